Source: an optimization exercise on an open RTL-to-GDS flow (aim: small area, a short achievable clock period and few clock cycles per item). Production flows keep margins and buffers that such runs may drop. RTL that was checked went through simulation tests only; none was proved equivalent to the original. Order is by start time. A run may have started before the one above it ended, and the first run may already hold edits. The series may have gaps, and a smaller design here may also do less where the tests do not look. Function not checked in runs 2, 12 and 15: the RTL went through the layout flow alone.

File: flow/design.v
`timescale 1ns / 1ps
module Booth_v1 #(parameter WIDTH=32)(clk, rst, start, multiplier, multiplicand, product, done);
    input clk, rst, start;                           
    input [WIDTH-1:0] multiplier, multiplicand;      
    output [2*WIDTH-1:0] product;                    
    output done;                                     
    reg [2*WIDTH-1:0] product;                       
    reg done;                                       
    reg [2:0] state;                                 
    reg [4:0] count;                                 
    reg [WIDTH:0] A;                                 
    reg [WIDTH-1:0] Q, M;                            
    reg Q_1;                                         
    parameter IDLE = 3'b000;                         
    parameter INITIALIZE = 3'b001;                   
    parameter OPERATION = 3'b010;                    
    parameter ADD = 3'b011;                          
    parameter SUBTRACT = 3'b100;                     
    parameter SHIFT_RIGHT = 3'b101;                  
    parameter DONE = 3'b110;                         
    always @( posedge clk)
        begin
            if (rst)
                begin
                    state = IDLE;
                    done = 0;
                end
            else
            case (state)  
            IDLE:
                if (start) state = INITIALIZE;
                else state = IDLE;
            INITIALIZE:
                begin
                    done = 0;
                    A = 0; 
                    Q_1 = 0;  
                    count = WIDTH[4:0];
                    M = multiplicand;
                    Q = multiplier;
                    state = OPERATION;
                end 
            OPERATION:
                begin 
                    case ({Q[0],Q_1})
                    2'b01: 
                        state = ADD;
                    2'b10: 
                        state = SUBTRACT;
                    2'b00,2'b11:
                        state = SHIFT_RIGHT;
                    endcase
                end 
            ADD: 
                begin
                    A = A + {M[WIDTH-1], M};
                    state = SHIFT_RIGHT;
                end
            SUBTRACT: 
                begin 
                    A = A - {M[WIDTH-1], M};
                    state = SHIFT_RIGHT;
                end
            SHIFT_RIGHT: 
                begin
                    {A,Q,Q_1} = {A[WIDTH],A,Q};   
                    count = count - 1;
                    if (count == 0) 
                        state = DONE; 
                    else
                       state= OPERATION;
                end
            DONE:
                if (start)
                    begin
                        done = 0;
                        state = INITIALIZE;
                    end
                else
                    done = 1;
            default: state = IDLE;
            endcase
            product = {A[WIDTH-1:0], Q};  
        end
endmodule 
File: flow/run.sh
#!/bin/bash
# synth_recipe.tcl (not shown) runs the flow's synth.tcl, then flattens the netlist and writes it again
# the make line also repeats each setting of config.mk as NAME=value (left out here)
make -C /OpenROAD-flow-scripts/flow DESIGN_CONFIG=/design/flow/config.mk WORK_HOME=/design/flow/orfs CLKGATE_MAP_FILE= SYNTH_SCRIPT=/design/flow/synth_recipe.tcl finish
File: flow/config.mk
export PLATFORM = sky130hd
export DESIGN_NAME = Booth_v1
export DESIGN_NICKNAME = Booth_v1
export VERILOG_FILES = /design/flow/design.v
export SDC_FILE = /design/flow/constraint.sdc
export NUM_CORES = 4
export LEC_CHECK = 0
export CAP_MARGIN = 20
export CORE_MARGIN = 2
export CORE_UTILIZATION = 40
export SLEW_MARGIN = 20
File: flow/constraint.sdc
create_clock -name core_clock -period 5.0 [get_ports {clk}]
set_input_delay 1.0000 -clock core_clock [delete_from_list [all_inputs] [get_ports {clk}]]
set_output_delay 1.0000 -clock core_clock [all_outputs]
set_load 0.01 [all_outputs]
==> out/results.tsv, run 1 <==
stage	metric	value	unit
synth	main combinational cell family by area after synthesis	compound AO/OA/AOI/OAI gates	
min_path	type of the most critical hold path	reg2reg	
sta	Rel. slew slack	38.3	%
floorplan	die height	137	microns
drt	final antenna-violating net count	0	
synth	Avg Cell Area, Syn	10.1	sq um
final_layout	most frequent cells in the layout	131 x clkdlybuf4s50_1, 103 x edfxtp_1, 66 x nor2_1, 56 x nand2_1, 52 x a21oi_1	
sta	Max Fclk	246	MHz
clock_tree	CTS tree	built	
synth	post-synth cell types	68	
global_route	vias in the first global route	5443	
sta	Slew Limit Fails	0	
global_route	first-pass GRT wire length	29000	microns
sta	Final Setup Violations	0	
drt	drt wl/cell	18.3	microns
final_layout	area added between synthesis and finish	23.3	%
job	maxcap violations	0	
clock_tree	H-tree depth	3	
drt	drc violations	0	
worst_setup_path	Setup crit start kind	flop	
final_layout	share of cells above drive strength 1	5.84	%
final_layout	# fillers	1547	
global_route	met3 Use GR	3.70	%
worst_setup_path	CP Data Required Time	5.10	ns
clock_tree	buffer count from post-CTS setup fixing	0	
clock_tree	cts repair resizes	0	
drt	Vias/cell	5.58	
drt	TritonRoute pass-1 iters	5	
clock_tree	clk root buf	clkbuf_16	
synth	share of flip-flops with an asynchronous set or reset	0	%
final_layout	ant diodes	0	
global_route	grt total ovfl	0	
global_route	GRT Util Overall	20.2	%
floorplan	Initial Util	40.8	%
final_layout	commonest non-fill, non-tap cell in the layout	clkdlybuf4s50_1	
clock_tree	CTS buffer count	9	
clock_tree	clock sinks	107	
synth	Compound-Gate Fraction of Synth Area	18.8	%
sta	clock skew	0.0130	ns
sta	fin crit share	81.4	%
final_layout	final core occ	50.3	%
synth	Cells after Synth	696	
synth	post-synthesis xor/xnor area fraction	6.73	%
global_route	Most Crowded Layer GR	met2	
floorplan	core region area	0.0172	sq mm
synth	synthesis warning total	1	
place	DP HPWL	14000	microns
floorplan	Die Width	137	microns
floorplan	Die Area	0.0187	sq mm
clock_tree	worst skew pair latency	0.36	ns
drt	final wirelength	18600	microns
sta	Final Hold Fails	0	
clock_tree	Worst-path clk slew	0.08	ns
drt	1st-iter DRT viols	410	
synth	Primary FF master, synth	edfxtp_1	
clock_tree	cts hold-fix bufs	0	
sta	Slew @ Worst Pin	0.922	ns
synth	Seq/Total Area, Yosys	45.1	%
global_route	met2 Resource Use GR	33.7	%
worst_setup_path	Setup crit end kind	flop	
final_layout	nets	886	
floorplan	Row Count	48	
worst_setup_path	WP data arrival	4.17	ns
synth	simple-gate share of the synthesized area	14.7	%
sta	unrepaired setup endpoints after global routing	false	
synth	post-synthesis mux area share	1.87	%
synth	#FFs+latches synth	107	
drt	DR vias	5652	
global_route	initial antenna violation count	0	
synth	Synth Net Count	799	
worst_setup_path	WS Path Type	reg2reg	
run_status	status	finished clean	
worst_setup_path	CP Max Fanout	25	
floorplan	I/O pins	132	
place	GP Congestion	0.909	
sta	post-layout min period	4.07	ns
place	IO buf count	131	
synth	Post-Synth Adder-Cell Area	6.51	%
clock_tree	Max clock buf depth	2	
global_route	largest net degree at the start of global routing	42	
synth	Post-synth EDFFs	103	
global_route	GR met1 Demand/Resource	27.4	%
synth	Cell Area, Synth	0.00703	sq mm
sta	setup tns final	0	ns
-- path summary, 6_finish.rpt --
path                                  start     endpoint  slack [ns]  cells after the start
worst min register to register  product[16]  product[15]        0.57                      1
worst min-delay path            product[16]  product[15]        0.57                      1
worst max-delay path               state[2]  product[61]        0.93                     13
worst max register to register     state[2]  product[61]        0.93                     13
-- synth_stat cells, types with 4 or more instances --
cell type | count | area, sq um
a21o_1 | 8 | 60.1
a21oi_1 | 52 | 260
a22o_1 | 22 | 193
a22oi_1 | 8 | 60.1
a311oi_1 | 4 | 35.0
a31oi_1 | 5 | 31.3
and2_1 | 5 | 31.3
and3_1 | 6 | 37.5
buf_2 | 4 | 20.0
buf_4 | 32 | 240
clkbuf_1 | 28 | 105
dfxtp_1 | 4 | 80.1
edfxtp_1 | 103 | 3090
ha_1 | 35 | 438
inv_1 | 20 | 75.1
mux2i_1 | 12 | 120
nand2_1 | 56 | 210
nand2b_1 | 6 | 37.5
nand3_1 | 16 | 80.1
nand4_1 | 9 | 56.3
nor2_1 | 68 | 255
nor2b_1 | 9 | 56.3
nor3_1 | 16 | 80.1
o211ai_1 | 7 | 52.6
o21a_1 | 6 | 45.0
o21ai_0 | 33 | 165
o31ai_1 | 6 | 45.0
xnor2_1 | 28 | 245
xor2_1 | 26 | 228
-- worst max-delay path, stage by stage, from the launching register on --
cell	delay, ns
dfxtp_1	0.34
buf_4	0.32
nor3b_2	0.22
buf_4	0.29
a21oi_1	0.09
xnor2_1	0.29
ha_1	0.36
a21oi_1	0.23
nand3_1	0.16
a311oi_2	0.54
o31ai_2	0.19
a31oi_1	0.50
or4_1	0.20
nand3_1	0.09
-- through the flow --
| stage | hold WS, ns | instances | instance area, sq um | setup WS, ns |
|---|---|---|---|---|
| after floorplan | 0.554 | 696 | 7030 | 1.50 |
| after global placement | 0.553 | 997 | 8340 | 1.03 |
| after detailed placement | 0.562 | 997 | 8340 | 0.971 |
| after CTS | 0.581 | 1013 | 8670 | 0.949 |
| after global routing | 0.599 | 1013 | 8670 | 0.573 |
| final | 0.574 | 1013 | 8670 | 0.931 |
-- state kept, by name (all words and copies together), names as in the netlist --
register,count
A,2
M,32
Q_1,1
count,5
done,1
product,63
state,3
-- logic make-up after synthesis --
family                   Yosys count
AO/OA/AOI/OAI                    191
flip-flops                       107
adder cells (fa/ha/maj)           36
XOR/XNOR                          54
buffers and inverters             84
AND/OR/NAND/NOR                  211
multiplexers                      13
-- cell type report --
class	instances	area, sq um	area share (%)
flip-flops and latches	107	3170	36.6
well taps	225	282	3.25
repair buffers	140	1380	15.9
clock buffers	9	225	2.60
clock inverters	7	104	1.20
multi-input cells	505	3430	39.6
inverters	20	75.1	0.866
-- layer usage --
| layer | part of all wire (%) | up-vias |
|---|---|---|
| met5 | 0 | - |
| li1 | - | 2744 |
| met3 | 6.4 | 14 |
| met1 | 45 | 2701 |
| met4 | 1.0 | 0 |
| met2 | 48 | 193 |
Testbench counts, summed over its fixed seeds: cycles 199,231, items 2,400.
Power of run 1 is not shown: the default activity estimate is doubtful for this run.
==> run 2: too many edits to list; what changed since run 1 <==
flow/design.v: 85 -> 2272 lines; modules unchanged: 0
  Booth_v1: edited, 84 -> 2272 lines, shown in part
  code outside the modules changed too, not shown
==> module Booth_v1 as of run 2, first 33 of 2272 lines <==
module Booth_v1 #(parameter WIDTH=32)(clk, rst, start, multiplier, multiplicand, product, done);
    input clk, rst, start;
    input [WIDTH-1:0] multiplier, multiplicand;
    output [2*WIDTH-1:0] product;
    output reg done;
    wire [31:0] x = multiplicand;
    wire [31:0] y = multiplier;
    wire [63:0] p;
    wire one0 = y[0] ^ 1'b0;
    wire two0 = (y[1] & ~y[0] & ~1'b0) | (~y[1] & y[0] & 1'b0);
    wire neg0 = y[1];
    wire [32:0] pp0;
    assign pp0[0] = ((one0 & x[0]) | (two0 & 1'b0)) ^ neg0;
    assign pp0[1] = ((one0 & x[1]) | (two0 & x[0])) ^ neg0;
    assign pp0[2] = ((one0 & x[2]) | (two0 & x[1])) ^ neg0;
    assign pp0[3] = ((one0 & x[3]) | (two0 & x[2])) ^ neg0;
    assign pp0[4] = ((one0 & x[4]) | (two0 & x[3])) ^ neg0;
    assign pp0[5] = ((one0 & x[5]) | (two0 & x[4])) ^ neg0;
    assign pp0[6] = ((one0 & x[6]) | (two0 & x[5])) ^ neg0;
    assign pp0[7] = ((one0 & x[7]) | (two0 & x[6])) ^ neg0;
    assign pp0[8] = ((one0 & x[8]) | (two0 & x[7])) ^ neg0;
    assign pp0[9] = ((one0 & x[9]) | (two0 & x[8])) ^ neg0;
    assign pp0[10] = ((one0 & x[10]) | (two0 & x[9])) ^ neg0;
    assign pp0[11] = ((one0 & x[11]) | (two0 & x[10])) ^ neg0;
    assign pp0[12] = ((one0 & x[12]) | (two0 & x[11])) ^ neg0;
    assign pp0[13] = ((one0 & x[13]) | (two0 & x[12])) ^ neg0;
    assign pp0[14] = ((one0 & x[14]) | (two0 & x[13])) ^ neg0;
    assign pp0[15] = ((one0 & x[15]) | (two0 & x[14])) ^ neg0;
    assign pp0[16] = ((one0 & x[16]) | (two0 & x[15])) ^ neg0;
    assign pp0[17] = ((one0 & x[17]) | (two0 & x[16])) ^ neg0;
    assign pp0[18] = ((one0 & x[18]) | (two0 & x[17])) ^ neg0;
    assign pp0[19] = ((one0 & x[19]) | (two0 & x[18])) ^ neg0;
    assign pp0[20] = ((one0 & x[20]) | (two0 & x[19])) ^ neg0;
removed: flow/run.sh
==> flow/flow/run.sh (new file) <==
#!/bin/bash
# Standard layout, except that the port buffers are sky130_fd_sc_hd__buf_2 instead of the
# delay buffer buffer_ports picks by default. Full tool output goes to standard.log.
set -euo pipefail
export BUFFER_PORTS_ARGS="-buffer_cell sky130_fd_sc_hd__buf_2"
bash standard.sh > standard.log 2>&1
==> flow/standard.sh (new file) <==
#!/bin/bash
# synth_recipe.tcl (not shown) runs the flow's synth.tcl, then flattens the netlist and writes it again
# the make line also repeats each setting of config.mk as NAME=value (left out here)
make -C /OpenROAD-flow-scripts/flow DESIGN_CONFIG=/design/flow/config.mk WORK_HOME=/design/flow/orfs CLKGATE_MAP_FILE= SYNTH_SCRIPT=/design/flow/synth_recipe.tcl "${@:-finish}"
--- a/flow/config.mk
+++ b/flow/config.mk
@@ -7,5 +7,6 @@
 export LEC_CHECK = 0
+export ABC_AREA = 1
 export CAP_MARGIN = 20
 export CORE_MARGIN = 2
-export CORE_UTILIZATION = 40
+export CORE_UTILIZATION = 50
 export SLEW_MARGIN = 20
==> run 2 against run 1 <==
Effect of this change:
- non-clock buffer count is 287 higher
- synthesized area grew to 3.9 times the previous value
- cell count grew to 3.9 times the previous value
- sequential cell count grew 19
- still clean
- global-route usage is 14 points higher
- die area increased to 3.0 times the previous value
- critical endpoint is now qb28
- sequential share of layout area is 24 points lower
==> out/results.tsv, run 2 <==
stage	metric	value	unit
clock_tree	clk root buf	clkbuf_16	
sta	Slew @ Worst Pin	0.725	ns
clock_tree	clock sinks	126	
floorplan	Die Area	0.0561	sq mm
synth	commonest cells in the netlist	525 x xor2_1, 495 x o22ai_1, 446 x inv_1	
global_route	vias in the first global route	23894	
synth	share of flip-flops with an asynchronous set or reset	0	%
drt	drc violations	0	
floorplan	Die Width	237	microns
global_route	initial antenna violation count	0	
worst_setup_path	CP delay by family, top	adder cells	
worst_setup_path	WS Path Type	in2reg	
place	dpl cells	3884	
global_route	grt total ovfl	0	
worst_setup_path	Setup crit start kind	primary input	
drt	final antenna-violating net count	0	
drt	1st-iter DRT viols	2624	
sta	unrepaired setup endpoints after global routing	false	
sta	Final Hold Fails	0	
worst_setup_path	R2R cell count	2	
worst_setup_path	CP Data Required Time	5.26	ns
floorplan	Initial Util	50.4	%
sta	Max Fclk	208	MHz
clock_tree	cts hold-fix bufs	0	
final_layout	area added between synthesis and finish	13.7	%
floorplan	I/O pins	132	
sta	Hold WS	0.477	ns
synth	Primary FF master, synth	edfxtp_1	
clock_tree	Worst-path clk slew	0.06	ns
synth	Avg Cell Area, Syn	8.98	sq um
worst_setup_path	CP Depth	16	
drt	drt wl/cell	24.1	microns
place	IO buf count	131	
synth	Seq/Total Area, Yosys	13.9	%
drt	final wirelength	94500	microns
synth	post-synth top area share	31.8	%
synth	synthesis warning total	1	
final_layout	ant diodes	0	
worst_setup_path	Most common cell on crit path	fa_1	
worst_setup_path	CP Max Fanout	10	
global_route	GRT Util Overall	34.5	%
worst_setup_path	CP peak stage delay	0.54	ns
worst_setup_path	cells along the critical path	buf_2 -> nor2_1 -> buf_4 -> o21ai_2 -> buf_4 -> buf_4 -> o22ai_1 -> xor2_1 -> ha_1 -> inv_1 -> fa_1 -> fa_1 -> fa_1 -> fa_1 -> fa_1 -> inv_1	
synth	Synth Net Count	3625	
synth	Synth area leaders	fa_1 32%, xor2_1 17%, edfxtp_1 14%	
global_route	met2 Resource Use GR	50.6	%
sta	clock skew	0	ns
min_path	hold path cells	2	
clock_tree	worst skew pair latency	0.50	ns
global_route	GR met1 Demand/Resource	48.2	%
drt	TritonRoute pass-1 iters	10	
final_layout	commonest non-fill, non-tap cell in the layout	xor2_1	
global_route	first-pass GRT wire length	145000	microns
clock_tree	buffer count from post-CTS setup fixing	0	
final_layout	share of cells above drive strength 1	16.5	%
synth	Post-synth EDFFs	125	
global_route	Most Crowded Layer GR	met2	
run_status	status	finished clean	
sta	Slew Limit Fails	0	
synth	largest area contributor in the synthesized netlist	fa_1	
synth	#FFs+latches synth	126	
floorplan	Row Count	85	
final_layout	Finished Layout Cells	3915	
drt	DR vias	23407	
global_route	met3 Use GR	10.1	%
final_layout	nets	3816	
synth	count leader, synth	xor2_1	
synth	Cells after Synth	3016	
sta	post-layout min period	4.82	ns
worst_setup_path	critical path buffer and inverter count	6	
sta	fin crit share	96.3	%
place	DP HPWL	74100	microns
synth	Cell Area, Synth	0.0271	sq mm
worst_setup_path	Setup crit end kind	flop	
clock_tree	CTS buffer count	17	
floorplan	die height	237	microns
clock_tree	H-tree depth	4	
global_route	largest net degree at the start of global routing	47	
drt	Vias/cell	5.98	
synth	post-synth cell types	41	
clock_tree	CTS tree	built	
place	GP Congestion	0.974	
floorplan	core region area	0.0537	sq mm
worst_setup_path	WP data arrival	5.07	ns
sta	Rel. slew slack	51.6	%
min_path	type of the most critical hold path	reg2reg	
sta	Final Setup Violations	0	
final_layout	most frequent cells in the layout	525 x xor2_1, 495 x o22ai_1, 445 x inv_1, 429 x fa_1, 307 x nand2_1	
clock_tree	Max clock buf depth	2	
job	maxcap violations	0	
worst_setup_path	slowest CP cell	fa_1	
run 2: changes by cell type after synthesis, sizes merged, moves of 77 or more:
| cell | delta |
|---|---|
| fa | +429 |
| ha | +77 |
| nand2 | +273 |
| xor2 | +499 |
| inv | +438 |
| buf | +114 |
| clkbuf | +77 |
| o22ai | +495 |
run 2: path summary, 6_finish.rpt:
check,endpoint,slack (ns),startpoint
worst max-delay path,qb28,0.18,multiplier[5]
worst min-delay path,done,0.48,done
worst max register to register,done,4.45,done
worst min register to register,done,0.48,done
run 2: what timing repair did:
action,CTS,global route
gates resized for setup,0,2
setup endpoints to repair,0,10
hold endpoints to repair,0,0
run 2: per-layer routing:
metal	part of all wire, %	vias up
li1	-	10233
met3	11	214
met5	0	-
met4	3.8	0
met2	43	1374
met1	41	11586
run 2: worst register-to-register path: cells and delay by family, from the launching register on:
family,cells,cell delay (ns)
simple gates,2,0.14
flops,1,0.31
run 2: layout make-up:
class / count / area, sq um
well taps: 696 / 871
clock inverters: 13 / 118
repair buffers: 427 / 3330
fillers: 4733 / 22900
inverters: 460 / 1730
flip-flops and latches: 126 / 3770
clock buffers: 18 / 429
multi-input cells: 2175 / 20600
run 2: cells by family (layout without fill, tap and decap cells):
kind of cell	count (synthesis)	after routing	share of synthesized area, %
compound gates	607	607	13.8
xor+xnor	532	532	17.2
fa+ha+maj	542	542	37.0
buf+inv	715	918	10.5
flops	126	126	13.9
simple gates	494	494	7.60
run 2: metrics by stage:
step                cell area (sq um)  setup slack, ns  utilization (%)  TNS, ns
global placement                30300           -0.434             56.3   -11.30
global route                    30800          0.00995             57.4        0
finish                          30800            0.184             57.4        0
detailed placement              30300           -0.419             56.3   -12.00
floorplan                       27200          -0.0351                -  -0.0507
CTS                             30800            0.109             57.3        0
Power of run 2 is not shown: the default activity estimate is doubtful for this run.
==> run 3: too many edits to list; what changed since run 2 <==
flow/design.v: 2272 -> 2238 lines; modules unchanged: 0
  Booth_v1: edited, 2272 -> 2226 lines, shown in part
  Booth_fa: new, 6 lines
  Booth_ha: new, 6 lines
==> module Booth_v1, changes in run 3, first 41 of 2460 lines <==
@@ -600,42 +600,42 @@
     assign pp15[32] = ((one15 & x[31]) | (two15 & x[31])) ^ neg15;
-    wire s1 = neg12 ^ pp0[24];
-    wire c2 = neg12 & pp0[24];
-    wire s3 = pp0[25] ^ pp1[23];
-    wire c4 = pp0[25] & pp1[23];
+    wire s1, c2;
+    Booth_ha u_s1 (.a(neg12), .b(pp0[24]), .s(s1), .co(c2));
+    wire s3, c4;
+    Booth_ha u_s3 (.a(pp0[25]), .b(pp1[23]), .s(s3), .co(c4));
     wire s5, c6;
-    assign {c6, s5} = {neg13} + {pp0[26]} + {pp1[24]};
-    wire s7 = pp2[22] ^ pp3[20];
-    wire c8 = pp2[22] & pp3[20];
+    Booth_fa u_s5 (.a(neg13), .b(pp0[26]), .c(pp1[24]), .s(s5), .co(c6));
+    wire s7, c8;
+    Booth_ha u_s7 (.a(pp2[22]), .b(pp3[20]), .s(s7), .co(c8));
     wire s9, c10;
-    assign {c10, s9} = {pp0[27]} + {pp1[25]} + {pp2[23]};
-    wire s11 = pp3[21] ^ pp4[19];
-    wire c12 = pp3[21] & pp4[19];
+    Booth_fa u_s9 (.a(pp0[27]), .b(pp1[25]), .c(pp2[23]), .s(s9), .co(c10));
+    wire s11, c12;
+    Booth_ha u_s11 (.a(pp3[21]), .b(pp4[19]), .s(s11), .co(c12));
     wire s13, c14;
-    assign {c14, s13} = {neg14} + {pp0[28]} + {pp1[26]};
+    Booth_fa u_s13 (.a(neg14), .b(pp0[28]), .c(pp1[26]), .s(s13), .co(c14));
     wire s15, c16;
-    assign {c16, s15} = {pp2[24]} + {pp3[22]} + {pp4[20]};
-    wire s17 = pp5[18] ^ pp6[16];
-    wire c18 = pp5[18] & pp6[16];
+    Booth_fa u_s15 (.a(pp2[24]), .b(pp3[22]), .c(pp4[20]), .s(s15), .co(c16));
+    wire s17, c18;
+    Booth_ha u_s17 (.a(pp5[18]), .b(pp6[16]), .s(s17), .co(c18));
     wire s19, c20;
-    assign {c20, s19} = {pp0[29]} + {pp1[27]} + {pp2[25]};
+    Booth_fa u_s19 (.a(pp0[29]), .b(pp1[27]), .c(pp2[25]), .s(s19), .co(c20));
     wire s21, c22;
-    assign {c22, s21} = {pp3[23]} + {pp4[21]} + {pp5[19]};
-    wire s23 = pp6[17] ^ pp7[15];
-    wire c24 = pp6[17] & pp7[15];
==> module Booth_fa as of run 3 <==
module Booth_fa(a, b, c, s, co);
    input a, b, c;
    output s, co;
    assign s = a ^ b ^ c;
    assign co = (a & b) | (a & c) | (b & c);
endmodule
==> module Booth_ha as of run 3 <==
module Booth_ha(a, b, s, co);
    input a, b;
    output s, co;
    assign s = a ^ b;
    assign co = a & b;
endmodule
--- a/flow/config.mk
+++ b/flow/config.mk
@@ -8,5 +8,6 @@
 export ABC_AREA = 1
-export CAP_MARGIN = 20
+export CAP_MARGIN = 0
 export CORE_MARGIN = 2
 export CORE_UTILIZATION = 50
-export SLEW_MARGIN = 20
+export SLEW_MARGIN = 0
+export SYNTH_HIERARCHICAL = 1
==> run 3 against run 2 <==
Effect of this change:
- routed wire length decreased by 12%
- sequential cell count decreased by 14
- register-to-register slack about the same
- synthesized cell count decreased by 17%
- setup slack got worse by 0.034 ns
- clock-buffer cell count decreased by 9
- critical path depth decreased by 3
==> out/results.tsv, run 3 <==
stage	metric	value	unit
min_path	type of the most critical hold path	reg2reg	
worst_setup_path	Setup crit start kind	primary input	
synth	Avg Cell Area, Syn	10.1	sq um
synth	post-synth cell types	33	
sta	clock skew	0	ns
sta	post-layout min period	4.85	ns
sta	Hold WS	0.477	ns
sta	Final Hold Fails	0	
worst_setup_path	Worst R2R Start	done	
place	dpl cells	3252	
place	GP Congestion	0.937	
synth	Cells after Synth	2500	
min_path	Min-Delay Endpoint	done	
drt	final wirelength	83200	microns
global_route	grt total ovfl	0	
sta	Slew Limit Fails	0	
final_layout	ant diodes	0	
final_layout	# fillers	4406	
worst_setup_path	CP Max Fanout	7	
synth	Seq/Total Area, Yosys	13.3	%
worst_setup_path	Setup crit end kind	flop	
synth	Post-synth EDFFs	111	
clock_tree	cts hold-fix bufs	0	
global_route	initial antenna violation count	1	
worst_setup_path	WS Path Type	in2reg	
clock_tree	clock sinks	112	
sta	Final Setup Violations	0	
global_route	first-pass GRT wire length	127000	microns
global_route	vias in the first global route	20976	
floorplan	Die Width	229	microns
worst_setup_path	WP data arrival	4.98	ns
worst_setup_path	RR Endpoint	done	
sta	Max Fclk	206	MHz
clock_tree	clk root buf	clkbuf_16	
drt	DR vias	20027	
synth	Synth Net Count	3130	
final_layout	share of cells above drive strength 1	17.4	%
sta	Rel. slew slack	55.5	%
place	IO buf count	131	
drt	drc violations	0	
clock_tree	CTS buffer count	9	
sta	unrepaired setup endpoints after global routing	false	
clock_tree	buffer count from post-CTS setup fixing	0	
sta	Slew @ Worst Pin	0.668	ns
worst_setup_path	r2r setup slk	4.45	ns
clock_tree	CTS tree	built	
synth	Primary FF master, synth	edfxtp_1	
synth	Synth area leaders	fa_1 36%, xor2_1 18%, edfxtp_1 13%	
final_layout	commonest non-fill, non-tap cell in the layout	xor2_1	
floorplan	Die Area	0.0523	sq mm
place	DP HPWL	64600	microns
clock_tree	Worst-path clk slew	0.09	ns
floorplan	I/O pins	132	
worst_setup_path	R2R cell count	2	
synth	largest area contributor in the synthesized netlist	fa_1	
drt	final antenna-violating net count	0	
drt	1st-iter DRT viols	1779	
sta	fin crit share	97.0	%
synth	share of flip-flops with an asynchronous set or reset	0	%
synth	synthesis warning total	7	
drt	TritonRoute pass-1 iters	6	
drt	Vias/cell	6.13	
floorplan	Row Count	82	
final_layout	most frequent cells in the layout	530 x xor2_1, 495 x o22ai_1, 452 x fa_1, 216 x buf_4, 163 x inv_1	
floorplan	Initial Util	50.5	%
final_layout	nets	3221	
floorplan	core region area	0.0500	sq mm
min_path	hold path cells	2	
worst_setup_path	CP Data Required Time	5.13	ns
job	maxcap violations	0	
drt	drt wl/cell	25.5	microns
run_status	status	finished clean	
global_route	largest net degree at the start of global routing	113	
clock_tree	cts repair resizes	0	
synth	post-synth top area share	35.8	%
synth	Cell Area, Synth	0.0253	sq mm
clock_tree	H-tree depth	3	
sta	setup tns final	0	ns
global_route	GRT Util Overall	32.3	%
clock_tree	worst skew pair latency	0.41	ns
synth	count leader, synth	xor2_1	
min_path	hold_sp	done	
floorplan	die height	229	microns
final_layout	Finished Layout Cells	3268	
final_layout	area added between synthesis and finish	11.8	%
clock_tree	Max clock buf depth	2	
synth	commonest cells in the netlist	530 x xor2_1, 495 x o22ai_1, 452 x fa_1	
synth	#FFs+latches synth	112	
-- run 3: cell count changes after synthesis, moves of 10 or more --
cell	previous run	this run
inv_1	446	163
nand2_1	310	129
buf_4	6	64
nand3_1	53	15
nor2_1	86	48
fa_1	430	452
a21oi_1	57	37
buf_1	49	31
buf_2	92	110
edfxtp_1	125	111
clkbuf_1	105	115
nand2_2	18	8
-- run 3: layer usage --
metal,track usage [%],vias to the layer above,share of wire [%]
met2,48.4,1152,44
met4,12.6,2,3.8
li1,-,8607,-
met3,9.97,172,11
met1,43.9,10094,41
met5,0,-,0.017
-- run 3: cell type report --
cell class / count / area [sq um] / share of cell area (%)
tap: 672 / 841 / 2.98
multi-input combinational: 1901 / 19800 / 70.0
inverter: 167 / 627 / 2.22
clock buffer: 9 / 225 / 0.797
clock inverter: 7 / 70.1 / 0.248
timing repair buffer: 400 / 3350 / 11.9
sequential: 112 / 3350 / 11.9
-- run 3: worst max-delay path by stage --
stage                     depth (start not counted)      startpoint  endpoint
after CTS                                        11  multiplier[15]      qb33
after detailed placement                         11  multiplier[15]      qb33
final                                            13   multiplier[3]      qb37
after global placement                           12  multiplier[15]      qb30
after floorplan                                  13   multiplier[5]      qb35
after global routing                             16   multiplier[7]      ql13
-- run 3: worst max-delay path, cell delays in order --
cell and delay (ns):
buf_2 0.13, nor2_1 0.34, inv_1 0.08, nand2_1 0.12
buf_12 0.13, o22ai_1 0.08, xor2_1 0.17, fa_1 0.51
fa_1 0.46, fa_1 0.54, fa_1 0.40, fa_1 0.52
fa_1 0.50
-- run 3: cell families (layout without fill, tap and decap cells) --
logic type / Yosys count / after routing / synth area share [%]
and+or+nand+nor: 209 / 209 / 3.39
buffers and inverters: 487 / 583 / 8.73
DFF: 112 / 112 / 13.3
AOI/OAI and AO/OA: 585 / 585 / 14.4
adders and majority gates: 563 / 563 / 41.3
xor gates and xnor gates: 544 / 544 / 18.9
-- run 3: per-stage QoR --
step                      setup WS, ns  instance area, sq um  util (%)
after detailed placement        -0.318                 27900      55.9
after floorplan                 0.0342                 25300         -
after CTS                        0.118                 28200      56.5
final                            0.151                 28200      56.5
after global placement          -0.315                 27900      55.9
after global routing            0.0320                 28200      56.5
-- run 3: Yosys stat by module (local to each module, per instance) --
| module | flops+latches | times used | cell area [sq um] |
|---|---|---|---|
| Booth_fa | 0 | 425 | 20.0 |
| Booth_ha | 0 | 39 | 12.5 |
| Booth_v1 | 112 | 1 | 16300 |
Testbench counts for the RTL of run 3, summed over its fixed seeds: cycles 2,400, items 2,400.
Power of run 3 is not shown: the default activity estimate is doubtful for this run.
==> run 4: changes to the inputs <==
--- a/flow/config.mk
+++ b/flow/config.mk
@@ -8,6 +8,6 @@
 export ABC_AREA = 1
-export CAP_MARGIN = 0
+export CAP_MARGIN = 20
 export CORE_MARGIN = 2
 export CORE_UTILIZATION = 50
-export SLEW_MARGIN = 0
+export SLEW_MARGIN = 20
 export SYNTH_HIERARCHICAL = 1
==> run 4 against run 3 <==
Effect of this change:
- critical path depth did not move
- fmax did not move
- utilization is the same
- sequential cell count is the same
- cell count unchanged
- non-clock buffer count unchanged
- global-route usage is the same
- via count stayed put
- sequential share of layout area is the same
- critical endpoint unchanged
==> out/results.tsv, run 4 <==
stage	metric	value	unit
global_route	vias in the first global route	20976	
sta	setup tns final	0	ns
drt	Vias/cell	6.13	
place	DP HPWL	64600	microns
floorplan	Initial Util	50.5	%
worst_setup_path	Most common cell on crit path	fa_1	
floorplan	die height	229	microns
final_layout	fin area	0.0282	sq mm
final_layout	commonest non-fill, non-tap cell in the layout	xor2_1	
sta	post-layout min period	4.85	ns
drt	final antenna-violating net count	0	
synth	post-synth cell types	33	
floorplan	Row Count	82	
clock_tree	clock sinks	112	
clock_tree	buffer count from post-CTS setup fixing	0	
global_route	first-pass GRT wire length	127000	microns
synth	share of flip-flops with an asynchronous set or reset	0	%
global_route	largest net degree at the start of global routing	113	
final_layout	share of cells above drive strength 1	17.4	%
worst_setup_path	cells along the critical path	buf_2 -> nor2_1 -> inv_1 -> nand2_1 -> buf_12 -> o22ai_1 -> xor2_1 -> fa_1 -> fa_1 -> fa_1 -> fa_1 -> fa_1 -> fa_1	
synth	Primary FF master, synth	edfxtp_1	
drt	drc violations	0	
final_layout	most frequent cells in the layout	530 x xor2_1, 495 x o22ai_1, 452 x fa_1, 216 x buf_4, 163 x inv_1	
drt	final wirelength	83200	microns
worst_setup_path	WS Path Type	in2reg	
global_route	grt total ovfl	0	
sta	Final Hold Fails	0	
job	maxcap violations	0	
worst_setup_path	CP Data Required Time	5.13	ns
run_status	status	finished clean	
synth	Seq/Total Area, Yosys	13.3	%
clock_tree	Worst-path clk slew	0.09	ns
clock_tree	CTS buffer count	9	
sta	Slew Limit Fails	0	
worst_setup_path	Setup crit end kind	flop	
worst_setup_path	WP data arrival	4.98	ns
clock_tree	CTS tree	built	
worst_setup_path	critical path buffer and inverter count	3	
sta	Final Setup Violations	0	
sta	fin crit share	97.0	%
worst_setup_path	slowest CP cell	fa_1	
floorplan	core region area	0.0500	sq mm
synth	Cell Area, Synth	0.0253	sq mm
floorplan	I/O pins	132	
drt	TritonRoute pass-1 iters	6	
synth	count leader, synth	xor2_1	
worst_setup_path	Setup crit start kind	primary input	
place	GP Congestion	0.937	
synth	Synth Net Count	3130	
synth	commonest cells in the netlist	530 x xor2_1, 495 x o22ai_1, 452 x fa_1	
sta	Rel. slew slack	55.5	%
synth	Post-synth EDFFs	111	
sta	Final WS setup	0.151	ns
synth	largest area contributor in the synthesized netlist	fa_1	
sta	clock skew	0	ns
clock_tree	Max clock buf depth	2	
final_layout	ant diodes	0	
sta	Max Fclk	206	MHz
global_route	GRT Util Overall	32.3	%
worst_setup_path	CP peak stage delay	0.54	ns
place	DP Area	0.0279	sq mm
sta	unrepaired setup endpoints after global routing	false	
final_layout	area added between synthesis and finish	11.8	%
synth	Synth area leaders	fa_1 36%, xor2_1 18%, edfxtp_1 13%	
place	Setup Slack @ Placement	-0.318	ns
drt	1st-iter DRT viols	1779	
synth	#FFs+latches synth	112	
clock_tree	worst skew pair latency	0.41	ns
synth	Cells after Synth	2500	
final_layout	nets	3221	
min_path	type of the most critical hold path	reg2reg	
worst_setup_path	CP delay by family, top	adder cells	
drt	DR vias	20027	
worst_setup_path	CP Max Fanout	7	
clock_tree	H-tree depth	3	
synth	Avg Cell Area, Syn	10.1	sq um
synth	post-synth top area share	35.8	%
synth	synthesis warning total	7	
drt	drt wl/cell	25.5	microns
place	IO buf count	131	
global_route	initial antenna violation count	1	
sta	Slew @ Worst Pin	0.668	ns
floorplan	Die Width	229	microns
floorplan	Die Area	0.0523	sq mm
clock_tree	clk root buf	clkbuf_16	
[run 4: per-module statistics from Yosys, one instance, submodules excluded]
module,cell area [sq um],times used,flops+latches
Booth_fa,20.0,425,0
Booth_ha,12.5,39,0
Booth_v1,16300,1,112
[run 4: routing by layer]
| layer | wire length (microns) | track usage, % | vias to the layer above | part of all wire, % |
|---|---|---|---|---|
| met5 | 14 | 0 | - | 0.017 |
| met4 | 3140 | 12.6 | 2 | 3.8 |
| met3 | 9300 | 9.97 | 172 | 11 |
| met2 | 36700 | 48.4 | 1152 | 44 |
| met1 | 34000 | 43.9 | 10094 | 41 |
| li1 | - | - | 8607 | - |
[run 4: path summary, 6_finish.rpt]
path / from / endpoint / slack (ns) / cells after the start
max: multiplier[3] / qb37 / 0.15 / 13
min reg2reg: done / done / 0.48 / 2
min: done / done / 0.48 / 2
max reg2reg: done / done / 4.45 / 2
[run 4: kinds of logic (layout without fill, tap and decap cells)]
logic type | after synthesis | after routing | synth area share (%)
DFF | 112 | 112 | 13.3
AOI/OAI and AO/OA | 585 | 585 | 14.4
xor gates and xnor gates | 544 | 544 | 18.9
adders and majority gates | 563 | 563 | 41.3
and+or+nand+nor | 209 | 209 | 3.39
buffers and inverters | 487 | 583 | 8.73
[run 4: timing repair]
item	in CTS	in global routing
resized for setup	0	5
hold buffers	0	0
endpoints found under the setup margin	0	11
[run 4: cell type report]
type | count | area (sq um)
fillers | 4406 | 21700
clock buffers | 9 | 225
well taps | 672 | 841
inverters | 167 | 627
repair buffers | 400 | 3350
multi-input cells | 1901 | 19800
clock inverters | 7 | 70.1
flip-flops and latches | 112 | 3350
[run 4: stage by stage]
step / instances / hold slack (ns) / util [%]
floorplan: 2500 / 0.503 / -
global placement: 3252 / 0.444 / 55.9
detailed placement: 3252 / 0.458 / 55.9
CTS: 3268 / 0.480 / 56.5
global route: 3268 / 0.529 / 56.5
finish: 3268 / 0.477 / 56.5
[run 4: tightest hold or removal path: cells and delay by family, from the launching register on]
kind	cells	cell delay, ns
flops	1	0.33
simple gates	2	0.11
Power of run 4 is not shown: the default activity estimate is doubtful for this run.
==> run 5: changes to the inputs <==
==> flow/flow/run.sh (replaced) <==
#!/bin/bash
# Standard layout, except that the port buffers are sky130_fd_sc_hd__buf_2 instead of the
# delay buffer buffer_ports picks by default, and that global routing's repair step downsizes
# gates on paths with positive slack (ORFS's RECOVER_POWER). Full tool output goes to
# standard.log; ORFS's own logs are under orfs/logs.
set -euo pipefail
export BUFFER_PORTS_ARGS="-buffer_cell sky130_fd_sc_hd__buf_2"
export RECOVER_POWER=100
bash standard.sh > standard.log 2>&1
==> run 5 against run 4 <==
Effect of this change:
- sequential cell count stayed put
- now fails the layout checks on max-capacitance violations, max-slew violations
- cell area is 0.50% lower
- synthesized area stayed put
- global-route usage stayed put
- critical path type unchanged
==> out/results.tsv, run 5 <==
stage	metric	value	unit
sta	unrepaired setup endpoints after global routing	false	
synth	Post-Synth Adder-Cell Area	41.3	%
clock_tree	CTS tree	built	
synth	Avg Cell Area, Syn	10.1	sq um
worst_setup_path	WS Path Type	in2reg	
clock_tree	cts hold-fix bufs	0	
run_status	status	failed layout checks	
synth	Primary FF master, synth	edfxtp_1	
sta	Final Hold Fails	0	
synth	main combinational cell family by area after synthesis	adder cells	
min_path	type of the most critical hold path	reg2reg	
clock_tree	buffer count from post-CTS setup fixing	0	
sta	Slew Limit Fails	113	
drt	1st-iter DRT viols	1793	
global_route	GR met1 Demand/Resource	43.9	%
synth	Post-synth EDFFs	111	
clock_tree	worst skew pair latency	0.41	ns
synth	Compound-Gate Fraction of Synth Area	14.4	%
sta	Max Fclk	205	MHz
drt	drt wl/cell	25.4	microns
worst_setup_path	CP Max Fanout	6	
floorplan	Die Width	229	microns
synth	#FFs+latches synth	112	
run_status	layout violations	max-capacitance violations, max-slew violations	
worst_setup_path	WP data arrival	5.03	ns
worst_setup_path	Setup crit start kind	primary input	
worst_setup_path	cells along the critical path	clkbuf_2 -> nor2_1 -> clkbuf_1 -> o21ai_2 -> clkbuf_2 -> o22ai_1 -> buf_4 -> xor2_1 -> ha_1 -> fa_1 -> fa_1 -> fa_1 -> fa_1 -> fa_1	
final_layout	area added between synthesis and finish	11.3	%
floorplan	core region area	0.0500	sq mm
global_route	first-pass GRT wire length	127000	microns
place	dpl cells	3252	
final_layout	nets	3221	
global_route	met2 Resource Use GR	48.4	%
sta	Hold WS	0.482	ns
synth	post-synth top area share	35.8	%
synth	count leader, synth	xor2_1	
place	IO buf count	131	
synth	post-synth cell types	33	
clock_tree	Worst-path clk slew	0.09	ns
floorplan	Row Count	82	
floorplan	Die Area	0.0523	sq mm
place	GP Congestion	0.937	
global_route	initial antenna violation count	1	
synth	Synth Net Count	3130	
job	maxcap violations	1	
final_layout	fin area	0.0281	sq mm
synth	Cells after Synth	2500	
synth	share of flip-flops with an asynchronous set or reset	0	%
final_layout	Finished Layout Cells	3268	
worst_setup_path	Setup crit end kind	flop	
final_layout	final core occ	56.3	%
synth	commonest cells in the netlist	530 x xor2_1, 495 x o22ai_1, 452 x fa_1	
drt	Vias/cell	6.13	
clock_tree	cts repair resizes	0	
drt	final antenna-violating net count	0	
global_route	GRT Util Overall	32.3	%
global_route	grt total ovfl	0	
drt	TritonRoute pass-1 iters	5	
place	DP HPWL	64600	microns
synth	simple-gate share of the synthesized area	3.39	%
drt	DR vias	20017	
final_layout	share of cells above drive strength 1	14.4	%
final_layout	# fillers	4437	
sta	Final Setup Violations	0	
clock_tree	H-tree depth	3	
clock_tree	CTS buffer count	9	
floorplan	die height	229	microns
sta	Slew @ Worst Pin	3.06	ns
global_route	vias in the first global route	20976	
clock_tree	clock sinks	112	
drt	drc violations	0	
final_layout	ant diodes	0	
global_route	largest net degree at the start of global routing	113	
final_layout	most frequent cells in the layout	530 x xor2_1, 495 x o22ai_1, 452 x fa_1, 206 x buf_4, 165 x inv_1	
synth	synthesis warning total	7	
sta	fin crit share	97.6	%
synth	post-synthesis xor/xnor area fraction	18.9	%
sta	clock skew	0	ns
place	DP Area	0.0279	sq mm
worst_setup_path	CP peak stage delay	0.54	ns
global_route	Most Crowded Layer GR	met2	
floorplan	Initial Util	50.5	%
floorplan	I/O pins	132	
drt	final wirelength	83100	microns
final_layout	commonest non-fill, non-tap cell in the layout	xor2_1	
synth	Cell Area, Synth	0.0253	sq mm
worst_setup_path	CP Data Required Time	5.15	ns
clock_tree	clk root buf	clkbuf_16	
synth	Synth area leaders	fa_1 36%, xor2_1 18%, edfxtp_1 13%	
sta	post-layout min period	4.88	ns
synth	largest area contributor in the synthesized netlist	fa_1	
global_route	met3 Use GR	9.97	%
worst_setup_path	slowest CP cell	fa_1	
synth	post-synthesis mux area share	0	%
worst_setup_path	Most common cell on crit path	fa_1	
sta	Rel. slew slack	-104	%
synth	Seq/Total Area, Yosys	13.3	%
clock_tree	Max clock buf depth	2	
## run 5: worst paths after layout
check	start	endpoint	slack, ns	cells past startpoint
worst max register to register	done	done	4.39	2
worst min register to register	done	done	0.48	2
worst max-delay path	multiplier[15]	qb32	0.12	14
worst min-delay path	done	done	0.48	2
## run 5: final cells by class
cell class	count	area [sq um]	area share, %
multi-input combinational	1901	19800	70.3
sequential	112	3350	11.9
tap	672	841	2.99
inverter	167	627	2.23
clock buffer	9	225	0.801
timing repair buffer	400	3230	11.5
clock inverter	7	70.1	0.249
## run 5: per-module statistics from Yosys (local to each module, per instance)
module | times used | flip-flops and latches | cell area [sq um]
Booth_fa | 425 | 0 | 20.0
Booth_ha | 39 | 0 | 12.5
Booth_v1 | 1 | 112 | 16300
## run 5: worst max-delay path: cells and delay by family
family	cells	cell delay, ns
adder cells (fa/ha/maj)	6	2.61
AND/OR/NAND/NOR	1	0.19
XOR/XNOR	1	0.19
buffers and inverters	4	0.70
AO/OA/AOI/OAI	2	0.33
## run 5: metal layers
metal	share of wire, %	up-vias
met5	0.017	-
met4	3.8	2
met3	11	164
met2	44	1118
met1	41	10119
li1	-	8614
## run 5: kinds of logic after synthesis
| family | count (synthesis) |
|---|---|
| flip-flops | 112 |
| adder cells (fa/ha/maj) | 563 |
| buffers and inverters | 487 |
| AND/OR/NAND/NOR | 209 |
| XOR/XNOR | 544 |
| AO/OA/AOI/OAI | 585 |
## run 5: stage by stage
| step | setup WS, ns | TNS [ns] |
|---|---|---|
| after global placement | -0.315 | -8.46 |
| after detailed placement | -0.318 | -8.39 |
| after global routing | 0.0207 | 0 |
| final | 0.118 | 0 |
| after floorplan | 0.0342 | 0 |
| after CTS | 0.118 | 0 |
Power of run 5 is not shown: the default activity estimate is doubtful for this run.
==> run 6: changes to the inputs <==
==> flow/flow/run.sh (replaced) <==
#!/bin/bash
# Standard layout, except that the port buffers are sky130_fd_sc_hd__buf_2 instead of the
# delay buffer buffer_ports picks by default. Full tool output goes to standard.log.
set -euo pipefail
export BUFFER_PORTS_ARGS="-buffer_cell sky130_fd_sc_hd__buf_2"
bash standard.sh > standard.log 2>&1
--- a/flow/config.mk
+++ b/flow/config.mk
@@ -11,2 +11,3 @@
 export CORE_UTILIZATION = 50
+export SETUP_SLACK_MARGIN = 0.5
 export SLEW_MARGIN = 20
==> run 6 against run 5 <==
Effect of this change:
- clock-buffer cell count did not move
- synthesized cell count unchanged
- global-route usage increased by 0.14 points
- sequential cell count did not move
- hold slack worse by 0.0098 ns
- non-clock buffer count shrank 26
- critical path depth down 2
- clock skew did not move
- now clean on timing, DRC and antenna
- synthesized area is the same
- critical path type unchanged
- fmax rose by 5.8%
- routed wire length grew 2.2%
==> out/results.tsv, run 6 <==
stage	metric	value	unit
place	IO buf count	131	
final_layout	most frequent cells in the layout	508 x xor2_1, 449 x o22ai_1, 390 x fa_1, 174 x buf_4, 143 x inv_1	
drt	Vias/cell	6.23	
final_layout	Finished Layout Cells	3245	
final_layout	commonest non-fill, non-tap cell in the layout	xor2_1	
sta	Final WS setup	0.385	ns
sta	post-layout min period	4.61	ns
worst_setup_path	WS Path Type	in2reg	
floorplan	Die Width	229	microns
floorplan	Die Area	0.0523	sq mm
synth	commonest cells in the netlist	530 x xor2_1, 495 x o22ai_1, 452 x fa_1	
sta	Final Hold Fails	0	
place	GP Congestion	0.937	
drt	drt wl/cell	26.2	microns
drt	DR vias	20201	
final_layout	Register Area	0.00335	sq mm
final_layout	area added between synthesis and finish	16.8	%
floorplan	die height	229	microns
drt	TritonRoute pass-1 iters	8	
clock_tree	Max clock buf depth	2	
sta	Slew @ Worst Pin	0.636	ns
worst_setup_path	CP Max Fanout	6	
final_layout	Multi-input gate area	0.0209	sq mm
sta	Max Fclk	217	MHz
min_path	type of the most critical hold path	reg2reg	
clock_tree	H-tree depth	3	
place	Setup Slack @ Placement	-0.141	ns
sta	unrepaired setup endpoints after global routing	true	
synth	Synth Net Count	3130	
clock_tree	clk root buf	clkbuf_16	
sta	Final Setup Violations	0	
run_status	status	finished clean	
sta	Slew Limit Fails	0	
drt	final antenna-violating net count	0	
clock_tree	CTS tree	built	
global_route	largest net degree at the start of global routing	41	
place	DP Area	0.0280	sq mm
global_route	vias in the first global route	20991	
synth	post-synth top area share	35.8	%
synth	largest area contributor in the synthesized netlist	fa_1	
global_route	grt total ovfl	0	
clock_tree	worst skew pair latency	0.40	ns
synth	Primary FF master, synth	edfxtp_1	
final_layout	# fillers	4209	
synth	Cells after Synth	2500	
drt	final wirelength	84900	microns
synth	post-synth cell types	33	
worst_setup_path	WP data arrival	4.76	ns
worst_setup_path	Setup crit end kind	flop	
global_route	GRT Util Overall	32.4	%
synth	Avg Cell Area, Syn	10.1	sq um
synth	share of flip-flops with an asynchronous set or reset	0	%
sta	Rel. slew slack	57.6	%
sta	clock skew	0	ns
sta	Hold WS	0.472	ns
worst_setup_path	Setup crit start kind	primary input	
worst_setup_path	CP Data Required Time	5.14	ns
job	maxcap violations	0	
final_layout	fin area	0.0295	sq mm
final_layout	ant diodes	0	
synth	Cell Area, Synth	0.0253	sq mm
place	dpl cells	3208	
floorplan	core region area	0.0500	sq mm
synth	#FFs+latches synth	112	
synth	synthesis warning total	7	
clock_tree	Worst-path clk slew	0.08	ns
global_route	initial antenna violation count	0	
final_layout	nets	3198	
floorplan	Row Count	82	
clock_tree	CTS buffer count	9	
synth	count leader, synth	xor2_1	
sta	fin crit share	92.3	%
final_layout	share of cells above drive strength 1	24.5	%
global_route	first-pass GRT wire length	129000	microns
clock_tree	clock sinks	112	
synth	Synth area leaders	fa_1 36%, xor2_1 18%, edfxtp_1 13%	
place	DP HPWL	64500	microns
floorplan	I/O pins	132	
synth	Post-synth EDFFs	111	
floorplan	Initial Util	50.5	%
drt	1st-iter DRT viols	2158	
drt	drc violations	0	
synth	Seq/Total Area, Yosys	13.3	%
==> run 6: changes by cell type in the layout (fill, tap and decap cells not counted), moves of 19 or more <==
cell / before / now
buf_2: 67 / 110
buf_4: 206 / 174
buf_6: 0 / 19
clkbuf_1: 68 / 0
fa_1: 452 / 390
fa_2: 0 / 62
inv_1: 165 / 143
nand2_1: 134 / 99
nor2_1: 48 / 29
o22ai_1: 495 / 449
o22ai_2: 0 / 40
xor2_1: 530 / 508
xor2_2: 0 / 22
==> run 6: cell families after synthesis <==
family,synth area share [%]
flip-flops,13.3
buffers and inverters,8.73
AO/OA/AOI/OAI,14.4
adder cells (fa/ha/maj),41.3
AND/OR/NAND/NOR,3.39
XOR/XNOR,18.9
==> run 6: area by class of cell <==
class,instances,area share [%]
multi-input cells,1904,70.8
repair buffers,374,11.7
flip-flops and latches,112,11.4
well taps,672,2.85
inverters,167,2.20
clock buffers,9,0.764
clock inverters,7,0.322
==> run 6: routing by layer <==
| metal | wire length (microns) | vias up | global-route usage, % |
|---|---|---|---|
| met5 | 0 | - | 0 |
| met4 | 3530 | 0 | 13.6 |
| met3 | 9010 | 185 | 6.46 |
| met2 | 37300 | 1275 | 48.7 |
| met1 | 35100 | 10176 | 46.0 |
| li1 | - | 8565 | - |
==> run 6: final timing paths <==
kind                                      from   end  slack (ns)  cells past startpoint
worst min-delay path                      done  done        0.47                      2
worst max register to register            done  done        4.45                      2
worst max-delay path            multiplier[11]  qb37        0.39                     12
worst min register to register            done  done        0.47                      2
==> run 6: what timing repair did <==
action,4_1_cts,5_1_grt
gates cloned,1,7
setup buffers,4,9
endpoints found under the setup margin,44,52
hold endpoints to repair,0,0
resized for setup,41,173
pin swaps,11,72
hold buffers,0,0
==> run 6: metrics by stage <==
stage	utilization [%]	setup TNS, ns
floorplan	-	0
global placement	56.0	-0.513
detailed placement	56.0	-1.23
CTS	57.1	0
global route	59.0	0
finish	59.0	0
==> run 6: critical path, stage by stage <==
cell	delay, ns
buf_8	0.11
inv_4	0.06
o21ai_4	0.26
buf_12	0.17
o22ai_4	0.07
xor2_2	0.19
fa_2	0.59
fa_1	0.46
fa_2	0.48
fa_2	0.37
fa_1	0.55
fa_1	0.44
==> run 6: per-module statistics from Yosys, one instance, submodules excluded <==
| module | flip-flops and latches | cells |
|---|---|---|
| Booth_fa | 0 | 1 |
| Booth_ha | 0 | 1 |
| Booth_v1 | 112 | 2036 |
Power of run 6 is not shown: the default activity estimate is doubtful for this run.
==> run 7: changes to the inputs <==
--- a/flow/config.mk
+++ b/flow/config.mk
@@ -11,3 +11,3 @@
 export CORE_UTILIZATION = 50
-export SETUP_SLACK_MARGIN = 0.5
+export SETUP_SLACK_MARGIN = 0.35
 export SLEW_MARGIN = 20
==> run 7 against run 6 <==
Effect of this change:
- clock-buffer cell count grew 1
- synthesized cell count did not move
- cell count is essentially flat
- cell area fell by 2.3%
- global-route usage is 0.066 points lower
- clock skew unchanged
- critical path depth is 2 higher
- sequential cell count did not move
- routed wire length is 1.6% lower
- first-iteration DRC count shrank 2.5%
- critical path type unchanged
- critical endpoint is now qb35
- highest routed layer unchanged
==> out/results.tsv, run 7 <==
stage	metric	value	unit
job	maxcap violations	0	
worst_setup_path	CP Max Fanout	6	
global_route	grt total ovfl	0	
worst_setup_path	WP data arrival	4.89	ns
drt	1st-iter DRT viols	2103	
floorplan	Die Area	0.0523	sq mm
synth	synthesis warning total	7	
min_path	type of the most critical hold path	reg2reg	
final_layout	most frequent cells in the layout	523 x xor2_1, 462 x o22ai_1, 410 x fa_1, 184 x buf_4, 150 x inv_1	
worst_setup_path	r2r setup slk	4.45	ns
clock_tree	Max clock buf depth	2	
worst_setup_path	Most common cell on crit path	fa_2	
worst_setup_path	RR Endpoint	done	
floorplan	core region area	0.0500	sq mm
sta	clock skew	0	ns
sta	Slew @ Worst Pin	0.683	ns
synth	largest area contributor in the synthesized netlist	fa_1	
sta	unrepaired setup endpoints after global routing	true	
synth	Cell Area, Synth	0.0253	sq mm
clock_tree	CTS buffer count	9	
clock_tree	H-tree depth	3	
worst_setup_path	WS Path Type	in2reg	
min_path	hold path cells	2	
sta	Final Hold Fails	0	
synth	count leader, synth	xor2_1	
worst_setup_path	cells along the critical path	buf_2 -> buf_4 -> nand2_2 -> nand2_2 -> o21ai_4 -> buf_12 -> o22ai_2 -> xor2_1 -> fa_1 -> fa_2 -> fa_2 -> fa_2 -> fa_1 -> fa_2	
sta	Rel. slew slack	54.4	%
sta	Max Fclk	211	MHz
synth	Seq/Total Area, Yosys	13.3	%
place	IO buf count	131	
global_route	GRT Util Overall	32.4	%
clock_tree	worst skew pair latency	0.40	ns
worst_setup_path	CP peak stage delay	0.60	ns
clock_tree	clock sinks	112	
synth	Synth area leaders	fa_1 36%, xor2_1 18%, edfxtp_1 13%	
worst_setup_path	Worst R2R Start	done	
place	DP HPWL	64000	microns
synth	Post-synth EDFFs	111	
global_route	initial antenna violation count	0	
final_layout	area added between synthesis and finish	14.1	%
synth	share of flip-flops with an asynchronous set or reset	0	%
synth	Avg Cell Area, Syn	10.1	sq um
floorplan	Initial Util	50.5	%
place	GP Congestion	0.935	
synth	#FFs+latches synth	112	
drt	final antenna-violating net count	0	
drt	TritonRoute pass-1 iters	6	
clock_tree	CTS tree	built	
final_layout	ant diodes	0	
run_status	status	finished clean	
global_route	largest net degree at the start of global routing	42	
sta	Slew Limit Fails	0	
drt	final wirelength	83600	microns
sta	setup tns final	0	ns
synth	commonest cells in the netlist	530 x xor2_1, 495 x o22ai_1, 452 x fa_1	
floorplan	die height	229	microns
drt	DR vias	20167	
synth	post-synth cell types	33	
synth	Cells after Synth	2500	
worst_setup_path	slowest CP cell	fa_1	
final_layout	# fillers	4297	
worst_setup_path	Setup crit start kind	primary input	
worst_setup_path	CP Data Required Time	5.15	ns
sta	Final Setup Violations	0	
min_path	Min-Delay Endpoint	done	
clock_tree	clk root buf	clkbuf_16	
place	dpl cells	3212	
worst_setup_path	R2R cell count	2	
global_route	vias in the first global route	21190	
global_route	first-pass GRT wire length	129000	microns
floorplan	Die Width	229	microns
sta	Hold WS	0.473	ns
drt	Vias/cell	6.21	
floorplan	Row Count	82	
min_path	hold_sp	done	
synth	Synth Net Count	3130	
sta	fin crit share	94.9	%
worst_setup_path	worst setup path start	multiplier[5]	
final_layout	final core occ	57.7	%
final_layout	commonest non-fill, non-tap cell in the layout	xor2_1	
clock_tree	cts hold-fix bufs	0	
sta	post-layout min period	4.74	ns
worst_setup_path	Setup crit end kind	flop	
synth	Primary FF master, synth	edfxtp_1	
clock_tree	Worst-path clk slew	0.09	ns
final_layout	Finished Layout Cells	3247	
final_layout	nets	3200	
final_layout	share of cells above drive strength 1	22.0	%
drt	drt wl/cell	25.7	microns
drt	drc violations	0	
floorplan	I/O pins	132	
synth	post-synth top area share	35.8	%
-- run 7: timing repair --
item                                    in CTS  in global routing
gates resized for setup                     20                107
gates cloned                                 1                  0
setup buffers                                5                 13
endpoints found under the setup margin      32                 46
endpoints found under the hold margin        0                  0
pin swaps                                    3                 47
-- run 7: cells by family (layout without fill, tap and decap cells) --
family	Yosys count	in the layout	share of synthesized area, %
DFF	112	112	13.3
and+or+nand+nor	209	209	3.39
xor gates and xnor gates	544	544	18.9
AOI/OAI and AO/OA	585	586	14.4
buffers and inverters	487	561	8.73
adders and majority gates	563	563	41.3
-- run 7: metrics by stage --
step           cell area, sq um  setup WS, ns
2_1_floorplan             25700         0.248
3_3_place_gp              27800        -0.194
3_5_place_dp              27800        -0.233
4_1_cts                   28200         0.362
5_1_grt                   28800         0.248
6_report                  28800         0.256
-- run 7: critical path, delay by kind of cell --
family | cells | cell delay, ns
adder cells (fa/ha/maj) | 6 | 3.00
buffers and inverters | 3 | 0.44
XOR/XNOR | 1 | 0.17
AO/OA/AOI/OAI | 2 | 0.14
AND/OR/NAND/NOR | 2 | 0.13
-- run 7: cell type report --
type / instances / area [sq um] / share of cell area, %
Clock buffer: 10 / 229 / 0.794
Clock inverter: 6 / 58.8 / 0.204
Inverter: 167 / 641 / 2.22
Multi-Input combinational cell: 1902 / 20400 / 70.9
Sequential cell: 112 / 3350 / 11.6
Tap cell: 672 / 841 / 2.92
Timing Repair Buffer: 378 / 3270 / 11.3
-- run 7: worst max path at each step --
stage | cells past startpoint | to
floorplan | 13 | qb35
global placement | 11 | qb34
detailed placement | 13 | qb28
CTS | 14 | qb35
global route | 13 | qb34
finish | 14 | qb35
-- run 7: routing by layer --
metal  vias to the layer above  part of all wire (%)  global-route usage, %
li1                       8565                     -                      -
met1                     10303                    43                   46.1
met2                      1158                    44                   48.1
met3                       141                    10                   8.52
met4                         0                   2.9                   10.5
met5                         -                     0                      0
-- run 7: per-module statistics from Yosys, one instance, submodules excluded --
module,cells inside,area (sq um),times used,flops+latches
Booth_v1,2036,16300,1,112
Booth_fa,1,20.0,425,0
Booth_ha,1,12.5,39,0
Power of run 7 is not shown: the default activity estimate is doubtful for this run.
==> run 8: changes to the inputs <==
--- a/flow/config.mk
+++ b/flow/config.mk
@@ -10,4 +10,4 @@
 export CORE_MARGIN = 2
-export CORE_UTILIZATION = 50
-export SETUP_SLACK_MARGIN = 0.35
+export CORE_UTILIZATION = 65
+export SETUP_SLACK_MARGIN = 0.25
 export SLEW_MARGIN = 20
==> run 8 against run 7 <==
Effect of this change:
- first-iteration DRC count grew 25%
- clock skew stayed put
- critical path depth is 3 lower
- highest routed layer is now met5
- critical endpoint is now qb30
==> out/results.tsv, run 8 <==
stage	metric	value	unit
sta	setup tns final	0	ns
job	maxcap violations	0	
drt	final wirelength	82100	microns
clock_tree	CTS buffer count	9	
worst_setup_path	RR Endpoint	done	
floorplan	Die Area	0.0404	sq mm
drt	final antenna-violating net count	0	
global_route	GRT Util Overall	41.0	%
drt	drc violations	0	
worst_setup_path	WP data arrival	4.87	ns
floorplan	Initial Util	65.7	%
place	GP Congestion	0.968	
final_layout	share of cells above drive strength 1	19.4	%
synth	Cells after Synth	2500	
sta	Rel. slew slack	59.3	%
clock_tree	Worst-path clk slew	0.08	ns
synth	commonest cells in the netlist	530 x xor2_1, 495 x o22ai_1, 452 x fa_1	
sta	Final Hold Fails	0	
worst_setup_path	WS Path Type	in2reg	
synth	post-synth cell types	33	
drt	1st-iter DRT viols	2629	
place	dpl cells	3038	
sta	Slew Limit Fails	0	
synth	#FFs+latches synth	112	
worst_setup_path	R2R cell count	2	
sta	Max Fclk	211	MHz
sta	post-layout min period	4.74	ns
sta	Slew @ Worst Pin	0.607	ns
sta	Hold WS	0.469	ns
min_path	type of the most critical hold path	reg2reg	
worst_setup_path	CP endpoint	qb30	
worst_setup_path	Setup crit end kind	flop	
clock_tree	worst skew pair latency	0.39	ns
synth	Cell Area, Synth	0.0253	sq mm
global_route	initial antenna violation count	2	
worst_setup_path	Setup crit start kind	primary input	
floorplan	Die Width	201	microns
floorplan	die height	201	microns
final_layout	Finished Layout Cells	3074	
global_route	vias in the first global route	21412	
final_layout	commonest non-fill, non-tap cell in the layout	xor2_1	
clock_tree	clk root buf	clkbuf_16	
synth	Synth Net Count	3130	
sta	Final Setup Violations	0	
worst_setup_path	CP Max Fanout	5	
clock_tree	H-tree depth	3	
global_route	first-pass GRT wire length	125000	microns
synth	share of flip-flops with an asynchronous set or reset	0	%
floorplan	I/O pins	132	
sta	unrepaired setup endpoints after global routing	true	
clock_tree	Max clock buf depth	2	
drt	Vias/cell	6.69	
final_layout	area added between synthesis and finish	11.1	%
sta	clock skew	0	ns
floorplan	core region area	0.0385	sq mm
synth	post-synth top area share	35.8	%
clock_tree	cts hold-fix bufs	0	
synth	count leader, synth	xor2_1	
synth	Post-synth EDFFs	111	
global_route	grt total ovfl	0	
global_route	largest net degree at the start of global routing	42	
synth	synthesis warning total	7	
drt	drt wl/cell	26.7	microns
clock_tree	CTS tree	built	
synth	Avg Cell Area, Syn	10.1	sq um
place	DP HPWL	61300	microns
run_status	status	finished clean	
synth	Primary FF master, synth	edfxtp_1	
worst_setup_path	Worst R2R Start	done	
synth	largest area contributor in the synthesized netlist	fa_1	
synth	Seq/Total Area, Yosys	13.3	%
worst_setup_path	CP Data Required Time	5.13	ns
drt	TritonRoute pass-1 iters	6	
worst_setup_path	worst setup path start	multiplier[5]	
drt	DR vias	20554	
place	IO buf count	131	
floorplan	Row Count	72	
worst_setup_path	r2r setup slk	4.45	ns
sta	fin crit share	94.7	%
final_layout	most frequent cells in the layout	525 x xor2_1, 483 x o22ai_1, 431 x fa_1, 181 x buf_4, 149 x inv_1	
final_layout	nets	3180	
clock_tree	clock sinks	112	
synth	Synth area leaders	fa_1 36%, xor2_1 18%, edfxtp_1 13%	
[run 8: cells by family after synthesis]
group	synth area share, %
AOI/OAI and AO/OA	14.4
adders and majority gates	41.3
xor gates and xnor gates	18.9
buffers and inverters	8.73
and+or+nand+nor	3.39
DFF	13.3
[run 8: critical path: stages]
cell and delay [ns]:
clkbuf_4 0.17, inv_4 0.08, o21ai_4 0.31, o22ai_2 0.12, xor2_1 0.21, fa_1 0.48, fa_1 0.61, fa_1 0.48
fa_2 0.40, fa_1 0.51, fa_1 0.50
[run 8: repair_timing]
| item | 4_1_cts | 5_1_grt |
|---|---|---|
| buffers inserted | 0 | 17 |
| pin swaps | 0 | 20 |
| gates resized for setup | 3 | 66 |
| endpoints found under the setup margin | 7 | 33 |
| cloned | 0 | 2 |
[run 8: final cells by class]
class	count	area, sq um
Clock buffer	12	246
Multi-Input combinational cell	1903	20200
Timing Repair Buffer	357	2910
Inverter	167	641
Fill cell	2833	10400
Sequential cell	112	3350
Clock inverter	4	53.8
Antenna cell	1	2.50
Tap cell	518	648
[run 8: through the flow]
stage,area (sq um),setup slack (ns),util [%]
finish,28100,0.264,73.0
global route,28100,0.214,73.0
CTS,27600,0.278,71.8
detailed placement,27300,-0.349,71.0
global placement,27300,-0.175,71.0
floorplan,25700,0.217,-
[run 8: how the worst min path moves through the flow]
stage / slack [ns] / endpoint / cells after the start / from
2_1_floorplan: 0.50 / done / 2 / done
3_3_place_gp: 0.44 / done / 2 / done
3_5_place_dp: 0.46 / done / 2 / done
4_1_cts: 0.47 / done / 2 / done
5_1_grt: 0.50 / done / 2 / done
6_report: 0.47 / done / 2 / done
[run 8: Yosys stat by module (local to each module, per instance)]
| module | area, sq um | cells inside | flip-flops and latches |
|---|---|---|---|
| Booth_fa | 20.0 | 1 | 0 |
| Booth_v1 | 16300 | 2036 | 112 |
| Booth_ha | 12.5 | 1 | 0 |
[run 8: per-layer routing]
metal	part of all wire (%)	routed length [microns]	track usage, %
met1	39	31900	57.4
met2	43	35600	59.7
met3	13	11000	11.8
met4	4.3	3530	18.0
met5	0.013	11	0
Power of run 8 is not shown: the default activity estimate is doubtful for this run.
==> run 9: changes to the inputs <==
--- a/flow/config.mk
+++ b/flow/config.mk
@@ -10,3 +10,3 @@
 export CORE_MARGIN = 2
-export CORE_UTILIZATION = 65
+export CORE_UTILIZATION = 50
 export SETUP_SLACK_MARGIN = 0.25
==> run 9 against run 8 <==
Effect of this change:
- setup slack improved by 0.044 ns
- clock skew unchanged
- fmax increased by 0.95%
- first-iteration DRC count decreased by 34%
- critical path depth increased by 4
- non-clock buffer count decreased by 5
- register-to-register slack about the same
==> out/results.tsv, run 9 <==
stage	metric	value	unit
min_path	hold path cells	2	
final_layout	final core occ	56.4	%
synth	Post-synth EDFFs	111	
worst_setup_path	R2R cell count	2	
clock_tree	cts hold-fix bufs	0	
floorplan	Row Count	82	
synth	share of flip-flops with an asynchronous set or reset	0	%
sta	Slew @ Worst Pin	0.657	ns
clock_tree	Max clock buf depth	2	
final_layout	area added between synthesis and finish	11.6	%
synth	Synth Net Count	3130	
worst_setup_path	RR Endpoint	done	
place	GP Congestion	0.925	
min_path	type of the most critical hold path	reg2reg	
job	maxcap violations	0	
synth	post-synthesis xor/xnor area fraction	18.9	%
floorplan	Die Area	0.0523	sq mm
sta	Final Hold Fails	0	
synth	commonest cells in the netlist	530 x xor2_1, 495 x o22ai_1, 452 x fa_1	
drt	TritonRoute pass-1 iters	5	
worst_setup_path	CP Data Required Time	5.14	ns
synth	#FFs+latches synth	112	
sta	post-layout min period	4.69	ns
synth	Primary FF master, synth	edfxtp_1	
worst_setup_path	CP Max Fanout	6	
final_layout	commonest non-fill, non-tap cell in the layout	xor2_1	
final_layout	Multi-input gate area	0.0200	sq mm
final_layout	share of cells above drive strength 1	18.5	%
synth	Avg Cell Area, Syn	10.1	sq um
drt	drc violations	0	
final_layout	Register Area	0.00335	sq mm
synth	largest area contributor in the synthesized netlist	fa_1	
floorplan	I/O pins	132	
synth	post-synth cell types	33	
worst_setup_path	Worst R2R Start	done	
floorplan	Initial Util	50.5	%
synth	Synth area leaders	fa_1 36%, xor2_1 18%, edfxtp_1 13%	
synth	Cells after Synth	2500	
floorplan	core region area	0.0500	sq mm
clock_tree	CTS buffer count	9	
global_route	initial antenna violation count	0	
final_layout	# fillers	4389	
drt	1st-iter DRT viols	1738	
global_route	GRT Util Overall	33.0	%
drt	final antenna-violating net count	0	
drt	drt wl/cell	26.4	microns
synth	Seq/Total Area, Yosys	13.3	%
floorplan	Die Width	229	microns
worst_setup_path	Setup crit end kind	flop	
clock_tree	clk root buf	clkbuf_16	
synth	simple-gate share of the synthesized area	3.39	%
sta	fin crit share	93.8	%
synth	main combinational cell family by area after synthesis	adder cells	
floorplan	die height	229	microns
run_status	status	finished clean	
final_layout	most frequent cells in the layout	527 x xor2_1, 487 x o22ai_1, 433 x fa_1, 167 x buf_4, 150 x inv_1	
clock_tree	clock sinks	112	
worst_setup_path	r2r setup slk	4.44	ns
synth	synthesis warning total	7	
final_layout	nets	3173	
clock_tree	H-tree depth	3	
synth	post-synthesis mux area share	0	%
sta	unrepaired setup endpoints after global routing	true	
global_route	first-pass GRT wire length	130000	microns
sta	Rel. slew slack	56.1	%
global_route	largest net degree at the start of global routing	44	
global_route	vias in the first global route	21339	
worst_setup_path	WS Path Type	in2reg	
global_route	grt total ovfl	0	
sta	Max Fclk	213	MHz
drt	Vias/cell	6.26	
place	DP HPWL	64700	microns
place	dpl cells	3203	
synth	Cell Area, Synth	0.0253	sq mm
sta	Hold WS	0.480	ns
synth	post-synth top area share	35.8	%
clock_tree	CTS tree	built	
drt	DR vias	20163	
clock_tree	Worst-path clk slew	0.09	ns
synth	count leader, synth	xor2_1	
synth	Compound-Gate Fraction of Synth Area	14.4	%
drt	final wirelength	85100	microns
sta	clock skew	0	ns
sta	setup tns final	0	ns
final_layout	ant diodes	0	
clock_tree	worst skew pair latency	0.40	ns
sta	Slew Limit Fails	0	
min_path	Min-Delay Endpoint	done	
synth	Post-Synth Adder-Cell Area	41.3	%
place	IO buf count	131	
final_layout	Finished Layout Cells	3220	
sta	Final Setup Violations	0	
min_path	hold_sp	done	
worst_setup_path	WP data arrival	4.83	ns
worst_setup_path	Setup crit start kind	primary input	
-- run 9: repair_timing --
item                                    4_1_cts  5_1_grt
endpoints found under the setup margin        2       34
pin swaps                                     0       10
setup buffers                                 0        1
gates resized for setup                       1       32
-- run 9: final cells by class --
cell class / count / area share (%)
inverter: 167 / 2.23
tap: 672 / 2.98
clock buffer: 9 / 0.799
clock inverter: 7 / 0.302
timing repair buffer: 352 / 10.7
sequential: 112 / 11.9
multi-input combinational: 1901 / 71.1
-- run 9: worst max-delay path by stage --
| stage | to | cells past startpoint | from |
|---|---|---|---|
| after floorplan | qb35 | 13 | multiplier[7] |
| after global placement | qa40 | 12 | multiplier[15] |
| after detailed placement | qb26 | 13 | multiplier[9] |
| after CTS | qb29 | 14 | multiplier[19] |
| after global routing | qb32 | 13 | multiplier[3] |
| final | qb32 | 15 | multiplier[19] |
-- run 9: metrics by stage --
| stage | area, sq um | setup WS, ns |
|---|---|---|
| floorplan | 25700 | 0.217 |
| global placement | 27700 | -0.162 |
| detailed placement | 27700 | -0.166 |
| CTS | 28100 | 0.261 |
| global route | 28200 | 0.217 |
| finish | 28200 | 0.308 |
-- run 9: critical path: stages --
cell	delay, ns
clkbuf_4	0.21
nor2_4	0.06
buf_4	0.13
inv_1	0.04
nand2_1	0.07
buf_4	0.16
buf_12	0.12
o22ai_1	0.17
xor2_1	0.23
ha_1	0.29
fa_1	0.58
fa_2	0.46
fa_2	0.37
fa_1	0.54
fa_1	0.41
-- run 9: per-module statistics from Yosys (local to each module, per instance) --
module / flip-flops and latches / times used / cell area [sq um] / cells inside
Booth_ha: 0 / 39 / 12.5 / 1
Booth_v1: 112 / 1 / 16300 / 2036
Booth_fa: 0 / 425 / 20.0 / 1
-- run 9: cell families (layout without fill, tap and decap cells) --
group | count (synthesis) | in the layout
compound gates | 585 | 585
fa+ha+maj | 563 | 563
xor+xnor | 544 | 544
buf+inv | 487 | 535
simple gates | 209 | 209
flops | 112 | 112
-- run 9: per-layer routing --
metal | part of all wire [%] | GRT usage [%] | up-vias | wire, microns
met3 | 10 | 7.93 | 146 | 8670
met1 | 43 | 47.3 | 10333 | 36400
met5 | 0.086 | 0 | - | 73
met4 | 2.9 | 11.1 | 2 | 2510
li1 | - | - | 8533 | -
met2 | 44 | 49.3 | 1149 | 37500
Power of run 9 is not shown: the default activity estimate is doubtful for this run.
==> run 10: changes to the inputs <==
==> flow/flow/run.sh (replaced) <==
#!/bin/bash
# Standard layout, except that the port buffers are sky130_fd_sc_hd__buf_1 instead of the
# delay buffer buffer_ports picks by default. Full tool output goes to standard.log.
set -euo pipefail
export BUFFER_PORTS_ARGS="-buffer_cell sky130_fd_sc_hd__buf_1"
bash standard.sh > standard.log 2>&1
==> run 10 against run 9 <==
Effect of this change:
- register-to-register slack lost 0.02 ns
- global-route usage down 0.53 points
- cell area is 1.7% higher
- still clean
- die area unchanged
- routed wire length is 0.31% higher
- clock-buffer cell count unchanged
- cell count grew 1.6%
- largest cell class unchanged
==> out/results.tsv, run 10 <==
stage	metric	value	unit
clock_tree	CTS buffer count	9	
final_layout	Register Area	0.00335	sq mm
final_layout	most frequent cells in the layout	523 x xor2_1, 475 x o22ai_1, 427 x fa_1, 219 x buf_4, 149 x inv_1	
run_status	status	finished clean	
drt	1st-iter DRT viols	2065	
synth	Cells after Synth	2500	
synth	largest area contributor in the synthesized netlist	fa_1	
synth	synthesis warning total	7	
clock_tree	clock sinks	112	
final_layout	share of cells above drive strength 1	17.3	%
synth	Seq/Total Area, Yosys	13.3	%
synth	Primary FF master, synth	edfxtp_1	
floorplan	Die Width	229	microns
final_layout	area added between synthesis and finish	13.6	%
clock_tree	cts hold-fix bufs	0	
synth	post-synth top area share	35.8	%
sta	post-layout min period	4.77	ns
worst_setup_path	CP Data Required Time	5.14	ns
global_route	first-pass GRT wire length	129000	microns
synth	share of flip-flops with an asynchronous set or reset	0	%
global_route	grt total ovfl	0	
sta	Slew @ Worst Pin	0.670	ns
drt	final antenna-violating net count	0	
synth	commonest cells in the netlist	530 x xor2_1, 495 x o22ai_1, 452 x fa_1	
synth	Synth Net Count	3130	
place	GP Congestion	0.944	
worst_setup_path	WP data arrival	4.91	ns
sta	Rel. slew slack	55.3	%
global_route	initial antenna violation count	3	
worst_setup_path	CP peak stage delay	0.58	ns
worst_setup_path	slowest CP cell	fa_1	
clock_tree	Max clock buf depth	2	
worst_setup_path	Most common cell on crit path	fa_1	
sta	clock skew	0	ns
floorplan	core region area	0.0500	sq mm
final_layout	nets	3224	
final_layout	final core occ	57.4	%
sta	Final Setup Violations	0	
drt	Vias/cell	6.23	
sta	unrepaired setup endpoints after global routing	true	
final_layout	commonest non-fill, non-tap cell in the layout	xor2_1	
floorplan	I/O pins	132	
sta	fin crit share	95.5	%
sta	Max Fclk	209	MHz
final_layout	# fillers	4346	
worst_setup_path	Setup crit start kind	primary input	
global_route	GRT Util Overall	32.5	%
synth	Post-synth EDFFs	111	
place	DP HPWL	65100	microns
job	maxcap violations	0	
global_route	largest net degree at the start of global routing	44	
synth	Avg Cell Area, Syn	10.1	sq um
sta	Slew Limit Fails	0	
clock_tree	CTS tree	built	
clock_tree	Worst-path clk slew	0.10	ns
worst_setup_path	CP Max Fanout	11	
synth	post-synth cell types	33	
synth	Cell Area, Synth	0.0253	sq mm
synth	Synth area leaders	fa_1 36%, xor2_1 18%, edfxtp_1 13%	
worst_setup_path	WS Path Type	in2reg	
min_path	type of the most critical hold path	reg2reg	
worst_setup_path	Setup crit end kind	flop	
synth	#FFs+latches synth	112	
floorplan	Die Area	0.0523	sq mm
floorplan	Initial Util	50.5	%
drt	drt wl/cell	26.1	microns
clock_tree	clk root buf	clkbuf_16	
clock_tree	H-tree depth	3	
place	IO buf count	131	
place	Setup Slack @ Placement	-0.421	ns
sta	Hold WS	0.490	ns
floorplan	Row Count	82	
sta	Final Hold Fails	0	
final_layout	Multi-input gate area	0.0203	sq mm
synth	count leader, synth	xor2_1	
drt	final wirelength	85400	microns
worst_setup_path	CP delay by family, top	adder cells	
drt	DR vias	20391	
global_route	vias in the first global route	21078	
floorplan	die height	229	microns
worst_setup_path	critical path buffer and inverter count	2	
drt	TritonRoute pass-1 iters	5	
sta	Final WS setup	0.226	ns
drt	drc violations	0	
worst_setup_path	cells along the critical path	clkbuf_4 -> nor2_4 -> o21ai_4 -> buf_12 -> o22ai_4 -> xor2_1 -> fa_1 -> fa_1 -> fa_1 -> fa_2 -> fa_1 -> fa_2	
clock_tree	worst skew pair latency	0.40	ns
==> run 10: cell types whose count changed in the layout (fill, tap and decap cells not counted), sizes merged <==
cell      change
diode         +2
buf          +34
clkinvlp      +1
o21ai         +1
clkinv        -1
clkbuf       +15
nand2         +1
==> run 10: cell families after synthesis <==
family	count (synthesis)	synth area share [%]
and+or+nand+nor	209	3.39
buffers and inverters	487	8.73
DFF	112	13.3
xor gates and xnor gates	544	18.9
AOI/OAI and AO/OA	585	14.4
adders and majority gates	563	41.3
==> run 10: tightest hold or removal path: stages (launching register included) <==
cell and delay (ns):
dfxtp_1 0.34, nor2_1 0.05, nor2_1 0.07
==> run 10: per-layer routing <==
| layer | vias to the layer above | part of all wire [%] | track usage, % |
|---|---|---|---|
| met4 | 0 | 2.5 | 9.25 |
| met2 | 1213 | 44 | 49.6 |
| li1 | 8620 | - | - |
| met3 | 142 | 11 | 7.26 |
| met1 | 10416 | 42 | 46.6 |
| met5 | - | 0 | 0 |
==> run 10: layout make-up <==
| type | instances | share of cell area, % |
|---|---|---|
| Multi-Input combinational cell | 1903 | 70.8 |
| Sequential cell | 112 | 11.7 |
| Timing Repair Buffer | 401 | 11.3 |
| Tap cell | 672 | 2.93 |
| Inverter | 167 | 2.23 |
| Clock buffer | 9 | 0.785 |
| Clock inverter | 7 | 0.288 |
| Antenna cell | 2 | 0.0174 |
==> run 10: timing repair <==
action                     4_1_cts  5_1_grt
pin swaps                        1       31
hold endpoints to repair         0        0
buffers inserted                 0       24
setup endpoints to repair       31       34
resized for setup                5      107
gates cloned                     0        5
==> run 10: final timing paths <==
path / startpoint / to / slack (ns) / cells after the start
max: multiplier[6] / qb37 / 0.23 / 12
min: done / done / 0.49 / 2
max reg2reg: done / done / 4.42 / 2
min reg2reg: done / done / 0.49 / 2
==> run 10: metrics by stage <==
stage	setup TNS, ns	area (sq um)	instances
after floorplan	0	25700	2500
after global placement	-6.08	27700	3226
after detailed placement	-9.98	27700	3226
after CTS	0	28000	3242
after global routing	0	28700	3272
final	0	28700	3273
==> run 10: modules after synthesis, one instance, submodules excluded <==
| module | flops+latches | cells inside | cell area (sq um) |
|---|---|---|---|
| Booth_ha | 0 | 1 | 12.5 |
| Booth_fa | 0 | 1 | 20.0 |
| Booth_v1 | 112 | 2036 | 16300 |
Power of run 10 is not shown: the default activity estimate is doubtful for this run.
==> run 11: changes to the inputs <==
==> flow/flow/run.sh (replaced) <==
#!/bin/bash
# Standard layout, except that the port buffers are sky130_fd_sc_hd__buf_2 instead of the
# delay buffer buffer_ports picks by default, and that timing-driven global placement does not
# keep its trial buffering (GPL_KEEP_OVERFLOW=0); the later repair steps buffer and size as
# needed. Full tool output goes to standard.log; ORFS's own logs are under orfs/logs.
set -euo pipefail
export BUFFER_PORTS_ARGS="-buffer_cell sky130_fd_sc_hd__buf_2"
export GPL_KEEP_OVERFLOW=0
bash standard.sh > standard.log 2>&1
==> run 11 against run 10 <==
Effect of this change:
- critical path depth rose by 1
- setup slack got worse by 0.067 ns
- via count rose by 2.3%
- clock skew did not move
- highest routed layer unchanged
- global-route usage rose by 0.29 points
==> out/results.tsv, run 11 <==
stage	metric	value	unit
synth	Post-synth EDFFs	111	
synth	#FFs+latches synth	112	
drt	drc violations	0	
worst_setup_path	Setup crit end kind	flop	
synth	share of flip-flops with an asynchronous set or reset	0	%
final_layout	commonest non-fill, non-tap cell in the layout	xor2_1	
synth	post-synth top area share	35.8	%
floorplan	Initial Util	50.5	%
min_path	hold path cells	2	
synth	post-synth cell types	33	
synth	Seq/Total Area, Yosys	13.3	%
drt	TritonRoute pass-1 iters	6	
worst_setup_path	CP peak stage delay	0.55	ns
sta	Slew @ Worst Pin	0.909	ns
sta	Final Hold Fails	0	
clock_tree	clock sinks	112	
clock_tree	worst skew pair latency	0.41	ns
synth	largest area contributor in the synthesized netlist	fa_1	
global_route	grt total ovfl	0	
floorplan	die height	229	microns
final_layout	nets	3073	
synth	Synth area leaders	fa_1 36%, xor2_1 18%, edfxtp_1 13%	
global_route	vias in the first global route	21549	
synth	Synth Net Count	3130	
run_status	status	finished clean	
floorplan	Die Width	229	microns
floorplan	core region area	0.0500	sq mm
final_layout	area added between synthesis and finish	12.7	%
sta	Final Setup Violations	0	
clock_tree	Worst-path clk slew	0.09	ns
drt	1st-iter DRT viols	2444	
worst_setup_path	R2R cell count	2	
worst_setup_path	slowest CP cell	fa_1	
global_route	largest net degree at the start of global routing	72	
worst_setup_path	CP Depth	13	
sta	Rel. slew slack	39.4	%
place	DP Area	0.0260	sq mm
worst_setup_path	critical path buffer and inverter count	3	
drt	DR vias	20870	
sta	Slew Limit Fails	0	
final_layout	fin area	0.0285	sq mm
final_layout	share of cells above drive strength 1	17.9	%
sta	clock skew	0	ns
clock_tree	cts hold-fix bufs	0	
synth	synthesis warning total	7	
drt	final antenna-violating net count	0	
worst_setup_path	CP delay by family, top	adder cells	
job	maxcap violations	0	
clock_tree	clk root buf	clkbuf_16	
worst_setup_path	RR Endpoint	done	
synth	Primary FF master, synth	edfxtp_1	
sta	unrepaired setup endpoints after global routing	true	
worst_setup_path	Setup crit start kind	primary input	
drt	final wirelength	89300	microns
final_layout	ant diodes	0	
place	DP HPWL	54700	microns
synth	commonest cells in the netlist	530 x xor2_1, 495 x o22ai_1, 452 x fa_1	
clock_tree	CTS tree	built	
worst_setup_path	cells along the critical path	buf_16 -> inv_4 -> nand2_2 -> o21ai_4 -> clkbuf_16 -> o22ai_1 -> xor2_1 -> fa_1 -> fa_1 -> fa_1 -> fa_1 -> fa_1 -> fa_2	
floorplan	Die Area	0.0523	sq mm
global_route	initial antenna violation count	0	
worst_setup_path	r2r setup slk	4.45	ns
clock_tree	Max clock buf depth	2	
sta	fin crit share	96.8	%
sta	post-layout min period	4.84	ns
floorplan	Row Count	82	
worst_setup_path	WS Path Type	in2reg	
min_path	Min-Delay Endpoint	done	
sta	Max Fclk	207	MHz
synth	Avg Cell Area, Syn	10.1	sq um
clock_tree	H-tree depth	3	
place	GP Congestion	0.868	
synth	count leader, synth	xor2_1	
worst_setup_path	CP Data Required Time	5.17	ns
worst_setup_path	WP data arrival	5.01	ns
drt	Vias/cell	6.69	
place	IO buf count	131	
worst_setup_path	CP Max Fanout	19	
worst_setup_path	Worst R2R Start	done	
drt	drt wl/cell	28.6	microns
worst_setup_path	Most common cell on crit path	fa_1	
min_path	type of the most critical hold path	reg2reg	
synth	Cell Area, Synth	0.0253	sq mm
floorplan	I/O pins	132	
min_path	hold_sp	done	
clock_tree	CTS buffer count	9	
global_route	first-pass GRT wire length	131000	microns
synth	Cells after Synth	2500	
final_layout	most frequent cells in the layout	526 x xor2_1, 481 x o22ai_1, 433 x fa_1, 112 x inv_1, 112 x buf_2	
global_route	GRT Util Overall	32.8	%
[run 11: layout make-up]
cell class	count	area (sq um)
Multi-Input combinational cell	1911	20600
Timing Repair Buffer	241	2610
Clock buffer	9	225
Clock inverter	7	71.3
Sequential cell	112	3350
Timing Repair inverter	1	5.00
Inverter	167	759
Fill cell	4208	21500
Tap cell	672	841
[run 11: routing by layer]
layer	part of all wire (%)	wire [microns]	up-vias	track usage [%]
met5	0	0	-	0
met3	12	10800	333	8.42
li1	-	-	8354	-
met2	44	39600	1666	49.6
met1	39	34800	10517	44.6
met4	4.6	4130	0	14.4
[run 11: worst max-delay path by stage]
stage | endpoint | from
after floorplan | qb35 | multiplier[7]
after global placement | qb36 | multiplier[29]
after detailed placement | qb30 | multiplier[0]
after CTS | qb36 | multiplier[23]
after global routing | qb37 | multiplier[7]
final | qb37 | multiplier[7]
[run 11: stage by stage]
stage	setup TNS, ns	hold slack [ns]	setup WS, ns	instances	utilization (%)
after floorplan	0	0.503	0.217	2500	-
after global placement	-209.87	0.445	-2.90	2983	50.9
after detailed placement	-100.13	0.457	-1.68	3000	52.1
after CTS	0	0.477	0.256	3072	55.2
after global routing	0	0.497	0.145	3120	57.0
final	0	0.470	0.159	3120	57.0
[run 11: repair_timing]
item | CTS | global route
endpoints found under the setup margin | 90 | 55
gates cloned | 13 | 14
pin swaps | 20 | 30
resized for setup | 122 | 90
buffers inserted | 43 | 34
[run 11: cells by family after synthesis]
family / count (synthesis) / synth area share, %
XOR/XNOR: 544 / 18.9
buffers and inverters: 487 / 8.73
AO/OA/AOI/OAI: 585 / 14.4
AND/OR/NAND/NOR: 209 / 3.39
flip-flops: 112 / 13.3
adder cells (fa/ha/maj): 563 / 41.3
[run 11: worst reg2reg max path: cells and delay by family, from the launching register on]
family	cells	cell delay (ns)
flip-flops	1	0.31
AND/OR/NAND/NOR	2	0.13
[run 11: modules after synthesis, one instance, submodules excluded]
module	flip-flops and latches	area, sq um	times used
Booth_ha	0	12.5	39
Booth_fa	0	20.0	425
Booth_v1	112	16300	1
Power of run 11 is not shown: the default activity estimate is doubtful for this run.
==> run 12: changes to the inputs <==
--- a/flow/design.v
+++ b/flow/design.v
@@ -1592,81 +1592,109 @@
     wire p992 = c866 ^ s867;
-    wire G993 = g963 | (p964 & g961);
-    wire P994 = p964 & p962;
-    wire G995 = g967 | (p968 & g965);
-    wire P996 = p968 & p966;
-    wire G997 = g971 | (p972 & g969);
-    wire P998 = p972 & p970;
-    wire G999 = g975 | (p976 & g973);
-    wire P1000 = p976 & p974;
-    wire G1001 = g979 | (p980 & g977);
-    wire P1002 = p980 & p978;
-    wire G1003 = g983 | (p984 & g981);
-    wire P1004 = p984 & p982;
-    wire G1005 = g987 | (p988 & g985);
-    wire P1006 = p988 & p986;
-    wire G1007 = g991 | (p992 & g989);
-    wire P1008 = p992 & p990;
-    wire G1009 = g965 | (p966 & G993);
-    wire P1010 = p966 & P994;
-    wire G1011 = G995 | (P996 & G993);
-    wire P1012 = P996 & P994;
-    wire G1013 = g973 | (p974 & G997);
-    wire P1014 = p974 & P998;
-    wire G1015 = G999 | (P1000 & G997);
-    wire P1016 = P1000 & P998;
-    wire G1017 = g981 | (p982 & G1001);
-    wire P1018 = p982 & P1002;
-    wire G1019 = G1003 | (P1004 & G1001);
-    wire P1020 = P1004 & P1002;
-    wire G1021 = g989 | (p990 & G1005);
-    wire P1022 = p990 & P1006;
-    wire G1023 = G1007 | (P1008 & G1005);
-    wire P1024 = P1008 & P1006;
-    wire G1025 = g969 | (p970 & G1011);
-    wire P1026 = p970 & P1012;
-    wire G1027 = G997 | (P998 & G1011);
-    wire P1028 = P998 & P1012;
-    wire G1029 = G1013 | (P1014 & G1011);
-    wire P1030 = P1014 & P1012;
-    wire G1031 = G1015 | (P1016 & G1011);
-    wire P1032 = P1016 & P1012;
-    wire G1033 = g985 | (p986 & G1019);
-    wire P1034 = p986 & P1020;
-    wire G1035 = G1005 | (P1006 & G1019);
-    wire P1036 = P1006 & P1020;
-    wire G1037 = G1021 | (P1022 & G1019);
-    wire P1038 = P1022 & P1020;
-    wire G1039 = G1023 | (P1024 & G1019);
-    wire P1040 = P1024 & P1020;
-    wire G1041 = g977 | (p978 & G1031);
-    wire P1042 = p978 & P1032;
-    wire G1043 = G1001 | (P1002 & G1031);
-    wire P1044 = P1002 & P1032;
-    wire G1045 = G1017 | (P1018 & G1031);
-    wire P1046 = P1018 & P1032;
-    wire G1047 = G1019 | (P1020 & G1031);
-    wire P1048 = P1020 & P1032;
-    wire G1049 = G1033 | (P1034 & G1031);
-    wire P1050 = P1034 & P1032;
-    wire G1051 = G1035 | (P1036 & G1031);
-    wire P1052 = P1036 & P1032;
-    wire G1053 = G1037 | (P1038 & G1031);
-    wire P1054 = P1038 & P1032;
-    wire G1055 = G1039 | (P1040 & G1031);
-    wire P1056 = P1040 & P1032;
-    wire sum1057 = p964 ^ g961;
-    wire sum1058 = p966 ^ G993;
-    wire sum1059 = p968 ^ G1009;
-    wire sum1060 = p970 ^ G1011;
-    wire sum1061 = p972 ^ G1025;
-    wire sum1062 = p974 ^ G1027;
-    wire sum1063 = p976 ^ G1029;
-    wire sum1064 = p978 ^ G1031;
-    wire sum1065 = p980 ^ G1041;
-    wire sum1066 = p982 ^ G1043;
-    wire sum1067 = p984 ^ G1045;
-    wire sum1068 = p986 ^ G1047;
-    wire sum1069 = p988 ^ G1049;
-    wire sum1070 = p990 ^ G1051;
-    wire sum1071 = p992 ^ G1053;
+    wire g993 = c868 & s869;
+    wire p994 = c868 ^ s869;
+    wire g995 = c870 & s871;
+    wire p996 = c870 ^ s871;
+    wire g997 = c872 & s873;
+    wire p998 = c872 ^ s873;
+    wire g999 = c874 & s875;
+    wire p1000 = c874 ^ s875;
+    wire G1001 = g963 | (p964 & g961);
+    wire P1002 = p964 & p962;
+    wire G1003 = g967 | (p968 & g965);
+    wire P1004 = p968 & p966;
+    wire G1005 = g971 | (p972 & g969);
+    wire P1006 = p972 & p970;
+    wire G1007 = g975 | (p976 & g973);
+    wire P1008 = p976 & p974;
+    wire G1009 = g979 | (p980 & g977);
+    wire P1010 = p980 & p978;
+    wire G1011 = g983 | (p984 & g981);
+    wire P1012 = p984 & p982;
+    wire G1013 = g987 | (p988 & g985);
+    wire P1014 = p988 & p986;
+    wire G1015 = g991 | (p992 & g989);
+    wire P1016 = p992 & p990;
+    wire G1017 = g995 | (p996 & g993);
+    wire P1018 = p996 & p994;
+    wire G1019 = g999 | (p1000 & g997);
+    wire P1020 = p1000 & p998;
+    wire G1021 = g965 | (p966 & G1001);
+    wire P1022 = p966 & P1002;
+    wire G1023 = G1003 | (P1004 & G1001);
+    wire P1024 = P1004 & P1002;
+    wire G1025 = g973 | (p974 & G1005);
+    wire P1026 = p974 & P1006;
+    wire G1027 = G1007 | (P1008 & G1005);
+    wire P1028 = P1008 & P1006;
+    wire G1029 = g981 | (p982 & G1009);
+    wire P1030 = p982 & P1010;
+    wire G1031 = G1011 | (P1012 & G1009);
+    wire P1032 = P1012 & P1010;
+    wire G1033 = g989 | (p990 & G1013);
+    wire P1034 = p990 & P1014;
+    wire G1035 = G1015 | (P1016 & G1013);
+    wire P1036 = P1016 & P1014;
+    wire G1037 = g997 | (p998 & G1017);
+    wire P1038 = p998 & P1018;
+    wire G1039 = G1019 | (P1020 & G1017);
+    wire P1040 = P1020 & P1018;
+    wire G1041 = g969 | (p970 & G1023);
+    wire P1042 = p970 & P1024;
+    wire G1043 = G1005 | (P1006 & G1023);
+    wire P1044 = P1006 & P1024;
+    wire G1045 = G1025 | (P1026 & G1023);
+    wire P1046 = P1026 & P1024;
+    wire G1047 = G1027 | (P1028 & G1023);
+    wire P1048 = P1028 & P1024;
+    wire G1049 = g985 | (p986 & G1031);
+    wire P1050 = p986 & P1032;
+    wire G1051 = G1013 | (P1014 & G1031);
+    wire P1052 = P1014 & P1032;
+    wire G1053 = G1033 | (P1034 & G1031);
+    wire P1054 = P1034 & P1032;
+    wire G1055 = G1035 | (P1036 & G1031);
+    wire P1056 = P1036 & P1032;
+    wire G1057 = g977 | (p978 & G1047);
+    wire P1058 = p978 & P1048;
+    wire G1059 = G1009 | (P1010 & G1047);
+    wire P1060 = P1010 & P1048;
+    wire G1061 = G1029 | (P1030 & G1047);
+    wire P1062 = P1030 & P1048;
+    wire G1063 = G1031 | (P1032 & G1047);
+    wire P1064 = P1032 & P1048;
+    wire G1065 = G1049 | (P1050 & G1047);
+    wire P1066 = P1050 & P1048;
+    wire G1067 = G1051 | (P1052 & G1047);
+    wire P1068 = P1052 & P1048;
+    wire G1069 = G1053 | (P1054 & G1047);
+    wire P1070 = P1054 & P1048;
+    wire G1071 = G1055 | (P1056 & G1047);
+    wire P1072 = P1056 & P1048;
+    wire G1073 = g993 | (p994 & G1071);
+    wire P1074 = p994 & P1072;
+    wire G1075 = G1017 | (P1018 & G1071);
+    wire P1076 = P1018 & P1072;
+    wire G1077 = G1037 | (P1038 & G1071);
+    wire P1078 = P1038 & P1072;
+    wire G1079 = G1039 | (P1040 & G1071);
+    wire P1080 = P1040 & P1072;
+    wire sum1081 = p964 ^ g961;
+    wire sum1082 = p966 ^ G1001;
+    wire sum1083 = p968 ^ G1021;
+    wire sum1084 = p970 ^ G1023;
+    wire sum1085 = p972 ^ G1041;
+    wire sum1086 = p974 ^ G1043;
+    wire sum1087 = p976 ^ G1045;
+    wire sum1088 = p978 ^ G1047;
+    wire sum1089 = p980 ^ G1057;
+    wire sum1090 = p982 ^ G1059;
+    wire sum1091 = p984 ^ G1061;
+    wire sum1092 = p986 ^ G1063;
+    wire sum1093 = p988 ^ G1065;
+    wire sum1094 = p990 ^ G1067;
+    wire sum1095 = p992 ^ G1069;
+    wire sum1096 = p994 ^ G1071;
+    wire sum1097 = p996 ^ G1073;
+    wire sum1098 = p998 ^ G1075;
+    wire sum1099 = p1000 ^ G1077;
     reg ql0;
@@ -1687,7 +1715,7 @@
     reg ql15;
-    reg qc16;
-    reg qa16;
-    reg qa17;
-    reg qa18;
-    reg qa19;
+    reg ql16;
+    reg ql17;
+    reg ql18;
+    reg ql19;
+    reg qc20;
     reg qa20;
@@ -1735,6 +1763,2 @@
     reg qa62;
-    reg qb16;
-    reg qb17;
-    reg qb18;
-    reg qb19;
     reg qb20;
@@ -1782,325 +1806,295 @@
     reg qb62;
-    wire g1072 = qa16 & qb16;
-    wire p1073 = qa16 ^ qb16;
-    wire g1074 = qa17 & qb17;
-    wire p1075 = qa17 ^ qb17;
-    wire g1076 = qa18 & qb18;
-    wire p1077 = qa18 ^ qb18;
-    wire g1078 = qa19 & qb19;
-    wire p1079 = qa19 ^ qb19;
-    wire g1080 = qa20 & qb20;
-    wire p1081 = qa20 ^ qb20;
-    wire g1082 = qa21 & qb21;
-    wire p1083 = qa21 ^ qb21;
-    wire g1084 = qa22 & qb22;
-    wire p1085 = qa22 ^ qb22;
-    wire g1086 = qa23 & qb23;
-    wire p1087 = qa23 ^ qb23;
-    wire g1088 = qa24 & qb24;
-    wire p1089 = qa24 ^ qb24;
-    wire g1090 = qa25 & qb25;
-    wire p1091 = qa25 ^ qb25;
-    wire g1092 = qa26 & qb26;
-    wire p1093 = qa26 ^ qb26;
-    wire g1094 = qa27 & qb27;
-    wire p1095 = qa27 ^ qb27;
-    wire g1096 = qa28 & qb28;
-    wire p1097 = qa28 ^ qb28;
-    wire g1098 = qa29 & qb29;
-    wire p1099 = qa29 ^ qb29;
-    wire g1100 = qa30 & qb30;
-    wire p1101 = qa30 ^ qb30;
-    wire g1102 = qa31 & qb31;
-    wire p1103 = qa31 ^ qb31;
-    wire g1104 = qa32 & qb32;
-    wire p1105 = qa32 ^ qb32;
-    wire g1106 = qa33 & qb33;
-    wire p1107 = qa33 ^ qb33;
-    wire g1108 = qa34 & qb34;
-    wire p1109 = qa34 ^ qb34;
-    wire g1110 = qa35 & qb35;
-    wire p1111 = qa35 ^ qb35;
-    wire g1112 = qa36 & qb36;
-    wire p1113 = qa36 ^ qb36;
-    wire g1114 = qa37 & qb37;
-    wire p1115 = qa37 ^ qb37;
-    wire g1116 = qa38 & qb38;
-    wire p1117 = qa38 ^ qb38;
-    wire g1118 = qa39 & qb39;
-    wire p1119 = qa39 ^ qb39;
-    wire g1120 = qa40 & qb40;
-    wire p1121 = qa40 ^ qb40;
-    wire g1122 = qa41 & qb41;
-    wire p1123 = qa41 ^ qb41;
-    wire g1124 = qa42 & qb42;
-    wire p1125 = qa42 ^ qb42;
-    wire g1126 = qa43 & qb43;
-    wire p1127 = qa43 ^ qb43;
-    wire g1128 = qa44 & qb44;
-    wire p1129 = qa44 ^ qb44;
-    wire g1130 = qa45 & qb45;
-    wire p1131 = qa45 ^ qb45;
-    wire g1132 = qa46 & qb46;
-    wire p1133 = qa46 ^ qb46;
-    wire g1134 = qa47 & qb47;
-    wire p1135 = qa47 ^ qb47;
-    wire g1136 = qa48 & qb48;
-    wire p1137 = qa48 ^ qb48;
-    wire g1138 = qa49 & qb49;
-    wire p1139 = qa49 ^ qb49;
-    wire g1140 = qa50 & qb50;
-    wire p1141 = qa50 ^ qb50;
-    wire g1142 = qa51 & qb51;
-    wire p1143 = qa51 ^ qb51;
-    wire g1144 = qa52 & qb52;
-    wire p1145 = qa52 ^ qb52;
-    wire g1146 = qa53 & qb53;
-    wire p1147 = qa53 ^ qb53;
-    wire g1148 = qa54 & qb54;
-    wire p1149 = qa54 ^ qb54;
-    wire g1150 = qa55 & qb55;
-    wire p1151 = qa55 ^ qb55;
-    wire g1152 = qa56 & qb56;
-    wire p1153 = qa56 ^ qb56;
-    wire g1154 = qa57 & qb57;
-    wire p1155 = qa57 ^ qb57;
-    wire g1156 = qa58 & qb58;
-    wire p1157 = qa58 ^ qb58;
-    wire g1158 = qa59 & qb59;
-    wire p1159 = qa59 ^ qb59;
-    wire g1160 = qa60 & qb60;
-    wire p1161 = qa60 ^ qb60;
-    wire g1162 = qa61 & qb61;
-    wire p1163 = qa61 ^ qb61;
-    wire g1164 = qa62 & qb62;
-    wire p1165 = qa62 ^ qb62;
-    wire g1166 = 1'b1 & 1'b0;
-    wire p1167 = 1'b1 ^ 1'b0;
-    wire G1168 = g1072 | (p1073 & qc16);
-    wire P1169 = p1073 & 1'b0;
-    wire G1170 = g1076 | (p1077 & g1074);
-    wire P1171 = p1077 & p1075;
-    wire G1172 = g1080 | (p1081 & g1078);
-    wire P1173 = p1081 & p1079;
-    wire G1174 = g1084 | (p1085 & g1082);
-    wire P1175 = p1085 & p1083;
-    wire G1176 = g1088 | (p1089 & g1086);
-    wire P1177 = p1089 & p1087;
-    wire G1178 = g1092 | (p1093 & g1090);
-    wire P1179 = p1093 & p1091;
-    wire G1180 = g1096 | (p1097 & g1094);
-    wire P1181 = p1097 & p1095;
-    wire G1182 = g1100 | (p1101 & g1098);
-    wire P1183 = p1101 & p1099;
-    wire G1184 = g1104 | (p1105 & g1102);
-    wire P1185 = p1105 & p1103;
-    wire G1186 = g1108 | (p1109 & g1106);
-    wire P1187 = p1109 & p1107;
-    wire G1188 = g1112 | (p1113 & g1110);
-    wire P1189 = p1113 & p1111;
-    wire G1190 = g1116 | (p1117 & g1114);
-    wire P1191 = p1117 & p1115;
-    wire G1192 = g1120 | (p1121 & g1118);
-    wire P1193 = p1121 & p1119;
-    wire G1194 = g1124 | (p1125 & g1122);
-    wire P1195 = p1125 & p1123;
-    wire G1196 = g1128 | (p1129 & g1126);
-    wire P1197 = p1129 & p1127;
-    wire G1198 = g1132 | (p1133 & g1130);
-    wire P1199 = p1133 & p1131;
-    wire G1200 = g1136 | (p1137 & g1134);
-    wire P1201 = p1137 & p1135;
-    wire G1202 = g1140 | (p1141 & g1138);
-    wire P1203 = p1141 & p1139;
-    wire G1204 = g1144 | (p1145 & g1142);
-    wire P1205 = p1145 & p1143;
-    wire G1206 = g1148 | (p1149 & g1146);
-    wire P1207 = p1149 & p1147;
-    wire G1208 = g1152 | (p1153 & g1150);
-    wire P1209 = p1153 & p1151;
-    wire G1210 = g1156 | (p1157 & g1154);
-    wire P1211 = p1157 & p1155;
-    wire G1212 = g1160 | (p1161 & g1158);
-    wire P1213 = p1161 & p1159;
-    wire G1214 = g1164 | (p1165 & g1162);
-    wire P1215 = p1165 & p1163;
-    wire G1216 = G1170 | (P1171 & G1168);
-    wire P1217 = P1171 & P1169;
-    wire G1218 = G1174 | (P1175 & G1172);
-    wire P1219 = P1175 & P1173;
-    wire G1220 = G1178 | (P1179 & G1176);
-    wire P1221 = P1179 & P1177;
-    wire G1222 = G1182 | (P1183 & G1180);
-    wire P1223 = P1183 & P1181;
-    wire G1224 = G1186 | (P1187 & G1184);
-    wire P1225 = P1187 & P1185;
-    wire G1226 = G1190 | (P1191 & G1188);
-    wire P1227 = P1191 & P1189;
-    wire G1228 = G1194 | (P1195 & G1192);
-    wire P1229 = P1195 & P1193;
-    wire G1230 = G1198 | (P1199 & G1196);
-    wire P1231 = P1199 & P1197;
-    wire G1232 = G1202 | (P1203 & G1200);
-    wire P1233 = P1203 & P1201;
-    wire G1234 = G1206 | (P1207 & G1204);
-    wire P1235 = P1207 & P1205;
-    wire G1236 = G1210 | (P1211 & G1208);
-    wire P1237 = P1211 & P1209;
-    wire G1238 = G1214 | (P1215 & G1212);
-    wire P1239 = P1215 & P1213;
-    wire G1240 = G1218 | (P1219 & G1216);
-    wire P1241 = P1219 & P1217;
-    wire G1242 = G1222 | (P1223 & G1220);
-    wire P1243 = P1223 & P1221;
-    wire G1244 = G1226 | (P1227 & G1224);
-    wire P1245 = P1227 & P1225;
-    wire G1246 = G1230 | (P1231 & G1228);
-    wire P1247 = P1231 & P1229;
-    wire G1248 = G1234 | (P1235 & G1232);
-    wire P1249 = P1235 & P1233;
-    wire G1250 = G1238 | (P1239 & G1236);
-    wire P1251 = P1239 & P1237;
-    wire G1252 = G1242 | (P1243 & G1240);
-    wire P1253 = P1243 & P1241;
-    wire G1254 = G1246 | (P1247 & G1244);
-    wire P1255 = P1247 & P1245;
-    wire G1256 = G1250 | (P1251 & G1248);
-    wire P1257 = P1251 & P1249;
-    wire G1258 = G1254 | (P1255 & G1252);
-    wire P1259 = P1255 & P1253;
-    wire G1260 = G1256 | (P1257 & G1258);
-    wire P1261 = P1257 & P1259;
-    wire G1262 = G1244 | (P1245 & G1252);
-    wire P1263 = P1245 & P1253;
-    wire G1264 = G1248 | (P1249 & G1258);
-    wire P1265 = P1249 & P1259;
-    wire G1266 = G1220 | (P1221 & G1240);
-    wire P1267 = P1221 & P1241;
-    wire G1268 = G1224 | (P1225 & G1252);
-    wire P1269 = P1225 & P1253;
-    wire G1270 = G1228 | (P1229 & G1262);
-    wire P1271 = P1229 & P1263;
-    wire G1272 = G1232 | (P1233 & G1258);
-    wire P1273 = P1233 & P1259;
-    wire G1274 = G1236 | (P1237 & G1264);
-    wire P1275 = P1237 & P1265;
-    wire G1276 = G1172 | (P1173 & G1216);
-    wire P1277 = P1173 & P1217;
-    wire G1278 = G1176 | (P1177 & G1240);
-    wire P1279 = P1177 & P1241;
-    wire G1280 = G1180 | (P1181 & G1266);
-    wire P1281 = P1181 & P1267;
-    wire G1282 = G1184 | (P1185 & G1252);
-    wire P1283 = P1185 & P1253;
-    wire G1284 = G1188 | (P1189 & G1268);
-    wire P1285 = P1189 & P1269;
-    wire G1286 = G1192 | (P1193 & G1262);
-    wire P1287 = P1193 & P1263;
-    wire G1288 = G1196 | (P1197 & G1270);
-    wire P1289 = P1197 & P1271;
-    wire G1290 = G1200 | (P1201 & G1258);
-    wire P1291 = P1201 & P1259;
-    wire G1292 = G1204 | (P1205 & G1272);
-    wire P1293 = P1205 & P1273;
-    wire G1294 = G1208 | (P1209 & G1264);
-    wire P1295 = P1209 & P1265;
-    wire G1296 = G1212 | (P1213 & G1274);
-    wire P1297 = P1213 & P1275;
-    wire G1298 = g1074 | (p1075 & G1168);
-    wire P1299 = p1075 & P1169;
-    wire G1300 = g1078 | (p1079 & G1216);
-    wire P1301 = p1079 & P1217;
-    wire G1302 = g1082 | (p1083 & G1276);
-    wire P1303 = p1083 & P1277;
-    wire G1304 = g1086 | (p1087 & G1240);
-    wire P1305 = p1087 & P1241;
-    wire G1306 = g1090 | (p1091 & G1278);
-    wire P1307 = p1091 & P1279;
-    wire G1308 = g1094 | (p1095 & G1266);
-    wire P1309 = p1095 & P1267;
-    wire G1310 = g1098 | (p1099 & G1280);
-    wire P1311 = p1099 & P1281;
-    wire G1312 = g1102 | (p1103 & G1252);
-    wire P1313 = p1103 & P1253;
-    wire G1314 = g1106 | (p1107 & G1282);
-    wire P1315 = p1107 & P1283;
-    wire G1316 = g1110 | (p1111 & G1268);
-    wire P1317 = p1111 & P1269;
-    wire G1318 = g1114 | (p1115 & G1284);
-    wire P1319 = p1115 & P1285;
-    wire G1320 = g1118 | (p1119 & G1262);
-    wire P1321 = p1119 & P1263;
-    wire G1322 = g1122 | (p1123 & G1286);
-    wire P1323 = p1123 & P1287;
-    wire G1324 = g1126 | (p1127 & G1270);
-    wire P1325 = p1127 & P1271;
-    wire G1326 = g1130 | (p1131 & G1288);
-    wire P1327 = p1131 & P1289;
-    wire G1328 = g1134 | (p1135 & G1258);
-    wire P1329 = p1135 & P1259;
-    wire G1330 = g1138 | (p1139 & G1290);
-    wire P1331 = p1139 & P1291;
-    wire G1332 = g1142 | (p1143 & G1272);
-    wire P1333 = p1143 & P1273;
-    wire G1334 = g1146 | (p1147 & G1292);
-    wire P1335 = p1147 & P1293;
-    wire G1336 = g1150 | (p1151 & G1264);
-    wire P1337 = p1151 & P1265;
-    wire G1338 = g1154 | (p1155 & G1294);
-    wire P1339 = p1155 & P1295;
-    wire G1340 = g1158 | (p1159 & G1274);
-    wire P1341 = p1159 & P1275;
-    wire G1342 = g1162 | (p1163 & G1296);
-    wire P1343 = p1163 & P1297;
-    wire G1344 = g1166 | (p1167 & G1260);
-    wire P1345 = p1167 & P1261;
-    wire sum1346 = p1073 ^ qc16;
-    wire sum1347 = p1075 ^ G1168;
-    wire sum1348 = p1077 ^ G1298;
-    wire sum1349 = p1079 ^ G1216;
-    wire sum1350 = p1081 ^ G1300;
-    wire sum1351 = p1083 ^ G1276;
-    wire sum1352 = p1085 ^ G1302;
-    wire sum1353 = p1087 ^ G1240;
-    wire sum1354 = p1089 ^ G1304;
-    wire sum1355 = p1091 ^ G1278;
-    wire sum1356 = p1093 ^ G1306;
-    wire sum1357 = p1095 ^ G1266;
-    wire sum1358 = p1097 ^ G1308;
-    wire sum1359 = p1099 ^ G1280;
-    wire sum1360 = p1101 ^ G1310;
-    wire sum1361 = p1103 ^ G1252;
-    wire sum1362 = p1105 ^ G1312;
-    wire sum1363 = p1107 ^ G1282;
-    wire sum1364 = p1109 ^ G1314;
-    wire sum1365 = p1111 ^ G1268;
-    wire sum1366 = p1113 ^ G1316;
-    wire sum1367 = p1115 ^ G1284;
-    wire sum1368 = p1117 ^ G1318;
-    wire sum1369 = p1119 ^ G1262;
-    wire sum1370 = p1121 ^ G1320;
-    wire sum1371 = p1123 ^ G1286;
-    wire sum1372 = p1125 ^ G1322;
-    wire sum1373 = p1127 ^ G1270;
-    wire sum1374 = p1129 ^ G1324;
-    wire sum1375 = p1131 ^ G1288;
-    wire sum1376 = p1133 ^ G1326;
-    wire sum1377 = p1135 ^ G1258;
-    wire sum1378 = p1137 ^ G1328;
-    wire sum1379 = p1139 ^ G1290;
-    wire sum1380 = p1141 ^ G1330;
-    wire sum1381 = p1143 ^ G1272;
-    wire sum1382 = p1145 ^ G1332;
-    wire sum1383 = p1147 ^ G1292;
-    wire sum1384 = p1149 ^ G1334;
-    wire sum1385 = p1151 ^ G1264;
-    wire sum1386 = p1153 ^ G1336;
-    wire sum1387 = p1155 ^ G1294;
-    wire sum1388 = p1157 ^ G1338;
-    wire sum1389 = p1159 ^ G1274;
-    wire sum1390 = p1161 ^ G1340;
-    wire sum1391 = p1163 ^ G1296;
-    wire sum1392 = p1165 ^ G1342;
-    wire sum1393 = p1167 ^ G1260;
-    assign p = {sum1393, sum1392, sum1391, sum1390, sum1389, sum1388, sum1387, sum1386, sum1385, sum1384, sum1383, sum1382, sum1381, sum1380, sum1379, sum1378, sum1377, sum1376, sum1375, sum1374, sum1373, sum1372, sum1371, sum1370, sum1369, sum1368, sum1367, sum1366, sum1365, sum1364, sum1363, sum1362, sum1361, sum1360, sum1359, sum1358, sum1357, sum1356, sum1355, sum1354, sum1353, sum1352, sum1351, sum1350, sum1349, sum1348, sum1347, sum1346, ql15, ql14, ql13, ql12, ql11, ql10, ql9, ql8, ql7, ql6, ql5, ql4, ql3, ql2, ql1, ql0};
+    wire g1100 = qa20 & qb20;
+    wire p1101 = qa20 ^ qb20;
+    wire g1102 = qa21 & qb21;
+    wire p1103 = qa21 ^ qb21;
+    wire g1104 = qa22 & qb22;
+    wire p1105 = qa22 ^ qb22;
+    wire g1106 = qa23 & qb23;
+    wire p1107 = qa23 ^ qb23;
+    wire g1108 = qa24 & qb24;
+    wire p1109 = qa24 ^ qb24;
+    wire g1110 = qa25 & qb25;
+    wire p1111 = qa25 ^ qb25;
+    wire g1112 = qa26 & qb26;
+    wire p1113 = qa26 ^ qb26;
+    wire g1114 = qa27 & qb27;
+    wire p1115 = qa27 ^ qb27;
+    wire g1116 = qa28 & qb28;
+    wire p1117 = qa28 ^ qb28;
+    wire g1118 = qa29 & qb29;
+    wire p1119 = qa29 ^ qb29;
+    wire g1120 = qa30 & qb30;
+    wire p1121 = qa30 ^ qb30;
+    wire g1122 = qa31 & qb31;
+    wire p1123 = qa31 ^ qb31;
+    wire g1124 = qa32 & qb32;
+    wire p1125 = qa32 ^ qb32;
+    wire g1126 = qa33 & qb33;
+    wire p1127 = qa33 ^ qb33;
+    wire g1128 = qa34 & qb34;
+    wire p1129 = qa34 ^ qb34;
+    wire g1130 = qa35 & qb35;
+    wire p1131 = qa35 ^ qb35;
+    wire g1132 = qa36 & qb36;
+    wire p1133 = qa36 ^ qb36;
+    wire g1134 = qa37 & qb37;
+    wire p1135 = qa37 ^ qb37;
+    wire g1136 = qa38 & qb38;
+    wire p1137 = qa38 ^ qb38;
+    wire g1138 = qa39 & qb39;
+    wire p1139 = qa39 ^ qb39;
+    wire g1140 = qa40 & qb40;
+    wire p1141 = qa40 ^ qb40;
+    wire g1142 = qa41 & qb41;
+    wire p1143 = qa41 ^ qb41;
+    wire g1144 = qa42 & qb42;
+    wire p1145 = qa42 ^ qb42;
+    wire g1146 = qa43 & qb43;
+    wire p1147 = qa43 ^ qb43;
+    wire g1148 = qa44 & qb44;
+    wire p1149 = qa44 ^ qb44;
+    wire g1150 = qa45 & qb45;
+    wire p1151 = qa45 ^ qb45;
+    wire g1152 = qa46 & qb46;
+    wire p1153 = qa46 ^ qb46;
+    wire g1154 = qa47 & qb47;
+    wire p1155 = qa47 ^ qb47;
+    wire g1156 = qa48 & qb48;
+    wire p1157 = qa48 ^ qb48;
+    wire g1158 = qa49 & qb49;
+    wire p1159 = qa49 ^ qb49;
+    wire g1160 = qa50 & qb50;
+    wire p1161 = qa50 ^ qb50;
+    wire g1162 = qa51 & qb51;
+    wire p1163 = qa51 ^ qb51;
+    wire g1164 = qa52 & qb52;
+    wire p1165 = qa52 ^ qb52;
+    wire g1166 = qa53 & qb53;
+    wire p1167 = qa53 ^ qb53;
+    wire g1168 = qa54 & qb54;
+    wire p1169 = qa54 ^ qb54;
+    wire g1170 = qa55 & qb55;
+    wire p1171 = qa55 ^ qb55;
+    wire g1172 = qa56 & qb56;
+    wire p1173 = qa56 ^ qb56;
+    wire g1174 = qa57 & qb57;
+    wire p1175 = qa57 ^ qb57;
+    wire g1176 = qa58 & qb58;
+    wire p1177 = qa58 ^ qb58;
+    wire g1178 = qa59 & qb59;
+    wire p1179 = qa59 ^ qb59;
+    wire g1180 = qa60 & qb60;
+    wire p1181 = qa60 ^ qb60;
+    wire g1182 = qa61 & qb61;
+    wire p1183 = qa61 ^ qb61;
+    wire g1184 = qa62 & qb62;
+    wire p1185 = qa62 ^ qb62;
+    wire g1186 = 1'b1 & 1'b0;
+    wire p1187 = 1'b1 ^ 1'b0;
+    wire G1188 = g1100 | (p1101 & qc20);
+    wire P1189 = p1101 & 1'b0;
+    wire G1190 = g1104 | (p1105 & g1102);
+    wire P1191 = p1105 & p1103;
+    wire G1192 = g1108 | (p1109 & g1106);
+    wire P1193 = p1109 & p1107;
+    wire G1194 = g1112 | (p1113 & g1110);
+    wire P1195 = p1113 & p1111;
+    wire G1196 = g1116 | (p1117 & g1114);
+    wire P1197 = p1117 & p1115;
+    wire G1198 = g1120 | (p1121 & g1118);
+    wire P1199 = p1121 & p1119;
+    wire G1200 = g1124 | (p1125 & g1122);
+    wire P1201 = p1125 & p1123;
+    wire G1202 = g1128 | (p1129 & g1126);
+    wire P1203 = p1129 & p1127;
+    wire G1204 = g1132 | (p1133 & g1130);
+    wire P1205 = p1133 & p1131;
+    wire G1206 = g1136 | (p1137 & g1134);
+    wire P1207 = p1137 & p1135;
+    wire G1208 = g1140 | (p1141 & g1138);
+    wire P1209 = p1141 & p1139;
+    wire G1210 = g1144 | (p1145 & g1142);
+    wire P1211 = p1145 & p1143;
+    wire G1212 = g1148 | (p1149 & g1146);
+    wire P1213 = p1149 & p1147;
+    wire G1214 = g1152 | (p1153 & g1150);
+    wire P1215 = p1153 & p1151;
+    wire G1216 = g1156 | (p1157 & g1154);
+    wire P1217 = p1157 & p1155;
+    wire G1218 = g1160 | (p1161 & g1158);
+    wire P1219 = p1161 & p1159;
+    wire G1220 = g1164 | (p1165 & g1162);
+    wire P1221 = p1165 & p1163;
+    wire G1222 = g1168 | (p1169 & g1166);
+    wire P1223 = p1169 & p1167;
+    wire G1224 = g1172 | (p1173 & g1170);
+    wire P1225 = p1173 & p1171;
+    wire G1226 = g1176 | (p1177 & g1174);
+    wire P1227 = p1177 & p1175;
+    wire G1228 = g1180 | (p1181 & g1178);
+    wire P1229 = p1181 & p1179;
+    wire G1230 = g1184 | (p1185 & g1182);
+    wire P1231 = p1185 & p1183;
+    wire G1232 = G1190 | (P1191 & G1188);
+    wire P1233 = P1191 & P1189;
+    wire G1234 = G1194 | (P1195 & G1192);
+    wire P1235 = P1195 & P1193;
+    wire G1236 = G1198 | (P1199 & G1196);
+    wire P1237 = P1199 & P1197;
+    wire G1238 = G1202 | (P1203 & G1200);
+    wire P1239 = P1203 & P1201;
+    wire G1240 = G1206 | (P1207 & G1204);
+    wire P1241 = P1207 & P1205;
+    wire G1242 = G1210 | (P1211 & G1208);
+    wire P1243 = P1211 & P1209;
+    wire G1244 = G1214 | (P1215 & G1212);
+    wire P1245 = P1215 & P1213;
+    wire G1246 = G1218 | (P1219 & G1216);
+    wire P1247 = P1219 & P1217;
+    wire G1248 = G1222 | (P1223 & G1220);
+    wire P1249 = P1223 & P1221;
+    wire G1250 = G1226 | (P1227 & G1224);
+    wire P1251 = P1227 & P1225;
+    wire G1252 = G1230 | (P1231 & G1228);
+    wire P1253 = P1231 & P1229;
+    wire G1254 = G1234 | (P1235 & G1232);
+    wire P1255 = P1235 & P1233;
+    wire G1256 = G1238 | (P1239 & G1236);
+    wire P1257 = P1239 & P1237;
+    wire G1258 = G1242 | (P1243 & G1240);
+    wire P1259 = P1243 & P1241;
+    wire G1260 = G1246 | (P1247 & G1244);
+    wire P1261 = P1247 & P1245;
+    wire G1262 = G1250 | (P1251 & G1248);
+    wire P1263 = P1251 & P1249;
+    wire G1264 = G1256 | (P1257 & G1254);
+    wire P1265 = P1257 & P1255;
+    wire G1266 = G1260 | (P1261 & G1258);
+    wire P1267 = P1261 & P1259;
+    wire G1268 = G1266 | (P1267 & G1264);
+    wire P1269 = P1267 & P1265;
+    wire G1270 = G1258 | (P1259 & G1264);
+    wire P1271 = P1259 & P1265;
+    wire G1272 = G1262 | (P1263 & G1268);
+    wire P1273 = P1263 & P1269;
+    wire G1274 = G1236 | (P1237 & G1254);
+    wire P1275 = P1237 & P1255;
+    wire G1276 = G1240 | (P1241 & G1264);
+    wire P1277 = P1241 & P1265;
+    wire G1278 = G1244 | (P1245 & G1270);
+    wire P1279 = P1245 & P1271;
+    wire G1280 = G1248 | (P1249 & G1268);
+    wire P1281 = P1249 & P1269;
+    wire G1282 = G1252 | (P1253 & G1272);
+    wire P1283 = P1253 & P1273;
+    wire G1284 = G1192 | (P1193 & G1232);
+    wire P1285 = P1193 & P1233;
+    wire G1286 = G1196 | (P1197 & G1254);
+    wire P1287 = P1197 & P1255;
+    wire G1288 = G1200 | (P1201 & G1274);
+    wire P1289 = P1201 & P1275;
+    wire G1290 = G1204 | (P1205 & G1264);
+    wire P1291 = P1205 & P1265;
+    wire G1292 = G1208 | (P1209 & G1276);
+    wire P1293 = P1209 & P1277;
+    wire G1294 = G1212 | (P1213 & G1270);
+    wire P1295 = P1213 & P1271;
+    wire G1296 = G1216 | (P1217 & G1278);
+    wire P1297 = P1217 & P1279;
+    wire G1298 = G1220 | (P1221 & G1268);
+    wire P1299 = P1221 & P1269;
+    wire G1300 = G1224 | (P1225 & G1280);
+    wire P1301 = P1225 & P1281;
+    wire G1302 = G1228 | (P1229 & G1272);
+    wire P1303 = P1229 & P1273;
+    wire G1304 = g1102 | (p1103 & G1188);
+    wire P1305 = p1103 & P1189;
+    wire G1306 = g1106 | (p1107 & G1232);
+    wire P1307 = p1107 & P1233;
+    wire G1308 = g1110 | (p1111 & G1284);
+    wire P1309 = p1111 & P1285;
+    wire G1310 = g1114 | (p1115 & G1254);
+    wire P1311 = p1115 & P1255;
+    wire G1312 = g1118 | (p1119 & G1286);
+    wire P1313 = p1119 & P1287;
+    wire G1314 = g1122 | (p1123 & G1274);
+    wire P1315 = p1123 & P1275;
+    wire G1316 = g1126 | (p1127 & G1288);
+    wire P1317 = p1127 & P1289;
+    wire G1318 = g1130 | (p1131 & G1264);
+    wire P1319 = p1131 & P1265;
+    wire G1320 = g1134 | (p1135 & G1290);
+    wire P1321 = p1135 & P1291;
+    wire G1322 = g1138 | (p1139 & G1276);
+    wire P1323 = p1139 & P1277;
+    wire G1324 = g1142 | (p1143 & G1292);
+    wire P1325 = p1143 & P1293;
+    wire G1326 = g1146 | (p1147 & G1270);
+    wire P1327 = p1147 & P1271;
+    wire G1328 = g1150 | (p1151 & G1294);
+    wire P1329 = p1151 & P1295;
+    wire G1330 = g1154 | (p1155 & G1278);
+    wire P1331 = p1155 & P1279;
+    wire G1332 = g1158 | (p1159 & G1296);
+    wire P1333 = p1159 & P1297;
+    wire G1334 = g1162 | (p1163 & G1268);
+    wire P1335 = p1163 & P1269;
+    wire G1336 = g1166 | (p1167 & G1298);
+    wire P1337 = p1167 & P1299;
+    wire G1338 = g1170 | (p1171 & G1280);
+    wire P1339 = p1171 & P1281;
+    wire G1340 = g1174 | (p1175 & G1300);
+    wire P1341 = p1175 & P1301;
+    wire G1342 = g1178 | (p1179 & G1272);
+    wire P1343 = p1179 & P1273;
+    wire G1344 = g1182 | (p1183 & G1302);
+    wire P1345 = p1183 & P1303;
+    wire G1346 = g1186 | (p1187 & G1282);
+    wire P1347 = p1187 & P1283;
+    wire sum1348 = p1101 ^ qc20;
+    wire sum1349 = p1103 ^ G1188;
+    wire sum1350 = p1105 ^ G1304;
+    wire sum1351 = p1107 ^ G1232;
+    wire sum1352 = p1109 ^ G1306;
+    wire sum1353 = p1111 ^ G1284;
+    wire sum1354 = p1113 ^ G1308;
+    wire sum1355 = p1115 ^ G1254;
+    wire sum1356 = p1117 ^ G1310;
+    wire sum1357 = p1119 ^ G1286;
+    wire sum1358 = p1121 ^ G1312;
+    wire sum1359 = p1123 ^ G1274;
+    wire sum1360 = p1125 ^ G1314;
+    wire sum1361 = p1127 ^ G1288;
+    wire sum1362 = p1129 ^ G1316;
+    wire sum1363 = p1131 ^ G1264;
+    wire sum1364 = p1133 ^ G1318;
+    wire sum1365 = p1135 ^ G1290;
+    wire sum1366 = p1137 ^ G1320;
+    wire sum1367 = p1139 ^ G1276;
+    wire sum1368 = p1141 ^ G1322;
+    wire sum1369 = p1143 ^ G1292;
+    wire sum1370 = p1145 ^ G1324;
+    wire sum1371 = p1147 ^ G1270;
+    wire sum1372 = p1149 ^ G1326;
+    wire sum1373 = p1151 ^ G1294;
+    wire sum1374 = p1153 ^ G1328;
+    wire sum1375 = p1155 ^ G1278;
+    wire sum1376 = p1157 ^ G1330;
+    wire sum1377 = p1159 ^ G1296;
+    wire sum1378 = p1161 ^ G1332;
+    wire sum1379 = p1163 ^ G1268;
+    wire sum1380 = p1165 ^ G1334;
+    wire sum1381 = p1167 ^ G1298;
+    wire sum1382 = p1169 ^ G1336;
+    wire sum1383 = p1171 ^ G1280;
+    wire sum1384 = p1173 ^ G1338;
+    wire sum1385 = p1175 ^ G1300;
+    wire sum1386 = p1177 ^ G1340;
+    wire sum1387 = p1179 ^ G1272;
+    wire sum1388 = p1181 ^ G1342;
+    wire sum1389 = p1183 ^ G1302;
+    wire sum1390 = p1185 ^ G1344;
+    wire sum1391 = p1187 ^ G1282;
+    assign p = {sum1391, sum1390, sum1389, sum1388, sum1387, sum1386, sum1385, sum1384, sum1383, sum1382, sum1381, sum1380, sum1379, sum1378, sum1377, sum1376, sum1375, sum1374, sum1373, sum1372, sum1371, sum1370, sum1369, sum1368, sum1367, sum1366, sum1365, sum1364, sum1363, sum1362, sum1361, sum1360, sum1359, sum1358, sum1357, sum1356, sum1355, sum1354, sum1353, sum1352, sum1351, sum1350, sum1349, sum1348, ql19, ql18, ql17, ql16, ql15, ql14, ql13, ql12, ql11, ql10, ql9, ql8, ql7, ql6, ql5, ql4, ql3, ql2, ql1, ql0};
     always @(posedge clk) begin
@@ -2112,22 +2106,22 @@
             ql0 <= p962;
-            ql1 <= sum1057;
-            ql2 <= sum1058;
-            ql3 <= sum1059;
-            ql4 <= sum1060;
-            ql5 <= sum1061;
-            ql6 <= sum1062;
-            ql7 <= sum1063;
-            ql8 <= sum1064;
-            ql9 <= sum1065;
-            ql10 <= sum1066;
-            ql11 <= sum1067;
-            ql12 <= sum1068;
-            ql13 <= sum1069;
-            ql14 <= sum1070;
-            ql15 <= sum1071;
-            qc16 <= G1055;
-            qa16 <= c868;
-            qa17 <= c870;
-            qa18 <= c872;
-            qa19 <= c874;
+            ql1 <= sum1081;
+            ql2 <= sum1082;
+            ql3 <= sum1083;
+            ql4 <= sum1084;
+            ql5 <= sum1085;
+            ql6 <= sum1086;
+            ql7 <= sum1087;
+            ql8 <= sum1088;
+            ql9 <= sum1089;
+            ql10 <= sum1090;
+            ql11 <= sum1091;
+            ql12 <= sum1092;
+            ql13 <= sum1093;
+            ql14 <= sum1094;
+            ql15 <= sum1095;
+            ql16 <= sum1096;
+            ql17 <= sum1097;
+            ql18 <= sum1098;
+            ql19 <= sum1099;
+            qc20 <= G1079;
             qa20 <= c876;
@@ -2175,6 +2169,2 @@
             qa62 <= c960;
-            qb16 <= s869;
-            qb17 <= s871;
-            qb18 <= s873;
-            qb19 <= s875;
             qb20 <= s877;
==> flow/flow/run.sh (replaced) <==
#!/bin/bash
# Standard layout, except that the port buffers are sky130_fd_sc_hd__buf_2 instead of the
# delay buffer buffer_ports picks by default. Full tool output goes to standard.log.
set -euo pipefail
export BUFFER_PORTS_ARGS="-buffer_cell sky130_fd_sc_hd__buf_2"
bash standard.sh > standard.log 2>&1
==> run 12 against run 11 <==
Effect of this change:
- die area up 3.9%
- synthesized cell count rose by 0.92%
- cell area grew 6.2%
- critical endpoint is now qb32
- highest routed layer is now met5
- clock-buffer cell count grew 2
- critical path type unchanged
- utilization up 0.89 points
==> out/results.tsv, run 12 <==
stage	metric	value	unit
run_status	status	finished clean	
synth	Synth Net Count	3152	
clock_tree	clk root buf	clkbuf_16	
synth	largest area contributor in the synthesized netlist	fa_1	
min_path	hold_sp	done	
floorplan	Die Width	233	microns
sta	Hold WS	0.471	ns
final_layout	share of cells above drive strength 1	29.6	%
worst_setup_path	CP Max Fanout	10	
global_route	first-pass GRT wire length	128000	microns
sta	Slew Limit Fails	0	
job	maxcap violations	0	
synth	synthesis warning total	7	
floorplan	I/O pins	132	
clock_tree	cts hold-fix bufs	0	
worst_setup_path	Worst R2R Start	done	
final_layout	ant diodes	0	
floorplan	Row Count	84	
min_path	type of the most critical hold path	reg2reg	
place	GP Congestion	0.974	
synth	Post-synth EDFFs	107	
sta	Max Fclk	209	MHz
floorplan	Die Area	0.0544	sq mm
clock_tree	CTS tree	built	
sta	post-layout min period	4.78	ns
global_route	GRT Util Overall	31.4	%
synth	post-synth top area share	34.4	%
clock_tree	Max clock buf depth	2	
worst_setup_path	R2R cell count	2	
global_route	vias in the first global route	21451	
clock_tree	CTS buffer count	9	
synth	count leader, synth	xor2_1	
min_path	Min-Delay Endpoint	done	
floorplan	die height	233	microns
clock_tree	worst skew pair latency	0.40	ns
synth	#FFs+latches synth	108	
drt	DR vias	20463	
worst_setup_path	Setup crit start kind	primary input	
synth	Cells after Synth	2523	
synth	Synth area leaders	fa_1 34%, xor2_1 18%, edfxtp_1 12%	
drt	final wirelength	83700	microns
clock_tree	clock sinks	108	
worst_setup_path	WS Path Type	in2reg	
drt	final antenna-violating net count	0	
clock_tree	Worst-path clk slew	0.09	ns
floorplan	core region area	0.0522	sq mm
drt	TritonRoute pass-1 iters	7	
drt	drc violations	0	
worst_setup_path	r2r setup slk	4.46	ns
sta	Final Hold Fails	0	
synth	Cell Area, Synth	0.0263	sq mm
place	DP HPWL	65800	microns
drt	1st-iter DRT viols	1869	
worst_setup_path	Setup crit end kind	flop	
synth	share of flip-flops with an asynchronous set or reset	0	%
floorplan	Initial Util	50.3	%
sta	fin crit share	95.5	%
sta	setup tns final	0	ns
global_route	largest net degree at the start of global routing	61	
synth	Seq/Total Area, Yosys	12.3	%
sta	clock skew	0	ns
min_path	hold path cells	2	
sta	unrepaired setup endpoints after global routing	true	
worst_setup_path	RR Endpoint	done	
synth	Primary FF master, synth	edfxtp_1	
clock_tree	H-tree depth	3	
worst_setup_path	WP data arrival	4.93	ns
final_layout	area added between synthesis and finish	15.0	%
synth	Avg Cell Area, Syn	10.4	sq um
final_layout	most frequent cells in the layout	516 x xor2_1, 417 x fa_1, 355 x o22ai_1, 286 x buf_4, 155 x inv_1	
drt	drt wl/cell	24.8	microns
global_route	grt total ovfl	0	
sta	Final Setup Violations	0	
drt	Vias/cell	6.05	
global_route	initial antenna violation count	1	
sta	Slew @ Worst Pin	0.782	ns
final_layout	nets	3317	
final_layout	commonest non-fill, non-tap cell in the layout	xor2_1	
place	IO buf count	131	
worst_setup_path	CP Data Required Time	5.16	ns
synth	commonest cells in the netlist	527 x xor2_1, 451 x fa_1, 379 x o22ai_1	
sta	Rel. slew slack	47.9	%
synth	post-synth cell types	34	
## run 12: cell types whose count changed in the layout (fill, tap and decap cells not counted), moves of 25 or more
cell and change:
inv_1 +43, o22ai_2 +125, buf_4 +221, buf_16 -25
o22ai_1 -126, buf_12 +26
## run 12: cells by family after synthesis
family | synth area share (%)
buf+inv | 9.40
simple gates | 3.89
xor+xnor | 18.0
flops | 12.3
compound gates | 16.7
fa+ha+maj | 39.7
## run 12: repair_timing
action                     in CTS  in global routing
setup endpoints to repair      25                 31
pin swaps                      15                 55
cloned                          0                  3
resized for setup              35                114
setup buffers                   3                 17
## run 12: final cells by class
cell class | instances | area [sq um]
inverters | 179 | 691
repair buffers | 474 | 3920
well taps | 688 | 861
flip-flops and latches | 108 | 3230
fillers | 4475 | 22000
clock buffers | 11 | 243
clock inverters | 5 | 41.3
multi-input cells | 1916 | 21200
## run 12: critical path, stage by stage
cell and delay [ns]:
buf_4 0.14, nor2_4 0.16, o21ai_4 0.09, buf_12 0.14, buf_6 0.16, o22ai_1 0.16, xor2_1 0.22, fa_2 0.48
fa_2 0.58, fa_2 0.46, fa_2 0.38, fa_2 0.54, fa_2 0.43
## run 12: per-stage QoR
step | instance area [sq um] | std cells | setup slack (ns) | util (%)
6_report | 30200 | 3381 | 0.223 | 57.8
5_1_grt | 30200 | 3381 | 0.146 | 57.8
4_1_cts | 29600 | 3361 | 0.221 | 56.6
3_5_place_dp | 29100 | 3342 | -0.396 | 55.7
3_3_place_gp | 29100 | 3342 | -0.392 | 55.7
2_1_floorplan | 26700 | 2523 | -0.0623 | -
## run 12: worst max-delay path by stage
stage / from / slack (ns) / cells past startpoint / end
after detailed placement: multiplier[11] / -0.40 / 12 / qb35
after global routing: multiplier[5] / 0.15 / 18 / ql17
final: multiplier[2] / 0.22 / 13 / qb32
after floorplan: multiplier[1] / -0.06 / 19 / ql17
after global placement: multiplier[11] / -0.39 / 16 / ql17
after CTS: multiplier[12] / 0.22 / 13 / qb35
## run 12: modules after synthesis (local to each module, per instance)
module    cells inside  flops+latches  area, sq um  copies in the design
Booth_fa             1              0         20.0                   425
Booth_ha             1              0         12.5                    39
Booth_v1          2059            108        17300                     1
## run 12: per-layer routing
layer / global-route usage (%) / wire, microns / up-vias
met5: 0 / 21 / -
met4: 13.5 / 3540 / 2
met3: 4.99 / 6400 / 161
met2: 48.0 / 37800 / 1039
met1: 44.2 / 35900 / 10459
li1: - / - / 8802
Power of run 12 is not shown: the default activity estimate is doubtful for this run.
==> run 13: changes to the inputs <==
==> flow/design.v: back to that of run 3 <==
--- a/flow/config.mk
+++ b/flow/config.mk
@@ -11,2 +11,4 @@
 export CORE_UTILIZATION = 50
+export GPL_ROUTABILITY_DRIVEN = 0
+export PLACE_DENSITY = 0.8
 export SETUP_SLACK_MARGIN = 0.25
==> run 13 against run 12 <==
Effect of this change:
- synthesized area is 3.8% lower
- sequential share of layout area up 1.4 points
- sequential cell count rose by 4
- highest routed layer unchanged
- clock skew is the same
- still clean on timing, DRC and antenna
- critical endpoint unchanged
- critical path depth decreased by 1
- first-iteration DRC count increased by 60%
- routed wire length down 5.7%
- synthesized cell count fell by 0.91%
- clock-buffer cell count decreased by 1
- global-route usage is 1.2 points lower
- die area fell by 3.8%
==> out/results.tsv, run 13 <==
stage	metric	value	unit
run_status	status	finished clean	
global_route	grt total ovfl	0	
floorplan	I/O pins	132	
sta	Slew Limit Fails	0	
place	IO buf count	131	
clock_tree	cts hold-fix bufs	0	
drt	DR vias	20867	
floorplan	Die Area	0.0523	sq mm
sta	Final WS setup	0.225	ns
worst_setup_path	CP Max Fanout	16	
synth	largest area contributor in the synthesized netlist	fa_1	
floorplan	core region area	0.0500	sq mm
clock_tree	clock sinks	112	
floorplan	die height	229	microns
global_route	largest net degree at the start of global routing	42	
worst_setup_path	WS Path Type	in2reg	
global_route	vias in the first global route	21872	
job	maxcap violations	0	
drt	TritonRoute pass-1 iters	9	
synth	Seq/Total Area, Yosys	13.3	%
drt	drc violations	0	
clock_tree	CTS tree	built	
drt	1st-iter DRT viols	2996	
global_route	first-pass GRT wire length	122000	microns
final_layout	nets	3152	
clock_tree	H-tree depth	3	
worst_setup_path	Worst R2R Start	done	
synth	count leader, synth	xor2_1	
final_layout	most frequent cells in the layout	529 x xor2_1, 488 x o22ai_1, 435 x fa_1, 161 x buf_4, 151 x inv_1	
drt	drt wl/cell	24.7	microns
synth	synthesis warning total	7	
synth	post-synth top area share	35.8	%
worst_setup_path	Most common cell on crit path	fa_1	
worst_setup_path	WP data arrival	4.93	ns
clock_tree	worst skew pair latency	0.41	ns
worst_setup_path	RR Endpoint	done	
clock_tree	Worst-path clk slew	0.08	ns
sta	Slew @ Worst Pin	0.884	ns
worst_setup_path	cells along the critical path	buf_2 -> buf_4 -> inv_1 -> nand2_1 -> a21boi_0 -> buf_4 -> fa_1 -> fa_1 -> fa_2 -> fa_2 -> fa_1 -> fa_1	
min_path	hold path cells	2	
clock_tree	CTS buffer count	9	
worst_setup_path	Setup crit end kind	flop	
final_layout	Multi-input gate area	0.0200	sq mm
global_route	initial antenna violation count	4	
final_layout	# fillers	4053	
clock_tree	Max clock buf depth	2	
synth	Synth Net Count	3130	
synth	Primary FF master, synth	edfxtp_1	
synth	commonest cells in the netlist	530 x xor2_1, 495 x o22ai_1, 452 x fa_1	
sta	Max Fclk	209	MHz
synth	post-synth cell types	33	
floorplan	Initial Util	50.5	%
synth	Cells after Synth	2500	
drt	final antenna-violating net count	0	
synth	Synth area leaders	fa_1 36%, xor2_1 18%, edfxtp_1 13%	
min_path	hold_sp	done	
final_layout	share of cells above drive strength 1	17.5	%
sta	Final Setup Violations	0	
synth	Post-synth EDFFs	111	
sta	clock skew	0	ns
clock_tree	clk root buf	clkbuf_16	
final_layout	Finished Layout Cells	3201	
synth	Cell Area, Synth	0.0253	sq mm
worst_setup_path	CP peak stage delay	0.56	ns
sta	Rel. slew slack	41.0	%
final_layout	area added between synthesis and finish	9.95	%
sta	fin crit share	95.5	%
floorplan	Row Count	82	
worst_setup_path	R2R cell count	2	
final_layout	commonest non-fill, non-tap cell in the layout	xor2_1	
final_layout	Register Area	0.00335	sq mm
min_path	Min-Delay Endpoint	done	
floorplan	Die Width	229	microns
worst_setup_path	r2r setup slk	4.45	ns
place	Setup Slack @ Placement	-0.198	ns
synth	share of flip-flops with an asynchronous set or reset	0	%
worst_setup_path	slowest CP cell	fa_1	
place	dpl cells	3181	
place	DP HPWL	60100	microns
sta	Final Hold Fails	0	
min_path	type of the most critical hold path	reg2reg	
worst_setup_path	Setup crit start kind	primary input	
worst_setup_path	CP Data Required Time	5.16	ns
drt	final wirelength	79000	microns
synth	#FFs+latches synth	112	
drt	Vias/cell	6.52	
synth	Avg Cell Area, Syn	10.1	sq um
sta	post-layout min period	4.77	ns
sta	unrepaired setup endpoints after global routing	true	
sta	setup tns final	0	ns
global_route	GRT Util Overall	30.2	%
-- run 13: cell types whose count changed after synthesis, moves of 4 or more --
cell,previous run,this run
o22ai_2,116,0
o21ai_2,10,0
nor2_1,31,48
edfxtp_1,107,111
nand2_1,134,129
inv_2,16,4
nor2_2,21,1
o21ai_1,5,15
buf_6,15,0
clkbuf_1,35,115
buf_1,69,31
o22ai_1,379,495
buf_4,93,64
nand2_2,19,8
-- run 13: cells by family (layout without fill, tap and decap cells) --
group                    Yosys count  after routing  share of synthesized area [%]
AND/OR/NAND/NOR                  209            209                           3.39
buffers and inverters            487            514                           8.73
AO/OA/AOI/OAI                    585            585                           14.4
adder cells (fa/ha/maj)          563            563                           41.3
other                              0              2                              0
XOR/XNOR                         544            544                           18.9
flip-flops                       112            112                           13.3
-- run 13: worst max-delay path, delay by kind of cell --
| kind | cells | cell delay, ns |
|---|---|---|
| buffers and inverters | 4 | 0.76 |
| adders and majority gates | 6 | 2.82 |
| AOI/OAI and AO/OA | 1 | 0.25 |
| and+or+nand+nor | 1 | 0.10 |
-- run 13: Yosys stat by module (local to each module, per instance) --
module / times used / area, sq um / cells / flip-flops and latches
Booth_v1: 1 / 16300 / 2036 / 112
Booth_fa: 425 / 20.0 / 1 / 0
Booth_ha: 39 / 12.5 / 1 / 0
-- run 13: metal layers --
| layer | track usage [%] | part of all wire [%] |
|---|---|---|
| met5 | 0 | 0.016 |
| met4 | 17.7 | 6.3 |
| met3 | 9.57 | 14 |
| met2 | 45.4 | 44 |
| met1 | 38.2 | 36 |
-- run 13: timing repair --
| item | 4_1_cts | 5_1_grt |
|---|---|---|
| buffers inserted | 0 | 2 |
| endpoints found under the setup margin | 0 | 27 |
| gates resized for setup | 0 | 18 |
-- run 13: final cells by class --
class                   instances  share of cell area (%)
multi-input cells            1901                    72.1
flip-flops and latches        112                    12.1
repair buffers                331                    9.52
well taps                     672                    3.03
inverters                     167                    2.27
clock buffers                  10                   0.825
clock inverters                 6                   0.207
diodes                          2                  0.0180
-- run 13: metrics by stage --
stage,util [%],hold WS (ns),cell area [sq um]
5_1_grt,55.6,0.505,27800
3_3_place_gp,54.8,0.450,27400
4_1_cts,55.4,0.481,27700
6_report,55.6,0.474,27800
2_1_floorplan,-,0.503,25700
3_5_place_dp,54.8,0.460,27400
-- run 13: worst max-delay path by stage --
stage                        startpoint  endpoint  slack, ns  depth (start not counted)
final                     multiplier[1]      qb32       0.23                         12
after global routing      multiplier[1]      ql15       0.19                         16
after CTS                 multiplier[7]      qb32       0.25                         12
after detailed placement  multiplier[7]      qb32      -0.20                         12
after global placement    multiplier[9]      ql15      -0.10                         18
after floorplan           multiplier[7]      qb35       0.22                         13
Testbench counts for the RTL of run 13, summed over its fixed seeds: cycles 2,400, items 2,400.
Power of run 13 is not shown: the default activity estimate is doubtful for this run.
==> run 14: changes to the inputs <==
--- a/flow/config.mk
+++ b/flow/config.mk
@@ -11,3 +11,2 @@
 export CORE_UTILIZATION = 50
-export GPL_ROUTABILITY_DRIVEN = 0
 export PLACE_DENSITY = 0.8
==> run 14 against run 13 <==
Effect of this change:
- register-to-register slack worse by 0.03 ns
- synthesized area unchanged
- cell count unchanged
- critical path depth is 1 lower
- critical path type unchanged
- fmax increased by 2.1%
==> out/results.tsv, run 14 <==
stage	metric	value	unit
final_layout	commonest non-fill, non-tap cell in the layout	xor2_1	
sta	fin crit share	93.5	%
sta	Rel. slew slack	57.1	%
worst_setup_path	slowest CP cell	fa_1	
run_status	status	finished clean	
place	dpl cells	3182	
final_layout	nets	3153	
sta	Slew Limit Fails	0	
drt	drc violations	0	
global_route	first-pass GRT wire length	128000	microns
worst_setup_path	CP Data Required Time	5.16	ns
synth	Cell Area, Synth	0.0253	sq mm
clock_tree	Max clock buf depth	2	
synth	Synth area leaders	fa_1 36%, xor2_1 18%, edfxtp_1 13%	
clock_tree	clk root buf	clkbuf_16	
worst_setup_path	Worst R2R Start	done	
global_route	grt total ovfl	0	
clock_tree	Worst-path clk slew	0.09	ns
sta	post-layout min period	4.68	ns
clock_tree	clock sinks	112	
synth	#FFs+latches synth	112	
min_path	hold path cells	2	
sta	Hold WS	0.499	ns
synth	Avg Cell Area, Syn	10.1	sq um
final_layout	Finished Layout Cells	3201	
synth	Cells after Synth	2500	
synth	commonest cells in the netlist	530 x xor2_1, 495 x o22ai_1, 452 x fa_1	
global_route	initial antenna violation count	3	
drt	final antenna-violating net count	0	
sta	Final Setup Violations	0	
place	DP HPWL	63000	microns
global_route	vias in the first global route	22094	
floorplan	core region area	0.0500	sq mm
worst_setup_path	RR Endpoint	done	
synth	synthesis warning total	7	
worst_setup_path	Setup crit start kind	primary input	
final_layout	area added between synthesis and finish	10.7	%
drt	Vias/cell	6.46	
sta	unrepaired setup endpoints after global routing	true	
worst_setup_path	CP peak stage delay	0.57	ns
synth	Seq/Total Area, Yosys	13.3	%
drt	1st-iter DRT viols	2626	
drt	TritonRoute pass-1 iters	5	
worst_setup_path	worst setup path start	multiplier[27]	
synth	largest area contributor in the synthesized netlist	fa_1	
drt	drt wl/cell	26.0	microns
synth	share of flip-flops with an asynchronous set or reset	0	%
synth	post-synth cell types	33	
sta	Slew @ Worst Pin	0.644	ns
sta	Max Fclk	214	MHz
floorplan	Die Area	0.0523	sq mm
floorplan	Row Count	82	
sta	Final Hold Fails	0	
worst_setup_path	R2R cell count	2	
worst_setup_path	CP delay by family, top	adder cells	
worst_setup_path	CP Max Fanout	15	
synth	Synth Net Count	3130	
place	IO buf count	131	
floorplan	I/O pins	132	
worst_setup_path	critical path buffer and inverter count	2	
synth	Post-synth EDFFs	111	
min_path	type of the most critical hold path	reg2reg	
synth	Primary FF master, synth	edfxtp_1	
final_layout	share of cells above drive strength 1	18.0	%
drt	DR vias	20685	
worst_setup_path	cells along the critical path	buf_2 -> nor2_1 -> nor2_1 -> inv_2 -> o22ai_1 -> xor2_1 -> fa_1 -> fa_1 -> fa_1 -> fa_1 -> fa_1	
clock_tree	H-tree depth	3	
place	GP Congestion	0.967	
final_layout	# fillers	4148	
global_route	largest net degree at the start of global routing	42	
floorplan	die height	229	microns
drt	final wirelength	83300	microns
worst_setup_path	Setup crit end kind	flop	
clock_tree	worst skew pair latency	0.41	ns
job	maxcap violations	0	
clock_tree	CTS tree	built	
global_route	GRT Util Overall	32.1	%
floorplan	Die Width	229	microns
worst_setup_path	WP data arrival	4.83	ns
final_layout	most frequent cells in the layout	530 x xor2_1, 484 x o22ai_1, 434 x fa_1, 160 x buf_4, 151 x inv_1	
synth	count leader, synth	xor2_1	
clock_tree	CTS buffer count	9	
worst_setup_path	CP Depth	11	
worst_setup_path	CP endpoint	qb37	
sta	clock skew	0	ns
worst_setup_path	Most common cell on crit path	fa_1	
worst_setup_path	r2r setup slk	4.42	ns
final_layout	final core occ	55.9	%
worst_setup_path	WS Path Type	in2reg	
floorplan	Initial Util	50.5	%
synth	post-synth top area share	35.8	%
==> run 14: changes by cell type in the layout (fill, tap and decap cells not counted), moves of 2 or more <==
cell,change
nand2_1,-5
buf_2,-3
o21ai_4,+2
nand2_4,+4
inv_6,-3
o22ai_1,-4
buf_12,+4
o22ai_2,+4
inv_8,+2
==> run 14: worst min-delay path by stage <==
| stage | from | to | slack, ns |
|---|---|---|---|
| CTS | done | done | 0.51 |
| finish | done | done | 0.50 |
| floorplan | done | done | 0.50 |
| global placement | done | done | 0.44 |
| global route | done | done | 0.56 |
| detailed placement | done | done | 0.49 |
==> run 14: cell families after synthesis <==
logic type	synth area share, %
buffers and inverters	8.73
AND/OR/NAND/NOR	3.39
XOR/XNOR	18.9
adder cells (fa/ha/maj)	41.3
flip-flops	13.3
AO/OA/AOI/OAI	14.4
==> run 14: final cells by class <==
| class | instances | area (sq um) | share of cell area (%) |
|---|---|---|---|
| Multi-Input combinational cell | 1902 | 20100 | 72.0 |
| Clock buffer | 10 | 239 | 0.855 |
| Sequential cell | 112 | 3350 | 12.0 |
| Timing Repair Buffer | 331 | 2690 | 9.64 |
| Tap cell | 672 | 841 | 3.01 |
| Antenna cell | 1 | 2.50 | 0.00895 |
| Clock inverter | 6 | 70.1 | 0.251 |
| Inverter | 167 | 629 | 2.25 |
==> run 14: repair_timing <==
action / in CTS / in global routing
setup endpoints to repair: 19 / 27
hold buffers: 0 / 0
hold endpoints to repair: 0 / 0
resized for setup: 3 / 36
pin swaps: 1 / 3
buffers inserted: 1 / 0
cloned: 0 / 1
==> run 14: per-layer routing <==
| metal | track usage, % | vias up | share of wire [%] | wire length (microns) |
|---|---|---|---|---|
| li1 | - | 8482 | - | - |
| met1 | 42.8 | 10299 | 38 | 31900 |
| met2 | 48.7 | 1563 | 45 | 37200 |
| met3 | 8.07 | 339 | 12 | 9960 |
| met4 | 16.1 | 2 | 5.1 | 4290 |
| met5 | 0 | - | 0.016 | 13 |
==> run 14: per-module statistics from Yosys, one instance, submodules excluded <==
module,copies in the design,cell area (sq um),flip-flops and latches,cells
Booth_fa,425,20.0,0,1
Booth_ha,39,12.5,0,1
Booth_v1,1,16300,112,2036
==> run 14: tightest hold or removal path, delay by kind of cell, from the launching register on <==
| kind | cells | cell delay, ns |
|---|---|---|
| simple gates | 2 | 0.13 |
| flops | 1 | 0.34 |
==> run 14: per-stage QoR <==
step	TNS [ns]	instance area, sq um	worst slack (ns)
after floorplan	0	25700	0.217
after detailed placement	-7.12	27400	-0.292
after global placement	-4.45	27400	-0.214
final	0	27900	0.324
after global routing	0	27900	0.177
after CTS	0	27800	0.275
Power of run 14 is not shown: the default activity estimate is doubtful for this run.
--- run 15: outline of the changes from run 14 ---
flow/design.v: 2238 -> 2240 lines; modules unchanged: 2
  Booth_v1: edited, 2226 -> 2228 lines, shown in part
==> module Booth_v1, changes in run 15, first 51 of 2626 lines <==
@@ -45,2 +45,4 @@
     assign pp0[32] = ((one0 & x[31]) | (two0 & x[31])) ^ neg0;
+    wire b0_0 = one0 & x[0];
+    wire e0_0 = neg0 & ~b0_0;
     wire one1 = y[2] ^ y[1];
@@ -82,2 +84,4 @@
     assign pp1[32] = ((one1 & x[31]) | (two1 & x[31])) ^ neg1;
+    wire b0_1 = one1 & x[0];
+    wire e0_1 = neg1 & ~b0_1;
     wire one2 = y[4] ^ y[3];
@@ -119,2 +123,4 @@
     assign pp2[32] = ((one2 & x[31]) | (two2 & x[31])) ^ neg2;
+    wire b0_2 = one2 & x[0];
+    wire e0_2 = neg2 & ~b0_2;
     wire one3 = y[6] ^ y[5];
@@ -156,2 +162,4 @@
     assign pp3[32] = ((one3 & x[31]) | (two3 & x[31])) ^ neg3;
+    wire b0_3 = one3 & x[0];
+    wire e0_3 = neg3 & ~b0_3;
     wire one4 = y[8] ^ y[7];
@@ -193,2 +201,4 @@
     assign pp4[32] = ((one4 & x[31]) | (two4 & x[31])) ^ neg4;
+    wire b0_4 = one4 & x[0];
+    wire e0_4 = neg4 & ~b0_4;
     wire one5 = y[10] ^ y[9];
@@ -230,2 +240,4 @@
     assign pp5[32] = ((one5 & x[31]) | (two5 & x[31])) ^ neg5;
+    wire b0_5 = one5 & x[0];
+    wire e0_5 = neg5 & ~b0_5;
     wire one6 = y[12] ^ y[11];
@@ -267,2 +279,4 @@
     assign pp6[32] = ((one6 & x[31]) | (two6 & x[31])) ^ neg6;
+    wire b0_6 = one6 & x[0];
+    wire e0_6 = neg6 & ~b0_6;
     wire one7 = y[14] ^ y[13];
@@ -304,2 +318,4 @@
     assign pp7[32] = ((one7 & x[31]) | (two7 & x[31])) ^ neg7;
+    wire b0_7 = one7 & x[0];
+    wire e0_7 = neg7 & ~b0_7;
     wire one8 = y[16] ^ y[15];
@@ -341,2 +357,4 @@
     assign pp8[32] = ((one8 & x[31]) | (two8 & x[31])) ^ neg8;
+    wire b0_8 = one8 & x[0];
+    wire e0_8 = neg8 & ~b0_8;
     wire one9 = y[18] ^ y[17];
@@ -378,2 +396,4 @@
     assign pp9[32] = ((one9 & x[31]) | (two9 & x[31])) ^ neg9;
+    wire b0_9 = one9 & x[0];
+    wire e0_9 = neg9 & ~b0_9;
     wire one10 = y[20] ^ y[19];
@@ -415,2 +435,4 @@
==> flow/flow/run.sh (replaced) <==
#!/bin/bash
# Standard layout with two changes:
# - the port buffers are sky130_fd_sc_hd__buf_2 instead of the delay buffer buffer_ports
#   picks by default;
# - synthesis is the standard flow's own script (synth_recipe.tcl, run unchanged), except that Yosys's abc
#   call reads flow/abc_area_noup.script: ORFS's area script without its upsize/dnsize steps,
#   so gate sizing is left to OpenROAD's repair steps, which see the placement.
# Full tool output goes to standard.log; ORFS's own logs are under orfs/logs.
set -euo pipefail
export BUFFER_PORTS_ARGS="-buffer_cell sky130_fd_sc_hd__buf_2"
export MY_ABC_SCRIPT="$PWD/flow/abc_area_noup.script"
{
  echo 'proc abc {args} {'
  echo '  set i [lsearch -exact $args -script]'
  echo '  if {$i >= 0} { lset args [expr {$i + 1}] $::env(MY_ABC_SCRIPT) }'
  echo '  yosys abc {*}$args'
  echo '}'
  cat synth_recipe.tcl
} > flow_synth.tcl
grep -q 'SYNTH_SCRIPT=[^ ]*synth_recipe.tcl' standard.sh
sed "s#SYNTH_SCRIPT=[^ ]*synth_recipe.tcl#SYNTH_SCRIPT=$PWD/flow_synth.tcl#" standard.sh > flow_standard.sh
bash flow_standard.sh > standard.log 2>&1
==> flow/flow/abc_area_noup.script (new file) <==
strash
dch
map -B 0.9
topo
stime -c
buffer -c
==> run 15 against run 14 <==
Effect of this change:
- die area increased by 8.5%
- cell count increased by 2.6%
- first-iteration DRC count up 1.2%
- fmax shrank 1.3%
- sequential cell count unchanged
- synthesized area is 8.7% higher
- synthesized cell count is 0.64% higher
- utilization is 4.0 points lower
- register-to-register slack improved by 0.03 ns
==> out/results.tsv, run 15 <==
stage	metric	value	unit
run_status	status	finished clean	
floorplan	Row Count	85	
synth	simple-gate share of the synthesized area	3.77	%
synth	post-synth top area share	33.0	%
final_layout	fin area	0.0281	sq mm
drt	DR vias	20796	
min_path	type of the most critical hold path	reg2reg	
drt	final wirelength	82600	microns
synth	Avg Cell Area, Syn	10.9	sq um
global_route	GRT Util Overall	29.3	%
floorplan	Die Width	238	microns
synth	post-synth cell types	28	
floorplan	Die Area	0.0568	sq mm
sta	fin crit share	94.8	%
clock_tree	cts hold-fix bufs	0	
worst_setup_path	critical path buffer and inverter count	2	
final_layout	most frequent cells in the layout	508 x xor2_1, 465 x o22ai_1, 431 x fa_1, 202 x buf_4, 162 x inv_1	
final_layout	commonest non-fill, non-tap cell in the layout	xor2_1	
floorplan	core region area	0.0540	sq mm
synth	Synth Net Count	3130	
sta	Rel. slew slack	43.7	%
synth	Primary FF master, synth	edfxtp_1	
clock_tree	H-tree depth	3	
job	maxcap violations	0	
worst_setup_path	WP data arrival	4.87	ns
clock_tree	Worst-path clk slew	0.08	ns
place	DP Area	0.0275	sq mm
synth	largest area contributor in the synthesized netlist	fa_1	
drt	drt wl/cell	25.2	microns
worst_setup_path	Setup crit end kind	flop	
clock_tree	CTS buffer count	9	
worst_setup_path	Setup crit start kind	primary input	
worst_setup_path	CP Max Fanout	29	
floorplan	I/O pins	132	
final_layout	nets	3195	
worst_setup_path	CP delay by family, top	adder cells	
final_layout	area added between synthesis and finish	2.25	%
global_route	largest net degree at the start of global routing	83	
clock_tree	Max clock buf depth	2	
global_route	first-pass GRT wire length	127000	microns
sta	Final Setup Violations	0	
clock_tree	worst skew pair latency	0.40	ns
sta	post-layout min period	4.74	ns
floorplan	die height	238	microns
worst_setup_path	CP Data Required Time	5.13	ns
drt	1st-iter DRT viols	2658	
synth	Synth area leaders	fa_1 33%, xor2_1 16%, edfxtp_1 12%	
global_route	initial antenna violation count	0	
synth	post-synthesis xor/xnor area fraction	16.8	%
place	IO buf count	131	
synth	Post-synth EDFFs	111	
drt	TritonRoute pass-1 iters	7	
place	GP Congestion	0.999	
synth	count leader, synth	xor2_1	
drt	Vias/cell	6.33	
synth	post-synthesis mux area share	0	%
synth	synthesis warning total	7	
clock_tree	clock sinks	112	
synth	main combinational cell family by area after synthesis	adder cells	
drt	final antenna-violating net count	0	
worst_setup_path	cells along the critical path	buf_2 -> buf_4 -> xor2_2 -> fa_1 -> fa_2 -> fa_2 -> fa_2 -> fa_1 -> fa_1	
place	DP HPWL	62600	microns
sta	clock skew	0	ns
synth	Cells after Synth	2516	
sta	unrepaired setup endpoints after global routing	true	
sta	Slew @ Worst Pin	0.845	ns
worst_setup_path	WS Path Type	in2reg	
synth	Post-Synth Adder-Cell Area	37.3	%
sta	Max Fclk	211	MHz
synth	Seq/Total Area, Yosys	12.2	%
synth	#FFs+latches synth	112	
synth	Cell Area, Synth	0.0274	sq mm
final_layout	share of cells above drive strength 1	19.3	%
clock_tree	CTS tree	built	
sta	Slew Limit Fails	0	
global_route	grt total ovfl	0	
sta	Final Hold Fails	0	
synth	share of flip-flops with an asynchronous set or reset	0	%
worst_setup_path	CP peak stage delay	0.57	ns
global_route	vias in the first global route	21658	
synth	Compound-Gate Fraction of Synth Area	13.1	%
drt	drc violations	0	
synth	commonest cells in the netlist	514 x xor2_1, 495 x o22ai_1, 452 x fa_1	
floorplan	Initial Util	50.8	%
worst_setup_path	slowest CP cell	fa_2	
clock_tree	clk root buf	clkbuf_16	
## run 15: final timing paths
| path | from | endpoint | slack, ns | depth (start not counted) |
|---|---|---|---|---|
| hold / removal | done | done | 0.48 | 2 |
| hold reg to reg | done | done | 0.48 | 2 |
| setup / recovery | multiplier[15] | qb33 | 0.26 | 9 |
| setup reg to reg | done | done | 4.45 | 2 |
## run 15: layout make-up
type	count	area, sq um
Inverter	163	612
Clock inverter	6	33.8
Clock buffer	10	229
Sequential cell	112	3350
Fill cell	4705	26000
Timing Repair Buffer	376	2970
Multi-Input combinational cell	1919	20000
Tap cell	696	871
Antenna cell	1	2.50
## run 15: cell families after synthesis
group | Yosys count
XOR/XNOR | 527
AND/OR/NAND/NOR | 257
flip-flops | 112
AO/OA/AOI/OAI | 587
buffers and inverters | 486
adder cells (fa/ha/maj) | 547
## run 15: what timing repair did
item | 4_1_cts | 5_1_grt
pin swaps | 1 | 18
setup buffers | 0 | 1
setup endpoints to repair | 4 | 37
resized for setup | 4 | 55
cloned | 0 | 1
## run 15: worst register-to-register path: stages, from the launching register on
cell	delay [ns]
dfxtp_1	0.32
nor2_1	0.09
nor2_1	0.04
## run 15: layer usage
layer	up-vias	share of wire, %	GRT usage, %
li1	8577	-	-
met1	10351	39	39.2
met4	0	5.1	13.0
met5	-	0	0
met3	319	11	6.48
met2	1549	45	45.8
## run 15: per-stage QoR
stage / hold WS, ns / TNS (ns) / std cells / setup WS, ns / utilization (%)
after global routing: 0.503 / 0 / 3282 / 0.198 / 51.9
after CTS: 0.488 / 0 / 3280 / 0.250 / 51.4
after global placement: 0.447 / -2.37 / 3264 / -0.235 / 50.9
final: 0.479 / 0 / 3283 / 0.261 / 51.9
after floorplan: 0.503 / 0 / 2516 / 0.0728 / -
after detailed placement: 0.469 / -3.99 / 3264 / -0.278 / 50.9
## run 15: Yosys stat by module (local to each module, per instance)
| module | copies in the design | cells | area, sq um |
|---|---|---|---|
| Booth_v1 | 1 | 2067 | 18600 |
| Booth_fa | 425 | 1 | 20.0 |
| Booth_ha | 24 | 1 | 12.5 |
Power of run 15 is not shown: the default activity estimate is doubtful for this run.
==> run 16: changes to the inputs <==
==> flow/design.v: back to that of run 3 <==
==> run 16 against run 15 <==
Effect of this change:
- still clean
- sequential cell count stayed put
- clock-buffer cell count decreased by 1
- fmax increased by 0.14%
- sequential share of layout area fell by 0.062 points
- synthesized area is 0.75% higher
- critical path type unchanged
- highest routed layer is now met5
==> out/results.tsv, run 16 <==
stage	metric	value	unit
global_route	initial antenna violation count	7	
worst_setup_path	CP peak stage delay	0.63	ns
clock_tree	CTS tree	built	
synth	Cell Area, Synth	0.0277	sq mm
floorplan	Die Area	0.0572	sq mm
drt	DR vias	20582	
worst_setup_path	slowest CP cell	fa_2	
sta	post-layout min period	4.73	ns
sta	Rel. slew slack	55.7	%
clock_tree	Max clock buf depth	2	
global_route	grt total ovfl	0	
final_layout	Finished Layout Cells	3281	
synth	Post-synth EDFFs	111	
synth	Cells after Synth	2500	
synth	post-synth top area share	32.7	%
synth	synthesis warning total	7	
global_route	GRT Util Overall	27.8	%
synth	largest area contributor in the synthesized netlist	fa_1	
global_route	largest net degree at the start of global routing	46	
worst_setup_path	cells along the critical path	buf_2 -> nor2_4 -> inv_1 -> nand2_4 -> o22ai_2 -> xor2_1 -> fa_1 -> fa_2 -> fa_2 -> fa_2 -> fa_1 -> fa_1	
synth	count leader, synth	xor2_1	
final_layout	commonest non-fill, non-tap cell in the layout	xor2_1	
drt	Vias/cell	6.27	
final_layout	share of cells above drive strength 1	18.8	%
clock_tree	cts hold-fix bufs	0	
synth	Primary FF master, synth	edfxtp_1	
floorplan	Initial Util	50.4	%
worst_setup_path	WP data arrival	4.88	ns
synth	commonest cells in the netlist	530 x xor2_1, 495 x o22ai_1, 452 x fa_1	
worst_setup_path	critical path buffer and inverter count	2	
clock_tree	worst skew pair latency	0.41	ns
place	DP HPWL	60600	microns
synth	#FFs+latches synth	112	
final_layout	nets	3197	
floorplan	Row Count	86	
worst_setup_path	Setup crit end kind	flop	
final_layout	area added between synthesis and finish	2.02	%
global_route	vias in the first global route	20611	
synth	post-synth cell types	27	
drt	drc violations	0	
clock_tree	clk root buf	clkbuf_16	
drt	final antenna-violating net count	0	
floorplan	core region area	0.0549	sq mm
sta	Final Setup Violations	0	
clock_tree	H-tree depth	3	
floorplan	Die Width	239	microns
worst_setup_path	CP Data Required Time	5.15	ns
run_status	status	finished clean	
job	maxcap violations	0	
place	dpl cells	3246	
worst_setup_path	WS Path Type	in2reg	
worst_setup_path	CP Max Fanout	9	
clock_tree	CTS buffer count	9	
synth	Synth Net Count	3130	
min_path	type of the most critical hold path	reg2reg	
final_layout	final core occ	51.4	%
drt	final wirelength	78900	microns
place	Setup Slack @ Placement	-0.213	ns
drt	TritonRoute pass-1 iters	8	
sta	Slew @ Worst Pin	0.660	ns
place	GP Congestion	1.01	
synth	share of flip-flops with an asynchronous set or reset	0	%
clock_tree	Worst-path clk slew	0.08	ns
sta	Final Hold Fails	0	
worst_setup_path	Setup crit start kind	primary input	
clock_tree	clock sinks	112	
drt	1st-iter DRT viols	2850	
synth	Avg Cell Area, Syn	11.1	sq um
final_layout	most frequent cells in the layout	529 x xor2_1, 487 x o22ai_1, 430 x fa_1, 201 x buf_4, 155 x inv_1	
synth	Synth area leaders	fa_1 33%, xor2_1 17%, edfxtp_1 12%	
drt	drt wl/cell	24.0	microns
sta	unrepaired setup endpoints after global routing	true	
synth	Seq/Total Area, Yosys	12.1	%
floorplan	I/O pins	132	
floorplan	die height	239	microns
sta	clock skew	0	ns
worst_setup_path	CP delay by family, top	adder cells	
place	IO buf count	131	
global_route	first-pass GRT wire length	122000	microns
sta	Slew Limit Fails	0	
sta	Max Fclk	211	MHz
sta	fin crit share	94.6	%
sta	Final WS setup	0.268	ns
==> run 16: what timing repair did <==
| action | CTS | global route |
|---|---|---|
| pin swaps | 0 | 19 |
| setup buffers | 0 | 12 |
| resized for setup | 3 | 53 |
| setup endpoints to repair | 3 | 42 |
| cloned | 0 | 2 |
==> run 16: tightest hold or removal path: cells and delay by family, from the launching register on <==
kind	cells	cell delay, ns
DFF	1	0.33
and+or+nand+nor	2	0.10
==> run 16: layer usage <==
layer | track usage [%] | share of wire (%) | wire length [microns] | vias to the layer above
met2 | 41.9 | 44 | 35000 | 1627
met3 | 7.38 | 13 | 10500 | 247
li1 | - | - | - | 8580
met1 | 37.8 | 38 | 29700 | 10126
met4 | 12.2 | 4.6 | 3650 | 2
met5 | 0 | 0.015 | 12 | -
==> run 16: final timing paths <==
| kind | slack (ns) | startpoint | endpoint | depth (start not counted) |
|---|---|---|---|---|
| setup / recovery | 0.27 | multiplier[1] | qb30 | 12 |
| hold / removal | 0.47 | done | done | 2 |
| setup reg to reg | 4.46 | done | done | 2 |
| hold reg to reg | 0.47 | done | done | 2 |
==> run 16: kinds of logic after synthesis <==
| family | Yosys count | synth area share, % |
|---|---|---|
| AOI/OAI and AO/OA | 585 | 13.1 |
| xor gates and xnor gates | 544 | 17.2 |
| adders and majority gates | 563 | 37.7 |
| buffers and inverters | 487 | 16.8 |
| DFF | 112 | 12.1 |
| and+or+nand+nor | 209 | 2.94 |
==> run 16: layout make-up <==
class | count | area [sq um]
fillers | 4777 | 26700
multi-input cells | 1903 | 20000
flip-flops and latches | 112 | 3350
repair buffers | 374 | 3010
well taps | 704 | 881
inverters | 167 | 641
clock buffers | 9 | 225
clock inverters | 6 | 90.1
diodes | 6 | 15.0
==> run 16: modules after synthesis (local to each module, per instance) <==
module	times used	flip-flops and latches	cells
Booth_fa	425	0	1
Booth_ha	39	0	1
Booth_v1	1	112	2036
==> run 16: metrics by stage <==
step	instance area, sq um	setup TNS [ns]	hold WS (ns)
2_1_floorplan	27800	0	0.503
3_3_place_gp	27500	-1.98	0.452
3_5_place_dp	27500	-4.08	0.454
4_1_cts	27900	0	0.473
5_1_grt	28200	0	0.513
6_report	28200	0	0.467
Testbench counts for the RTL of run 16, summed over its fixed seeds: cycles 2,400, items 2,400.
Power of run 16 is not shown: the default activity estimate is doubtful for this run.

what the ideal ports hide:
In the flow no input, the clock included, has a driving cell. The finished layouts below were timed again as built, in two steps. Step 1 assumes that a clkbuf_16 drives the clock port and a buf_2 every other input. Step 2, shift: input delay + t, output delay - t, t = (earliest + latest rising clock arrival at the registers) / 2. This alone moves slack from input paths to output paths. Three values: ideal, step 1, step 2; two values: the first two.
run | shift t [ns] | slack for setup (ns) | worst setup path after step 2 | slew at the worst register clock pin (ns)
run 1 | 0.393 | 0.931 / 0.931 / 0.931 | register to register | 0.09 / 0.09
run 2 | 0.559 | 0.184 / 0.209 / -0.350 | input to register | 0.07 / 0.07
run 3 | 0.467 | 0.151 / 0.188 / -0.278 | input to register | 0.09 / 0.09
run 4 | 0.467 | 0.151 / 0.188 / -0.278 | input to register | 0.09 / 0.09
run 5 | 0.467 | 0.118 / 0.152 / -0.315 | input to register | 0.09 / 0.09
run 6 | 0.463 | 0.385 / 0.384 / -0.079 | input to register | 0.09 / 0.09
run 7 | 0.457 | 0.256 / 0.292 / -0.164 | input to register | 0.09 / 0.09
run 8 | 0.454 | 0.264 / 0.293 / -0.160 | input to register | 0.10 / 0.10
run 9 | 0.460 | 0.308 / 0.336 / -0.123 | input to register | 0.10 / 0.10
run 10 | 0.469 | 0.226 / 0.262 / -0.206 | input to register | 0.11 / 0.11
run 11 | 0.471 | 0.159 / 0.035 / -0.436 | input to register | 0.10 / 0.10
run 12 | 0.457 | 0.223 / 0.253 / -0.203 | input to register | 0.09 / 0.09
run 13 | 0.481 | 0.225 / 0.257 / -0.224 | input to register | 0.12 / 0.12
run 14 | 0.464 | 0.324 / 0.332 / -0.131 | input to register | 0.10 / 0.10
run 15 | 0.460 | 0.261 / 0.257 / -0.202 | input to register | 0.08 / 0.08
run 16 | 0.473 | 0.268 / 0.288 / -0.184 | input to register | 0.10 / 0.10
The setup slack of run 11, which loses most, moves by -0.124 ns with the drivers and by -0.595 ns with both steps.
